From an optimization exercise on the open Yosys and OpenROAD flow, aimed at small area; shortcuts taken in it are not production practice. RTL that was checked went through simulation tests only; none was proved equivalent to the original. The runs stand in the order in which they began. Some may have run side by side, so a run need not build on the results above it, and the first need not be the original design. The series may have gaps, and a smaller design here may also do less where the tests do not look. The RTL of runs 4 to 7 and 20 was laid out without a check of its function. The clock cells of runs 7 to 23 come from the design's own scripts or RTL, not from TritonCTS. The clock input has no modelled driver; a real chip could not lean on it and would need a root buffer or a full tree.

File: run.sh
#!/bin/bash
# synth_recipe.tcl (not shown) runs the flow's synth.tcl, then flattens the netlist and writes it again
# the make line also repeats each setting of config.mk as NAME=value (left out here)
make -C /OpenROAD-flow-scripts/flow DESIGN_CONFIG=/design/flow/config.mk WORK_HOME=/design/flow/orfs CLKGATE_MAP_FILE= SYNTH_SCRIPT=/design/flow/synth_recipe.tcl finish
File: config.mk
export PLATFORM = sky130hd
export DESIGN_NAME = adcSGM58600Ctrler
export DESIGN_NICKNAME = adcSGM58600Ctrler
export VERILOG_FILES = /design/flow/design.v
export SDC_FILE = /design/flow/constraint.sdc
export NUM_CORES = 4
export LEC_CHECK = 0
export CAP_MARGIN = 20
export CORE_MARGIN = 2
export CORE_UTILIZATION = 40
export SLEW_MARGIN = 20
File: constraint.sdc
create_clock -name core_clock -period 10.0 [get_ports {clk}]
set_input_delay 2.0000 -clock core_clock [delete_from_list [all_inputs] [get_ports {clk}]]
set_output_delay 2.0000 -clock core_clock [all_outputs]
set_load 0.01 [all_outputs]
File: design.v
`default_nettype none
module adcSGM58600Ctrler
#(
  parameter STATUS = 8'b0000_0100, 
  parameter MUX    = 8'b0001_0000,  
  parameter ADCON  = 8'b0000_0001,  
  parameter DRATE  = 8'b1111_0000   
)(
  output reg  [23 : 0]  adc_dout_24b,
  output reg            adc_dout_24b_valid,
  output wire         adc_cs_n,
  output wire         adc_sclk,
  output reg          adc_din,
  input  wire         adc_dout,
  input  wire         adc_drdy_n,
  output wire         adc_sync_n,
  output wire         adc_rst_n,
  input  wire         clk,     
  input  wire         rstn
);
wire adc_clk = clk;
reg adc_drdy_n_r1;
always @(posedge adc_clk) begin
  adc_drdy_n_r1 <= adc_drdy_n;
end
wire adc_drdy_n_nedge = ~adc_drdy_n && adc_drdy_n_r1;
wire adc_drdy_n_pedge = adc_drdy_n && ~adc_drdy_n_r1;
assign adc_cs_n   = 1'b0;  
assign adc_sync_n = 1'b1; 
assign adc_rst_n  = rstn;  
localparam IDLE                     = 4'b0001;
localparam WRITE_REG                = 4'b0010;
localparam SEND_CONTINUOUS_READ_CMD = 4'b0100;
localparam CONTINUOUS_READ_DATA     = 4'b1000;
reg [3 : 0] state, next;
always @(posedge adc_clk) begin
  if (~rstn)
    state <= IDLE;
  else
    state <= next;
end
wire write_reg_finish; 
wire rdatac_cmd_clk_space_finish;  
always @(*) begin
  next = state;
  case (1'b1)
    state[0]: if (adc_drdy_n_nedge)                     next = WRITE_REG;
    state[1]: if (adc_drdy_n_nedge && write_reg_finish) next = SEND_CONTINUOUS_READ_CMD;
    state[2]: if (rdatac_cmd_clk_space_finish)          next = CONTINUOUS_READ_DATA;
    state[3]: ;
    default: next = IDLE;
  endcase
end
reg adc_sclk_en;
reg [1:0] adc_sclk_cnt;
always @(posedge adc_clk) begin
  if (adc_sclk_en)
    adc_sclk_cnt <= adc_sclk_cnt + 1'b1;
  else if (adc_sclk_cnt == 2'b10)  
    adc_sclk_cnt <= adc_sclk_cnt + 1'b1;
  else
    adc_sclk_cnt <= 'd0;
end
assign adc_sclk = adc_sclk_cnt[1];  
wire adc_sclk_pedge = (adc_sclk_cnt == 2'b10);
localparam [5 : 0] STATE_1_SCLK_CNT_MAX = 16 + 32;
reg [5 : 0] state_1_sclk_pedge_cnt;
always @(posedge adc_clk) begin
  if (~rstn)
    state_1_sclk_pedge_cnt <= 'd0;
  else
    case (1'b1)
      state[1]: if (adc_sclk_pedge && state_1_sclk_pedge_cnt < STATE_1_SCLK_CNT_MAX)
                  state_1_sclk_pedge_cnt <= state_1_sclk_pedge_cnt + 1'b1;
      default: ;
    endcase
end
assign write_reg_finish = (state_1_sclk_pedge_cnt == STATE_1_SCLK_CNT_MAX) ? 1'b1 : 1'b0;
localparam [3 : 0] RDATAC_CMD_SCLK_CNT_MAX = 8;
reg [3 : 0] rdatac_cmd_sclk_pedge_cnt;
always @(posedge adc_clk) begin
  if (~rstn)
    rdatac_cmd_sclk_pedge_cnt <= 'd0;
  else
    case (1'b1)
      state[2]: if (adc_sclk_pedge && rdatac_cmd_sclk_pedge_cnt < RDATAC_CMD_SCLK_CNT_MAX)
                  rdatac_cmd_sclk_pedge_cnt <= rdatac_cmd_sclk_pedge_cnt + 1'b1;
      default: ;
    endcase
end
wire rdatac_cmd_finish = (rdatac_cmd_sclk_pedge_cnt == RDATAC_CMD_SCLK_CNT_MAX);
localparam RDATAC_CMD_CLK_SPACE_CNT_MAX = 50;  
reg [5 : 0] rdatac_cmd_clk_space_cnt;
always @(posedge adc_clk) begin
  if (~rstn)
    rdatac_cmd_clk_space_cnt <= 'd0;
  else
    case (1'b1)
      state[2]: if (rdatac_cmd_finish && rdatac_cmd_clk_space_cnt < RDATAC_CMD_CLK_SPACE_CNT_MAX)
                  rdatac_cmd_clk_space_cnt <= rdatac_cmd_clk_space_cnt + 1'b1;
      default: ;
    endcase
end
assign rdatac_cmd_clk_space_finish = (rdatac_cmd_clk_space_cnt == RDATAC_CMD_CLK_SPACE_CNT_MAX);
always @(*) begin
  adc_sclk_en = 1'b0;
  case (1'b1)
    state[1]: if (~write_reg_finish)                 adc_sclk_en = 1'b1;
    state[2]: if (~adc_drdy_n && ~rdatac_cmd_finish) adc_sclk_en = 1'b1;
    state[3]: if (~adc_drdy_n)                       adc_sclk_en = 1'b1;
    default: ;
  endcase
end
localparam WREG = 4'b0101;
localparam STATUS_ADDR = 4'h0;
localparam [15 : 0] WRITE_REG_CMD = {WREG, STATUS_ADDR, 4'h0, 4'h3};
localparam [31 : 0] ADC_DIN_VALUE = {STATUS, MUX, ADCON, DRATE};
reg [16+32 : 0] adc_din_wreg;
always @(posedge adc_clk) begin
  if (~rstn)
    adc_din_wreg <= {1'b0, WRITE_REG_CMD, ADC_DIN_VALUE};  
  else
    case (1'b1)
      state[1]: if (adc_sclk_pedge)
                  adc_din_wreg <= adc_din_wreg << 1;
      default: ;
    endcase
end
localparam RDATAC = 8'b0000_0011;
reg [8 : 0] adc_din_send_continuous_read_cmd;
always @(posedge adc_clk) begin
  if (~rstn)
    adc_din_send_continuous_read_cmd <= {1'b0, RDATAC};  
  else
    case (1'b1)
      state[2]: if (adc_sclk_pedge)
                  adc_din_send_continuous_read_cmd <= adc_din_send_continuous_read_cmd << 1;
      default: ;
    endcase
end
always @(*) begin
  adc_din = 1'b0;
  case (1'b1)
    state[1]: adc_din = adc_din_wreg[16 + 32];
    state[2]: adc_din = adc_din_send_continuous_read_cmd[8];
    default: ;
  endcase
end
reg adc_sclk_pedge_r1;  
always @(posedge adc_clk) begin
  adc_sclk_pedge_r1 <= adc_sclk_pedge;
end
reg [23 : 0] adc_dout_24b_temp;
always @(posedge adc_clk) begin
  case (1'b1)
    state[3]: if (adc_sclk_pedge_r1)
                adc_dout_24b_temp <= {adc_dout_24b_temp[22 : 0], adc_dout};
    default: adc_dout_24b_temp <= 'd0;
  endcase
end
always @(posedge adc_clk) begin
  if (~rstn)
    adc_dout_24b <= 'd0;
  else
    case (1'b1)
      state[3]: if (adc_drdy_n_pedge) adc_dout_24b <= adc_dout_24b_temp;
      default: ;
    endcase
end
always @(posedge adc_clk) begin
  case (1'b1)
    state[3]: if (adc_drdy_n_pedge) adc_dout_24b_valid <= 1'b1;
              else                  adc_dout_24b_valid <= 1'b0;
    default: adc_dout_24b_valid <= 1'b0;
  endcase
end
endmodule
`resetall
==> reports/metrics.yaml, run 1 <==
yosysTopAreaCell: "dfxtp_1"
numCtsBuffers: 17
cts.path.max_buffers: 2
cts-hold-fix-buffers: 0
grt_overflow_total: 0
timing.rr.end: "state_1_sclk_pedge_cnt[3]$_SDFFE_PN0P_"
num_rows: 40
synth_top_area_frac: 0.523
critical_path_depth: 3
route.detailed.drc: 0
slowest_stage: "clkdlybuf4s50_1"
cp_slowest_stage_delay_ns: 0.67
relSlewSlack: 0.410
syn_to_final_growth_pct: 19.9
start_kind: "primary input"
r2r_setup_slack_ns: 7.77
die_area_um2: 13100
via_count: 3502
reg2regPathDepth: 5
portBuffers: 31
path_delay_family: "buffers and inverters"
status: "finished clean"
end_kind: "output port"
finalClockSkew_ns: 0.00675
max_freq_mhz: 187
dp.final_hpwl_um: 4780
die_x_um: 114
hold_end: "adc_sclk_cnt[0]$_DFF_P_"
ys.flop_type: "dfxtp_1"
ys_ff_latch: 127
cts_resized: 0
multi_input_area_um2: 2110
critPathBufInv: 3
postCtsSetupBuffers: 0
arrival_ns: 3.36
drt_pass1_iterations: 4
grt_pass1_wl_um: 13500
timing_worst_slew_pin_value_ns: 0.885
seqCellArea_um2: 2540
synthTopCellsByArea: "dfxtp_1 52%, nand2_1 13%, a21boi_0 7.7%"
synth_edf_count: 0
cts_tree: "built"
grt_max_degree: 100
ant_nets: 0
clkTransAtPathRegs_ns: 0.05
rsz0062_at_grt: "no"
drt_iter0_markers: 132
wl_per_cell_um: 11.1
syn_nets: 563
cts.sinks: 127
path_cells: "buf_2 -> buf_4 -> clkdlybuf4s50_1"
setup_tns_ns: 0
grt_pass1_vias: 3115
cts_root_buf: "clkbuf_16"
synthCells: 552
setup-violations-final: 0
holdPathStages: 1
ioPinCount: 34
syn_area_um2: 4860
start_util: 0.407
antenna_found_initial: 0
period_share: 0.536
viasPerCell: 4.81
ys_seq_area_frac: 0.523
layout.nets: 579
hold_viol_final: 0
cap_violations: 0
grtUsageTotal: 0.129
fin_crit_ns: 5.36
clk_latency_ns: 0.41
routed_wirelength_um: 8050
synth_area_per_cell_um2: 8.81
die_h_um: 114
cp_data_required_time_ns: 8.00
ys_types: 41
critPathKind: "in2out"
final_max_slew_viol_count: 0
crit_path_max_fanout: 99
coreArea_um2: 12000
htree_levels: 4
num_antenna_cells: 0
nFillCells: 1134
hold_class: "reg2reg"
place_congestion: 0.713
synth_warnings: 1
r2r_start: "adc_sclk_cnt[1]$_DFF_P_"
async_flop_share: 0
layout-drive-gt1-share: 0.0637
min_from: "adc_sclk_cnt[0]$_DFF_P_"
## per-stage QoR
stage	utilization	setup WS [ns]	area, um2	cells	hold WS [ns]
after floorplan	-	5.88	4860	552	0.411
after global placement	0.435	4.60	5210	696	0.422
after detailed placement	0.435	4.59	5210	696	0.430
after CTS	0.487	4.60	5830	728	0.443
after global routing	0.487	4.52	5830	728	0.464
final	0.487	4.64	5830	728	0.443
## cells in the mapped netlist, types with 2 or more instances
library cell  count
xnor2_1           6
conb_1            2
a21boi_1         21
nand2_1         171
o211ai_1          2
mux2i_1          26
ha_1              7
o21ai_0           6
buf_2             6
o211a_1           2
nor3_1            3
nor2b_1           2
buf_4             6
nand3_1          14
a21oi_1           2
and2_1           11
a21boi_0         50
nor2_1           29
o21a_1            4
inv_1             9
or2_1             2
clkbuf_1         24
and3_1            2
or3_1             2
dfxtp_1         127
## placed cells by master (no fill, tap or decap), types with 7 or more instances in the layout
master and n:
nand3_1 14, and2_1 10, ha_1 7, nand2_1 171, dfxtp_1 127, inv_1 9
nor2_1 29, clkdlybuf4s50_1 30, a21boi_0 50, a21boi_1 21, clkbuf_16 17, mux2i_1 26
## state kept, by name, summed over array words and instances, names as in the netlist
register,flops
state,4
adc_dout_24b_temp,24
adc_sclk_pedge_r1,1
adc_dout_24b_valid,1
state_1_sclk_pedge_cnt,6
rdatac_cmd_sclk_pedge_cnt,4
adc_din_send_continuous_read_cmd,9
rdatac_cmd_clk_space_cnt,6
adc_drdy_n_r1,1
adc_dout_24b,24
adc_din_wreg,45
adc_sclk_cnt,2
## kinds of logic (layout without fill, tap and decap cells)
kind of cell	Yosys count	after routing	synth area share
buffers and inverters	48	77	0.0435
and+or+nand+nor	244	244	0.210
muxes	26	26	0.0535
AOI/OAI and AO/OA	91	91	0.138
DFF	127	127	0.523
adders and majority gates	7	7	0.0180
xor gates and xnor gates	7	7	0.0126
other	2	2	0.00154
## worst register-to-register path, cell delays in order (launching register included)
cell	delay, ns
dfxtp_1	0.35
ha_1	0.27
and2_2	0.73
nand2_1	0.25
or3_1	0.41
a21boi_1	0.15
## layout make-up
class / instances / area share
clock inverter: 11 / 0.0279
multi-input combinational: 377 / 0.362
inverter: 11 / 0.00708
tap: 147 / 0.0316
sequential: 127 / 0.436
clock buffer: 21 / 0.0790
timing repair buffer: 34 / 0.0562
## routing by layer
metal  global-route usage  share of wire
met3               0.0487          0.033
met4               0.0642          0.019
met5                    0              0
met2                0.202           0.44
met1                0.156           0.51
## worst max path at each step
| stage | from | slack (ns) | endpoint |
|---|---|---|---|
| final | rstn | 4.64 | adc_rst_n |
| after floorplan | rstn | 5.88 | adc_rst_n |
| after global routing | rstn | 4.52 | adc_rst_n |
| after CTS | rstn | 4.60 | adc_rst_n |
| after global placement | rstn | 4.60 | adc_rst_n |
| after detailed placement | rstn | 4.59 | adc_rst_n |
Power of run 1 is not shown: the default activity estimate is doubtful for this run.
==> inputs of run 2 (changes only) <==
==> design.v (replaced) <==
`default_nettype none
module adcSGM58600Ctrler
#(
  parameter STATUS = 8'b0000_0100,
  parameter MUX    = 8'b0001_0000,
  parameter ADCON  = 8'b0000_0001,
  parameter DRATE  = 8'b1111_0000
)(
  output reg  [23 : 0]  adc_dout_24b,
  output reg            adc_dout_24b_valid,
  output wire         adc_cs_n,
  output wire         adc_sclk,
  output reg          adc_din,
  input  wire         adc_dout,
  input  wire         adc_drdy_n,
  output wire         adc_sync_n,
  output wire         adc_rst_n,
  input  wire         clk,
  input  wire         rstn
);
reg adc_drdy_n_r1;
always @(posedge clk)
  adc_drdy_n_r1 <= adc_drdy_n;
wire adc_drdy_n_nedge = ~adc_drdy_n &  adc_drdy_n_r1;
wire adc_drdy_n_pedge =  adc_drdy_n & ~adc_drdy_n_r1;
assign adc_cs_n   = 1'b0;
assign adc_sync_n = 1'b1;
assign adc_rst_n  = rstn;
localparam [1:0] IDLE = 2'd0, WRITE_REG = 2'd1, SEND_CMD = 2'd2, READ = 2'd3;
reg [1:0] state;
reg [5:0] cnt;        
reg [1:0] adc_sclk_cnt;
wire s_idle = (state == IDLE);
wire s_wreg = (state == WRITE_REG);
wire s_cmd  = (state == SEND_CMD);
wire s_read = (state == READ);
assign adc_sclk = adc_sclk_cnt[1];
wire adc_sclk_pedge    = (adc_sclk_cnt == 2'b10);
wire adc_sclk_pedge_r1 = (adc_sclk_cnt == 2'b11);  
wire write_reg_finish  = cnt[5] & cnt[4];            
wire rdatac_cmd_finish = |cnt[5:3];                  
wire rdatac_wait_finish = cnt[5] & cnt[4] & cnt[3] & cnt[1];  
reg adc_sclk_en;
always @(*) begin
  case (state)
    WRITE_REG: adc_sclk_en = ~write_reg_finish;
    SEND_CMD:  adc_sclk_en = ~adc_drdy_n & ~rdatac_cmd_finish;
    READ:      adc_sclk_en = ~adc_drdy_n;
    default:   adc_sclk_en = 1'b0;
  endcase
end
always @(posedge clk) begin
  if (adc_sclk_en)
    adc_sclk_cnt <= adc_sclk_cnt + 1'b1;
  else if (adc_sclk_cnt == 2'b10)
    adc_sclk_cnt <= 2'b11;
  else
    adc_sclk_cnt <= 2'b00;
end
always @(posedge clk) begin
  if (~rstn) begin
    state <= IDLE;
    cnt   <= 6'd0;
  end else
    case (state)
      IDLE: if (adc_drdy_n_nedge) state <= WRITE_REG;
      WRITE_REG:
        if (adc_drdy_n_nedge && write_reg_finish) begin
          state <= SEND_CMD;
          cnt   <= 6'd0;
        end else if (adc_sclk_pedge)
          cnt <= cnt + 1'b1;
      SEND_CMD:
        if (rdatac_wait_finish)
          state <= READ;
        else if (adc_sclk_pedge || rdatac_cmd_finish)
          cnt <= cnt + 1'b1;
      default: ;
    endcase
end
localparam [48:0] WREG_FRAME = {1'b0, 4'b0101, 4'h0, 4'h0, 4'h3, STATUS, MUX, ADCON, DRATE};
wire wreg_bit = WREG_FRAME[6'd48 - cnt];
always @(*) begin
  case (state)
    WRITE_REG: adc_din = wreg_bit;
    SEND_CMD:  adc_din = (cnt >= 6'd7);  
    default:   adc_din = 1'b0;
  endcase
end
reg [23:0] adc_dout_24b_temp;
always @(posedge clk) begin
  if (s_read) begin
    if (adc_sclk_pedge_r1)
      adc_dout_24b_temp <= {adc_dout_24b_temp[22:0], adc_dout};
  end else
    adc_dout_24b_temp <= 24'd0;
end
always @(posedge clk) begin
  if (~rstn)
    adc_dout_24b <= 24'd0;
  else if (s_read && adc_drdy_n_pedge)
    adc_dout_24b <= adc_dout_24b_temp;
end
always @(posedge clk)
  adc_dout_24b_valid <= s_read & adc_drdy_n_pedge;
endmodule
`resetall
==> run 2 against run 1 <==
  * Still clean
  * Hold slack improved by 0.0076 ns
  * Die area is 40% lower
  * Global-route usage increased by 1.2 points
  * Cell count shrank 41%
  * Largest cell class is now multi-input combinational cells
==> reports/metrics.yaml, run 2 <==
place_congestion: 0.804  # +13%
htree_levels: 3  # -1
r2r_start: "state[0]$_SDFFE_PN0P_"
crit_path_max_fanout: 28  # -72%
dp.final_hpwl_um: 3310  # -31%
reg_top3: "adc_dout_24b: 24 flops, adc_dout_24b_temp: 24 flops, cnt: 6 flops"
setup-violations-final: 0  # unchanged
via_count: 2015  # -42%
portBuffers: 31  # unchanged
grt_pass1_wl_um: 8620  # -36%
viasPerCell: 4.73  # -1.7%
holdPathStages: 2  # +1
start_kind: "primary input"
final_common_cell: "dfxtp_1"
numCtsBuffers: 9  # -8
syn_area_um2: 2850  # -41%
synth_warnings: 1  # unchanged
cap_violations: 0  # unchanged
syn_to_final_growth_pct: 19.8  # about the same
cts-hold-fix-buffers: 0  # unchanged
mostFrequentLayoutCells: "60 x dfxtp_1, 54 x nand2_1, 31 x clkdlybuf4s50_1"
routed_wirelength_um: 5140  # -36%
grt_max_degree: 29  # -71%
end_kind: "output port"
grtUsageTotal: 0.141  # +0.0119
die_x_um: 88.5  # -23%
ant_nets: 0  # unchanged
hold_class: "reg2reg"
num_antenna_cells: 0  # unchanged
die_area_um2: 7830  # -40%
route.detailed.drc: 0  # unchanged
finalClockSkew_ns: 0.00677  # +0.0000212 ns
critPathKind: "in2out"
rsz0062_at_grt: "no"
grt_pass1_vias: 1864  # -40%
period_share: 0.529  # -0.00684
relSlewSlack: 0.474  # +0.0643
layout-drive-gt1-share: 0.0970  # +0.0333
ys_ff_latch: 60  # -53%
clkTransAtPathRegs_ns: 0.07  # +0.02 ns
synth_top_area_frac: 0.421  # -0.102
ioPinCount: 34  # unchanged
hold_end: "adc_dout_24b[1]$_SDFFE_PN0P_"
wl_per_cell_um: 12.1  # +9.2%
cp_data_required_time_ns: 8.00  # about the same
setup_tns_ns: 0  # unchanged
synthTopCellsByArea: "dfxtp_1 42%, mux2i_1 9.8%, nand2_1 7.1%"
max_freq_mhz: 189  # +1.3%
timing_worst_slew_pin_value_ns: 0.789  # -0.0964 ns
cts.sinks: 60  # -53%
grt_overflow_total: 0  # unchanged
min_from: "adc_dout_24b[1]$_SDFFE_PN0P_"
yosysMostFrequentCell: "dfxtp_1"
drt_pass1_iterations: 3  # -1
synth_edf_count: 0  # unchanged
cts.path.max_buffers: 2  # unchanged
syn_nets: 316  # -44%
start_util: 0.418  # +0.0112
clk_latency_ns: 0.33  # -0.08 ns
yosysTopAreaCell: "dfxtp_1"
timing.rr.end: "adc_dout_24b[18]$_SDFFE_PN0P_"
drt_iter0_markers: 72  # -45%
synthCells: 301  # -45%
antenna_found_initial: 0  # unchanged
postCtsSetupBuffers: 0  # unchanged
final_max_slew_viol_count: 0  # unchanged
cts_resized: 0  # unchanged
reg2regPathDepth: 5  # unchanged
die_h_um: 88.5  # -23%
num_rows: 30  # -25%
synth_area_per_cell_um2: 9.48  # +7.6%
synth_common_cells: "60 x dfxtp_1, 54 x nand2_1, 28 x mux2i_1, 28 x nor2b_1, 19 x a21boi_1"
arrival_ns: 3.29  # -0.07 ns
cts_root_buf: "clkbuf_8"
coreArea_um2: 6830  # -43%
ys_seq_area_frac: 0.421  # -0.102
fin_crit_ns: 5.29  # -0.0684 ns
ys_types: 49  # +20%
hold_viol_final: 0  # unchanged
async_flop_share: 0  # unchanged
r2r_setup_slack_ns: 7.53  # -0.24 ns
ys.flop_type: "dfxtp_1"
cts_tree: "built"
status: "finished clean"
layout.nets: 340  # -41%
[run 2: changes by cell type in the layout (fill, tap and decap cells not counted), moves of 7 or more]
cell / delta
nand2_1: -117
dfxtp_1: -67
a21boi_0: -45
nor2b_1: +26
nor2_1: -20
clkbuf_16: -17
nand3_1: -13
and2_1: -9
clkbuf_8: +7
[run 2: metal layers]
layer / up-vias / routed length [um] / GRT usage
met5: - / 0 / 0
met4: 0 / 77 / 0.0579
met3: 7 / 163 / 0.0448
met2: 29 / 2270 / 0.211
met1: 923 / 2630 / 0.188
li1: 1056 / - / -
[run 2: how the worst max path moves through the flow]
stage,start,endpoint,slack [ns],cells past startpoint
after CTS,rstn,adc_rst_n,4.69,3
after global routing,rstn,adc_rst_n,4.64,3
after global placement,rstn,adc_rst_n,4.69,3
final,rstn,adc_rst_n,4.71,3
after detailed placement,rstn,adc_rst_n,4.69,3
after floorplan,rstn,adc_rst_n,5.88,1
[run 2: through the flow]
step                      instance area (um2)   util  setup WS, ns  cells  hold WS [ns]
after floorplan                          2850      -          5.88    301         0.430
after global placement                   3170  0.464          4.69    409         0.440
after detailed placement                 3170  0.464          4.69    409         0.444
after CTS                                3410  0.499          4.69    425         0.455
after global routing                     3420  0.501          4.64    426         0.473
final                                    3420  0.501          4.71    426         0.450
[run 2: worst max-delay path: stages]
cell and delay [ns]:
clkdlybuf4s50_1 0.45, buf_4 0.25, clkdlybuf4s50_1 0.58
[run 2: kinds of logic after synthesis]
group / share of synthesized area
other: 0.00263
xor gates and xnor gates: 0.0272
and+or+nand+nor: 0.199
DFF: 0.421
AOI/OAI and AO/OA: 0.148
muxes: 0.0982
buffers and inverters: 0.0561
adders and majority gates: 0.0482
[run 2: area by class of cell]
type	instances	area [um2]
well taps	96	120
fillers	673	3410
multi-input cells	212	1490
inverters	8	30.0
clock buffers	10	128
clock inverters	6	111
repair buffers	34	337
flip-flops and latches	60	1200
Power of run 2 is not shown: the default activity estimate is doubtful for this run.
==> inputs of run 3 (changes only) <==
--- a/config.mk
+++ b/config.mk
@@ -5,7 +5,10 @@
 export SDC_FILE = /design/flow/constraint.sdc
 export NUM_CORES = 4
 export LEC_CHECK = 0
+export ABC_AREA = 1
 export CAP_MARGIN = 20
 export CORE_MARGIN = 2
 export CORE_UTILIZATION = 40
+export CTS_BUF_LIST = sky130_fd_sc_hd__clkbuf_4
+export CTS_CLUSTER_SIZE = 30
 export SLEW_MARGIN = 20
==> run 3 against run 2 <==
  * Still clean on timing, DRC and antenna
  * Wire length increased by 2.5%
  * Clock-buffer cell count stayed put
  * Synthesized cell count increased by 16%
  * Final area shrank 10%
  * Via count is 9.7% higher
  * Register-to-register slack got worse by 0.16 ns
  * Clock skew is 0.0015 ns higher
  * Synthesized area decreased by 8.3%
  * Die area shrank 7.9%
  * Cell count grew 7.0%
  * Sequential cell count did not move
  * Global-route usage is 1.1 points higher
==> reports/metrics.yaml, run 3 <==
yosysTopAreaCell: "dfxtp_1"
setup_tns_ns: 0  # unchanged
synth_area_per_cell_um2: 7.50  # -21%
syn_area_um2: 2620  # -8.3%
clk_latency_ns: 0.40  # +0.07 ns
critPathKind: "in2out"
max_freq_mhz: 171  # -9.5%
cap_violations: 0  # unchanged
ant_nets: 0  # unchanged
postCtsSetupBuffers: 0  # unchanged
cp_slowest_stage_delay_ns: 1.14  # +0.56 ns
synth_common_cells: "105 x nor2_1, 60 x dfxtp_1, 54 x o21ai_0"
dp.final_hpwl_um: 3440  # +4.0%
yosysMostFrequentCell: "nor2_1"
numCtsBuffers: 9  # unchanged
setup-violations-final: 0  # unchanged
cts_resized: 0  # unchanged
route.detailed.drc: 0  # unchanged
grt_pass1_vias: 2069  # +11%
layout.nets: 389  # +14%
r2r_setup_slack_ns: 7.37  # -0.16 ns
finalClockSkew_ns: 0.00830  # +0.00153 ns
htree_levels: 3  # unchanged
clkTransAtPathRegs_ns: 0.10  # +0.03 ns
antenna_found_initial: 0  # unchanged
relSlewSlack: 0.320  # -0.154
synth_top_area_frac: 0.459  # +0.0380
crit_path_max_fanout: 29  # +3.6%
timing_worst_slew_pin_value_ns: 1.02  # +0.228 ns
path_delay_family: "buffers and inverters"
place_congestion: 0.780  # -3.0%
drt_pass1_iterations: 4  # +1
seqCellArea_um2: 1200  # unchanged
cts.sinks: 60  # unchanged
wl_met1_um: 2610  # -0.57%
routed_wirelength_um: 5270  # +2.5%
rsz0062_at_grt: "no"
synthCells: 349  # +16%
final_common_cell: "nor2_1"
ys_types: 32  # -35%
ys.flop_type: "dfxtp_1"
cts_root_buf: "clkbuf_4"
met2_length_um: 2430  # +7.0%
hold_viol_final: 0  # unchanged
hold_class: "reg2reg"
die_h_um: 84.9  # -4.0%
route.met3.wl_um: 157  # -3.7%
grtUsageTotal: 0.152  # +0.0113
viasPerCell: 4.85  # +2.5%
cp_common_cell: "clkdlybuf4s50_1"
status: "finished clean"
via_count: 2210  # +9.7%
end_kind: "output port"
start_util: 0.412  # -0.00555
cts_tree: "built"
cts-hold-fix-buffers: 0  # unchanged
mostFrequentLayoutCells: "105 x nor2_1, 60 x dfxtp_1, 54 x o21ai_0"
slowest_stage: "clkdlybuf4s50_1"
synthTopCellsByArea: "dfxtp_1 46%, nor2_1 15%, o21ai_0 10%"
critPathBufInv: 2  # -1
period_share: 0.584  # +0.0553
multi_input_area_um2: 1220  # -18%
synth_warnings: 1  # unchanged
num_rows: 29  # -3.3%
die_x_um: 84.9  # -4.0%
reg_top3: "adc_dout_24b: 24 flops, adc_dout_24b_temp: 24 flops, cnt: 6 flops"
wl_per_cell_um: 11.6  # -4.2%
portBuffers: 31  # unchanged
nFillCells: 652  # -3.1%
ys_seq_area_frac: 0.459  # +0.0380
ioPinCount: 34  # unchanged
cp_data_required_time_ns: 8.00  # about the same
grt_pass1_wl_um: 8920  # +3.5%
async_flop_share: 0  # unchanged
ys_ff_latch: 60  # unchanged
drt_iter0_markers: 96  # +33%
fin_crit_ns: 5.84  # +0.553 ns
cts.path.max_buffers: 2  # unchanged
grt_overflow_total: 0  # unchanged
path_cells: "clkdlybuf4s50_1 -> clkdlybuf4s50_1"
start_kind: "primary input"
coreArea_um2: 6350  # -7.1%
synth_edf_count: 0  # unchanged
arrival_ns: 3.84  # +0.55 ns
num_antenna_cells: 0  # unchanged
die_area_um2: 7210  # -7.9%
top_layer_used: "met4"
final_max_slew_viol_count: 0  # unchanged
layout-drive-gt1-share: 0.0844  # -0.0125
syn_nets: 364  # +15%
syn_to_final_growth_pct: 17.1
grt_max_degree: 30  # +3.4%
[run 3: cell count changes after synthesis, moves of 8 or more]
cell	change
a21boi_1	-19
inv_1	+12
mux2i_1	-28
nand2_1	-24
nand3_1	+8
nor2_1	+96
nor2b_1	-28
o21ai_0	+50
[run 3: stage by stage]
step                      utilization  cells  worst slack (ns)  area [um2]  hold slack [ns]
after floorplan                     -    349              5.88        2620            0.438
after global placement          0.462    440              4.15        2940            0.455
after detailed placement        0.462    440              4.14        2940            0.466
after CTS                       0.483    456              4.14        3070            0.483
after global routing            0.483    456              4.08        3070            0.494
final                           0.483    456              4.16        3070            0.471
[run 3: area by class of cell]
class	instances	share of cell area
multi-input combinational	245	0.399
sequential	60	0.392
timing repair buffer	31	0.101
inverter	27	0.0339
tap	77	0.0314
clock buffer	10	0.0245
clock inverter	6	0.0180
[run 3: worst paths after layout]
kind                                               from                            end  depth (start not counted)
worst max-delay path                               rstn                      adc_rst_n                          2
worst min-delay path            adc_sclk_cnt[0]$_DFF_P_        adc_sclk_cnt[0]$_DFF_P_                          1
worst min register to register  adc_sclk_cnt[0]$_DFF_P_        adc_sclk_cnt[0]$_DFF_P_                          1
worst max register to register    state[0]$_SDFFE_PN0P_  adc_dout_24b[12]$_SDFFE_PN0P_                          6
[run 3: metal layers]
metal	up-vias	track usage
met5	-	0
met4	0	0.0606
met3	8	0.0457
met2	27	0.251
met1	1009	0.187
li1	1166	-
[run 3: worst reg2reg max path: stages (launching register included)]
cell and delay (ns):
dfxtp_1 0.36, ha_1 0.68, inv_2 0.12, nor3_4 0.68
inv_2 0.39, nor2_1 0.23, nor2_1 0.06
[run 3: cell families after synthesis]
logic type | count (synthesis) | synth area share
xor gates and xnor gates | 2 | 0.00669
and+or+nand+nor | 157 | 0.255
DFF | 60 | 0.459
AOI/OAI and AO/OA | 73 | 0.151
adders and majority gates | 11 | 0.0526
buffers and inverters | 44 | 0.0736
other | 2 | 0.00287
Power of run 3 is not shown: the default activity estimate is doubtful for this run.
==> inputs of run 4 (changes only) <==
--- a/design.v
+++ b/design.v
@@ -87,21 +87,19 @@
     default:   adc_din = 1'b0;
   endcase
 end
+wire tmp_shift = s_read &  adc_sclk_pedge_r1;
+wire tmp_hold  = s_read & ~adc_sclk_pedge_r1;    
+wire word_done = s_read & adc_drdy_n_pedge;
+wire out_load  = rstn &  word_done;
+wire out_hold  = rstn & ~word_done;               
 reg [23:0] adc_dout_24b_temp;
-always @(posedge clk) begin
-  if (s_read) begin
-    if (adc_sclk_pedge_r1)
-      adc_dout_24b_temp <= {adc_dout_24b_temp[22:0], adc_dout};
-  end else
-    adc_dout_24b_temp <= 24'd0;
-end
-always @(posedge clk) begin
-  if (~rstn)
-    adc_dout_24b <= 24'd0;
-  else if (s_read && adc_drdy_n_pedge)
-    adc_dout_24b <= adc_dout_24b_temp;
-end
 always @(posedge clk)
-  adc_dout_24b_valid <= s_read & adc_drdy_n_pedge;
+  adc_dout_24b_temp <= ({24{tmp_shift}} & {adc_dout_24b_temp[22:0], adc_dout})
+                     | ({24{tmp_hold}}  & adc_dout_24b_temp);
+always @(posedge clk)
+  adc_dout_24b <= ({24{out_load}} & adc_dout_24b_temp)
+                | ({24{out_hold}} & adc_dout_24b);
+always @(posedge clk)
+  adc_dout_24b_valid <= word_done;
 endmodule
 `resetall
==> flow/run.sh (new file) <==
#!/bin/bash
# Standard layout, unchanged; keeps the tool output in a log of its own.
bash standard.sh > standard.log 2>&1
==> standard.sh (new file) <==
#!/bin/bash
# synth_recipe.tcl (not shown) runs the flow's synth.tcl, then flattens the netlist and writes it again
# the make line also repeats each setting of config.mk as NAME=value (left out here)
make -C /OpenROAD-flow-scripts/flow DESIGN_CONFIG=/design/flow/config.mk WORK_HOME=/design/flow/orfs CLKGATE_MAP_FILE= SYNTH_SCRIPT=/design/flow/synth_recipe.tcl "${@:-finish}"
--- a/config.mk
+++ b/config.mk
@@ -9,6 +9,4 @@
 export CAP_MARGIN = 20
 export CORE_MARGIN = 2
 export CORE_UTILIZATION = 40
-export CTS_BUF_LIST = sky130_fd_sc_hd__clkbuf_4
-export CTS_CLUSTER_SIZE = 30
 export SLEW_MARGIN = 20
removed: run.sh
==> run 4 against run 3 <==
  * Non-clock buffer count stayed put
  * Clock-buffer cell count did not move
  * Cell count decreased by 11%
  * Synthesized cell count fell by 14%
  * Clock skew shrank 0.0017 ns
  * Largest cell class is now sequential cells
  * Core utilization is 3.1 points higher
  * Still clean
  * Global-route usage increased by 0.57 points
  * Fmax increased by 14%
  * Wire length shrank 7.6%
  * Synthesized area fell by 5.1%
  * Sequential share of layout area increased by 0.064 points
  * Register-to-register slack improved by 0.64 ns
==> reports/metrics.yaml, run 4 <==
status: "finished clean"
ant_nets: 0  # unchanged
crit_path_max_fanout: 6  # -79%
path_cells: "clkdlybuf4s50_1 -> clkdlybuf4s50_1"
multi_input_area_um2: 931  # -24%
grtUsageTotal: 0.158  # +0.00572
portBuffers: 31  # unchanged
arrival_ns: 3.14  # -0.70 ns
relSlewSlack: 0.382  # +0.0619
crit_start: "rstn"
timing.rr.end: "adc_dout_24b[12]$_DFF_P_"
drt_iter0_markers: 73  # -24%
die_h_um: 82.8  # -2.5%
synth_top_area_frac: 0.484  # +0.0247
yosysTopAreaCell: "dfxtp_1"
wl_per_cell_um: 12.0  # +3.5%
synth_area_per_cell_um2: 8.31  # +11%
ys_types: 33  # +3.1%
ys_ff_latch: 60  # unchanged
die_x_um: 82.8  # -2.5%
critPathKind: "in2out"
fin_crit_ns: 5.14  # -0.697 ns
final_max_slew_viol_count: 0  # unchanged
numCtsBuffers: 9  # unchanged
clkTransAtPathRegs_ns: 0.07  # -0.03 ns
clk_latency_ns: 0.34  # -0.06 ns
num_antenna_cells: 0  # unchanged
die_area_um2: 6860  # -4.9%
slowest_stage: "clkdlybuf4s50_1"
viasPerCell: 4.85  # about the same
syn_nets: 314  # -14%
syn_to_final_growth_pct: 23.2
synthCells: 299  # -14%
critical_path_depth: 2  # unchanged
cts_tree: "built"
cts-hold-fix-buffers: 0  # unchanged
r2r_start: "state[0]$_SDFFE_PN0P_"
synthTopCellsByArea: "dfxtp_1 48%, o22ai_1 12%, inv_1 11%"
syn_area_um2: 2480  # -5.1%
cp_slowest_stage_delay_ns: 0.57  # -0.57 ns
async_flop_share: 0  # unchanged
drt_pass1_iterations: 4  # unchanged
ys_seq_area_frac: 0.484  # +0.0247
yosysMostFrequentCell: "inv_1"
synth_common_cells: "71 x inv_1, 60 x dfxtp_1, 47 x o22ai_1"
via_count: 1972  # -11%
setup_tns_ns: 0  # unchanged
cts_resized: 0  # unchanged
coreArea_um2: 5960  # -6.2%
synth_top_family_by_area: "compound AO/OA/AOI/OAI gates"
max_freq_mhz: 194  # +14%
grt_pass1_wl_um: 8110  # -9.1%
period_share: 0.514  # -0.0697
end_kind: "output port"
layout.nets: 342  # -12%
grt_max_degree: 25  # -17%
dp.final_hpwl_um: 3180  # -7.6%
synth_warnings: 1  # unchanged
timing_worst_slew_pin_value_ns: 0.925  # -0.0920 ns
postCtsSetupBuffers: 0  # unchanged
num_rows: 28  # -3.4%
route.detailed.drc: 0  # unchanged
worstSetupEndpoint: "adc_rst_n"
critPathBufInv: 2  # unchanged
cts_root_buf: "clkbuf_8"
cp_common_cell: "clkdlybuf4s50_1"
grt_pass1_vias: 1794  # -13%
cap_violations: 0  # unchanged
synth_edf_count: 0  # unchanged
antenna_found_initial: 0  # unchanged
rsz0062_at_grt: "no"
start_kind: "primary input"
mostFrequentLayoutCells: "71 x inv_1, 60 x dfxtp_1, 47 x o22ai_1"
reg_top3: "adc_dout_24b: 24 flops, adc_dout_24b_temp: 24 flops, cnt: 6 flops"
start_util: 0.417  # +0.00480
setup-violations-final: 0  # unchanged
synthMuxAreaShare: 0  # unchanged
reg2regPathDepth: 5  # -1
synth-xor-area-share: 0.0106  # +0.00389
ioPinCount: 34  # unchanged
holdPathStages: 2  # +1
layout-drive-gt1-share: 0.0813  # -0.00311
seqCellArea_um2: 1200  # unchanged
post_synth_and_or_nand_nor_area_fraction: 0.119  # -0.136
cts.path.max_buffers: 2  # unchanged
hold_viol_final: 0  # unchanged
finalClockSkew_ns: 0.00663  # -0.00167 ns
path_delay_family: "buffers and inverters"
synth_compound_area_frac: 0.187  # +0.0363
nFillCells: 596  # -8.6%
hold_class: "reg2reg"
place_congestion: 0.804  # +3.1%
r2r_setup_slack_ns: 8.01  # +0.64 ns
grt_overflow_total: 0  # unchanged
htree_levels: 3  # unchanged
cts.sinks: 60  # unchanged
ys.flop_type: "dfxtp_1"
synth_fa_ha_area_frac: 0.0554  # +0.00283
final_common_cell: "inv_1"
cp_data_required_time_ns: 8.00  # about the same
routed_wirelength_um: 4870  # -7.6%
## run 4: changes by cell type after synthesis, moves of 3 or more
cell and delta:
nor2_1 -97, o22ai_1 +47, inv_1 +52, inv_2 -6
nand3_1 +4, o21ai_0 -42, o21ai_1 -3
## run 4: kinds of logic (layout without fill, tap and decap cells)
kind of cell	count (synthesis)	in the layout
adders and majority gates	11	11
and+or+nand+nor	62	62
AOI/OAI and AO/OA	75	75
DFF	60	60
xor gates and xnor gates	3	3
other	2	2
buffers and inverters	86	119
## run 4: how the worst min path moves through the flow
stage / slack [ns] / start / to
2_1_floorplan: 0.42 / adc_drdy_n_r1$_DFF_P_ / adc_dout_24b_valid$_DFF_P_
3_3_place_gp: 0.45 / adc_drdy_n_r1$_DFF_P_ / adc_dout_24b_valid$_DFF_P_
3_5_place_dp: 0.45 / adc_drdy_n_r1$_DFF_P_ / adc_dout_24b_valid$_DFF_P_
4_1_cts: 0.46 / adc_drdy_n_r1$_DFF_P_ / adc_dout_24b_valid$_DFF_P_
5_1_grt: 0.48 / adc_drdy_n_r1$_DFF_P_ / adc_dout_24b_valid$_DFF_P_
6_report: 0.46 / adc_dout_24b[19]$_DFF_P_ / adc_dout_24b[19]$_DFF_P_
## run 4: through the flow
stage	hold slack (ns)	cell area, um2	instances	worst slack (ns)	utilization
floorplan	0.421	2480	299	5.88	-
CTS	0.456	3060	407	4.85	0.514
global route	0.478	3060	407	4.80	0.514
finish	0.464	3060	407	4.86	0.514
detailed placement	0.446	2810	391	4.86	0.472
global placement	0.448	2810	391	4.88	0.472
## run 4: per-layer routing
metal / part of all wire / track usage
met5: 0 / 0
met3: 0.037 / 0.0357
met4: 0.018 / 0.105
met1: 0.50 / 0.206
met2: 0.44 / 0.232
## run 4: cell type report
cell class | instances | share of cell area
tap | 75 | 0.0307
timing repair buffer | 31 | 0.101
sequential | 60 | 0.392
clock inverter | 6 | 0.0364
multi-input combinational | 153 | 0.304
inverter | 72 | 0.0899
clock buffer | 10 | 0.0450
Power of run 4 is not shown: the default activity estimate is doubtful for this run.
==> inputs of run 5 (changes only) <==
--- a/design.v
+++ b/design.v
@@ -28,17 +28,16 @@
 assign adc_rst_n  = rstn;
 localparam [1:0] IDLE = 2'd0, WRITE_REG = 2'd1, SEND_CMD = 2'd2, READ = 2'd3;
 reg [1:0] state;
-reg [5:0] cnt;        
-reg [1:0] adc_sclk_cnt;
-wire s_idle = (state == IDLE);
+reg [5:0] cnt;
 wire s_wreg = (state == WRITE_REG);
 wire s_cmd  = (state == SEND_CMD);
 wire s_read = (state == READ);
-assign adc_sclk = adc_sclk_cnt[1];
-wire adc_sclk_pedge    = (adc_sclk_cnt == 2'b10);
-wire adc_sclk_pedge_r1 = (adc_sclk_cnt == 2'b11);  
-wire write_reg_finish  = cnt[5] & cnt[4];            
-wire rdatac_cmd_finish = |cnt[5:3];                  
+reg [1:0] ph;
+assign adc_sclk = ph[1];
+wire adc_sclk_pedge    =  ph[1] &  ph[0];
+wire adc_sclk_pedge_r1 =  ph[1] & ~ph[0];
+wire write_reg_finish   = cnt[5] & cnt[4];                    
+wire rdatac_cmd_finish  = |cnt[5:3];                          
 wire rdatac_wait_finish = cnt[5] & cnt[4] & cnt[3] & cnt[1];  
 reg adc_sclk_en;
 always @(*) begin
@@ -50,36 +49,33 @@
   endcase
 end
 always @(posedge clk) begin
-  if (adc_sclk_en)
-    adc_sclk_cnt <= adc_sclk_cnt + 1'b1;
-  else if (adc_sclk_cnt == 2'b10)
-    adc_sclk_cnt <= 2'b11;
+  ph[0] <= adc_sclk_en & ~ph[1];
+  ph[1] <= ph[0] & (adc_sclk_en | ph[1]);
+end
+wire wreg_done = s_wreg & adc_drdy_n_nedge & write_reg_finish;
+wire cnt_keep  = rstn & ((s_wreg & ~wreg_done) | s_cmd);    
+wire cnt_inc   = adc_sclk_pedge | (s_cmd & rdatac_cmd_finish);
+always @(posedge clk)
+  cnt <= {6{cnt_keep}} & (cnt + cnt_inc);
+always @(posedge clk) begin
+  if (~rstn)
+    state <= IDLE;
   else
-    adc_sclk_cnt <= 2'b00;
-end
-always @(posedge clk) begin
-  if (~rstn) begin
-    state <= IDLE;
-    cnt   <= 6'd0;
-  end else
     case (state)
-      IDLE: if (adc_drdy_n_nedge) state <= WRITE_REG;
-      WRITE_REG:
-        if (adc_drdy_n_nedge && write_reg_finish) begin
-          state <= SEND_CMD;
-          cnt   <= 6'd0;
-        end else if (adc_sclk_pedge)
-          cnt <= cnt + 1'b1;
-      SEND_CMD:
-        if (rdatac_wait_finish)
-          state <= READ;
-        else if (adc_sclk_pedge || rdatac_cmd_finish)
-          cnt <= cnt + 1'b1;
+      IDLE:      if (adc_drdy_n_nedge)   state <= WRITE_REG;
+      WRITE_REG: if (wreg_done)          state <= SEND_CMD;
+      SEND_CMD:  if (rdatac_wait_finish) state <= READ;
       default: ;
     endcase
 end
 localparam [48:0] WREG_FRAME = {1'b0, 4'b0101, 4'h0, 4'h0, 4'h3, STATUS, MUX, ADCON, DRATE};
-wire wreg_bit = WREG_FRAME[6'd48 - cnt];
+reg wreg_bit;
+integer k;
+always @(*) begin
+  wreg_bit = 1'b0;
+  for (k = 0; k <= 48; k = k + 1)
+    if (cnt == k) wreg_bit = WREG_FRAME[48 - k];
+end
 always @(*) begin
   case (state)
     WRITE_REG: adc_din = wreg_bit;
==> run.sh (new file) <==
#!/bin/bash
# synth_recipe.tcl (not shown) runs the flow's synth.tcl, then flattens the netlist and writes it again
# the make line also repeats each setting of config.mk as NAME=value (left out here)
make -C /OpenROAD-flow-scripts/flow DESIGN_CONFIG=/design/flow/config.mk WORK_HOME=/design/flow/orfs CLKGATE_MAP_FILE= SYNTH_SCRIPT=/design/flow/synth_recipe.tcl finish
--- a/config.mk
+++ b/config.mk
@@ -9,4 +9,7 @@
 export CAP_MARGIN = 20
 export CORE_MARGIN = 2
 export CORE_UTILIZATION = 40
+export CTS_BUF_LIST = sky130_fd_sc_hd__clkbuf_8
+export CTS_CLUSTER_DIAMETER = 500
+export CTS_CLUSTER_SIZE = 64
 export SLEW_MARGIN = 20
removed: flow/run.sh
removed: standard.sh
==> run 5 against run 4 <==
  * Still clean on timing, DRC and antenna
  * Critical path depth up 1
  * Clock skew increased by 0.00081 ns
  * Highest routed layer unchanged
  * Non-clock buffer count is 1 higher
==> reports/metrics.yaml, run 5 <==
numCtsBuffers: 9  # unchanged
die_h_um: 80.3  # -3.0%
start_util: 0.418  # +0.000716
synth_edf_count: 0  # unchanged
fin_cells: 375  # -7.9%
arrival_ns: 3.35  # +0.21 ns
crit_path_max_fanout: 29  # +23
grt_overflow_total: 0  # unchanged
synth_top_area_frac: 0.516  # +0.0322
routed_wirelength_um: 4570  # -6.1%
portBuffers: 31  # unchanged
hold_class: "reg2reg"
ant_nets: 0  # unchanged
mostFrequentLayoutCells: "60 x dfxtp_1, 43 x inv_1, 33 x nand3_1"
cts_root_buf: "clkbuf_8"
syn_nets: 280  # -11%
dp.final_hpwl_um: 2950  # -7.0%
critPathBufInv: 3  # +1
grt_pass1_wl_um: 7890  # -2.6%
relSlewSlack: 0.355  # -0.0268
ys.flop_type: "dfxtp_1"
clkTransAtPathRegs_ns: 0.07  # about the same
async_flop_share: 0  # unchanged
final_max_slew_viol_count: 0  # unchanged
critPathKind: "in2out"
drt_pass1_iterations: 4  # unchanged
die_area_um2: 6450  # -5.9%
fin_crit_ns: 5.35  # +0.212 ns
synth_common_cells: "60 x dfxtp_1, 42 x inv_1, 33 x nand3_1"
reg_top3: "adc_dout_24b: 24 flops, adc_dout_24b_temp: 24 flops, cnt: 6 flops"
yosysTopAreaCell: "dfxtp_1"
postCtsSetupBuffers: 0  # unchanged
viasPerCell: 4.87  # +0.61%
ys_types: 25  # -24%
route.detailed.drc: 0  # unchanged
cts.sinks: 60  # unchanged
via_count: 1828  # -7.3%
cap_violations: 0  # unchanged
ioPinCount: 34  # unchanged
cts_tree: "built"
finalClockSkew_ns: 0.00744  # +0.000807 ns
synth_warnings: 1  # unchanged
num_rows: 27  # -3.6%
cp_slowest_stage_delay_ns: 0.60  # +0.03 ns
grt_max_degree: 30  # +20%
syn_area_um2: 2330  # -6.2%
clk_latency_ns: 0.33  # about the same
path_delay_family: "buffers and inverters"
die_x_um: 80.3  # -3.0%
ys_seq_area_frac: 0.516  # +0.0322
ys_ff_latch: 60  # unchanged
htree_levels: 3  # unchanged
nFillCells: 538  # -9.7%
synthTopCellsByArea: "dfxtp_1 52%, o21ai_2 7.9%, nand3_1 7.1%"
grt_pass1_vias: 1755  # -2.2%
setup_tns_ns: 0  # unchanged
final_common_cell: "dfxtp_1"
max_freq_mhz: 187  # -4.0%
period_share: 0.535  # +0.0212
layout-drive-gt1-share: 0.132  # +0.0507
cts.path.max_buffers: 2  # unchanged
hold_viol_final: 0  # unchanged
slowest_stage: "clkdlybuf4s50_1"
cts_resized: 0  # unchanged
timing_worst_slew_pin_value_ns: 0.965  # +0.0397 ns
num_antenna_cells: 0  # unchanged
coreArea_um2: 5570  # -6.4%
synth_area_per_cell_um2: 8.66  # +4.2%
status: "finished clean"
layout.nets: 309  # -9.6%
grtUsageTotal: 0.161  # +0.00300
cts-hold-fix-buffers: 0  # unchanged
cp_common_cell: "clkdlybuf4s50_1"
rsz0062_at_grt: "no"
start_kind: "primary input"
synthCells: 269  # -10%
place_congestion: 0.785  # -2.4%
setup-violations-final: 0  # unchanged
path_cells: "clkdlybuf4s50_1 -> buf_4 -> clkdlybuf4s50_1"
antenna_found_initial: 0  # unchanged
drt_iter0_markers: 66  # -9.6%
end_kind: "output port"
wl_per_cell_um: 12.2  # +1.9%
syn_to_final_growth_pct: 24.1
cp_data_required_time_ns: 8.00  # about the same
yosysMostFrequentCell: "dfxtp_1"
dpl.cell_count: 359  # -8.2%
run 5: kinds of logic after synthesis:
logic type,share of synthesized area
other,0.00323
xor gates and xnor gates,0.00376
AOI/OAI and AO/OA,0.172
buffers and inverters,0.106
DFF,0.516
and+or+nand+nor,0.161
adders and majority gates,0.0376
run 5: worst paths after layout:
check,slack [ns],endpoint,cells past startpoint,start
worst min register to register,0.48,adc_dout_24b_temp[23]$_DFF_P_,2,adc_dout_24b_temp[23]$_DFF_P_
worst max-delay path,4.65,adc_rst_n,3,rstn
worst max register to register,7.97,adc_dout_24b[13]$_DFF_P_,5,state[0]$_SDFFE_PN0P_
worst min-delay path,0.48,adc_dout_24b_temp[23]$_DFF_P_,2,adc_dout_24b_temp[23]$_DFF_P_
run 5: layout make-up:
| class | count | area (um2) | share of cell area |
|---|---|---|---|
| inverters | 43 | 161 | 0.0558 |
| repair buffers | 32 | 318 | 0.110 |
| well taps | 72 | 90.1 | 0.0312 |
| clock buffers | 9 | 124 | 0.0429 |
| flip-flops and latches | 60 | 1200 | 0.416 |
| clock inverters | 7 | 116 | 0.0403 |
| multi-input cells | 152 | 880 | 0.304 |
run 5: tightest hold or removal path, stage by stage (launching register included):
cell     delay [ns]
dfxtp_1        0.30
inv_1          0.06
o22ai_1        0.07
run 5: through the flow:
stage / cell area (um2) / utilization / hold WS [ns] / setup WS (ns)
2_1_floorplan: 2330 / - / 0.444 / 5.88
3_3_place_gp: 2650 / 0.475 / 0.455 / 4.63
3_5_place_dp: 2650 / 0.475 / 0.464 / 4.63
4_1_cts: 2890 / 0.519 / 0.474 / 4.63
5_1_grt: 2890 / 0.519 / 0.508 / 4.58
6_report: 2890 / 0.519 / 0.476 / 4.65
run 5: layer usage:
layer  GRT usage  vias up  share of wire
met4      0.0559        0         0.0070
met2       0.249       32           0.45
li1            -      943              -
met5           0        -              0
met1       0.200      849           0.50
met3      0.0685        4          0.044
Power of run 5 is not shown: the default activity estimate is doubtful for this run.
==> inputs of run 6 (changes only) <==
==> flow/run.sh (new file) <==
#!/bin/bash
# Standard ORFS layout with three changes:
#  - synthesis maps logic with an area-oriented ABC script (synth.tcl, area.abc);
#  - port buffers use the smallest buffer, sky130_fd_sc_hd__buf_1;
#  - CTS builds one cluster of sinks under a single buffer level.
set -euo pipefail
here=$(pwd)
export MY_ABC_SCRIPT=$here/flow/area.abc
bash standard.sh \
  SYNTH_SCRIPT=$here/flow/synth.tcl \
  "BUFFER_PORTS_ARGS=-buffer_cell sky130_fd_sc_hd__buf_1" \
  "CTS_ARGS=-sink_clustering_enable -sink_clustering_size 64 -sink_clustering_max_diameter 500 -buf_list sky130_fd_sc_hd__clkbuf_8 -root_buf sky130_fd_sc_hd__clkbuf_8 -repair_clock_nets" \
  finish > standard.log 2>&1
==> flow/area.abc (new file) <==
strash
&get -n
&st
&dch -f
&nf -R 1000
&put
topo
==> flow/synth.tcl (new file) <==
# The standard flow's synthesis script (synth_recipe.tcl) with one change: ABC maps the
# logic with an area-oriented script (MY_ABC_SCRIPT) in place of ORFS's.
# Registers, their names and the flatten/rename steps are unchanged.
proc synth {args} { yosys synth -nofsm -noshare {*}$args }
proc abc {args} {
  set i [lsearch -exact $args -script]
  if { $i >= 0 && [info exists ::env(MY_ABC_SCRIPT)] } {
    set args [lreplace $args [expr {$i + 1}] [expr {$i + 1}] $::env(MY_ABC_SCRIPT)]
  }
  yosys abc {*}$args
}
source $::env(SCRIPTS_DIR)/synth.tcl
# left out here: clear keep_hierarchy, flatten, clean up, hide names made inside functions, write 1_2_yosys.v
==> standard.sh (new file) <==
#!/bin/bash
# synth_recipe.tcl (not shown) runs the flow's synth.tcl, then flattens the netlist and writes it again
# the make line also repeats each setting of config.mk as NAME=value (left out here)
make -C /OpenROAD-flow-scripts/flow DESIGN_CONFIG=/design/flow/config.mk WORK_HOME=/design/flow/orfs CLKGATE_MAP_FILE= SYNTH_SCRIPT=/design/flow/synth_recipe.tcl "${@:-finish}"
--- a/config.mk
+++ b/config.mk
@@ -9,7 +9,4 @@
 export CAP_MARGIN = 20
 export CORE_MARGIN = 2
 export CORE_UTILIZATION = 40
-export CTS_BUF_LIST = sky130_fd_sc_hd__clkbuf_8
-export CTS_CLUSTER_DIAMETER = 500
-export CTS_CLUSTER_SIZE = 64
 export SLEW_MARGIN = 20
removed: run.sh
==> run 6 against run 5 <==
  * Sequential share of layout area up 7.0 points
  * Largest cell class unchanged
  * Wire length down 13%
  * Synthesized cell count down 32%
  * Critical path depth down 1
  * Die area down 10%
==> reports/metrics.yaml, run 6 <==
place_congestion: 0.828  # +5.4%
syn_nets: 195  # -30%
ys_ff_latch: 60  # unchanged
syn_to_final_growth_pct: 19.0
timing_worst_slew_pin_value_ns: 0.845  # -0.120 ns
synth_top_area_frac: 0.578  # +0.0618
numCtsBuffers: 9  # unchanged
layout-drive-gt1-share: 0.0823  # -0.0498
synthTopCellsByArea: "dfxtp_1 58%, a22o_1 20%, ha_1 4.2%"
r2r_setup_slack_ns: 8.12  # +0.15 ns
synth_area_per_cell_um2: 11.3  # +31%
synth_edf_count: 0  # unchanged
portBuffers: 31  # unchanged
reg2regPathDepth: 9  # +4
coreArea_um2: 5070  # -9.0%
critPathKind: "in2out"
rsz0062_at_grt: "no"
async_flop_share: 0  # unchanged
cp_slowest_stage_delay_ns: 0.17  # -0.43 ns
ys.flop_type: "dfxtp_1"
max_freq_mhz: 231  # +24%
relSlewSlack: 0.437  # +0.0815
worstSetupEndpoint: "adc_rst_n"
synth_warnings: 1  # unchanged
start_util: 0.410  # -0.00797
routed_wirelength_um: 3960  # -13%
layout.nets: 237  # -23%
use_met1: 0.183  # -0.0176
ant_nets: 0  # unchanged
slowest_stage: "buf_1"
setup-violations-final: 0  # unchanged
critPathBufInv: 2  # -1
grtUsageMet3: 0.0699  # +0.00137
ys_types: 28  # +12%
path_delay_family: "buffers and inverters"
period_share: 0.433  # -0.103
cts_tree: "built"
die_area_um2: 5790  # -10%
yosysMostFrequentCell: "dfxtp_1"
htree_levels: 3  # unchanged
status: "finished clean"
via_count: 1557  # -15%
synthCells: 184  # -32%
final_max_slew_viol_count: 0  # unchanged
hold_viol_final: 0  # unchanged
route.detailed.drc: 0  # unchanged
die_h_um: 76.1  # -5.2%
grt_max_degree: 25  # -17%
antenna_found_initial: 0  # unchanged
hold_class: "reg2reg"
setup_tns_ns: 0  # unchanged
critical_path_depth: 2  # -1
clkTransAtPathRegs_ns: 0.06  # about the same
cts-hold-fix-buffers: 0  # unchanged
cts_resized: 0  # unchanged
path_cells: "buf_1 -> buf_1"
mostFrequentLayoutCells: "60 x dfxtp_1, 48 x a22o_1, 31 x buf_1"
use_met2: 0.222  # -0.0268
grt-busiest-layer: "met2"
syn_area_um2: 2080  # -11%
start_kind: "primary input"
viasPerCell: 5.17  # +6.1%
crit_start: "rstn"
min_from: "adc_drdy_n_r1$_DFF_P_"
ioPinCount: 34  # unchanged
arrival_ns: 2.33  # -1.02 ns
postCtsSetupBuffers: 0  # unchanged
finalClockSkew_ns: 0.00825  # +0.000810 ns
wl_per_cell_um: 13.1  # +7.8%
cp_data_required_time_ns: 8.00  # about the same
die_x_um: 76.1  # -5.2%
cap_violations: 0  # unchanged
grt_pass1_wl_um: 6790  # -14%
ys_seq_area_frac: 0.578  # +0.0618
drt_pass1_iterations: 4  # unchanged
r2r_start: "state[0]$_SDFFE_PN0P_"
num_rows: 26  # -3.7%
grt_overflow_total: 0  # unchanged
crit_path_max_fanout: 6  # -79%
clk_latency_ns: 0.33  # about the same
cts_root_buf: "clkbuf_8"
yosysTopAreaCell: "dfxtp_1"
num_antenna_cells: 0  # unchanged
grtUsageTotal: 0.150  # -0.0115
cts.path.max_buffers: 2  # unchanged
final_common_cell: "dfxtp_1"
end_kind: "output port"
grt_pass1_vias: 1421  # -19%
synth_common_cells: "60 x dfxtp_1, 48 x a22o_1, 9 x nand2_1"
cp_common_cell: "buf_1"
drt_iter0_markers: 76  # +15%
cts.sinks: 60  # unchanged
dp.final_hpwl_um: 2510  # -15%
timing.rr.end: "cnt[4]$_DFF_P_"
fin_crit_ns: 4.33  # -1.03 ns
reg_top3: "adc_dout_24b: 24 flops, adc_dout_24b_temp: 24 flops, cnt: 6 flops"
==> run 6: cell types whose count changed in the layout (fill, tap and decap cells not counted), moves of 3 or more <==
cell             delta
o22ai_1            -24
nor2b_1             +3
nand2_1            -20
bufinv_16           -3
buf_1              +31
clkdlybuf4s50_1    -31
nor3_1              +4
inv_1              -42
a22o_1             +48
nor2_1              -8
clkinv_1            +7
o21ai_2            -21
nand3_1            -32
==> run 6: cell families after synthesis <==
family	Yosys count	synth area share
mux	1	0.00481
compound gates	68	0.258
other cells	2	0.00361
buf+inv	10	0.0235
fa+ha+maj	7	0.0421
xor+xnor	2	0.00843
flops	60	0.578
simple gates	34	0.0818
==> run 6: worst min-delay path by stage <==
stage                                 endpoint  cells past startpoint
floorplan           adc_dout_24b_valid$_DFF_P_                      1
global placement    adc_dout_24b_valid$_DFF_P_                      1
detailed placement  adc_dout_24b_valid$_DFF_P_                      1
CTS                 adc_dout_24b_valid$_DFF_P_                      1
global route          adc_dout_24b[20]$_DFF_P_                      1
finish              adc_dout_24b_valid$_DFF_P_                      1
==> run 6: metal layers <==
layer / routed length [um] / part of all wire
met1: 1920 / 0.49
met2: 1720 / 0.43
met3: 257 / 0.065
met4: 61 / 0.015
met5: 0 / 0
==> run 6: final cells by class <==
type	instances	area (um2)
fill	491	2600
clock inverter	5	27.5
clock buffer	11	151
multi-input combinational	114	833
tap	70	87.6
timing repair buffer	34	146
inverter	7	26.3
sequential	60	1200
==> run 6: per-stage QoR <==
| stage | instance area [um2] | setup WS [ns] | hold WS [ns] | util | cells |
|---|---|---|---|---|---|
| global placement | 2280 | 5.69 | 0.444 | 0.449 | 284 |
| detailed placement | 2280 | 5.67 | 0.448 | 0.449 | 284 |
| CTS | 2460 | 5.67 | 0.466 | 0.484 | 300 |
| global route | 2470 | 5.63 | 0.484 | 0.487 | 301 |
| finish | 2470 | 5.67 | 0.463 | 0.487 | 301 |
| floorplan | 2080 | 5.88 | 0.411 | - | 184 |
Power of run 6 is not shown: the default activity estimate is doubtful for this run.
==> inputs of run 7 (changes only) <==
==> flow/run.sh (replaced) <==
#!/bin/bash
# Standard ORFS layout with these changes:
#  - synthesis maps logic with an area-oriented ABC script (synth.tcl, area.abc);
#  - port buffers use the smallest buffer, sky130_fd_sc_hd__buf_1;
#  - CTS is a one-level tree: the clock port drives a few buffers, each
#    driving a group of nearby registers (cts_pre.tcl, clock_buffers.tcl).
set -euo pipefail
here=$(pwd)
export MY_ABC_SCRIPT=$here/flow/area.abc
export MY_CLK_BUF=${MY_CLK_BUF:-sky130_fd_sc_hd__clkbuf_8}
export MY_CLK_GROUPS=${MY_CLK_GROUPS:-4}
bash standard.sh \
  SYNTH_SCRIPT=$here/flow/synth.tcl \
  "BUFFER_PORTS_ARGS=-buffer_cell sky130_fd_sc_hd__buf_1" \
  PRE_CTS_TCL=$here/flow/cts_pre.tcl \
  finish > standard.log 2>&1
==> flow/clock_buffers.tcl (new file) <==
# Manual clock buffering: split the clock sinks into K groups (k-means on
# their positions) and drive each group from its own buffer placed at the
# group's centroid; the clock port drives the K buffers directly.
proc manual_clock_buffers { clk_net_name buf_cell k } {
  set block [ord::get_db_block]
  set net [$block findNet $clk_net_name]
  set pts {}
  foreach it [$net getITerms] {
    set b [[$it getInst] getBBox]
    lappend pts [list [expr {([$b xMin] + [$b xMax]) / 2.0}] [expr {([$b yMin] + [$b yMax]) / 2.0}] [$it getInst] [[$it getMTerm] getName]]
  }
  set n [llength $pts]
  # initial centres: sinks spread along x order
  set sorted [lsort -real -index 0 $pts]
  set cent {}
  for {set c 0} {$c < $k} {incr c} {
    set p [lindex $sorted [expr {int(($c + 0.5) * $n / $k)}]]
    lappend cent [list [lindex $p 0] [lindex $p 1]]
  }
  for {set iter 0} {$iter < 50} {incr iter} {
    set asg {}
    foreach p $pts {
      set best 0; set bd 1e30
      for {set c 0} {$c < $k} {incr c} {
        set d [expr {abs([lindex $p 0] - [lindex $cent $c 0]) + abs([lindex $p 1] - [lindex $cent $c 1])}]
        if {$d < $bd} { set bd $d; set best $c }
      }
      lappend asg $best
    }
    set newc {}
    for {set c 0} {$c < $k} {incr c} {
      set sx 0; set sy 0; set m 0
      foreach p $pts a $asg { if {$a == $c} { set sx [expr {$sx + [lindex $p 0]}]; set sy [expr {$sy + [lindex $p 1]}]; incr m } }
      if {$m > 0} { lappend newc [list [expr {$sx / $m}] [expr {$sy / $m}]] } else { lappend newc [lindex $cent $c] }
    }
    set cent $newc
  }
  set dbu [$block getDbUnitsPerMicron]
  for {set c 0} {$c < $k} {incr c} {
    set pins {}
    foreach p $pts a $asg {
      if {$a == $c} { lappend pins [get_pins -of_objects [get_cells [[lindex $p 2] getName]] -filter "name == [lindex $p 3]"] }
    }
    if {[llength $pins] == 0} { continue }
    set x [expr {[lindex $cent $c 0] / $dbu}]
    set y [expr {[lindex $cent $c 1] / $dbu}]
    puts "clock group $c: [llength $pins] sinks, buffer at $x $y"
    insert_buffer -buffer_cell $buf_cell -net $clk_net_name -load_pins $pins -location [list $x $y] \
      -buffer_name clkbuf_leaf_$c -net_name clknet_leaf_$c
  }
}
==> flow/cts_pre.tcl (new file) <==
# PRE_CTS hook: replace TritonCTS by a one-level clock tree. The clock port
# drives MY_CLK_GROUPS buffers (MY_CLK_BUF), each driving the registers
# nearest to it (see clock_buffers.tcl).
source [file join [file dirname [info script]] clock_buffers.tcl]
proc clock_tree_synthesis { args } {
  manual_clock_buffers clk $::env(MY_CLK_BUF) $::env(MY_CLK_GROUPS)
  set_propagated_clock [all_clocks]
}
--- a/config.mk
+++ b/config.mk
@@ -6,7 +6,7 @@
 export NUM_CORES = 4
 export LEC_CHECK = 0
 export ABC_AREA = 1
-export CAP_MARGIN = 20
+export CAP_MARGIN = 0
 export CORE_MARGIN = 2
 export CORE_UTILIZATION = 40
-export SLEW_MARGIN = 20
+export SLEW_MARGIN = 0
==> run 7 against run 6 <==
  * Wire length decreased by 5.8%
  * Register-to-register slack about the same
  * Core utilization decreased by 2.7 points
  * Die area unchanged
  * Critical path depth unchanged
  * Highest routed layer unchanged
  * Global-route usage decreased by 1.9 points
  * Synthesized area unchanged
==> reports/metrics.yaml, run 7 <==
synthTopCellsByArea: "dfxtp_1 58%, a22o_1 20%, ha_1 4.2%"
relSlewSlack: 0.326  # -0.110
synth_common_cells: "60 x dfxtp_1, 48 x a22o_1, 9 x nand2_1"
ys.flop_type: "dfxtp_1"
synth_area_per_cell_um2: 11.3  # unchanged
crit_path_max_fanout: 6  # unchanged
period_share: 0.433  # +0.000599
grt_pass1_wl_um: 6630  # -2.3%
viasPerCell: 5.24  # +1.2%
synth_top_area_frac: 0.578  # unchanged
async_flop_share: 0  # unchanged
routed_wirelength_um: 3730  # -5.8%
grt_overflow_total: 0  # unchanged
die_x_um: 76.1  # unchanged
start_util: 0.410  # unchanged
hold_class: "reg2reg"
finalClockSkew_ns: 0.0114  # +0.00311 ns
grt_pass1_vias: 1392  # -2.0%
cts-hold-fix-buffers: 0  # unchanged
clkTransAtPathRegs_ns: 0.08  # +0.02 ns
cap_violations: 0  # unchanged
reg2regPathDepth: 9  # unchanged
mostFrequentLayoutCells: "60 x dfxtp_1, 48 x a22o_1, 31 x buf_1"
synth_edf_count: 0  # unchanged
layout.nets: 231  # -2.5%
ys_ff_latch: 60  # unchanged
yosysTopAreaCell: "dfxtp_1"
fin_crit_ns: 4.33  # +0.00599 ns
route.detailed.drc: 0  # unchanged
synth_warnings: 1  # unchanged
yosysMostFrequentCell: "dfxtp_1"
slowest_stage: "buf_1"
critPathBufInv: 2  # unchanged
portBuffers: 31  # unchanged
ioPinCount: 34  # unchanged
coreArea_um2: 5070  # unchanged
num_rows: 26  # unchanged
path_cells: "buf_1 -> buf_1"
grt_max_degree: 25  # unchanged
ys_types: 28  # unchanged
path_delay_family: "buffers and inverters"
ant_nets: 0  # unchanged
end_kind: "output port"
num_antenna_cells: 0  # unchanged
layout-drive-gt1-share: 0.0321  # -0.0501
final_max_slew_viol_count: 0  # unchanged
die_area_um2: 5790  # unchanged
wl_per_cell_um: 12.9  # -1.5%
cts_resized: 0  # unchanged
syn_to_final_growth_pct: 12.3
arrival_ns: 2.33  # about the same
rsz0062_at_grt: "no"
reg_top3: "adc_dout_24b: 24 flops, adc_dout_24b_temp: 24 flops, cnt: 6 flops"
setup_tns_ns: 0  # unchanged
cp_slowest_stage_delay_ns: 0.17  # about the same
critical_path_depth: 2  # unchanged
dp.final_hpwl_um: 2510  # unchanged
cp_data_required_time_ns: 8.00  # about the same
postCtsSetupBuffers: 0  # unchanged
antenna_found_initial: 0  # unchanged
critPathKind: "in2out"
syn_nets: 195  # unchanged
syn_area_um2: 2080  # unchanged
clk_latency_ns: 0.15  # -0.18 ns
die_h_um: 76.1  # unchanged
max_freq_mhz: 231  # -0.14%
drt_pass1_iterations: 4  # unchanged
drt_iter0_markers: 70  # -7.9%
timing_worst_slew_pin_value_ns: 1.00  # +0.159 ns
setup-violations-final: 0  # unchanged
via_count: 1508  # -3.1%
ys_seq_area_frac: 0.578  # unchanged
fin_hold_ws_ns: 0.475  # +0.0123 ns
synthCells: 184  # unchanged
cp_common_cell: "buf_1"
final_common_cell: "dfxtp_1"
status: "finished clean"
hold_viol_final: 0  # unchanged
start_kind: "primary input"
place_congestion: 0.828  # unchanged
holdPathStages: 1  # unchanged
grtUsageTotal: 0.130  # -0.0192
-- run 7: kinds of logic after synthesis --
logic type                 after synthesis  synth area share
DFF                                     60             0.578
other                                    2           0.00361
muxes                                    1           0.00481
buffers and inverters                   10            0.0235
AOI/OAI and AO/OA                       68             0.258
adders and majority gates                7            0.0421
and+or+nand+nor                         34            0.0818
xor gates and xnor gates                 2           0.00843
-- run 7: area by class of cell, without the clock buffers --
type | instances | area (um2)
Multi-Input combinational cell | 114 | 833
Timing Repair Buffer | 33 | 131
Tap cell | 70 | 87.6
Inverter | 7 | 26.3
Sequential cell | 60 | 1200
Fill cell | 500 | 2740
-- run 7: through the flow --
step / utilization / cells / instance area (um2) / setup slack (ns)
after floorplan: - / 184 / 2080 / 5.88
after global placement: 0.449 / 284 / 2280 / 5.69
after detailed placement: 0.449 / 284 / 2280 / 5.67
after CTS: 0.460 / 288 / 2330 / 5.67
after global routing: 0.460 / 288 / 2330 / 5.63
final: 0.460 / 288 / 2330 / 5.67
-- run 7: final timing paths --
path | startpoint | end | slack [ns]
setup / recovery | rstn | adc_rst_n | 5.67
setup reg to reg | state[0]$_SDFFE_PN0P_ | cnt[4]$_DFF_P_ | 8.11
hold / removal | adc_drdy_n_r1$_DFF_P_ | adc_dout_24b_valid$_DFF_P_ | 0.48
hold reg to reg | adc_drdy_n_r1$_DFF_P_ | adc_dout_24b_valid$_DFF_P_ | 0.48
-- run 7: layer usage --
metal | wire length (um) | global-route usage
met5 | 0 | 0
met4 | 56 | 0.0218
met3 | 177 | 0.0154
met2 | 1670 | 0.229
met1 | 1820 | 0.176
Power of run 7 is not shown: the default activity estimate is doubtful for this run.
==> inputs of run 8 (changes only) <==
--- a/design.v
+++ b/design.v
@@ -26,7 +26,7 @@
 assign adc_cs_n   = 1'b0;
 assign adc_sync_n = 1'b1;
 assign adc_rst_n  = rstn;
-localparam [1:0] IDLE = 2'd0, WRITE_REG = 2'd1, SEND_CMD = 2'd2, READ = 2'd3;
+localparam [1:0] IDLE = 2'd1, WRITE_REG = 2'd3, SEND_CMD = 2'd2, READ = 2'd0;
 reg [1:0] state;
 reg [5:0] cnt;
 wire s_wreg = (state == WRITE_REG);
@@ -36,9 +36,22 @@
 assign adc_sclk = ph[1];
 wire adc_sclk_pedge    =  ph[1] &  ph[0];
 wire adc_sclk_pedge_r1 =  ph[1] & ~ph[0];
-wire write_reg_finish   = cnt[5] & cnt[4];                    
-wire rdatac_cmd_finish  = |cnt[5:3];                          
-wire rdatac_wait_finish = cnt[5] & cnt[4] & cnt[3] & cnt[1];  
+wire wreg_bit = (cnt[5] & cnt[4] & ~cnt[3] & ~cnt[2])
+  | (cnt[5] & ~cnt[3] & cnt[2] & ~cnt[1] & ~cnt[0])
+  | (~cnt[5] & ~cnt[3] & cnt[2] & cnt[1] & cnt[0])
+  | (cnt[4] & cnt[3] & cnt[2] & cnt[1] & ~cnt[0])
+  | (~cnt[5] & ~cnt[4] & cnt[2] & ~cnt[1] & ~cnt[0])
+  | (~cnt[5] & ~cnt[4] & ~cnt[2] & cnt[1] & ~cnt[0])
+  | (~cnt[5] & cnt[4] & cnt[3] & ~cnt[2] & ~cnt[1] & ~cnt[0]);
+wire write_reg_finish = (cnt[5] & cnt[4] & cnt[3]);
+wire rdatac_cmd_finish = (~cnt[4])
+  | (~cnt[5])
+  | (~cnt[3]);
+wire rdatac_din = (~cnt[4])
+  | (~cnt[5])
+  | (~cnt[3])
+  | (cnt[2] & cnt[1] & cnt[0]);
+wire rdatac_wait_finish = (cnt[5] & cnt[4] & ~cnt[3] & cnt[1]);
 reg adc_sclk_en;
 always @(*) begin
   case (state)
@@ -53,10 +66,11 @@
   ph[1] <= ph[0] & (adc_sclk_en | ph[1]);
 end
 wire wreg_done = s_wreg & adc_drdy_n_nedge & write_reg_finish;
-wire cnt_keep  = rstn & ((s_wreg & ~wreg_done) | s_cmd);    
 wire cnt_inc   = adc_sclk_pedge | (s_cmd & rdatac_cmd_finish);
+wire cnt_keep = rstn & (s_wreg | s_cmd);    
+wire [5:0] cnt_next = cnt + cnt_inc;
 always @(posedge clk)
-  cnt <= {6{cnt_keep}} & (cnt + cnt_inc);
+  cnt <= ({6{cnt_keep}} & cnt_next) | (~{6{cnt_keep}} & 6'd8);
 always @(posedge clk) begin
   if (~rstn)
     state <= IDLE;
@@ -68,18 +82,10 @@
       default: ;
     endcase
 end
-localparam [48:0] WREG_FRAME = {1'b0, 4'b0101, 4'h0, 4'h0, 4'h3, STATUS, MUX, ADCON, DRATE};
-reg wreg_bit;
-integer k;
-always @(*) begin
-  wreg_bit = 1'b0;
-  for (k = 0; k <= 48; k = k + 1)
-    if (cnt == k) wreg_bit = WREG_FRAME[48 - k];
-end
 always @(*) begin
   case (state)
     WRITE_REG: adc_din = wreg_bit;
-    SEND_CMD:  adc_din = (cnt >= 6'd7);  
+    SEND_CMD:  adc_din = rdatac_din;    
     default:   adc_din = 1'b0;
   endcase
 end
==> run 8 against run 7 <==
  * Still clean
  * Final area shrank 4.2%
  * Cell count shrank 6.6%
  * Fmax shrank 1.7%
  * Clock skew grew 0.019 ns
  * Wire length grew 0.78%
==> reports/metrics.yaml, run 8 <==
status: "finished clean"
arrival_ns: 2.41  # +0.08 ns
grt_max_degree: 25  # unchanged
async_flop_share: 0  # unchanged
cts-hold-fix-buffers: 0  # unchanged
num_rows: 25  # -3.8%
end_kind: "output port"
critPathKind: "in2out"
layout.nets: 210  # -9.1%
mostFrequentLayoutCells: "60 x dfxtp_1, 48 x a22o_1, 31 x buf_1"
num_antenna_cells: 0  # unchanged
postCtsSetupBuffers: 0  # unchanged
rsz0062_at_grt: "no"
syn_area_um2: 1970  # -5.4%
ys.flop_type: "dfxtp_1"
syn_to_final_growth_pct: 13.6
die_x_um: 74.1  # -2.6%
clkTransAtPathRegs_ns: 0.08  # about the same
grt_pass1_vias: 1244  # -11%
fin_hold_ws_ns: 0.466  # -0.00893 ns
layout-drive-gt1-share: 0.0495  # +0.0174
relSlewSlack: 0.317  # -0.00969
start_util: 0.417  # +0.00693
cts_resized: 0  # unchanged
yosysMostFrequentCell: "dfxtp_1"
max_freq_mhz: 227  # -1.7%
antenna_found_initial: 0  # unchanged
portBuffers: 31  # unchanged
syn_nets: 173  # -11%
die_h_um: 74.1  # -2.6%
cp_common_cell: "buf_1"
place_congestion: 0.772  # -6.8%
grt_overflow_total: 0  # unchanged
grt_pass1_wl_um: 6070  # -8.4%
start_kind: "primary input"
yosysTopAreaCell: "dfxtp_1"
clk_latency_ns: 0.17  # +0.02 ns
fin_cells: 269  # -6.6%
path_delay_family: "buffers and inverters"
ys_types: 24  # -14%
dpl.cell_count: 265  # -6.7%
fin_area_um2: 2240  # -4.2%
reg_top3: "adc_dout_24b: 24 flops, adc_dout_24b_temp: 24 flops, cnt: 6 flops"
ys_seq_area_frac: 0.610  # +0.0327
crit_path_max_fanout: 8  # +2
final_common_cell: "dfxtp_1"
ioPinCount: 34  # unchanged
setup-violations-final: 0  # unchanged
synth_area_per_cell_um2: 11.8  # +4.3%
synth_edf_count: 0  # unchanged
route.detailed.drc: 0  # unchanged
ant_nets: 0  # unchanged
synth_warnings: 1  # unchanged
grtUsageTotal: 0.133  # +0.00273
routed_wirelength_um: 3760  # +0.78%
synth_common_cells: "60 x dfxtp_1, 48 x a22o_1, 7 x nand2_1, 7 x nor2_1, 6 x o21ai_0"
drt_iter0_markers: 74  # +5.7%
cp_slowest_stage_delay_ns: 0.21  # +0.04 ns
hold_viol_final: 0  # unchanged
die_area_um2: 5500  # -5.1%
drt_pass1_iterations: 4  # unchanged
viasPerCell: 5.36  # +2.4%
critPathBufInv: 2  # unchanged
period_share: 0.441  # +0.00744
synth_top_area_frac: 0.610  # +0.0327
coreArea_um2: 4720  # -6.9%
synthCells: 167  # -9.2%
wl_per_cell_um: 14.0  # +7.9%
final_max_slew_viol_count: 0  # unchanged
r2r_setup_slack_ns: 8.02  # -0.09 ns
path_cells: "buf_1 -> buf_1"
fin_crit_ns: 4.41  # +0.0744 ns
cp_data_required_time_ns: 8.00  # about the same
timing_worst_slew_pin_value_ns: 1.02  # +0.0158 ns
dp.final_hpwl_um: 2510  # about the same
synthTopCellsByArea: "dfxtp_1 61%, a22o_1 21%, o21ai_0 1.5%"
hold_class: "reg2reg"
setup_tns_ns: 0  # unchanged
cap_violations: 0  # unchanged
via_count: 1442  # -4.4%
slowest_stage: "buf_1"
ys_ff_latch: 60  # unchanged
post_dp_cell_area_um2: 2180  # -4.3%
finalClockSkew_ns: 0.0299  # +0.0185 ns
-- run 8: cells by family after synthesis --
kind of cell             after synthesis  synth area share
AO/OA/AOI/OAI                         65             0.267
XOR/XNOR                               1           0.00445
adder cells (fa/ha/maj)                2            0.0127
buffers and inverters                  5            0.0153
flip-flops                            60             0.610
multiplexers                           1           0.00509
other                                  2           0.00382
AND/OR/NAND/NOR                       31            0.0814
-- run 8: final timing paths --
check / startpoint / cells after the start / to
hold reg to reg: ph[1]$_DFF_P_ / 1 / ph[0]$_DFF_P_
hold / removal: ph[1]$_DFF_P_ / 1 / ph[0]$_DFF_P_
setup reg to reg: cnt[3]$_DFF_P_ / 8 / cnt[4]$_DFF_P_
setup / recovery: rstn / 2 / adc_rst_n
-- run 8: stage by stage --
stage               setup slack (ns)   util
finish                          5.59  0.473
global route                    5.57  0.473
CTS                             5.60  0.473
detailed placement              5.60  0.462
global placement                5.60  0.462
floorplan                       5.88      -
-- run 8: area by class of cell, without the clock buffers --
| class | instances | area (um2) |
|---|---|---|
| multi-input cells | 102 | 749 |
| fillers | 440 | 2490 |
| well taps | 67 | 83.8 |
| flip-flops and latches | 60 | 1200 |
| inverters | 2 | 7.51 |
| repair buffers | 34 | 139 |
-- run 8: layer usage --
metal,up-vias,track usage,wire (um)
li1,713,-,-
met1,691,0.191,1830
met2,30,0.217,1720
met3,8,0.0122,134
met4,0,0.0323,72
met5,-,0,0
Power of run 8 is not shown: the default activity estimate is doubtful for this run.
==> inputs of run 9 (changes only) <==
==> flow/area.abc (replaced) <==
strash
&get -n
&st
&deepsyn -T 20
&dch -f
&nf -R 1000
&put
topo
==> run 9 against run 8 <==
  * Sequential cell count unchanged
  * First-iteration DRC count decreased by 8.1%
  * Via count decreased by 1.0%
  * Sequential share of layout area increased by 0.45 points
  * Core utilization decreased by 0.40 points
  * Clock skew increased by 0.0025 ns
  * Register-to-register slack improved by 0.14 ns
  * Synthesized area decreased by 0.95%
  * Final area decreased by 0.84%
  * Die area decreased by 0.90%
  * Fmax about the same
  * Setup slack about the same
==> reports/metrics.yaml, run 9 <==
arrival_ns: 2.41  # about the same
place_congestion: 0.770  # -0.31%
portBuffers: 31  # unchanged
syn_nets: 170  # -1.7%
dp.final_hpwl_um: 2430  # -3.0%
synth_top_area_frac: 0.616  # +0.00588
yosysTopAreaCell: "dfxtp_1"
cp_common_cell: "buf_1"
fin_area_um2: 2220  # -0.84%
hold_viol_final: 0  # unchanged
synth_common_cells: "60 x dfxtp_1, 48 x a22o_1, 7 x nand2_1, 7 x nor2_1, 5 x nor3_1"
synth_edf_count: 0  # unchanged
dpl.cell_count: 262  # -1.1%
cap_violations: 0  # unchanged
fin_cells: 266  # -1.1%
relSlewSlack: 0.314  # -0.00268
ys.flop_type: "dfxtp_1"
setup_tns_ns: 0  # unchanged
final_common_cell: "dfxtp_1"
setup-violations-final: 0  # unchanged
synth_warnings: 1  # unchanged
max_freq_mhz: 227  # about the same
cts_resized: 0  # unchanged
grt_pass1_wl_um: 6110  # +0.56%
clk_latency_ns: 0.17  # about the same
rsz0062_at_grt: "no"
layout.nets: 207  # -1.4%
critPathKind: "in2out"
hold_class: "reg2reg"
ant_nets: 0  # unchanged
coreArea_um2: 4720  # unchanged
viasPerCell: 5.36  # about the same
num_rows: 25  # unchanged
cp_slowest_stage_delay_ns: 0.22  # about the same
period_share: 0.441  # about the same
yosysMostFrequentCell: "dfxtp_1"
postCtsSetupBuffers: 0  # unchanged
die_area_um2: 5450  # -0.90%
drt_iter0_markers: 68  # -8.1%
ys_ff_latch: 60  # unchanged
route.detailed.drc: 0  # unchanged
wl_per_cell_um: 14.1  # +1.1%
post_synth_and_or_nand_nor_area_fraction: 0.0873  # +0.00592
ys_types: 22  # -8.3%
routed_wirelength_um: 3760  # unchanged
cts-hold-fix-buffers: 0  # unchanged
timing_worst_slew_pin_value_ns: 1.02  # +0.00400 ns
path_cells: "buf_1 -> buf_1"
end_kind: "output port"
via_count: 1427  # -1.0%
reg_top3: "adc_dout_24b: 24 flops, adc_dout_24b_temp: 24 flops, cnt: 6 flops"
path_delay_family: "buffers and inverters"
mostFrequentLayoutCells: "60 x dfxtp_1, 48 x a22o_1, 31 x buf_1"
ioPinCount: 34  # unchanged
num_antenna_cells: 0  # unchanged
grt_max_degree: 25  # unchanged
syn_to_final_growth_pct: 13.7
synth_fa_ha_area_frac: 0.0128  # +0.000122
die_h_um: 73.8  # -0.45%
fin_crit_ns: 4.41  # -0.000460 ns
synthTopCellsByArea: "dfxtp_1 62%, a22o_1 22%, nand2_1 1.3%"
cp_data_required_time_ns: 8.00  # about the same
die_x_um: 73.8  # -0.45%
grt_overflow_total: 0  # unchanged
layout-drive-gt1-share: 0.0503  # +0.000746
synth_compound_area_frac: 0.268  # +0.00129
status: "finished clean"
grtUsageTotal: 0.136  # +0.00312
synthMuxAreaShare: 0  # -0.00509
drt_pass1_iterations: 4  # unchanged
synth-xor-area-share: 0  # -0.00445
final_max_slew_viol_count: 0  # unchanged
slowest_stage: "buf_1"
grt_pass1_vias: 1284  # +3.2%
clkTransAtPathRegs_ns: 0.07  # about the same
syn_area_um2: 1950  # -0.95%
post_dp_cell_area_um2: 2160  # -0.86%
async_flop_share: 0  # unchanged
start_kind: "primary input"
synthCells: 164  # -1.8%
antenna_found_initial: 0  # unchanged
ys_seq_area_frac: 0.616  # +0.00588
critPathBufInv: 2  # unchanged
crit_path_max_fanout: 8  # unchanged
synth_top_family_by_area: "compound AO/OA/AOI/OAI gates"
finalClockSkew_ns: 0.0324  # +0.00248 ns
synth_area_per_cell_um2: 11.9  # +0.86%
start_util: 0.413  # -0.00397
## run 9: cell types whose count changed in the layout (fill, tap and decap cells not counted), sizes merged, moves of 2 or more
cell,delta
o211ai,+3
clkinv,-2
nor3,+2
o21a,+2
o21ai,-2
o311ai,-2
## run 9: per-stage QoR
stage          utilization  setup slack (ns)  hold WS [ns]
2_1_floorplan            -              5.88         0.409
3_3_place_gp         0.458              5.60         0.434
3_5_place_dp         0.458              5.58         0.452
4_1_cts              0.469              5.58         0.467
5_1_grt              0.469              5.54         0.488
6_report             0.469              5.59         0.460
## run 9: path summary, 6_finish.rpt
check | from | to | slack, ns | depth (start not counted)
worst max-delay path | rstn | adc_rst_n | 5.59 | 2
worst min register to register | adc_drdy_n_r1$_DFF_P_ | adc_dout_24b_valid$_DFF_P_ | 0.46 | 1
worst min-delay path | adc_drdy_n_r1$_DFF_P_ | adc_dout_24b_valid$_DFF_P_ | 0.46 | 1
worst max register to register | cnt[3]$_DFF_P_ | cnt[4]$_DFF_P_ | 8.16 | 8
## run 9: final cells by class, without the clock buffers
class                           count  area, um2
Sequential cell                    60       1200
Tap cell                           67       83.8
Multi-Input combinational cell    101        738
Fill cell                         458       2510
Timing Repair Buffer               34        139
## run 9: kinds of logic (layout without fill, tap and decap cells)
logic type | count (synthesis) | in the layout
flip-flops | 60 | 60
adder cells (fa/ha/maj) | 2 | 2
AO/OA/AOI/OAI | 64 | 64
other | 2 | 2
AND/OR/NAND/NOR | 33 | 33
buffers and inverters | 3 | 38
## run 9: per-layer routing
layer / share of wire / vias up / GRT usage
met5: 0 / - / 0
met4: 0.011 / 0 / 0.0222
met3: 0.049 / 3 / 0.00960
met2: 0.45 / 44 / 0.227
met1: 0.49 / 680 / 0.196
li1: - / 700 / -
Power of run 9 is not shown: the default activity estimate is doubtful for this run.
==> inputs of run 10 (changes only) <==
--- a/flow/run.sh
+++ b/flow/run.sh
@@ -7,8 +7,8 @@
 set -euo pipefail
 here=$(pwd)
 export MY_ABC_SCRIPT=$here/flow/area.abc
-export MY_CLK_BUF=${MY_CLK_BUF:-sky130_fd_sc_hd__clkbuf_8}
-export MY_CLK_GROUPS=${MY_CLK_GROUPS:-4}
+export MY_CLK_BUF=${MY_CLK_BUF:-sky130_fd_sc_hd__clkbuf_16}
+export MY_CLK_GROUPS=${MY_CLK_GROUPS:-2}
 bash standard.sh \
   SYNTH_SCRIPT=$here/flow/synth.tcl \
   "BUFFER_PORTS_ARGS=-buffer_cell sky130_fd_sc_hd__buf_1" \
==> flow/area.abc (replaced) <==
strash
&get -n
&st
&dch -f
&nf -R 1000
&put
topo
==> run 10 against run 9 <==
  * Via count increased by 0.70%
  * Critical path type unchanged
  * Cell count increased by 0.38%
  * First-iteration DRC count decreased by 16%
  * Final area increased by 0.62%
  * Die area increased by 0.91%
  * Sequential share of layout area decreased by 0.33 points
  * Wire length decreased by 0.59%
  * Global-route usage decreased by 0.43 points
  * Setup slack improved by 0.0017 ns
==> reports/metrics.yaml, run 10 <==
die_h_um: 74.1  # +0.45%
synth_top_area_frac: 0.610  # -0.00588
synthTopCellsByArea: "dfxtp_1 61%, a22o_1 21%, o21ai_0 1.5%"
mostFrequentLayoutCells: "60 x dfxtp_1, 48 x a22o_1, 31 x buf_1"
fin_crit_ns: 4.40  # -0.00175 ns
synth_area_per_cell_um2: 11.8  # -0.85%
relSlewSlack: 0.307  # -0.00740
grt-busiest-layer: "met2"
cp_slowest_stage_delay_ns: 0.21  # about the same
crit_path_max_fanout: 8  # unchanged
finalClockSkew_ns: 0.0239  # -0.00842 ns
ys.flop_type: "dfxtp_1"
multi_input_area_um2: 749  # +1.5%
portBuffers: 31  # unchanged
syn_to_final_growth_pct: 13.4
ys_types: 24  # +9.1%
critPathBufInv: 2  # unchanged
synth_edf_count: 0  # unchanged
cap_violations: 0  # unchanged
hold_viol_final: 0  # unchanged
yosysTopAreaCell: "dfxtp_1"
synth_common_cells: "60 x dfxtp_1, 48 x a22o_1, 7 x nand2_1, 7 x nor2_1, 6 x o21ai_0"
syn_nets: 173  # +1.8%
setup_tns_ns: 0  # unchanged
routed_wirelength_um: 3730  # -0.59%
clk_latency_ns: 0.17  # about the same
nFillCells: 438  # -4.4%
cts-hold-fix-buffers: 0  # unchanged
cts_resized: 0  # unchanged
drt_pass1_iterations: 4  # unchanged
viasPerCell: 5.38  # +0.32%
final_max_slew_viol_count: 0  # unchanged
place_congestion: 0.772  # +0.31%
drt_iter0_markers: 57  # -16%
critPathKind: "in2out"
seqCellArea_um2: 1200  # unchanged
async_flop_share: 0  # unchanged
num_antenna_cells: 0  # unchanged
grtUsageMet3: 0.0122  # +0.00259
arrival_ns: 2.40  # about the same
fin_cells: 267  # +0.38%
layout-drive-gt1-share: 0.0400  # -0.0103
use_met2: 0.219  # -0.00794
num_rows: 25  # unchanged
start_kind: "primary input"
hold_class: "reg2reg"
reg_top3: "adc_dout_24b: 24 flops, adc_dout_24b_temp: 24 flops, cnt: 6 flops"
grtUsageTotal: 0.132  # -0.00425
slowest_stage: "buf_1"
use_met1: 0.190  # -0.00576
antenna_found_initial: 0  # unchanged
period_share: 0.440  # about the same
end_kind: "output port"
die_x_um: 74.1  # +0.45%
dp.final_hpwl_um: 2510  # +3.1%
syn_area_um2: 1970  # +0.96%
die_area_um2: 5500  # +0.91%
crit_start: "rstn"
ys_seq_area_frac: 0.610  # -0.00588
final_common_cell: "dfxtp_1"
path_cells: "buf_1 -> buf_1"
via_count: 1437  # +0.70%
wl_per_cell_um: 14.0  # -0.96%
clkTransAtPathRegs_ns: 0.09  # +0.02 ns
ys_ff_latch: 60  # unchanged
route.detailed.drc: 0  # unchanged
grt_pass1_wl_um: 6040  # -1.1%
grt_max_degree: 36  # +44%
ant_nets: 0  # unchanged
dpl.cell_count: 265  # +1.1%
postCtsSetupBuffers: 0  # unchanged
r2r_setup_slack_ns: 8.02  # -0.14 ns
timing_worst_slew_pin_value_ns: 1.04  # +0.0111 ns
coreArea_um2: 4720  # unchanged
max_freq_mhz: 227  # about the same
grt_overflow_total: 0  # unchanged
r2r_start: "cnt[3]$_DFF_P_"
layout.nets: 208  # +0.48%
cp_data_required_time_ns: 8.00  # about the same
setup-violations-final: 0  # unchanged
cp_common_cell: "buf_1"
rsz0062_at_grt: "no"
synthCells: 167  # +1.8%
synth_warnings: 1  # unchanged
path_delay_family: "buffers and inverters"
grt_pass1_vias: 1231  # -4.1%
min_from: "ph[1]$_DFF_P_"
ioPinCount: 34  # unchanged
yosysMostFrequentCell: "dfxtp_1"
status: "finished clean"
start_util: 0.417  # +0.00397
run 10: cell count changes after synthesis, moves of 2 or more:
cell      change
o211ai_1      -3
o21ai_0       +2
o311ai_0      +2
o21a_1        -2
clkinv_1      +2
nor3_1        -2
run 10: stage by stage:
stage                     setup slack [ns]  cell area [um2]  utilization  hold slack, ns
after global routing                  5.57             2230        0.472           0.504
final                                 5.60             2230        0.472           0.469
after CTS                             5.60             2230        0.472           0.475
after floorplan                       5.88             1970            -           0.424
after global placement                5.60             2180        0.462           0.440
after detailed placement              5.60             2180        0.462           0.453
run 10: layout make-up, without the clock buffers:
class | instances | share of cell area
Multi-Input combinational cell | 102 | 0.336
Tap cell | 67 | 0.0376
Timing Repair Buffer | 34 | 0.0623
Sequential cell | 60 | 0.538
Inverter | 2 | 0.00337
run 10: final timing paths:
path / end / depth (start not counted)
worst max-delay path: adc_rst_n / 2
worst min-delay path: ph[0]$_DFF_P_ / 1
worst max register to register: cnt[4]$_DFF_P_ / 8
worst min register to register: ph[0]$_DFF_P_ / 1
run 10: logic make-up after synthesis:
| family | Yosys count | share of synthesized area |
|---|---|---|
| AO/OA/AOI/OAI | 65 | 0.267 |
| flip-flops | 60 | 0.610 |
| AND/OR/NAND/NOR | 31 | 0.0814 |
| buffers and inverters | 5 | 0.0153 |
| adder cells (fa/ha/maj) | 2 | 0.0127 |
| other | 2 | 0.00382 |
| XOR/XNOR | 1 | 0.00445 |
| multiplexers | 1 | 0.00509 |
run 10: metal layers:
metal / vias up / wire, um / part of all wire
met4: 0 / 55 / 0.015
met2: 33 / 1750 / 0.47
met1: 687 / 1800 / 0.48
met3: 6 / 131 / 0.035
li1: 711 / - / -
met5: - / 0 / 0
Power of run 10 is not shown: the default activity estimate is doubtful for this run.
==> inputs of run 11 (changes only) <==
--- a/design.v
+++ b/design.v
@@ -26,9 +26,9 @@
 assign adc_cs_n   = 1'b0;
 assign adc_sync_n = 1'b1;
 assign adc_rst_n  = rstn;
-localparam [1:0] IDLE = 2'd1, WRITE_REG = 2'd3, SEND_CMD = 2'd2, READ = 2'd0;
+localparam [1:0] IDLE = 2'd0, WRITE_REG = 2'd2, SEND_CMD = 2'd3, READ = 2'd1;
 reg [1:0] state;
-reg [5:0] cnt;
+wire s_idle = (state == IDLE);
 wire s_wreg = (state == WRITE_REG);
 wire s_cmd  = (state == SEND_CMD);
 wire s_read = (state == READ);
@@ -36,22 +36,21 @@
 assign adc_sclk = ph[1];
 wire adc_sclk_pedge    =  ph[1] &  ph[0];
 wire adc_sclk_pedge_r1 =  ph[1] & ~ph[0];
-wire wreg_bit = (cnt[5] & cnt[4] & ~cnt[3] & ~cnt[2])
-  | (cnt[5] & ~cnt[3] & cnt[2] & ~cnt[1] & ~cnt[0])
-  | (~cnt[5] & ~cnt[3] & cnt[2] & cnt[1] & cnt[0])
-  | (cnt[4] & cnt[3] & cnt[2] & cnt[1] & ~cnt[0])
-  | (~cnt[5] & ~cnt[4] & cnt[2] & ~cnt[1] & ~cnt[0])
-  | (~cnt[5] & ~cnt[4] & ~cnt[2] & cnt[1] & ~cnt[0])
-  | (~cnt[5] & cnt[4] & cnt[3] & ~cnt[2] & ~cnt[1] & ~cnt[0]);
-wire write_reg_finish = (cnt[5] & cnt[4] & cnt[3]);
-wire rdatac_cmd_finish = (~cnt[4])
-  | (~cnt[5])
-  | (~cnt[3]);
-wire rdatac_din = (~cnt[4])
-  | (~cnt[5])
-  | (~cnt[3])
-  | (cnt[2] & cnt[1] & cnt[0]);
-wire rdatac_wait_finish = (cnt[5] & cnt[4] & ~cnt[3] & cnt[1]);
+reg  [23:0] adc_dout_24b_temp;
+wire [23:0] cnt = adc_dout_24b_temp;
+wire wreg_bit = (cnt[14] & ~cnt[9] & ~cnt[4])
+  | (~cnt[4] & ~cnt[2] & cnt[1])
+  | (~cnt[16] & cnt[14] & cnt[1])
+  | (~cnt[9] & ~cnt[4] & cnt[3])
+  | (cnt[13] & ~cnt[8] & cnt[7]);
+wire write_reg_finish = (~cnt[10] & cnt[7] & ~cnt[0]);
+wire rdatac_cmd_finish = (cnt[7])
+  | (cnt[12])
+  | (cnt[17]);
+wire rdatac_din = (cnt[6])
+  | (cnt[11])
+  | (cnt[16]);
+wire rdatac_wait_finish = (cnt[13] & ~cnt[8] & cnt[7] & ~cnt[0]);
 reg adc_sclk_en;
 always @(*) begin
   case (state)
@@ -66,11 +65,6 @@
   ph[1] <= ph[0] & (adc_sclk_en | ph[1]);
 end
 wire wreg_done = s_wreg & adc_drdy_n_nedge & write_reg_finish;
-wire cnt_inc   = adc_sclk_pedge | (s_cmd & rdatac_cmd_finish);
-wire cnt_keep = rstn & (s_wreg | s_cmd);    
-wire [5:0] cnt_next = cnt + cnt_inc;
-always @(posedge clk)
-  cnt <= ({6{cnt_keep}} & cnt_next) | (~{6{cnt_keep}} & 6'd8);
 always @(posedge clk) begin
   if (~rstn)
     state <= IDLE;
@@ -89,14 +83,18 @@
     default:   adc_din = 1'b0;
   endcase
 end
-wire tmp_shift = s_read &  adc_sclk_pedge_r1;
-wire tmp_hold  = s_read & ~adc_sclk_pedge_r1;    
+wire cnt_step  = s_wreg ? adc_sclk_pedge
+               : (adc_sclk_pedge | rdatac_cmd_finish);           
+wire tmp_shift = s_read ?  adc_sclk_pedge_r1
+               : ((s_wreg & ~wreg_done) | (s_cmd & ~rdatac_wait_finish)) & cnt_step;
+wire tmp_hold  = s_read ? ~adc_sclk_pedge_r1
+               : ((s_wreg & ~wreg_done) | (s_cmd & ~rdatac_wait_finish)) & ~cnt_step;
+wire tmp_in    = s_read ? adc_dout : ~(cnt[19] ^ cnt[14]);
 wire word_done = s_read & adc_drdy_n_pedge;
 wire out_load  = rstn &  word_done;
 wire out_hold  = rstn & ~word_done;               
-reg [23:0] adc_dout_24b_temp;
 always @(posedge clk)
-  adc_dout_24b_temp <= ({24{tmp_shift}} & {adc_dout_24b_temp[22:0], adc_dout})
+  adc_dout_24b_temp <= ({24{tmp_shift}} & {adc_dout_24b_temp[22:0], tmp_in})
                      | ({24{tmp_hold}}  & adc_dout_24b_temp);
 always @(posedge clk)
   adc_dout_24b <= ({24{out_load}} & adc_dout_24b_temp)
--- a/flow/run.sh
+++ b/flow/run.sh
@@ -7,8 +7,8 @@
 set -euo pipefail
 here=$(pwd)
 export MY_ABC_SCRIPT=$here/flow/area.abc
-export MY_CLK_BUF=${MY_CLK_BUF:-sky130_fd_sc_hd__clkbuf_16}
-export MY_CLK_GROUPS=${MY_CLK_GROUPS:-2}
+export MY_CLK_BUF=${MY_CLK_BUF:-sky130_fd_sc_hd__clkbuf_8}
+export MY_CLK_GROUPS=${MY_CLK_GROUPS:-4}
 bash standard.sh \
   SYNTH_SCRIPT=$here/flow/synth.tcl \
   "BUFFER_PORTS_ARGS=-buffer_cell sky130_fd_sc_hd__buf_1" \
==> run 11 against run 10 <==
  * Setup slack better by 0.081 ns
  * Synthesized area fell by 11%
  * Final area shrank 10%
  * Cell count shrank 12%
  * Register-to-register slack better by 0.04 ns
  * Synthesized cell count shrank 11%
  * Highest routed layer unchanged
==> reports/metrics.yaml, run 11 <==
status: "finished clean"
ys.flop_type: "dfxtp_1"
grt_overflow_total: 0  # unchanged
r2r_start: "adc_dout_24b_temp[7]$_DFF_P_"
cp_common_cell: "buf_1"
reg2regPathDepth: 6  # -2
die_h_um: 70.2  # -5.3%
crit_start: "rstn"
grt_max_degree: 25  # -31%
syn_area_um2: 1750  # -11%
period_share: 0.432  # -0.00811
slowest_stage: "buf_1"
mostFrequentLayoutCells: "54 x dfxtp_1, 49 x a22o_1, 31 x buf_1"
portBuffers: 31  # unchanged
place_congestion: 0.846  # +9.5%
ys_seq_area_frac: 0.616  # +0.00596
setup-violations-final: 0  # unchanged
finalClockSkew_ns: 0.0204  # -0.00357 ns
die_x_um: 70.2  # -5.3%
async_flop_share: 0  # unchanged
timing.rr.end: "adc_dout_24b_temp[8]$_DFF_P_"
ant_nets: 0  # unchanged
yosysTopAreaCell: "dfxtp_1"
dp.final_hpwl_um: 2300  # -8.2%
wl_per_cell_um: 14.7  # +5.0%
max_freq_mhz: 231  # +1.9%
syn_nets: 152  # -12%
holdPathStages: 1  # unchanged
ys_ff_latch: 54  # -10%
via_count: 1287  # -10%
fin_crit_ns: 4.32  # -0.0811 ns
postCtsSetupBuffers: 0  # unchanged
synthTopCellsByArea: "dfxtp_1 62%, a22o_1 24%, o21ai_0 1.7%"
crit_path_max_fanout: 5  # -3
num_rows: 24  # -4.0%
layout-drive-gt1-share: 0.0435  # +0.00348
critPathKind: "in2out"
cap_violations: 0  # unchanged
routed_wirelength_um: 3470  # -7.2%
grtUsageTotal: 0.138  # +0.00592
synth_warnings: 1  # unchanged
antenna_found_initial: 0  # unchanged
grt_pass1_wl_um: 5770  # -4.5%
path_delay_family: "buffers and inverters"
reg_top3: "adc_dout_24b: 24 flops, adc_dout_24b_temp: 24 flops"
hold_end: "adc_dout_24b_valid$_DFF_P_"
critPathBufInv: 2  # unchanged
layout.nets: 190  # -8.7%
synth_common_cells: "54 x dfxtp_1, 49 x a22o_1, 6 x o21ai_0"
start_util: 0.409  # -0.00818
synth_top_area_frac: 0.616  # +0.00596
clk_latency_ns: 0.15  # -0.02 ns
path_cells: "buf_1 -> buf_1"
r2r_setup_slack_ns: 8.06  # +0.04 ns
route.detailed.drc: 0  # unchanged
cp_data_required_time_ns: 8.00  # about the same
hold_class: "reg2reg"
viasPerCell: 5.45  # +1.3%
seqCellArea_um2: 1080  # -10%
min_from: "adc_drdy_n_r1$_DFF_P_"
multi_input_area_um2: 636  # -15%
grt_pass1_vias: 1212  # -1.5%
coreArea_um2: 4290  # -9.1%
cts-hold-fix-buffers: 0  # unchanged
setup_tns_ns: 0  # unchanged
cp_slowest_stage_delay_ns: 0.17  # -0.04 ns
start_kind: "primary input"
num_antenna_cells: 0  # unchanged
arrival_ns: 2.32  # -0.08 ns
fin_area_um2: 2000  # -10%
drt_pass1_iterations: 4  # unchanged
clkTransAtPathRegs_ns: 0.08  # about the same
drt_iter0_markers: 61  # +7.0%
hold_viol_final: 0  # unchanged
syn_to_final_growth_pct: 13.9
synth_edf_count: 0  # unchanged
final_common_cell: "dfxtp_1"
end_kind: "output port"
post_dp_cell_area_um2: 1940  # -11%
synth_area_per_cell_um2: 11.9  # +0.57%
yosysMostFrequentCell: "dfxtp_1"
final_max_slew_viol_count: 0  # unchanged
die_area_um2: 4930  # -10%
synthCells: 148  # -11%
ys_types: 23  # -4.2%
cts_resized: 0  # unchanged
rsz0062_at_grt: "no"
ioPinCount: 34  # unchanged
nFillCells: 421  # -3.9%
run 11: how the worst max path moves through the flow:
stage                     end  slack (ns)  depth (start not counted)
floorplan           adc_rst_n        5.88                          1
global placement    adc_rst_n        5.69                          2
global route        adc_rst_n        5.63                          2
CTS                 adc_rst_n        5.67                          2
finish              adc_rst_n        5.68                          2
detailed placement  adc_rst_n        5.67                          2
run 11: cell type report, without the clock buffers:
type / instances / area share
Inverter: 4 / 0.00751
Sequential cell: 54 / 0.541
Tap cell: 52 / 0.0326
Timing Repair Buffer: 35 / 0.0733
Multi-Input combinational cell: 87 / 0.318
run 11: cell families (layout without fill, tap and decap cells):
kind of cell,Yosys count,after routing,share of synthesized area
compound gates,65,65,0.297
flops,54,54,0.616
simple gates,19,19,0.0556
buf+inv,7,43,0.0214
other cells,2,2,0.00428
xor+xnor,1,1,0.00499
run 11: per-stage QoR:
stage	std cells	utilization	hold WS, ns	setup slack, ns
after floorplan	148	-	0.410	5.88
after global placement	232	0.453	0.432	5.69
after detailed placement	232	0.453	0.434	5.67
after CTS	236	0.465	0.455	5.67
after global routing	236	0.465	0.473	5.63
final	236	0.465	0.452	5.68
run 11: routing by layer:
metal	share of wire	GRT usage	vias to the layer above
met5	0	0	-
met4	0.013	0.0128	0
met3	0.040	0.0130	3
met2	0.45	0.227	29
met1	0.50	0.203	623
li1	-	-	632
Power of run 11 is not shown: the default activity estimate is doubtful for this run.
==> inputs of run 12 (changes only) <==
--- a/flow/run.sh
+++ b/flow/run.sh
@@ -7,8 +7,8 @@
 set -euo pipefail
 here=$(pwd)
 export MY_ABC_SCRIPT=$here/flow/area.abc
-export MY_CLK_BUF=${MY_CLK_BUF:-sky130_fd_sc_hd__clkbuf_8}
-export MY_CLK_GROUPS=${MY_CLK_GROUPS:-4}
+export MY_CLK_BUF=${MY_CLK_BUF:-sky130_fd_sc_hd__clkbuf_16}
+export MY_CLK_GROUPS=${MY_CLK_GROUPS:-2}
 bash standard.sh \
   SYNTH_SCRIPT=$here/flow/synth.tcl \
   "BUFFER_PORTS_ARGS=-buffer_cell sky130_fd_sc_hd__buf_1" \
==> flow/area.abc (replaced) <==
strash
&get -n
&st
&deepsyn -T 20
&dch -f
&nf -R 1000
&put
topo
==> run 12 against run 11 <==
  * Still clean on timing, DRC and antenna
  * Final area decreased by 0.19%
  * Fmax increased by 0.20%
  * Synthesized area about the same
  * Sequential cell count unchanged
==> reports/metrics.yaml, run 12 <==
status: "finished clean"
mostFrequentLayoutCells: "54 x dfxtp_1, 48 x a22o_1, 31 x buf_1"
async_flop_share: 0  # unchanged
cts_resized: 0  # unchanged
layout.nets: 187  # -1.6%
hold_class: "reg2reg"
routed_wirelength_um: 3340  # -3.5%
reg2regPathDepth: 10  # +4
grt_max_degree: 29  # +16%
hold_viol_final: 0  # unchanged
seqCellArea_um2: 1080  # unchanged
critPathKind: "in2out"
viasPerCell: 5.38  # -1.3%
ys_ff_latch: 54  # unchanged
die_x_um: 70.2  # about the same
setup-violations-final: 0  # unchanged
r2r_setup_slack_ns: 7.72  # -0.34 ns
syn_area_um2: 1760  # about the same
synth_warnings: 1  # unchanged
max_freq_mhz: 232  # +0.20%
crit_path_max_fanout: 5  # unchanged
syn_to_final_growth_pct: 13.6
hold_end: "adc_dout_24b_valid$_DFF_P_"
start_kind: "primary input"
min_from: "adc_drdy_n_r1$_DFF_P_"
grt_overflow_total: 0  # unchanged
dp.final_hpwl_um: 2270  # -1.4%
path_cells: "buf_1 -> buf_1"
synthTopCellsByArea: "dfxtp_1 62%, a22o_1 24%, a21oi_1 1.7%"
start_util: 0.409  # about the same
synth_top_area_frac: 0.616  # about the same
layout-drive-gt1-share: 0.0331  # -0.0103
path_delay_family: "buffers and inverters"
cp_slowest_stage_delay_ns: 0.17  # about the same
synth_area_per_cell_um2: 11.9  # +0.75%
fin_crit_ns: 4.31  # -0.00877 ns
ys_types: 22  # -4.3%
route.detailed.drc: 0  # unchanged
holdPathStages: 1  # unchanged
end_kind: "output port"
arrival_ns: 2.31  # about the same
timing.rr.end: "adc_dout_24b_temp[13]$_DFF_P_"
synth_common_cells: "54 x dfxtp_1, 48 x a22o_1, 7 x nor2_1"
critical_path_depth: 2  # unchanged
yosysTopAreaCell: "dfxtp_1"
synthCells: 147  # -0.68%
drt_pass1_iterations: 4  # unchanged
die_h_um: 70.2  # about the same
rsz0062_at_grt: "no"
die_area_um2: 4930  # about the same
drt_iter0_markers: 64  # +4.9%
r2r_start: "adc_dout_24b_temp[7]$_DFF_P_"
reg_top3: "adc_dout_24b: 24 flops, adc_dout_24b_temp: 24 flops"
grt_pass1_wl_um: 5550  # -3.7%
ant_nets: 0  # unchanged
multi_input_area_um2: 641  # +0.79%
final_max_slew_viol_count: 0  # unchanged
slowest_stage: "buf_1"
wl_per_cell_um: 14.3  # -2.3%
coreArea_um2: 4290  # unchanged
critPathBufInv: 2  # unchanged
ys.flop_type: "dfxtp_1"
cts-hold-fix-buffers: 0  # unchanged
clkTransAtPathRegs_ns: 0.09  # about the same
clk_latency_ns: 0.16  # about the same
num_antenna_cells: 0  # unchanged
synth_edf_count: 0  # unchanged
grt_pass1_vias: 1130  # -6.8%
syn_nets: 151  # -0.66%
period_share: 0.431  # -0.000877
nFillCells: 410  # -2.6%
final_common_cell: "dfxtp_1"
cp_common_cell: "buf_1"
finalClockSkew_ns: 0.00799  # -0.0124 ns
antenna_found_initial: 0  # unchanged
postCtsSetupBuffers: 0  # unchanged
grtUsageTotal: 0.132  # -0.00624
cp_data_required_time_ns: 8.00  # about the same
cap_violations: 0  # unchanged
ioPinCount: 34  # unchanged
yosysMostFrequentCell: "dfxtp_1"
portBuffers: 31  # unchanged
ys_seq_area_frac: 0.616  # about the same
place_congestion: 0.723  # -15%
via_count: 1254  # -2.6%
setup_tns_ns: 0  # unchanged
num_rows: 24  # unchanged
-- run 12: metrics by stage --
stage	std cells	instance area, um2	worst slack, ns	hold WS (ns)	util
3_5_place_dp	231	1940	5.69	0.442	0.453
3_3_place_gp	231	1940	5.71	0.421	0.453
6_report	233	1990	5.69	0.456	0.464
4_1_cts	233	1990	5.68	0.456	0.464
2_1_floorplan	147	1760	5.39	0.409	-
5_1_grt	233	1990	5.65	0.476	0.464
-- run 12: cell type report, without the clock buffers --
class | instances | area share
Inverter | 3 | 0.00565
Multi-Input combinational cell | 87 | 0.321
Sequential cell | 54 | 0.542
Tap cell | 52 | 0.0326
Timing Repair Buffer | 35 | 0.0734
-- run 12: worst max path at each step --
| stage | from | end |
|---|---|---|
| 2_1_floorplan | adc_drdy_n | adc_dout_24b_temp[0]$_DFF_P_ |
| 3_3_place_gp | rstn | adc_rst_n |
| 3_5_place_dp | rstn | adc_rst_n |
| 4_1_cts | rstn | adc_rst_n |
| 5_1_grt | rstn | adc_rst_n |
| 6_report | rstn | adc_rst_n |
-- run 12: metal layers --
layer	wire (um)	track usage	vias to the layer above
li1	-	-	633
met1	1650	0.198	595
met2	1540	0.216	23
met3	116	0.00866	3
met4	35	0.0107	0
met5	0	0	-
-- run 12: cells by family (layout without fill, tap and decap cells) --
logic type                after synthesis  count (layout)  synth area share
buffers and inverters                   6              40            0.0192
other                                   2               2           0.00428
AOI/OAI and AO/OA                      63              63             0.291
DFF                                    54              54             0.616
and+or+nand+nor                        21              21            0.0649
xor gates and xnor gates                1               1           0.00499
Power of run 12 is not shown: the default activity estimate is doubtful for this run.
==> inputs of run 13 (changes only) <==
--- a/config.mk
+++ b/config.mk
@@ -8,5 +8,6 @@
 export ABC_AREA = 1
 export CAP_MARGIN = 0
 export CORE_MARGIN = 2
-export CORE_UTILIZATION = 40
+export CORE_UTILIZATION = 65
+export PLACE_DENSITY = 0.75
 export SLEW_MARGIN = 0
==> run 13 against run 12 <==
  * Register-to-register slack lost 0.05 ns
  * Critical path type unchanged
  * Synthesized cell count did not move
  * Sequential share of layout area grew 0.97 points
  * Core utilization rose by 31 points
  * Clock skew fell by 0.0042 ns
  * Final area fell by 1.8%
  * Setup slack better by 0.011 ns
  * Hold slack got worse by 0.016 ns
  * Sequential cell count unchanged
==> reports/metrics.yaml, run 13 <==
place_congestion: 0.739  # +2.2%
portBuffers: 31  # unchanged
syn_nets: 151  # unchanged
route.detailed.drc: 0  # unchanged
setup_tns_ns: 0  # unchanged
relSlewSlack: 0.147
max_freq_mhz: 232  # +0.26%
start_kind: "primary input"
grt_max_degree: 28  # -3.4%
hold_viol_final: 0  # unchanged
cts-hold-fix-buffers: 0  # unchanged
period_share: 0.430  # -0.00112
status: "finished clean"
crit_path_max_fanout: 5  # unchanged
cap_violations: 0  # unchanged
grt_pass1_wl_um: 5550  # -0.13%
grtUsageTotal: 0.210  # +0.0786
num_antenna_cells: 0  # unchanged
r2r_setup_slack_ns: 7.67  # -0.05 ns
drt_iter0_markers: 52  # -19%
fin_crit_ns: 4.30  # -0.0112 ns
cp_slowest_stage_delay_ns: 0.17  # about the same
hold_class: "reg2reg"
cp_data_required_time_ns: 8.00  # about the same
r2r_start: "adc_dout_24b_temp[7]$_DFF_P_"
wl_per_cell_um: 16.1  # +12%
use_met1: 0.317  # +0.119
reg_top3: "adc_dout_24b: 24 flops, adc_dout_24b_temp: 24 flops"
use_met2: 0.353  # +0.137
grt-busiest-layer: "met2"
critPathBufInv: 2  # unchanged
layout.nets: 186  # -0.53%
path_cells: "buf_1 -> buf_1"
final_max_slew_viol_count: 0  # unchanged
mostFrequentLayoutCells: "54 x dfxtp_1, 48 x a22o_1, 31 x buf_1"
cts_resized: 0  # unchanged
worstSetupEndpoint: "adc_rst_n"
via_count: 1321  # +5.3%
start_util: 0.696  # +0.287
path_delay_family: "buffers and inverters"
slowest_stage: "buf_1"
viasPerCell: 6.29  # +17%
ys_seq_area_frac: 0.616  # unchanged
dp.final_hpwl_um: 2270  # about the same
synth_fa_ha_area_frac: 0  # unchanged
finalClockSkew_ns: 0.00382  # -0.00417 ns
clkTransAtPathRegs_ns: 0.10  # about the same
synth_warnings: 1  # unchanged
die_x_um: 56.0  # -20%
synth_area_per_cell_um2: 11.9  # unchanged
arrival_ns: 2.30  # about the same
grt_overflow_total: 0  # unchanged
synth_common_cells: "54 x dfxtp_1, 48 x a22o_1, 7 x nor2_1"
crit_start: "rstn"
nFillCells: 184  # -55%
setup-violations-final: 0  # unchanged
synth_top_area_frac: 0.616  # unchanged
postCtsSetupBuffers: 0  # unchanged
reg2regPathDepth: 10  # unchanged
final_common_cell: "dfxtp_1"
timing.rr.end: "adc_dout_24b_temp[7]$_DFF_P_"
num_rows: 18  # -25%
die_area_um2: 3130  # -37%
synth-xor-area-share: 0.00499  # unchanged
synthCells: 147  # unchanged
synth_compound_area_frac: 0.291  # unchanged
yosysTopAreaCell: "dfxtp_1"
drt_pass1_iterations: 7  # +3
async_flop_share: 0  # unchanged
ys_types: 22  # unchanged
synthTopCellsByArea: "dfxtp_1 62%, a22o_1 24%, a21oi_1 1.7%"
yosysMostFrequentCell: "dfxtp_1"
ant_nets: 0  # unchanged
synth_top_family_by_area: "compound AO/OA/AOI/OAI gates"
coreArea_um2: 2520  # -41%
ys.flop_type: "dfxtp_1"
syn_area_um2: 1760  # unchanged
rsz0062_at_grt: "no"
cp_common_cell: "buf_1"
routed_wirelength_um: 3380  # +1.2%
post_synth_and_or_nand_nor_area_fraction: 0.0649  # unchanged
critPathKind: "in2out"
synthMuxAreaShare: 0  # unchanged
grt_pass1_vias: 1174  # +3.9%
clk_latency_ns: 0.16  # about the same
ys_ff_latch: 54  # unchanged
syn_to_final_growth_pct: 11.6
ioPinCount: 34  # unchanged
critical_path_depth: 2  # unchanged
grtUsageMet3: 0.00930  # +0.000644
timing_worst_slew_pin_value_ns: 1.28
die_h_um: 56.0  # -20%
end_kind: "output port"
synth_edf_count: 0  # unchanged
antenna_found_initial: 0  # unchanged
layout-drive-gt1-share: 0.0278  # -0.00537
fin_hold_ws_ns: 0.440  # -0.0158 ns
[run 13: cell count changes in the layout (fill, tap and decap cells not counted), sizes merged]
cell | before | now
buf | 35 | 34
[run 13: cells by family (layout without fill, tap and decap cells)]
kind of cell	after synthesis	in the layout
XOR/XNOR	1	1
buffers and inverters	6	39
AO/OA/AOI/OAI	63	63
flip-flops	54	54
other	2	2
AND/OR/NAND/NOR	21	21
[run 13: routing by layer]
| layer | up-vias | part of all wire |
|---|---|---|
| li1 | 629 | - |
| met1 | 649 | 0.44 |
| met2 | 41 | 0.50 |
| met3 | 2 | 0.047 |
| met4 | 0 | 0.0062 |
| met5 | - | 0 |
[run 13: worst min path at each step]
| stage | from | end | slack (ns) | cells past startpoint |
|---|---|---|---|---|
| 5_1_grt | adc_drdy_n_r1$_DFF_P_ | adc_dout_24b_valid$_DFF_P_ | 0.47 | 1 |
| 3_5_place_dp | adc_drdy_n_r1$_DFF_P_ | adc_dout_24b_valid$_DFF_P_ | 0.43 | 1 |
| 2_1_floorplan | adc_drdy_n_r1$_DFF_P_ | adc_dout_24b_valid$_DFF_P_ | 0.41 | 1 |
| 4_1_cts | adc_drdy_n_r1$_DFF_P_ | adc_dout_24b_valid$_DFF_P_ | 0.44 | 1 |
| 6_report | adc_drdy_n_r1$_DFF_P_ | adc_dout_24b_valid$_DFF_P_ | 0.44 | 1 |
| 3_3_place_gp | adc_drdy_n_r1$_DFF_P_ | adc_dout_24b_valid$_DFF_P_ | 0.42 | 1 |
[run 13: cell type report, without the clock buffers]
cell class,instances,area (um2),area share
tap,30,37.5,0.0192
sequential,54,1080,0.552
multi-input combinational,87,641,0.327
inverter,3,11.3,0.00575
timing repair buffer,34,139,0.0709
[run 13: per-stage QoR]
stage,util,setup WS (ns),instance area [um2],cells
2_1_floorplan,-,5.39,1760,147
3_5_place_dp,0.757,5.70,1910,208
4_1_cts,0.777,5.69,1960,210
3_3_place_gp,0.757,5.71,1910,208
6_report,0.777,5.70,1960,210
5_1_grt,0.777,5.67,1960,210
Power of run 13 is not shown: the default activity estimate is doubtful for this run.
==> inputs of run 14 (changes only) <==
==> flow/run.sh (replaced) <==
#!/bin/bash
# Standard ORFS layout with these changes:
#  - synthesis maps logic with an area-oriented ABC script (synth.tcl, area.abc);
#  - port buffers use the smallest buffer, sky130_fd_sc_hd__buf_1;
#  - CTS is a one-level tree: the clock port drives a few buffers, each
#    driving a group of nearby registers (cts_pre.tcl, clock_buffers.tcl);
#  - before the post-placement repair, high-fanout nets get a stronger driver
#    in place of buffers (upsize.tcl).
set -euo pipefail
here=$(pwd)
export MY_ABC_SCRIPT=$here/flow/area.abc
export MY_CLK_BUF=${MY_CLK_BUF:-sky130_fd_sc_hd__clkbuf_8}
export MY_CLK_GROUPS=${MY_CLK_GROUPS:-3}
export MY_SLEW_TARGET=${MY_SLEW_TARGET:-1.1}
bash standard.sh \
  SYNTH_SCRIPT=$here/flow/synth.tcl \
  "BUFFER_PORTS_ARGS=-buffer_cell sky130_fd_sc_hd__buf_1" \
  PRE_CTS_TCL=$here/flow/cts_pre.tcl \
  PRE_RESIZE_TCL=$here/flow/upsize.tcl \
  finish > standard.log 2>&1
==> flow/upsize.tcl (new file) <==
# PRE_RESIZE hook: drive high-fanout nets by upsizing their driver instead of
# splitting them with buffers. Buffers that timing-driven global placement
# added inside the logic are removed first; then each driver whose output
# slew exceeds MY_SLEW_TARGET (ns) is replaced by the next stronger cell of
# the same function (_1 -> _2 -> _4) while that cell exists.
proc upsize_weak_drivers { target } {
  set bufs [get_cells -quiet {place* load_slew* split* rebuffer* wire*}]
  if { [llength $bufs] > 0 } {
    puts "upsize_weak_drivers: removing [llength $bufs] buffers"
    remove_buffers $bufs
  }
  estimate_parasitics -placement
  foreach net [get_nets *] {
    set drv [get_pins -quiet -of_objects $net -filter "direction == output"]
    if { [llength $drv] != 1 } { continue }
    set inst [get_cells -quiet -of_objects $drv]
    if { [llength $inst] != 1 } { continue }
    set ref [get_property $inst ref_name]
    if { [string match "*df*" $ref] || [string match "*conb*" $ref] } { continue }
    while { [get_property $drv slew_max] > $target } {
      if { ![regexp {^(.*)_(\d+)$} $ref -> base size] } { break }
      set next ""
      foreach s {2 4 8} {
        if { $s > $size && [llength [get_lib_cells -quiet */${base}_$s]] > 0 } { set next ${base}_$s; break }
      }
      if { $next eq "" } { break }
      puts "upsize_weak_drivers: [get_full_name $inst] $ref -> $next (slew [get_property $drv slew_max])"
      replace_cell $inst [lindex [get_lib_cells */$next] 0]
      set ref $next
      estimate_parasitics -placement
    }
  }
}
upsize_weak_drivers $::env(MY_SLEW_TARGET)
==> run 14 against run 13 <==
  * Critical endpoint is now adc_dout_24b_temp[5]$_DFF_P_
  * Clock skew is 0.014 ns higher
  * Global-route usage is 1.6 points lower
  * Register-to-register slack worse by 0.65 ns
  * First-iteration DRC count is 23% lower
  * Critical path depth is 6 higher
  * Largest cell class unchanged
  * Setup slack better by 0.017 ns
==> reports/metrics.yaml, run 14 <==
status: "finished clean"
synthTopCellsByArea: "dfxtp_1 62%, a22o_1 24%, a21oi_1 1.7%"
end_kind: "flip-flop"
cp_slowest_stage_delay_ns: 0.84  # +0.67 ns
cap_violations: 0  # unchanged
critPathKind: "in2reg"
crit_path_max_fanout: 25  # +20
hold_class: "reg2reg"
path_cells: "or3b_1 -> nor2_1 -> nor2_1 -> nand3_1 -> o21ai_0 -> a21oi_2 -> nor2_2 -> a22o_1"
ioPinCount: 34  # unchanged
cp_common_cell: "nor2_1"
viasPerCell: 6.60  # +5.0%
max_freq_mhz: 233  # +0.39%
grt_pass1_vias: 1087  # -7.4%
async_flop_share: 0  # unchanged
critPathBufInv: 0  # -2
postCtsSetupBuffers: 0  # unchanged
arrival_ns: 4.33  # +2.03 ns
num_rows: 18  # unchanged
use_met2: 0.314  # -0.0387
clkTransAtPathRegs_ns: 0.11  # about the same
clk_latency_ns: 0.17  # about the same
use_met1: 0.286  # -0.0313
via_count: 1169  # -12%
relSlewSlack: 0.235  # +0.0876
grtUsageMet3: 0.0349  # +0.0256
final_common_cell: "dfxtp_1"
grt_max_degree: 26  # -7.1%
final_util: 0.722  # -0.0546
start_kind: "primary input"
wl_per_cell_um: 17.7  # +10%
ys_types: 22  # unchanged
layout.nets: 153  # -18%
ys.flop_type: "dfxtp_1"
rsz0062_at_grt: "no"
grtUsageTotal: 0.194  # -0.0158
ys_seq_area_frac: 0.616  # unchanged
fin_crit_ns: 4.29  # -0.0168 ns
synth_area_per_cell_um2: 11.9  # unchanged
grt_overflow_total: 0  # unchanged
num_antenna_cells: 0  # unchanged
synth_common_cells: "54 x dfxtp_1, 48 x a22o_1, 7 x nor2_1"
route.detailed.drc: 0  # unchanged
syn_to_final_growth_pct: 3.78
portBuffers: 31  # unchanged
cts-hold-fix-buffers: 0  # unchanged
coreArea_um2: 2520  # unchanged
slowest_stage: "a21oi_2"
dp_slack_ns: 5.58  # -0.114 ns
finalClockSkew_ns: 0.0173  # +0.0135 ns
ant_nets: 0  # unchanged
drt_iter0_markers: 40  # -23%
synth_warnings: 1  # unchanged
synthCells: 147  # unchanged
synth_top_area_frac: 0.616  # unchanged
yosysTopAreaCell: "dfxtp_1"
die_x_um: 56.0  # unchanged
grt_pass1_wl_um: 5180  # -6.6%
routed_wirelength_um: 3140  # -7.2%
syn_nets: 151  # unchanged
timing_worst_slew_pin_value_ns: 1.15  # -0.131 ns
synth_edf_count: 0  # unchanged
path_delay_family: "compound AO/OA/AOI/OAI gates"
r2r_start: "adc_dout_24b_temp[7]$_DFF_P_"
crit_start: "adc_drdy_n"
dp.final_hpwl_um: 2030  # -11%
die_h_um: 56.0  # unchanged
antenna_found_initial: 0  # unchanged
period_share: 0.429  # -0.00168
ys_ff_latch: 54  # unchanged
syn_area_um2: 1760  # unchanged
drt_pass1_iterations: 4  # -3
place_congestion: 0.739  # unchanged
cts_resized: 0  # unchanged
yosysMostFrequentCell: "dfxtp_1"
nFillCells: 190  # +3.3%
die_area_um2: 3130  # unchanged
reg_top3: "adc_dout_24b: 24 flops, adc_dout_24b_temp: 24 flops"
setup_tns_ns: 0  # unchanged
start_util: 0.696  # unchanged
grt-busiest-layer: "met2"
hold_viol_final: 0  # unchanged
setup_ws_ns: 5.71  # +0.0168 ns
final_max_slew_viol_count: 0  # unchanged
min_from: "adc_drdy_n_r1$_DFF_P_"
setup-violations-final: 0  # unchanged
cp_data_required_time_ns: 10.05  # +2.05 ns
fin_hold_ws_ns: 0.462  # +0.0212 ns
layout-drive-gt1-share: 0.0476  # +0.0198
mostFrequentLayoutCells: "54 x dfxtp_1, 48 x a22o_1, 6 x nor2_1"
-- run 14: cell count changes in the layout (fill, tap and decap cells not counted), moves of 2 or more --
cell       delta
clkbuf_8      +3
buf_4         -3
buf_1        -31
clkbuf_16     -2
-- run 14: cell families (layout without fill, tap and decap cells) --
group	after synthesis	after routing	share of synthesized area
compound gates	63	63	0.291
simple gates	21	21	0.0649
buf+inv	6	6	0.0192
xor+xnor	1	1	0.00499
flops	54	54	0.616
other cells	2	2	0.00428
-- run 14: final timing paths --
check / end / slack, ns / cells past startpoint
max: adc_dout_24b_temp[5]$_DFF_P_ / 5.71 / 8
min: adc_dout_24b_valid$_DFF_P_ / 0.46 / 1
max reg2reg: adc_dout_24b_temp[5]$_DFF_P_ / 7.02 / 8
min reg2reg: adc_dout_24b_valid$_DFF_P_ / 0.46 / 1
-- run 14: area by class of cell, without the clock buffers --
cell class                      count  area, um2  share of cell area
Sequential cell                    54       1080               0.593
Inverter                            3       11.3             0.00618
Multi-Input combinational cell     87        651               0.357
Tap cell                           30       37.5              0.0206
-- run 14: routing by layer --
metal	routed length, um	part of all wire	vias to the layer above
li1	-	-	560
met1	1430	0.46	575
met2	1520	0.48	32
met3	167	0.053	2
met4	21	0.0067	0
met5	0	0	-
-- run 14: through the flow --
step	std cells	instance area [um2]
3_5_place_dp	174	1780
2_1_floorplan	147	1760
3_3_place_gp	208	1910
4_1_cts	177	1820
6_report	177	1820
5_1_grt	177	1820
Power of run 14 is not shown: the default activity estimate is doubtful for this run.
==> inputs of run 15 (changes only) <==
--- a/flow/run.sh
+++ b/flow/run.sh
@@ -9,8 +9,8 @@
 set -euo pipefail
 here=$(pwd)
 export MY_ABC_SCRIPT=$here/flow/area.abc
-export MY_CLK_BUF=${MY_CLK_BUF:-sky130_fd_sc_hd__clkbuf_8}
-export MY_CLK_GROUPS=${MY_CLK_GROUPS:-3}
+export MY_CLK_BUF=${MY_CLK_BUF:-sky130_fd_sc_hd__clkbuf_16}
+export MY_CLK_GROUPS=${MY_CLK_GROUPS:-2}
 export MY_SLEW_TARGET=${MY_SLEW_TARGET:-1.1}
 bash standard.sh \
   SYNTH_SCRIPT=$here/flow/synth.tcl \
--- a/flow/upsize.tcl
+++ b/flow/upsize.tcl
@@ -5,9 +5,21 @@
 # the same function (_1 -> _2 -> _4) while that cell exists.
 proc upsize_weak_drivers { target } {
   set bufs [get_cells -quiet {place* load_slew* split* rebuffer* wire*}]
-  if { [llength $bufs] > 0 } {
-    puts "upsize_weak_drivers: removing [llength $bufs] buffers"
-    remove_buffers $bufs
+  foreach b $bufs {
+    # reconnect the buffer's loads to its input net, then delete it
+    set inst [[ord::get_db_block] findInst [get_full_name $b]]
+    set in_net ""; set out_net ""
+    foreach it [$inst getITerms] {
+      if { [$it isInputSignal] } { set in_net [$it getNet] }
+      if { [$it isOutputSignal] } { set out_net [$it getNet] }
+    }
+    if { $in_net eq "" || $out_net eq "" || [llength [$out_net getBTerms]] > 0 } { continue }
+    puts "upsize_weak_drivers: removing buffer [$inst getName]"
+    foreach it [$out_net getITerms] {
+      if { [$it getInst] ne $inst } { $it disconnect; $it connect $in_net }
+    }
+    odb::dbInst_destroy $inst
+    odb::dbNet_destroy $out_net
   }
   estimate_parasitics -placement
   foreach net [get_nets *] {
--- a/config.mk
+++ b/config.mk
@@ -8,6 +8,5 @@
 export ABC_AREA = 1
 export CAP_MARGIN = 0
 export CORE_MARGIN = 2
-export CORE_UTILIZATION = 65
-export PLACE_DENSITY = 0.75
+export CORE_UTILIZATION = 40
 export SLEW_MARGIN = 0
==> run 15 against run 14 <==
  * Critical endpoint is now adc_dout_24b_temp[23]$_DFF_P_
  * Synthesized cell count is the same
  * Largest cell class unchanged
  * Wire length grew 6.1%
  * First-iteration DRC count grew 83%
  * Hold slack lost 0.0062 ns
==> reports/metrics.yaml, run 15 <==
route.detailed.drc: 0  # unchanged
path_cells: "buf_1 -> or3b_1 -> nor2_1 -> nor2_1 -> nand3_1 -> o21ai_0 -> a21oi_2 -> nor2_2 -> a22o_1"
die_area_um2: 4930  # +58%
synthCells: 147  # unchanged
fin_crit_ns: 4.34  # +0.0525 ns
clk_latency_ns: 0.17  # about the same
top_layer_used: "met4"
hold_viol_final: 0  # unchanged
num_rows: 24  # +6
ioPinCount: 34  # unchanged
ant_nets: 0  # unchanged
timing_worst_slew_pin_value_ns: 1.10  # -0.0519 ns
path_delay_family: "compound AO/OA/AOI/OAI gates"
via_count: 1250  # +6.9%
start_kind: "primary input"
clkTransAtPathRegs_ns: 0.10  # about the same
cap_violations: 0  # unchanged
num_antenna_cells: 0  # unchanged
viasPerCell: 5.46  # -17%
dp_slack_ns: 5.45  # -0.132 ns
hold_class: "reg2reg"
grt_max_degree: 29  # +12%
synth_warnings: 1  # unchanged
drt_iter0_markers: 73  # +83%
die_x_um: 70.2  # +26%
dp.final_hpwl_um: 2260  # +11%
seqCellArea_um2: 1080  # unchanged
period_share: 0.434  # +0.00525
layout-drive-gt1-share: 0.0339  # -0.0137
finalClockSkew_ns: 0.0114  # -0.00589 ns
synth_top_area_frac: 0.616  # unchanged
synth_common_cells: "54 x dfxtp_1, 48 x a22o_1, 7 x nor2_1"
routed_wirelength_um: 3330  # +6.1%
arrival_ns: 4.39  # +0.06 ns
cts-hold-fix-buffers: 0  # unchanged
setup-violations-final: 0  # unchanged
relSlewSlack: 0.270  # +0.0346
synth_edf_count: 0  # unchanged
cts_resized: 0  # unchanged
coreArea_um2: 4290  # +70%
syn_nets: 151  # unchanged
critPathKind: "in2reg"
grt_pass1_wl_um: 5590  # +7.9%
wl_met1_um: 1650  # +15%
cp_data_required_time_ns: 10.06  # about the same
reg_top3: "adc_dout_24b: 24 flops, adc_dout_24b_temp: 24 flops"
final_common_cell: "dfxtp_1"
end_kind: "flip-flop"
async_flop_share: 0  # unchanged
ys_ff_latch: 54  # unchanged
drt_pass1_iterations: 4  # unchanged
ys_seq_area_frac: 0.616  # unchanged
met2_length_um: 1530  # +1.1%
mostFrequentLayoutCells: "54 x dfxtp_1, 48 x a22o_1, 31 x buf_1"
synth_area_per_cell_um2: 11.9  # unchanged
grtUsageTotal: 0.131  # -0.0634
crit_path_max_fanout: 25  # unchanged
syn_area_um2: 1760  # unchanged
antenna_found_initial: 0  # unchanged
wl_per_cell_um: 14.5  # -18%
yosysMostFrequentCell: "dfxtp_1"
cp_common_cell: "nor2_1"
place_congestion: 0.723  # -2.1%
final_max_slew_viol_count: 0  # unchanged
setup_ws_ns: 5.66  # -0.0525 ns
yosysTopAreaCell: "dfxtp_1"
rsz0062_at_grt: "no"
portBuffers: 31  # unchanged
critPathBufInv: 1  # +1
slowest_stage: "a21oi_2"
route.met3.wl_um: 120  # -28%
setup_tns_ns: 0  # unchanged
grt_overflow_total: 0  # unchanged
ys.flop_type: "dfxtp_1"
max_freq_mhz: 231  # -1.2%
synthTopCellsByArea: "dfxtp_1 62%, a22o_1 24%, a21oi_1 1.7%"
die_h_um: 70.2  # +26%
syn_to_final_growth_pct: 12.5
status: "finished clean"
cp_slowest_stage_delay_ns: 0.81  # -0.03 ns
ys_types: 22  # unchanged
layout.nets: 183  # +20%
grt_pass1_vias: 1163  # +7.0%
start_util: 0.409  # -0.287
postCtsSetupBuffers: 0  # unchanged
multi_input_area_um2: 651  # unchanged
nFillCells: 412  # +120%
-- run 15: final cells by class, without the clock buffers --
cell class                      instances  share of cell area
Inverter                                3             0.00570
Multi-Input combinational cell         87               0.330
Sequential cell                        54               0.548
Tap cell                               52              0.0330
Timing Repair Buffer                   31              0.0589
-- run 15: final timing paths --
path | from | endpoint | slack [ns] | cells after the start
worst max-delay path | adc_drdy_n | adc_dout_24b_temp[23]$_DFF_P_ | 5.66 | 9
worst max register to register | adc_dout_24b_temp[7]$_DFF_P_ | adc_dout_24b_temp[23]$_DFF_P_ | 7.08 | 8
worst min register to register | adc_drdy_n_r1$_DFF_P_ | adc_dout_24b_valid$_DFF_P_ | 0.46 | 1
worst min-delay path | adc_drdy_n_r1$_DFF_P_ | adc_dout_24b_valid$_DFF_P_ | 0.46 | 1
-- run 15: cell families (layout without fill, tap and decap cells) --
logic type,after synthesis,after routing,share of synthesized area
AOI/OAI and AO/OA,63,63,0.291
buffers and inverters,6,36,0.0192
and+or+nand+nor,21,21,0.0649
other,2,2,0.00428
DFF,54,54,0.616
xor gates and xnor gates,1,1,0.00499
-- run 15: layer usage --
| layer | global-route usage | up-vias |
|---|---|---|
| met1 | 0.194 | 606 |
| met4 | 0.00641 | 0 |
| met5 | 0 | - |
| met2 | 0.219 | 21 |
| met3 | 0.0115 | 2 |
| li1 | - | 621 |
-- run 15: per-stage QoR --
step	util	cell area, um2	hold WS, ns	cells
floorplan	-	1760	0.409	147
global placement	0.453	1940	0.421	231
detailed placement	0.448	1920	0.441	227
CTS	0.460	1970	0.459	229
global route	0.460	1970	0.475	229
finish	0.460	1970	0.455	229
Power of run 15 is not shown: the default activity estimate is doubtful for this run.
==> inputs of run 16 (changes only) <==
--- a/flow/run.sh
+++ b/flow/run.sh
@@ -9,8 +9,8 @@
 set -euo pipefail
 here=$(pwd)
 export MY_ABC_SCRIPT=$here/flow/area.abc
-export MY_CLK_BUF=${MY_CLK_BUF:-sky130_fd_sc_hd__clkbuf_16}
-export MY_CLK_GROUPS=${MY_CLK_GROUPS:-2}
+export MY_CLK_BUF=${MY_CLK_BUF:-sky130_fd_sc_hd__clkbuf_8}
+export MY_CLK_GROUPS=${MY_CLK_GROUPS:-3}
 export MY_SLEW_TARGET=${MY_SLEW_TARGET:-1.1}
 bash standard.sh \
   SYNTH_SCRIPT=$here/flow/synth.tcl \
--- a/flow/upsize.tcl
+++ b/flow/upsize.tcl
@@ -1,4 +1,6 @@
-# PRE_RESIZE hook: drive high-fanout nets by upsizing their driver instead of
+# PRE_RESIZE hook, run after global placement.
+# 1. merge_tie_cells: see below.
+# 2. upsize_weak_drivers: drive high-fanout nets by upsizing their driver instead of
 # splitting them with buffers. Buffers that timing-driven global placement
 # added inside the logic are removed first; then each driver whose output
 # slew exceeds MY_SLEW_TARGET (ns) is replaced by the next stronger cell of
@@ -43,4 +45,28 @@
     }
   }
 }
+
+# One sky130 conb_1 tie cell has both a HI and a LO output: when one tie
+# cell drives only HI and another only LO, move the LO net to the first cell
+# and delete the second.
+proc merge_tie_cells { } {
+  set block [ord::get_db_block]
+  set hi_only {}; set lo_only {}
+  foreach inst [$block getInsts] {
+    if { [[$inst getMaster] getName] ne "sky130_fd_sc_hd__conb_1" } { continue }
+    set hi [$inst findITerm HI]; set lo [$inst findITerm LO]
+    set hn [$hi getNet]; set ln [$lo getNet]
+    if { $hn ne "NULL" && $hn ne "" && ($ln eq "NULL" || $ln eq "") } { lappend hi_only $inst }
+    if { $ln ne "NULL" && $ln ne "" && ($hn eq "NULL" || $hn eq "") } { lappend lo_only $inst }
+  }
+  foreach keep $hi_only drop $lo_only {
+    if { $keep eq "" || $drop eq "" } { break }
+    set net [[$drop findITerm LO] getNet]
+    [$drop findITerm LO] disconnect
+    [$keep findITerm LO] connect $net
+    puts "merge_tie_cells: [$drop getName] LO moved to [$keep getName]"
+    odb::dbInst_destroy $drop
+  }
+}
+merge_tie_cells
 upsize_weak_drivers $::env(MY_SLEW_TARGET)
--- a/config.mk
+++ b/config.mk
@@ -9,4 +9,5 @@
 export CAP_MARGIN = 0
 export CORE_MARGIN = 2
 export CORE_UTILIZATION = 40
+export PLACE_DENSITY = 0.9
 export SLEW_MARGIN = 0
==> run 16 against run 15 <==
  * Sequential cell count stayed put
  * Largest cell class unchanged
  * Register-to-register slack better by 0.02 ns
  * Highest routed layer unchanged
  * Sequential share of layout area is 0.35 points higher
==> reports/metrics.yaml, run 16 <==
path_cells: "buf_1 -> or3b_1 -> nor2_1 -> nor2_1 -> nand3_1 -> o21ai_0 -> a21oi_2 -> nor2_2 -> a22o_1"
rsz0062_at_grt: "no"
slowest_stage: "a21oi_2"
max_freq_mhz: 231  # +0.24%
end_kind: "flip-flop"
period_share: 0.433  # -0.00106
cts_resized: 0  # unchanged
ys_types: 22  # unchanged
yosysMostFrequentCell: "dfxtp_1"
drt_pass1_iterations: 4  # unchanged
cap_violations: 0  # unchanged
postCtsSetupBuffers: 0  # unchanged
syn_to_final_growth_pct: 11.8
cp_slowest_stage_delay_ns: 0.79  # -0.02 ns
die_x_um: 70.2  # unchanged
grt_overflow_total: 0  # unchanged
ant_nets: 0  # unchanged
final_max_slew_viol_count: 0  # unchanged
grtUsageTotal: 0.136  # +0.00554
mostFrequentLayoutCells: "54 x dfxtp_1, 48 x a22o_1, 31 x buf_1"
critPathKind: "in2reg"
cts-hold-fix-buffers: 0  # unchanged
via_count: 1255  # +0.40%
post_synth_and_or_nand_nor_area_fraction: 0.0649  # unchanged
synth_compound_area_frac: 0.291  # unchanged
synth_area_per_cell_um2: 11.9  # unchanged
grt_pass1_wl_um: 5730  # +2.5%
layout-drive-gt1-share: 0.0395  # +0.00565
nFillCells: 413  # +0.24%
wl_per_cell_um: 14.7  # +1.1%
setup_tns_ns: 0  # unchanged
coreArea_um2: 4290  # unchanged
arrival_ns: 4.38  # about the same
dp.final_hpwl_um: 2280  # +0.92%
start_kind: "primary input"
synth_edf_count: 0  # unchanged
clkTransAtPathRegs_ns: 0.10  # about the same
cp_common_cell: "nor2_1"
place_congestion: 0.797  # +10%
ys_ff_latch: 54  # unchanged
viasPerCell: 5.48  # +0.40%
finalClockSkew_ns: 0.0100  # -0.00140 ns
synth_common_cells: "54 x dfxtp_1, 48 x a22o_1, 7 x nor2_1"
synthCells: 147  # unchanged
route.detailed.drc: 0  # unchanged
syn_area_um2: 1760  # unchanged
grt-busiest-layer: "met1"
final_common_cell: "dfxtp_1"
fin_hold_ws_ns: 0.449  # -0.00619 ns
synth_top_family_by_area: "compound AO/OA/AOI/OAI gates"
grtUsageMet3: 0.0159  # +0.00433
layout.nets: 184  # +0.55%
synth-xor-area-share: 0.00499  # unchanged
die_area_um2: 4930  # unchanged
num_antenna_cells: 0  # unchanged
use_met2: 0.209  # -0.0105
drt_iter0_markers: 103  # +41%
start_util: 0.409  # unchanged
routed_wirelength_um: 3370  # +1.1%
synthMuxAreaShare: 0  # unchanged
async_flop_share: 0  # unchanged
ioPinCount: 34  # unchanged
synthTopCellsByArea: "dfxtp_1 62%, a22o_1 24%, a21oi_1 1.7%"
portBuffers: 31  # unchanged
synth_top_area_frac: 0.616  # unchanged
grt_pass1_vias: 1127  # -3.1%
timing_worst_slew_pin_value_ns: 1.08  # -0.0179 ns
synth_fa_ha_area_frac: 0  # unchanged
antenna_found_initial: 0  # unchanged
cp_data_required_time_ns: 10.05  # about the same
grt_max_degree: 26  # -10%
yosysTopAreaCell: "dfxtp_1"
clk_latency_ns: 0.16  # about the same
crit_path_max_fanout: 25  # unchanged
ys_seq_area_frac: 0.616  # unchanged
ys.flop_type: "dfxtp_1"
setup-violations-final: 0  # unchanged
status: "finished clean"
hold_class: "reg2reg"
num_rows: 24  # unchanged
relSlewSlack: 0.281  # +0.0120
die_h_um: 70.2  # unchanged
synth_warnings: 1  # unchanged
syn_nets: 151  # unchanged
setup_ws_ns: 5.67  # +0.0106 ns
hold_viol_final: 0  # unchanged
use_met1: 0.213  # +0.0196
fin_crit_ns: 4.33  # -0.0106 ns
dp_slack_ns: 5.53  # +0.0756 ns
reg_top3: "adc_dout_24b: 24 flops, adc_dout_24b_temp: 24 flops"
-- run 16: changes by cell type in the layout (fill, tap and decap cells not counted) --
cell,change
clkbuf_8,+3
conb_1,-1
clkbuf_16,-2
-- run 16: layout make-up, without the clock buffers --
type | instances | area, um2 | share of cell area
timing repair buffer | 31 | 116 | 0.0593
sequential | 54 | 1080 | 0.551
inverter | 3 | 11.3 | 0.00574
multi-input combinational | 86 | 647 | 0.330
tap | 52 | 65.1 | 0.0332
-- run 16: logic make-up after synthesis --
kind of cell           count (synthesis)
buffers and inverters                  6
AO/OA/AOI/OAI                         63
flip-flops                            54
AND/OR/NAND/NOR                       21
other                                  2
XOR/XNOR                               1
-- run 16: stage by stage --
step	cells	instance area, um2	utilization
6_report	229	1960	0.457
5_1_grt	229	1960	0.457
4_1_cts	229	1960	0.457
3_5_place_dp	226	1920	0.447
3_3_place_gp	231	1940	0.453
2_1_floorplan	147	1760	-
-- run 16: metal layers --
metal	wire length, um	up-vias
li1	-	624
met1	1590	593
met2	1550	34
met3	185	4
met4	41	0
met5	0	-
-- run 16: path summary, 6_finish.rpt --
| path | start | to | slack [ns] | cells after the start |
|---|---|---|---|---|
| worst max-delay path | adc_drdy_n | adc_dout_24b_temp[10]$_DFF_P_ | 5.67 | 9 |
| worst min-delay path | adc_drdy_n_r1$_DFF_P_ | adc_dout_24b_valid$_DFF_P_ | 0.45 | 1 |
| worst max register to register | adc_dout_24b_temp[7]$_DFF_P_ | adc_dout_24b_temp[10]$_DFF_P_ | 7.10 | 8 |
| worst min register to register | adc_drdy_n_r1$_DFF_P_ | adc_dout_24b_valid$_DFF_P_ | 0.45 | 1 |
-- run 16: critical path: cells and delay by family --
kind / cells / cell delay [ns]
buffers and inverters: 1 / 0.10
AND/OR/NAND/NOR: 5 / 1.10
AO/OA/AOI/OAI: 3 / 1.18
Power of run 16 is not shown: the default activity estimate is doubtful for this run.
==> inputs of run 17 (changes only) <==
--- a/design.v
+++ b/design.v
@@ -26,7 +26,7 @@
 assign adc_cs_n   = 1'b0;
 assign adc_sync_n = 1'b1;
 assign adc_rst_n  = rstn;
-localparam [1:0] IDLE = 2'd0, WRITE_REG = 2'd2, SEND_CMD = 2'd3, READ = 2'd1;
+localparam [1:0] IDLE = 2'd2, WRITE_REG = 2'd0, SEND_CMD = 2'd1, READ = 2'd3;
 reg [1:0] state;
 wire s_idle = (state == IDLE);
 wire s_wreg = (state == WRITE_REG);
@@ -38,19 +38,17 @@
 wire adc_sclk_pedge_r1 =  ph[1] & ~ph[0];
 reg  [23:0] adc_dout_24b_temp;
 wire [23:0] cnt = adc_dout_24b_temp;
-wire wreg_bit = (cnt[14] & ~cnt[9] & ~cnt[4])
-  | (~cnt[4] & ~cnt[2] & cnt[1])
-  | (~cnt[16] & cnt[14] & cnt[1])
-  | (~cnt[9] & ~cnt[4] & cnt[3])
-  | (cnt[13] & ~cnt[8] & cnt[7]);
-wire write_reg_finish = (~cnt[10] & cnt[7] & ~cnt[0]);
+wire wreg_bit = (~cnt[20] & cnt[9] & ~cnt[1] & ~cnt[0])
+  | (~cnt[4] & cnt[3])
+  | (~cnt[22] & ~cnt[16] & cnt[14])
+  | (cnt[3] & ~cnt[2])
+  | (~cnt[7] & ~cnt[2] & cnt[1]);
+wire write_reg_finish = (cnt[10] & ~cnt[9] & ~cnt[0]);
 wire rdatac_cmd_finish = (cnt[7])
-  | (cnt[12])
   | (cnt[17]);
 wire rdatac_din = (cnt[6])
-  | (cnt[11])
   | (cnt[16]);
-wire rdatac_wait_finish = (cnt[13] & ~cnt[8] & cnt[7] & ~cnt[0]);
+wire rdatac_wait_finish = (~cnt[10] & cnt[1] & ~cnt[0]);
 reg adc_sclk_en;
 always @(*) begin
   case (state)
@@ -85,11 +83,10 @@
 end
 wire cnt_step  = s_wreg ? adc_sclk_pedge
                : (adc_sclk_pedge | rdatac_cmd_finish);           
-wire tmp_shift = s_read ?  adc_sclk_pedge_r1
-               : ((s_wreg & ~wreg_done) | (s_cmd & ~rdatac_wait_finish)) & cnt_step;
-wire tmp_hold  = s_read ? ~adc_sclk_pedge_r1
-               : ((s_wreg & ~wreg_done) | (s_cmd & ~rdatac_wait_finish)) & ~cnt_step;
-wire tmp_in    = s_read ? adc_dout : ~(cnt[19] ^ cnt[14]);
+wire cnt_run   = (s_wreg & ~wreg_done) | (s_cmd & ~rdatac_wait_finish);
+wire tmp_shift = s_read ?  adc_sclk_pedge_r1 : cnt_run &  cnt_step;
+wire tmp_hold  = s_read ? ~adc_sclk_pedge_r1 : cnt_run & ~cnt_step;
+wire tmp_in    = s_read ? adc_dout : ~(cnt[23] ^ cnt[18]);
 wire word_done = s_read & adc_drdy_n_pedge;
 wire out_load  = rstn &  word_done;
 wire out_hold  = rstn & ~word_done;               
==> run 17 against run 16 <==
  * Still clean
  * Core utilization rose by 1.7 points
  * Sequential cell count did not move
  * Fmax rose by 0.44%
  * Die area fell by 1.1%
  * Hold slack got worse by 0.0032 ns
  * Register-to-register slack improved by 0.08 ns
  * Synthesized cell count fell by 2.0%
  * First-iteration DRC count fell by 26%
  * Sequential share of layout area rose by 0.75 points
  * Critical path depth fell by 7
  * Wire length fell by 2.7%
  * Cell count fell by 2.2%
==> reports/metrics.yaml, run 17 <==
status: "finished clean"
cap_violations: 0  # unchanged
ant_nets: 0  # unchanged
post_dp_cell_area_um2: 1890  # -1.4%
timing.rr.end: "adc_dout_24b_temp[13]$_DFF_P_"
wl_per_cell_um: 14.6  # -0.50%
seqCellArea_um2: 1080  # unchanged
min_from: "adc_drdy_n_r1$_DFF_P_"
viasPerCell: 5.45  # -0.54%
relSlewSlack: 0.308  # +0.0269
die_area_um2: 4880  # -1.1%
grt_pass1_wl_um: 5390  # -5.9%
fin_crit_ns: 4.31  # -0.0189 ns
ioPinCount: 34  # unchanged
timing_worst_slew_pin_value_ns: 1.04  # -0.0404 ns
layout-drive-gt1-share: 0.0345  # -0.00507
portBuffers: 31  # unchanged
period_share: 0.431  # -0.00189
path_cells: "buf_1 -> buf_1"
antenna_found_initial: 0  # unchanged
dp_slack_ns: 5.66  # +0.137 ns
start_util: 0.424  # +0.0156
cp_common_cell: "buf_1"
reg2regPathDepth: 7  # -1
synth_edf_count: 0  # unchanged
fin_hold_ws_ns: 0.446  # -0.00320 ns
worstSetupEndpoint: "adc_rst_n"
grtUsageTotal: 0.128  # -0.00875
drt_iter0_markers: 76  # -26%
syn_to_final_growth_pct: 11.6
path_delay_family: "buffers and inverters"
critPathKind: "in2out"
async_flop_share: 0  # unchanged
synth_area_per_cell_um2: 12.0  # +0.85%
synthCells: 144  # -2.0%
critPathBufInv: 2  # +1
grt_pass1_vias: 1054  # -6.5%
synth_top_area_frac: 0.623  # +0.00755
cts-hold-fix-buffers: 0  # unchanged
ys_seq_area_frac: 0.623  # +0.00755
dp.final_hpwl_um: 2230  # -2.0%
synthTopCellsByArea: "dfxtp_1 62%, a22o_1 24%, o21ai_0 1.4%"
crit_start: "rstn"
final_max_slew_viol_count: 0  # unchanged
end_kind: "output port"
synth_warnings: 1  # unchanged
route.detailed.drc: 0  # unchanged
max_freq_mhz: 232  # +0.44%
die_x_um: 69.8  # -0.57%
grt_overflow_total: 0  # unchanged
num_antenna_cells: 0  # unchanged
setup_ws_ns: 5.69  # +0.0189 ns
ys.flop_type: "dfxtp_1"
synth_common_cells: "54 x dfxtp_1, 48 x a22o_1, 5 x nand2_1, 5 x nor2_1, 5 x o21ai_0"
finalClockSkew_ns: 0.0358  # +0.0258 ns
ys_ff_latch: 54  # unchanged
hold_class: "reg2reg"
syn_nets: 148  # -2.0%
arrival_ns: 2.31  # -2.07 ns
hold_viol_final: 0  # unchanged
critical_path_depth: 2  # -7
setup_tns_ns: 0  # unchanged
ys_types: 20  # -9.1%
reg_top3: "adc_dout_24b: 24 flops, adc_dout_24b_temp: 24 flops"
num_rows: 23  # -4.2%
mostFrequentLayoutCells: "54 x dfxtp_1, 48 x a22o_1, 31 x buf_1"
via_count: 1221  # -2.7%
multi_input_area_um2: 623  # -3.7%
r2r_start: "adc_dout_24b_temp[10]$_DFF_P_"
cts_resized: 0  # unchanged
yosysTopAreaCell: "dfxtp_1"
r2r_setup_slack_ns: 7.18  # +0.08 ns
coreArea_um2: 4090  # -4.8%
crit_path_max_fanout: 5  # -80%
clkTransAtPathRegs_ns: 0.12  # +0.02 ns
cp_data_required_time_ns: 8.00  # -2.05 ns
nFillCells: 383  # -7.3%
final_common_cell: "dfxtp_1"
grt_max_degree: 26  # unchanged
drt_pass1_iterations: 4  # unchanged
cp_slowest_stage_delay_ns: 0.17  # -0.62 ns
yosysMostFrequentCell: "dfxtp_1"
layout.nets: 181  # -1.6%
clk_latency_ns: 0.17  # about the same
start_kind: "primary input"
die_h_um: 69.8  # -0.57%
fin_area_um2: 1940  # -1.3%
setup-violations-final: 0  # unchanged
place_congestion: 0.813  # +2.1%
routed_wirelength_um: 3280  # -2.7%
syn_area_um2: 1730  # -1.2%
postCtsSetupBuffers: 0  # unchanged
rsz0062_at_grt: "no"
slowest_stage: "buf_1"
==> run 17: cell count changes after synthesis, sizes merged, moves of 2 or more <==
cell and delta:
nor2 -2, or3b -2, a21oi -3, a31oi +2, o21ai +2, a21boi -2
nand2 +2, nor3b +2
==> run 17: logic make-up (layout without fill, tap and decap cells) <==
group	count (synthesis)	in the layout	share of synthesized area
AOI/OAI and AO/OA	62	62	0.292
buffers and inverters	6	37	0.0195
xor gates and xnor gates	1	1	0.00505
other	2	1	0.00433
DFF	54	54	0.623
and+or+nand+nor	19	19	0.0556
==> run 17: area by class of cell, without the clock buffers <==
cell class,instances,area share
well taps,50,0.0323
flip-flops and latches,54,0.559
multi-input cells,83,0.322
repair buffers,31,0.0601
inverters,3,0.00582
==> run 17: per-stage QoR <==
| stage | utilization | cells |
|---|---|---|
| 2_1_floorplan | - | 144 |
| 3_3_place_gp | 0.466 | 224 |
| 3_5_place_dp | 0.464 | 221 |
| 4_1_cts | 0.474 | 224 |
| 5_1_grt | 0.474 | 224 |
| 6_report | 0.474 | 224 |
==> run 17: routing by layer <==
layer,GRT usage,vias up,part of all wire,wire [um]
met5,0,-,0,0
met4,0.0128,0,0.0076,25
met1,0.189,580,0.49,1610
met2,0.206,27,0.45,1480
met3,0.0160,2,0.051,167
li1,-,612,-,-
==> run 17: worst min-delay path by stage <==
stage,end,slack [ns],depth (start not counted)
after global routing,adc_dout_24b_valid$_DFF_P_,0.46,1
final,adc_dout_24b_valid$_DFF_P_,0.45,1
after global placement,adc_dout_24b_valid$_DFF_P_,0.43,1
after detailed placement,adc_dout_24b_valid$_DFF_P_,0.45,1
after CTS,adc_dout_24b_valid$_DFF_P_,0.45,1
after floorplan,adc_dout_24b_valid$_DFF_P_,0.41,1
Power of run 17 is not shown: the default activity estimate is doubtful for this run.
==> inputs of run 18 (changes only) <==
--- a/flow/clock_buffers.tcl
+++ b/flow/clock_buffers.tcl
@@ -17,15 +17,25 @@
     set p [lindex $sorted [expr {int(($c + 0.5) * $n / $k)}]]
     lappend cent [list [lindex $p 0] [lindex $p 1]]
   }
+  # k-means, with each group holding at most ceil(n / k) sinks: sinks are
+  # assigned greedily in order of distance to the group centres.
+  set cap [expr {($n + $k - 1) / $k}]
   for {set iter 0} {$iter < 50} {incr iter} {
-    set asg {}
-    foreach p $pts {
-      set best 0; set bd 1e30
+    set pairs {}
+    for {set i 0} {$i < $n} {incr i} {
+      set p [lindex $pts $i]
       for {set c 0} {$c < $k} {incr c} {
-        set d [expr {abs([lindex $p 0] - [lindex $cent $c 0]) + abs([lindex $p 1] - [lindex $cent $c 1])}]
-        if {$d < $bd} { set bd $d; set best $c }
+        lappend pairs [list [expr {abs([lindex $p 0] - [lindex $cent $c 0]) + abs([lindex $p 1] - [lindex $cent $c 1])}] $i $c]
       }
-      lappend asg $best
+    }
+    set pairs [lsort -real -index 0 $pairs]
+    set asg [lrepeat $n -1]
+    set fill [lrepeat $k 0]
+    foreach pr $pairs {
+      lassign $pr d i c
+      if { [lindex $asg $i] >= 0 || [lindex $fill $c] >= $cap } { continue }
+      lset asg $i $c
+      lset fill $c [expr {[lindex $fill $c] + 1}]
     }
     set newc {}
     for {set c 0} {$c < $k} {incr c} {
==> run 18 against run 17 <==
  * Sequential cell count unchanged
  * Wire length increased by 2.0%
  * Die area unchanged
  * Clock skew decreased by 0.019 ns
  * Setup slack about the same
  * Via count decreased by 0.16%
  * Hold slack improved by 0.0014 ns
  * Cell count unchanged
  * Critical path depth unchanged
==> reports/metrics.yaml, run 18 <==
status: "finished clean"
start_util: 0.424  # unchanged
syn_nets: 148  # unchanged
synth_top_family_by_area: "compound AO/OA/AOI/OAI gates"
ioPinCount: 34  # unchanged
die_x_um: 69.8  # unchanged
cp_common_cell: "buf_1"
die_area_um2: 4880  # unchanged
post_synth_and_or_nand_nor_area_fraction: 0.0556  # unchanged
drt_pass1_iterations: 4  # unchanged
syn_to_final_growth_pct: 11.6  # unchanged
grt_overflow_total: 0  # unchanged
synth_top_area_frac: 0.623  # unchanged
critPathKind: "in2out"
relSlewSlack: 0.301  # -0.00790
max_freq_mhz: 232  # about the same
finalClockSkew_ns: 0.0170  # -0.0188 ns
cap_violations: 0  # unchanged
crit_path_max_fanout: 5  # unchanged
drt_iter0_markers: 64  # -16%
synth_edf_count: 0  # unchanged
num_rows: 23  # unchanged
synth_fa_ha_area_frac: 0  # unchanged
clkTransAtPathRegs_ns: 0.11  # about the same
hold_class: "reg2reg"
yosysMostFrequentCell: "dfxtp_1"
period_share: 0.431  # about the same
ant_nets: 0  # unchanged
dp.final_hpwl_um: 2230  # unchanged
fin_crit_ns: 4.31  # -0.000350 ns
ys_types: 20  # unchanged
cp_slowest_stage_delay_ns: 0.17  # about the same
ys_seq_area_frac: 0.623  # unchanged
setup_tns_ns: 0  # unchanged
critPathBufInv: 2  # unchanged
synth-xor-area-share: 0.00505  # unchanged
synthCells: 144  # unchanged
cts_resized: 0  # unchanged
grt_max_degree: 26  # unchanged
cts-hold-fix-buffers: 0  # unchanged
rsz0062_at_grt: "no"
grtUsageTotal: 0.130  # +0.00243
wl_per_cell_um: 14.9  # +2.0%
syn_area_um2: 1730  # unchanged
start_kind: "primary input"
reg_top3: "adc_dout_24b: 24 flops, adc_dout_24b_temp: 24 flops"
synthTopCellsByArea: "dfxtp_1 62%, a22o_1 24%, o21ai_0 1.4%"
grt_pass1_wl_um: 5490  # +1.8%
setup-violations-final: 0  # unchanged
antenna_found_initial: 0  # unchanged
routed_wirelength_um: 3340  # +2.0%
via_count: 1219  # -0.16%
timing_worst_slew_pin_value_ns: 1.05  # +0.0119 ns
yosysTopAreaCell: "dfxtp_1"
final_common_cell: "dfxtp_1"
async_flop_share: 0  # unchanged
end_kind: "output port"
final_max_slew_viol_count: 0  # unchanged
synth_compound_area_frac: 0.292  # unchanged
ys.flop_type: "dfxtp_1"
path_cells: "buf_1 -> buf_1"
route.detailed.drc: 0  # unchanged
arrival_ns: 2.31  # about the same
postCtsSetupBuffers: 0  # unchanged
hold_viol_final: 0  # unchanged
cp_data_required_time_ns: 8.00  # about the same
synthMuxAreaShare: 0  # unchanged
slowest_stage: "buf_1"
die_h_um: 69.8  # unchanged
coreArea_um2: 4090  # unchanged
portBuffers: 31  # unchanged
num_antenna_cells: 0  # unchanged
synth_area_per_cell_um2: 12.0  # unchanged
grt_pass1_vias: 1071  # +1.6%
synth_common_cells: "54 x dfxtp_1, 48 x a22o_1, 5 x nand2_1, 5 x nor2_1, 5 x o21ai_0"
place_congestion: 0.813  # unchanged
synth_warnings: 1  # unchanged
layout.nets: 181  # unchanged
path_delay_family: "buffers and inverters"
mostFrequentLayoutCells: "54 x dfxtp_1, 48 x a22o_1, 31 x buf_1"
viasPerCell: 5.44  # -0.16%
clk_latency_ns: 0.17  # about the same
layout-drive-gt1-share: 0.0345  # unchanged
ys_ff_latch: 54  # unchanged
[run 18: final cells by class, without the clock buffers]
cell class | count | area, um2
Tap cell | 50 | 62.6
Timing Repair Buffer | 31 | 116
Fill cell | 385 | 2150
Multi-Input combinational cell | 83 | 623
Inverter | 3 | 11.3
Sequential cell | 54 | 1080
[run 18: kinds of logic (layout without fill, tap and decap cells)]
group           Yosys count  after routing
compound gates           62             62
xor+xnor                  1              1
buf+inv                   6             37
simple gates             19             19
flops                    54             54
other cells               2              1
[run 18: path summary, 6_finish.rpt]
path | start | depth (start not counted) | endpoint | slack, ns
worst max-delay path | rstn | 2 | adc_rst_n | 5.69
worst min-delay path | adc_drdy_n_r1$_DFF_P_ | 1 | adc_dout_24b_valid$_DFF_P_ | 0.45
worst max register to register | adc_dout_24b_temp[10]$_DFF_P_ | 7 | adc_dout_24b_temp[10]$_DFF_P_ | 7.22
worst min register to register | adc_drdy_n_r1$_DFF_P_ | 1 | adc_dout_24b_valid$_DFF_P_ | 0.45
[run 18: stage by stage]
stage                     area [um2]  setup WS [ns]  utilization  std cells  hold slack [ns]
after floorplan                 1730           5.87            -        144            0.408
after global placement          1910           5.70        0.466        224            0.427
after detailed placement        1890           5.66        0.464        221            0.445
after CTS                       1940           5.68        0.474        224            0.448
after global routing            1940           5.57        0.474        224            0.467
final                           1940           5.69        0.474        224            0.447
[run 18: metal layers]
metal	global-route usage	share of wire	routed length (um)
met1	0.189	0.49	1620
met2	0.215	0.46	1540
met3	0.0160	0.045	152
met4	0.0128	0.0075	25
met5	0	0	0
Power of run 18 is not shown: the default activity estimate is doubtful for this run.
==> inputs of run 19 (changes only) <==
--- a/config.mk
+++ b/config.mk
@@ -9,5 +9,5 @@
 export CAP_MARGIN = 0
 export CORE_MARGIN = 2
 export CORE_UTILIZATION = 40
-export PLACE_DENSITY = 0.9
+export PLACE_DENSITY = 0.95
 export SLEW_MARGIN = 0
==> run 19 against run 18 <==
  * Still clean
  * Die area did not move
  * Critical path depth did not move
  * Synthesized area did not move
  * Clock skew fell by 0.0018 ns
  * Via count rose by 0.74%
  * Sequential cell count did not move
  * Register-to-register slack improved by 0.03 ns
  * Final area did not move
  * Wire length rose by 0.99%
  * Critical path type unchanged
  * Critical endpoint unchanged
==> reports/metrics.yaml, run 19 <==
status: "finished clean"
postCtsSetupBuffers: 0  # unchanged
worstSetupEndpoint: "adc_rst_n"
fin_hold_ws_ns: 0.452  # +0.00420 ns
synthTopCellsByArea: "dfxtp_1 62%, a22o_1 24%, o21ai_0 1.4%"
critPathKind: "in2out"
syn_nets: 148  # unchanged
grt_pass1_wl_um: 5530  # +0.88%
final_max_slew_viol_count: 0  # unchanged
end_kind: "output port"
synth_top_area_frac: 0.623  # unchanged
num_rows: 23  # unchanged
holdPathStages: 1  # unchanged
reg2regPathDepth: 7  # unchanged
syn_area_um2: 1730  # unchanged
dp.final_hpwl_um: 2300  # +3.1%
setup-violations-final: 0  # unchanged
yosysMostFrequentCell: "dfxtp_1"
path_cells: "buf_1 -> buf_1"
ant_nets: 0  # unchanged
final_util: 0.474  # unchanged
r2r_setup_slack_ns: 7.25  # +0.03 ns
antenna_found_initial: 0  # unchanged
grt_max_degree: 26  # unchanged
die_h_um: 69.8  # unchanged
cts_resized: 0  # unchanged
fin_crit_ns: 4.31  # +0.00141 ns
clkTransAtPathRegs_ns: 0.10  # about the same
layout.nets: 181  # unchanged
reg_top3: "adc_dout_24b: 24 flops, adc_dout_24b_temp: 24 flops"
wl_per_cell_um: 15.1  # +0.99%
r2r_start: "adc_dout_24b_temp[10]$_DFF_P_"
synth_area_per_cell_um2: 12.0  # unchanged
nFillCells: 388  # +0.78%
via_count: 1228  # +0.74%
grt_pass1_vias: 1084  # +1.2%
ys_types: 20  # unchanged
cts-hold-fix-buffers: 0  # unchanged
hold_class: "reg2reg"
portBuffers: 31  # unchanged
ioPinCount: 34  # unchanged
grt_overflow_total: 0  # unchanged
cap_violations: 0  # unchanged
crit_path_max_fanout: 5  # unchanged
period_share: 0.431  # about the same
viasPerCell: 5.48  # +0.74%
ys_seq_area_frac: 0.623  # unchanged
timing_worst_slew_pin_value_ns: 1.01  # -0.0395 ns
grtUsageTotal: 0.134  # +0.00422
die_x_um: 69.8  # unchanged
synthCells: 144  # unchanged
clk_latency_ns: 0.17  # about the same
synth_common_cells: "54 x dfxtp_1, 48 x a22o_1, 5 x nand2_1, 5 x nor2_1, 5 x o21ai_0"
place_congestion: 0.778  # -4.4%
rsz0062_at_grt: "no"
max_freq_mhz: 232  # about the same
mostFrequentLayoutCells: "54 x dfxtp_1, 48 x a22o_1, 31 x buf_1"
drt_pass1_iterations: 4  # unchanged
route.detailed.drc: 0  # unchanged
path_delay_family: "buffers and inverters"
layout-drive-gt1-share: 0.0345  # unchanged
ys.flop_type: "dfxtp_1"
start_util: 0.424  # unchanged
crit_start: "rstn"
routed_wirelength_um: 3370  # +0.99%
slowest_stage: "buf_1"
ys_ff_latch: 54  # unchanged
final_common_cell: "dfxtp_1"
arrival_ns: 2.31  # about the same
synth_warnings: 1  # unchanged
cp_data_required_time_ns: 8.00  # about the same
num_antenna_cells: 0  # unchanged
cp_slowest_stage_delay_ns: 0.17  # about the same
critPathBufInv: 2  # unchanged
relSlewSlack: 0.327  # +0.0263
finalClockSkew_ns: 0.0152  # -0.00180 ns
drt_iter0_markers: 61  # -4.7%
die_area_um2: 4880  # unchanged
start_kind: "primary input"
hold_viol_final: 0  # unchanged
syn_to_final_growth_pct: 11.6  # unchanged
cp_common_cell: "buf_1"
setup_tns_ns: 0  # unchanged
timing.rr.end: "adc_dout_24b_temp[0]$_DFF_P_"
critical_path_depth: 2  # unchanged
synth_edf_count: 0  # unchanged
coreArea_um2: 4090  # unchanged
yosysTopAreaCell: "dfxtp_1"
async_flop_share: 0  # unchanged
[run 19: kinds of logic after synthesis]
logic type,synth area share
and+or+nand+nor,0.0556
xor gates and xnor gates,0.00505
AOI/OAI and AO/OA,0.292
other,0.00433
buffers and inverters,0.0195
DFF,0.623
[run 19: layout make-up, without the clock buffers]
| class | count | area [um2] | share of cell area |
|---|---|---|---|
| well taps | 50 | 62.6 | 0.0323 |
| inverters | 3 | 11.3 | 0.00582 |
| flip-flops and latches | 54 | 1080 | 0.559 |
| multi-input cells | 83 | 623 | 0.322 |
| repair buffers | 31 | 116 | 0.0601 |
[run 19: layer usage]
metal / part of all wire / vias to the layer above / global-route usage
li1: - / 618 / -
met1: 0.50 / 582 / 0.188
met4: 0.0024 / 0 / 0.0150
met5: 0 / - / 0
met3: 0.042 / 2 / 0.0174
met2: 0.46 / 26 / 0.229
[run 19: how the worst min path moves through the flow]
stage / from / endpoint / slack, ns
2_1_floorplan: adc_drdy_n_r1$_DFF_P_ / adc_dout_24b_valid$_DFF_P_ / 0.41
3_3_place_gp: adc_drdy_n_r1$_DFF_P_ / adc_dout_24b_valid$_DFF_P_ / 0.42
3_5_place_dp: adc_drdy_n_r1$_DFF_P_ / adc_dout_24b_valid$_DFF_P_ / 0.44
4_1_cts: adc_drdy_n_r1$_DFF_P_ / adc_dout_24b_valid$_DFF_P_ / 0.46
5_1_grt: adc_drdy_n_r1$_DFF_P_ / adc_dout_24b_valid$_DFF_P_ / 0.50
6_report: adc_drdy_n_r1$_DFF_P_ / adc_dout_24b_valid$_DFF_P_ / 0.45
[run 19: stage by stage]
stage,setup WS (ns),std cells,instance area [um2]
2_1_floorplan,5.87,144,1730
3_3_place_gp,5.70,224,1910
3_5_place_dp,5.69,221,1890
4_1_cts,5.68,224,1940
5_1_grt,5.61,224,1940
6_report,5.69,224,1940
Power of run 19 is not shown: the default activity estimate is doubtful for this run.
==> inputs of run 20 (changes only) <==
--- a/design.v
+++ b/design.v
@@ -38,17 +38,19 @@
 wire adc_sclk_pedge_r1 =  ph[1] & ~ph[0];
 reg  [23:0] adc_dout_24b_temp;
 wire [23:0] cnt = adc_dout_24b_temp;
-wire wreg_bit = (~cnt[20] & cnt[9] & ~cnt[1] & ~cnt[0])
-  | (~cnt[4] & cnt[3])
-  | (~cnt[22] & ~cnt[16] & cnt[14])
-  | (cnt[3] & ~cnt[2])
-  | (~cnt[7] & ~cnt[2] & cnt[1]);
-wire write_reg_finish = (cnt[10] & ~cnt[9] & ~cnt[0]);
+wire wreg_bit = (cnt[14] & ~cnt[9] & ~cnt[4])
+  | (~cnt[4] & ~cnt[2] & cnt[1])
+  | (~cnt[16] & cnt[14] & cnt[1])
+  | (~cnt[9] & ~cnt[4] & cnt[3])
+  | (cnt[13] & ~cnt[8] & cnt[7]);
+wire write_reg_finish = (~cnt[10] & cnt[7] & ~cnt[0]);
 wire rdatac_cmd_finish = (cnt[7])
+  | (cnt[12])
   | (cnt[17]);
 wire rdatac_din = (cnt[6])
+  | (cnt[11])
   | (cnt[16]);
-wire rdatac_wait_finish = (~cnt[10] & cnt[1] & ~cnt[0]);
+wire rdatac_wait_finish = (cnt[13] & ~cnt[8] & cnt[7] & ~cnt[0]);
 reg adc_sclk_en;
 always @(*) begin
   case (state)
@@ -86,7 +88,7 @@
 wire cnt_run   = (s_wreg & ~wreg_done) | (s_cmd & ~rdatac_wait_finish);
 wire tmp_shift = s_read ?  adc_sclk_pedge_r1 : cnt_run &  cnt_step;
 wire tmp_hold  = s_read ? ~adc_sclk_pedge_r1 : cnt_run & ~cnt_step;
-wire tmp_in    = s_read ? adc_dout : ~(cnt[23] ^ cnt[18]);
+wire tmp_in    = s_read ? adc_dout : ~(cnt[19] ^ cnt[14]);
 wire word_done = s_read & adc_drdy_n_pedge;
 wire out_load  = rstn &  word_done;
 wire out_hold  = rstn & ~word_done;               
==> flow/run.sh (replaced) <==
#!/bin/bash
# Standard ORFS layout with these changes:
#  - synthesis maps logic with an area-oriented ABC script (synth.tcl, area.abc);
#  - port buffers use the smallest buffer, sky130_fd_sc_hd__buf_1;
#  - CTS is a one-level tree: the clock port drives a few buffers (MY_CLK_BUF), each
#    driving a group of nearby registers (cts_pre.tcl, clock_buffers.tcl);
#  - before the post-placement repair, high-fanout nets get a stronger driver
#    in place of buffers (upsize.tcl).
set -euo pipefail
here=$(pwd)
export MY_ABC_SCRIPT=$here/flow/area.abc
export MY_CLK_BUF=${MY_CLK_BUF:-sky130_fd_sc_hd__buf_12}
export MY_CLK_GROUPS=${MY_CLK_GROUPS:-2}
export MY_SLEW_TARGET=${MY_SLEW_TARGET:-1.1}
bash standard.sh \
  SYNTH_SCRIPT=$here/flow/synth.tcl \
  "BUFFER_PORTS_ARGS=-buffer_cell sky130_fd_sc_hd__buf_1" \
  PRE_CTS_TCL=$here/flow/cts_pre.tcl \
  PRE_RESIZE_TCL=$here/flow/upsize.tcl \
  finish > standard.log 2>&1
==> run 20 against run 19 <==
  * Still clean on timing, DRC and antenna
  * Critical path depth unchanged
  * Hold slack better by 0.016 ns
  * Sequential share of layout area about the same
==> reports/metrics.yaml, run 20 <==
status: "finished clean"
critical_path_depth: 2  # unchanged
num_antenna_cells: 0  # unchanged
wl_per_cell_um: 15.8  # +4.6%
drt_iter0_markers: 71  # +16%
synth_area_per_cell_um2: 12.1  # +0.14%
synth_top_area_frac: 0.622  # -0.000898
start_util: 0.425  # +0.000613
clk_latency_ns: 0.13  # -0.04 ns
via_count: 1246  # +1.5%
mostFrequentLayoutCells: "54 x dfxtp_1, 48 x a22o_1, 31 x buf_1"
fin_crit_ns: 4.32  # +0.0125 ns
reg2regPathDepth: 7  # unchanged
worstSetupEndpoint: "adc_rst_n"
grt_pass1_wl_um: 5830  # +5.4%
portBuffers: 31  # unchanged
die_x_um: 69.9  # about the same
syn_to_final_growth_pct: 11.5  # about the same
ys_types: 22  # +10%
synth_fa_ha_area_frac: 0  # unchanged
period_share: 0.432  # +0.00125
post_synth_and_or_nand_nor_area_fraction: 0.0519  # -0.00368
layout.nets: 180  # -0.55%
top_layer_used: "met4"
final_common_cell: "dfxtp_1"
path_delay_family: "buffers and inverters"
r2r_start: "adc_dout_24b_temp[7]$_DFF_P_"
crit_path_max_fanout: 5  # unchanged
synth_common_cells: "54 x dfxtp_1, 48 x a22o_1, 6 x nand2_1"
synth_compound_area_frac: 0.295  # +0.00246
hold_class: "reg2reg"
route.met3.wl_um: 148  # +5.0%
dp.final_hpwl_um: 2420  # +5.1%
critPathKind: "in2out"
place_congestion: 0.812  # +4.5%
synth_top_family_by_area: "compound AO/OA/AOI/OAI gates"
end_kind: "output port"
timing.rr.end: "adc_dout_24b_temp[0]$_DFF_P_"
syn_area_um2: 1740  # +0.14%
route.detailed.drc: 0  # unchanged
relSlewSlack: 0.314  # -0.0126
ant_nets: 0  # unchanged
cp_data_required_time_ns: 8.00  # about the same
coreArea_um2: 4090  # unchanged
cp_common_cell: "buf_1"
ys.flop_type: "dfxtp_1"
synth-xor-area-share: 0.00504  # -0.00000728
timing_worst_slew_pin_value_ns: 1.03  # +0.0189 ns
synth_warnings: 1  # unchanged
cts_resized: 0  # unchanged
slowest_stage: "buf_1"
fin_area_um2: 1940  # about the same
routed_wirelength_um: 3510  # +4.1%
cap_violations: 0  # unchanged
setup_tns_ns: 0  # unchanged
max_freq_mhz: 231  # -0.29%
grt_max_degree: 28  # +7.7%
hold_viol_final: 0  # unchanged
yosysTopAreaCell: "dfxtp_1"
clkTransAtPathRegs_ns: 0.10  # about the same
antenna_found_initial: 0  # unchanged
final_max_slew_viol_count: 0  # unchanged
rsz0062_at_grt: "no"
crit_start: "rstn"
synthTopCellsByArea: "dfxtp_1 62%, a22o_1 24%, buf_4 1.3%"
setup-violations-final: 0  # unchanged
synth_edf_count: 0  # unchanged
ys_seq_area_frac: 0.622  # -0.000898
cp_slowest_stage_delay_ns: 0.18  # about the same
die_area_um2: 4880  # +0.13%
critPathBufInv: 2  # unchanged
reg_top3: "adc_dout_24b: 24 flops, adc_dout_24b_temp: 24 flops"
postCtsSetupBuffers: 0  # unchanged
grt_pass1_vias: 1126  # +3.9%
post_dp_cell_area_um2: 1900  # +0.13%
die_h_um: 69.9  # about the same
cts-hold-fix-buffers: 0  # unchanged
finalClockSkew_ns: 0.00485  # -0.0103 ns
ys_ff_latch: 54  # unchanged
synthMuxAreaShare: 0  # unchanged
met2_length_um: 1630  # +5.5%
grt_overflow_total: 0  # unchanged
viasPerCell: 5.59  # +1.9%
grtUsageTotal: 0.140  # +0.00600
syn_nets: 148  # unchanged
yosysMostFrequentCell: "dfxtp_1"
wl_met1_um: 1720  # +2.2%
drt_pass1_iterations: 4  # unchanged
ioPinCount: 34  # unchanged
async_flop_share: 0  # unchanged
arrival_ns: 2.32  # about the same
num_rows: 23  # unchanged
r2r_setup_slack_ns: 7.23  # -0.02 ns
path_cells: "buf_1 -> buf_1"
start_kind: "primary input"
layout-drive-gt1-share: 0.0289  # -0.00558
synthCells: 144  # unchanged
==> run 20: cell type report, without the clock buffers <==
cell class / instances / area (um2)
well taps: 50 / 62.6
multi-input cells: 82 / 622
inverters: 4 / 15.0
fillers: 391 / 2150
repair buffers: 31 / 116
flip-flops and latches: 54 / 1080
==> run 20: metrics by stage <==
step / util / cells / hold WS [ns] / setup WS [ns]
floorplan: - / 144 / 0.408 / 5.86
global placement: 0.469 / 225 / 0.426 / 5.71
detailed placement: 0.464 / 221 / 0.438 / 5.68
CTS: 0.474 / 223 / 0.459 / 5.68
global route: 0.474 / 223 / 0.483 / 5.56
finish: 0.474 / 223 / 0.468 / 5.68
==> run 20: how the worst min path moves through the flow <==
stage | start | cells past startpoint | endpoint
4_1_cts | adc_drdy_n_r1$_DFF_P_ | 1 | adc_dout_24b_valid$_DFF_P_
6_report | adc_drdy_n_r1$_DFF_P_ | 1 | adc_dout_24b_valid$_DFF_P_
3_5_place_dp | adc_drdy_n_r1$_DFF_P_ | 1 | adc_dout_24b_valid$_DFF_P_
5_1_grt | adc_drdy_n_r1$_DFF_P_ | 1 | adc_dout_24b_valid$_DFF_P_
2_1_floorplan | adc_drdy_n_r1$_DFF_P_ | 1 | adc_dout_24b_valid$_DFF_P_
3_3_place_gp | adc_drdy_n_r1$_DFF_P_ | 1 | adc_dout_24b_valid$_DFF_P_
==> run 20: metal layers <==
metal  up-vias  global-route usage
met5         -                   0
met4         0             0.00641
met3         3              0.0115
met2        26               0.236
met1       603               0.208
li1        614                   -
==> run 20: logic make-up after synthesis <==
kind of cell	Yosys count
simple gates	18
other cells	2
compound gates	62
xor+xnor	1
buf+inv	7
flops	54
Power of run 20 is not shown: the default activity estimate is doubtful for this run.
==> inputs of run 21 (changes only) <==
--- a/design.v
+++ b/design.v
@@ -38,19 +38,17 @@
 wire adc_sclk_pedge_r1 =  ph[1] & ~ph[0];
 reg  [23:0] adc_dout_24b_temp;
 wire [23:0] cnt = adc_dout_24b_temp;
-wire wreg_bit = (cnt[14] & ~cnt[9] & ~cnt[4])
-  | (~cnt[4] & ~cnt[2] & cnt[1])
-  | (~cnt[16] & cnt[14] & cnt[1])
-  | (~cnt[9] & ~cnt[4] & cnt[3])
-  | (cnt[13] & ~cnt[8] & cnt[7]);
-wire write_reg_finish = (~cnt[10] & cnt[7] & ~cnt[0]);
+wire wreg_bit = (~cnt[20] & cnt[9] & ~cnt[1] & ~cnt[0])
+  | (~cnt[4] & cnt[3])
+  | (~cnt[22] & ~cnt[16] & cnt[14])
+  | (cnt[3] & ~cnt[2])
+  | (~cnt[7] & ~cnt[2] & cnt[1]);
+wire write_reg_finish = (cnt[10] & ~cnt[9] & ~cnt[0]);
 wire rdatac_cmd_finish = (cnt[7])
-  | (cnt[12])
   | (cnt[17]);
 wire rdatac_din = (cnt[6])
-  | (cnt[11])
   | (cnt[16]);
-wire rdatac_wait_finish = (cnt[13] & ~cnt[8] & cnt[7] & ~cnt[0]);
+wire rdatac_wait_finish = (~cnt[10] & cnt[1] & ~cnt[0]);
 reg adc_sclk_en;
 always @(*) begin
   case (state)
@@ -88,7 +86,7 @@
 wire cnt_run   = (s_wreg & ~wreg_done) | (s_cmd & ~rdatac_wait_finish);
 wire tmp_shift = s_read ?  adc_sclk_pedge_r1 : cnt_run &  cnt_step;
 wire tmp_hold  = s_read ? ~adc_sclk_pedge_r1 : cnt_run & ~cnt_step;
-wire tmp_in    = s_read ? adc_dout : ~(cnt[19] ^ cnt[14]);
+wire tmp_in    = s_read ? adc_dout : ~(cnt[23] ^ cnt[18]);
 wire word_done = s_read & adc_drdy_n_pedge;
 wire out_load  = rstn &  word_done;
 wire out_hold  = rstn & ~word_done;               
--- a/flow/run.sh
+++ b/flow/run.sh
@@ -11,7 +11,7 @@
 export MY_ABC_SCRIPT=$here/flow/area.abc
 export MY_CLK_BUF=${MY_CLK_BUF:-sky130_fd_sc_hd__buf_12}
 export MY_CLK_GROUPS=${MY_CLK_GROUPS:-2}
-export MY_SLEW_TARGET=${MY_SLEW_TARGET:-1.1}
+export MY_SLEW_TARGET=${MY_SLEW_TARGET:-1.3}
 bash standard.sh \
   SYNTH_SCRIPT=$here/flow/synth.tcl \
   "BUFFER_PORTS_ARGS=-buffer_cell sky130_fd_sc_hd__buf_1" \
==> run 21 against run 20 <==
  * Register-to-register slack improved by 0.03 ns
  * Die area down 0.13%
  * Wire length shrank 5.8%
  * Critical path depth unchanged
  * Core utilization decreased by 0.092 points
  * Global-route usage is 0.95 points lower
  * Cell count unchanged
  * Critical endpoint unchanged
==> reports/metrics.yaml, run 21 <==
status: "finished clean"
num_rows: 23  # unchanged
min_from: "adc_drdy_n_r1$_DFF_P_"
layout.nets: 180  # unchanged
postCtsSetupBuffers: 0  # unchanged
layout-drive-gt1-share: 0.0231  # -0.00578
grt_max_degree: 28  # unchanged
cts_resized: 0  # unchanged
period_share: 0.431  # -0.00119
hold_viol_final: 0  # unchanged
synthTopCellsByArea: "dfxtp_1 62%, a22o_1 24%, o21ai_0 1.4%"
fin_crit_ns: 4.31  # -0.0119 ns
mostFrequentLayoutCells: "54 x dfxtp_1, 48 x a22o_1, 31 x buf_1"
post_dp_cell_area_um2: 1890  # -0.20%
synth_area_per_cell_um2: 12.0  # -0.14%
ys_ff_latch: 54  # unchanged
ioPinCount: 34  # unchanged
crit_path_max_fanout: 5  # unchanged
ys.flop_type: "dfxtp_1"
clkTransAtPathRegs_ns: 0.10  # about the same
timing_worst_slew_pin_value_ns: 1.22  # +0.186 ns
via_count: 1244  # -0.16%
synth_edf_count: 0  # unchanged
cp_data_required_time_ns: 8.00  # about the same
critPathKind: "in2out"
multi_input_area_um2: 622  # unchanged
reg2regPathDepth: 7  # unchanged
finalClockSkew_ns: 0.00414  # -0.000713 ns
cts-hold-fix-buffers: 0  # unchanged
holdPathStages: 1  # unchanged
synth_common_cells: "54 x dfxtp_1, 48 x a22o_1, 5 x nand2_1, 5 x nor2_1, 5 x o21ai_0"
nFillCells: 392  # +0.26%
use_met1: 0.185  # -0.0225
timing.rr.end: "adc_dout_24b_temp[0]$_DFF_P_"
final_max_slew_viol_count: 0  # unchanged
critPathBufInv: 2  # unchanged
path_delay_family: "buffers and inverters"
ys_types: 20  # -9.1%
grt_pass1_vias: 1103  # -2.0%
setup_tns_ns: 0  # unchanged
grt_pass1_wl_um: 5440  # -6.6%
synth_top_area_frac: 0.623  # +0.000898
max_freq_mhz: 232  # +0.28%
seqCellArea_um2: 1080  # unchanged
yosysTopAreaCell: "dfxtp_1"
reg_top3: "adc_dout_24b: 24 flops, adc_dout_24b_temp: 24 flops"
die_area_um2: 4880  # -0.13%
synthCells: 144  # unchanged
use_met2: 0.225  # -0.0106
place_congestion: 0.778  # -4.3%
num_antenna_cells: 0  # unchanged
path_cells: "buf_1 -> buf_1"
syn_to_final_growth_pct: 11.5  # about the same
dp.final_hpwl_um: 2300  # -4.8%
die_h_um: 69.8  # about the same
wl_per_cell_um: 14.8  # -5.8%
grtUsageTotal: 0.131  # -0.00946
final_common_cell: "dfxtp_1"
async_flop_share: 0  # unchanged
drt_pass1_iterations: 4  # unchanged
fin_area_um2: 1930  # -0.19%
relSlewSlack: 0.190  # -0.125
r2r_start: "adc_dout_24b_temp[10]$_DFF_P_"
syn_area_um2: 1730  # -0.14%
coreArea_um2: 4090  # unchanged
end_kind: "output port"
clk_latency_ns: 0.13  # about the same
yosysMostFrequentCell: "dfxtp_1"
rsz0062_at_grt: "no"
arrival_ns: 2.31  # about the same
portBuffers: 31  # unchanged
cp_slowest_stage_delay_ns: 0.17  # about the same
ant_nets: 0  # unchanged
viasPerCell: 5.58  # -0.16%
setup-violations-final: 0  # unchanged
cap_violations: 0  # unchanged
die_x_um: 69.8  # about the same
r2r_setup_slack_ns: 7.26  # +0.03 ns
grt-busiest-layer: "met2"
hold_class: "reg2reg"
start_kind: "primary input"
grt_overflow_total: 0  # unchanged
synth_warnings: 1  # unchanged
syn_nets: 148  # unchanged
antenna_found_initial: 0  # unchanged
hold_end: "adc_dout_24b_valid$_DFF_P_"
slowest_stage: "buf_1"
start_util: 0.424  # -0.000613
route.detailed.drc: 0  # unchanged
ys_seq_area_frac: 0.623  # +0.000898
drt_iter0_markers: 77  # +8.5%
cp_common_cell: "buf_1"
routed_wirelength_um: 3310  # -5.8%
grtUsageMet3: 0.0145  # +0.00299
[run 21: cell type report, without the clock buffers]
type | count | area share
flip-flops and latches | 54 | 0.559
multi-input cells | 83 | 0.322
repair buffers | 31 | 0.0602
well taps | 50 | 0.0324
inverters | 3 | 0.00583
[run 21: cell families after synthesis]
family | count (synthesis) | synth area share
AO/OA/AOI/OAI | 62 | 0.292
flip-flops | 54 | 0.623
AND/OR/NAND/NOR | 19 | 0.0556
buffers and inverters | 6 | 0.0195
other | 2 | 0.00433
XOR/XNOR | 1 | 0.00505
[run 21: how the worst max path moves through the flow]
| stage | cells after the start | slack [ns] | from | endpoint |
|---|---|---|---|---|
| floorplan | 7 | 5.87 | adc_drdy_n | adc_dout_24b_temp[0]$_DFF_P_ |
| global placement | 2 | 5.70 | rstn | adc_rst_n |
| detailed placement | 2 | 5.69 | rstn | adc_rst_n |
| CTS | 2 | 5.68 | rstn | adc_rst_n |
| global route | 8 | 5.61 | adc_drdy_n | adc_dout_24b_temp[0]$_DFF_P_ |
| finish | 2 | 5.69 | rstn | adc_rst_n |
[run 21: layer usage]
metal  vias to the layer above  wire [um]
met3                         2        226
met5                         -          0
met1                       587       1550
li1                        614          -
met2                        41       1510
met4                         0         29
[run 21: per-stage QoR]
step,utilization,hold slack (ns),std cells,setup slack [ns]
after global routing,0.473,0.496,223,5.61
after CTS,0.473,0.458,223,5.68
after floorplan,-,0.408,144,5.87
after global placement,0.466,0.425,224,5.70
final,0.473,0.453,223,5.69
after detailed placement,0.463,0.442,221,5.69
Power of run 21 is not shown: the default activity estimate is doubtful for this run.
==> inputs of run 22 (changes only) <==
==> flow/area.abc (replaced) <==
strash
&get -n
&st
&dch -f
&nf -R 1000
&put
topo
==> run 22 against run 21 <==
  * Wire length is 1.0% higher
  * Final area is 1.4% higher
  * Still clean on timing, DRC and antenna
  * Die area is 1.4% higher
  * Cell count is 2.7% higher
  * Critical endpoint unchanged
  * Core utilization is 1.6 points lower
  * First-iteration DRC count is 62% higher
==> reports/metrics.yaml, run 22 <==
grt_max_degree: 28  # unchanged
setup-violations-final: 0  # unchanged
multi_input_area_um2: 654  # +5.2%
synth_common_cells: "54 x dfxtp_1, 48 x a22o_1, 8 x nor2_1"
ant_nets: 0  # unchanged
synthCells: 148  # +2.8%
grt_pass1_vias: 1071  # -2.9%
coreArea_um2: 4290  # +5.1%
route.detailed.drc: 0  # unchanged
viasPerCell: 5.43  # -2.7%
reg_top3: "adc_dout_24b: 24 flops, adc_dout_24b_temp: 24 flops"
nFillCells: 408  # +4.1%
die_x_um: 70.3  # +0.67%
start_util: 0.410  # -0.0147
grt_pass1_wl_um: 5470  # +0.50%
die_area_um2: 4940  # +1.4%
critPathKind: "in2out"
path_delay_family: "buffers and inverters"
cp_common_cell: "buf_1"
seqCellArea_um2: 1080  # unchanged
postCtsSetupBuffers: 0  # unchanged
synthTopCellsByArea: "dfxtp_1 61%, a22o_1 24%, o21ai_0 1.7%"
portBuffers: 31  # unchanged
synth_edf_count: 0  # unchanged
cts-hold-fix-buffers: 0  # unchanged
syn_area_um2: 1760  # +1.4%
final_common_cell: "dfxtp_1"
clk_latency_ns: 0.13  # about the same
timing_worst_slew_pin_value_ns: 1.30  # +0.0804 ns
crit_path_max_fanout: 5  # unchanged
final_max_slew_viol_count: 0  # unchanged
drt_iter0_markers: 125  # +62%
max_freq_mhz: 232  # about the same
syn_to_final_growth_pct: 11.5  # about the same
hold_viol_final: 0  # unchanged
synth_top_area_frac: 0.615  # -0.00887
relSlewSlack: 0.136  # -0.0536
period_share: 0.431  # about the same
num_rows: 24  # +4.3%
clkTransAtPathRegs_ns: 0.10  # about the same
hold_class: "reg2reg"
path_cells: "buf_1 -> buf_1"
status: "finished clean"
ys.flop_type: "dfxtp_1"
layout-drive-gt1-share: 0.0226  # -0.000523
critPathBufInv: 2  # unchanged
cp_data_required_time_ns: 8.00  # about the same
ys_ff_latch: 54  # unchanged
setup_tns_ns: 0  # unchanged
routed_wirelength_um: 3340  # +1.0%
syn_nets: 152  # +2.7%
yosysMostFrequentCell: "dfxtp_1"
ys_seq_area_frac: 0.615  # -0.00887
cap_violations: 0  # unchanged
async_flop_share: 0  # unchanged
rsz0062_at_grt: "no"
slowest_stage: "buf_1"
die_h_um: 70.3  # +0.67%
fin_crit_ns: 4.31  # +0.0000600 ns
via_count: 1243  # -0.080%
finalClockSkew_ns: 0.00602  # +0.00188 ns
cts_resized: 0  # unchanged
antenna_found_initial: 0  # unchanged
dp.final_hpwl_um: 2340  # +1.6%
arrival_ns: 2.31  # about the same
mostFrequentLayoutCells: "54 x dfxtp_1, 48 x a22o_1, 31 x buf_1"
synth_area_per_cell_um2: 11.9  # -1.3%
end_kind: "output port"
layout.nets: 184  # +2.2%
drt_pass1_iterations: 4  # unchanged
start_kind: "primary input"
place_congestion: 0.834  # +7.3%
ys_types: 22  # +10%
grt_overflow_total: 0  # unchanged
num_antenna_cells: 0  # unchanged
grtUsageTotal: 0.130  # -0.00124
ioPinCount: 34  # unchanged
wl_per_cell_um: 14.6  # -1.6%
yosysTopAreaCell: "dfxtp_1"
synth_warnings: 1  # unchanged
cp_slowest_stage_delay_ns: 0.17  # about the same
## run 22: cell type report, without the clock buffers
class                           count  area share
Inverter                            1     0.00191
Multi-Input combinational cell     89       0.334
Sequential cell                    54       0.551
Tap cell                           52      0.0332
Timing Repair Buffer               31      0.0593
## run 22: final timing paths
| path | startpoint | end | slack, ns | cells past startpoint |
|---|---|---|---|---|
| worst max-delay path | rstn | adc_rst_n | 5.69 | 2 |
| worst min-delay path | adc_drdy_n_r1$_DFF_P_ | adc_dout_24b_valid$_DFF_P_ | 0.46 | 1 |
| worst max register to register | state[1]$_SDFFE_PN1P_ | adc_dout_24b_temp[3]$_DFF_P_ | 7.65 | 7 |
| worst min register to register | adc_drdy_n_r1$_DFF_P_ | adc_dout_24b_valid$_DFF_P_ | 0.46 | 1 |
## run 22: kinds of logic (layout without fill, tap and decap cells)
kind of cell | count (synthesis) | after routing | synth area share
xor gates and xnor gates | 1 | 1 | 0.00498
DFF | 54 | 54 | 0.615
AOI/OAI and AO/OA | 61 | 61 | 0.284
and+or+nand+nor | 26 | 26 | 0.0768
buffers and inverters | 4 | 34 | 0.0149
other | 2 | 1 | 0.00427
## run 22: metal layers
layer	up-vias	share of wire	GRT usage
li1	625	-	-
met1	574	0.49	0.208
met2	42	0.44	0.199
met3	2	0.066	0.0115
met4	0	0.0033	0.00214
met5	-	0	0
## run 22: through the flow
step | hold WS [ns] | setup slack (ns) | cells | cell area [um2] | util
floorplan | 0.419 | 5.88 | 148 | 1760 | -
global placement | 0.431 | 5.70 | 230 | 1930 | 0.450
detailed placement | 0.446 | 5.69 | 227 | 1920 | 0.447
CTS | 0.463 | 5.69 | 229 | 1960 | 0.457
global route | 0.477 | 5.64 | 229 | 1960 | 0.457
finish | 0.460 | 5.69 | 229 | 1960 | 0.457
Power of run 22 is not shown: the default activity estimate is doubtful for this run.
==> inputs of run 23 (changes only) <==
==> flow/area.abc (replaced) <==
strash
&get -n
&st
&deepsyn -T 60
&dch -f
&nf -R 1000
&put
topo
==> run 23 against run 22 <==
  * Still clean on timing, DRC and antenna
  * Register-to-register slack got worse by 0.39 ns
  * Sequential share of layout area increased by 0.79 points
  * First-iteration DRC count decreased by 38%
  * Clock skew decreased by 0.0019 ns
==> reports/metrics.yaml, run 23 <==
num_antenna_cells: 0  # unchanged
hold_class: "reg2reg"
grt_pass1_vias: 1103  # +3.0%
synth_top_area_frac: 0.623  # +0.00887
final_common_cell: "dfxtp_1"
slowest_stage: "buf_1"
ys_seq_area_frac: 0.623  # +0.00887
drt_pass1_iterations: 4  # unchanged
layout.nets: 180  # -2.2%
timing_worst_slew_pin_value_ns: 1.22  # -0.0804 ns
holdPathStages: 1  # unchanged
end_kind: "output port"
setup_tns_ns: 0  # unchanged
postCtsSetupBuffers: 0  # unchanged
ioPinCount: 34  # unchanged
clkTransAtPathRegs_ns: 0.10  # about the same
critPathKind: "in2out"
grt_overflow_total: 0  # unchanged
dp.final_hpwl_um: 2300  # -1.6%
setup-violations-final: 0  # unchanged
syn_to_final_growth_pct: 11.5  # about the same
antenna_found_initial: 0  # unchanged
die_x_um: 69.8  # -0.67%
hold_viol_final: 0  # unchanged
min_from: "adc_drdy_n_r1$_DFF_P_"
route.detailed.drc: 0  # unchanged
hold_end: "adc_dout_24b_valid$_DFF_P_"
routed_wirelength_um: 3310  # -0.99%
viasPerCell: 5.58  # +2.8%
ys_ff_latch: 54  # unchanged
mostFrequentLayoutCells: "54 x dfxtp_1, 48 x a22o_1, 31 x buf_1"
start_util: 0.424  # +0.0147
cap_violations: 0  # unchanged
synthTopCellsByArea: "dfxtp_1 62%, a22o_1 24%, o21ai_0 1.4%"
timing.rr.end: "adc_dout_24b_temp[0]$_DFF_P_"
clk_latency_ns: 0.13  # about the same
reg2regPathDepth: 7  # unchanged
syn_area_um2: 1730  # -1.4%
max_freq_mhz: 232  # about the same
synth_area_per_cell_um2: 12.0  # +1.3%
portBuffers: 31  # unchanged
relSlewSlack: 0.190  # +0.0536
ys.flop_type: "dfxtp_1"
path_cells: "buf_1 -> buf_1"
yosysTopAreaCell: "dfxtp_1"
r2r_start: "adc_dout_24b_temp[10]$_DFF_P_"
async_flop_share: 0  # unchanged
arrival_ns: 2.31  # about the same
via_count: 1244  # +0.080%
status: "finished clean"
grt_pass1_wl_um: 5440  # -0.49%
die_h_um: 69.8  # -0.67%
layout-drive-gt1-share: 0.0231  # +0.000523
num_rows: 23  # -4.2%
r2r_setup_slack_ns: 7.26  # -0.39 ns
syn_nets: 148  # -2.6%
cts_resized: 0  # unchanged
ys_types: 20  # -9.1%
fin_crit_ns: 4.31  # -0.0000600 ns
ant_nets: 0  # unchanged
rsz0062_at_grt: "no"
grtUsageTotal: 0.131  # +0.00124
crit_path_max_fanout: 5  # unchanged
drt_iter0_markers: 77  # -38%
place_congestion: 0.778  # -6.8%
yosysMostFrequentCell: "dfxtp_1"
cp_slowest_stage_delay_ns: 0.17  # about the same
period_share: 0.431  # about the same
critPathBufInv: 2  # unchanged
start_kind: "primary input"
synth_warnings: 1  # unchanged
cp_data_required_time_ns: 8.00  # about the same
die_area_um2: 4880  # -1.3%
cts-hold-fix-buffers: 0  # unchanged
final_max_slew_viol_count: 0  # unchanged
synth_common_cells: "54 x dfxtp_1, 48 x a22o_1, 5 x nand2_1, 5 x nor2_1, 5 x o21ai_0"
grt_max_degree: 28  # unchanged
reg_top3: "adc_dout_24b: 24 flops, adc_dout_24b_temp: 24 flops"
coreArea_um2: 4090  # -4.8%
cp_common_cell: "buf_1"
synth_edf_count: 0  # unchanged
wl_per_cell_um: 14.8  # +1.7%
synthCells: 144  # -2.7%
path_delay_family: "buffers and inverters"
finalClockSkew_ns: 0.00414  # -0.00188 ns
run 23: layout make-up, without the clock buffers:
type                            instances  area, um2
Sequential cell                        54       1080
Multi-Input combinational cell         83        622
Tap cell                               50       62.6
Timing Repair Buffer                   31        116
Inverter                                3       11.3
Fill cell                             392       2150
run 23: worst max path at each step:
| stage | from | to | cells past startpoint |
|---|---|---|---|
| floorplan | adc_drdy_n | adc_dout_24b_temp[0]$_DFF_P_ | 7 |
| global placement | rstn | adc_rst_n | 2 |
| detailed placement | rstn | adc_rst_n | 2 |
| CTS | rstn | adc_rst_n | 2 |
| global route | adc_drdy_n | adc_dout_24b_temp[0]$_DFF_P_ | 8 |
| finish | rstn | adc_rst_n | 2 |
run 23: metrics by stage:
| stage | std cells | hold WS, ns | setup WS [ns] | cell area [um2] | utilization |
|---|---|---|---|---|---|
| finish | 223 | 0.453 | 5.69 | 1930 | 0.473 |
| global route | 223 | 0.496 | 5.61 | 1930 | 0.473 |
| CTS | 223 | 0.458 | 5.68 | 1930 | 0.473 |
| detailed placement | 221 | 0.442 | 5.69 | 1890 | 0.463 |
| global placement | 224 | 0.425 | 5.70 | 1910 | 0.466 |
| floorplan | 144 | 0.408 | 5.87 | 1730 | - |
run 23: metal layers:
layer / GRT usage / part of all wire / up-vias / wire [um]
li1: - / - / 614 / -
met1: 0.185 / 0.47 / 587 / 1550
met2: 0.225 / 0.46 / 41 / 1510
met3: 0.0145 / 0.068 / 2 / 226
met4: 0.00855 / 0.0088 / 0 / 29
met5: 0 / 0 / - / 0
run 23: kinds of logic after synthesis:
logic type                count (synthesis)  share of synthesized area
xor gates and xnor gates                  1                    0.00505
buffers and inverters                     6                     0.0195
other                                     2                    0.00433
and+or+nand+nor                          19                     0.0556
DFF                                      54                      0.623
AOI/OAI and AO/OA                        62                      0.292
Power of run 23 is not shown: the default activity estimate is doubtful for this run.

==> afterwards: timing with drivers on the ports <==
The flow's constraints put no driver on any port. The routed layouts listed below were extracted and timed again, unchanged, in two steps.
Step 1, drivers: a clkbuf_16 drives clk and a buf_2 each remaining input, both assumed.
Step 2 also shifts input and output timing later by t, the mid clock arrival at the registers, as if the neighbouring blocks saw the same clock.
Three values: ideal ports, drivers, drivers and shift; two values: the first two.
run	t, ns	setup slack, ns	latest minus earliest clock arrival (ns)	slew at the worst register clock pin (ns)	cell pins on the clock port's net
run 1	0.442	4.644 / 4.622 / 4.622	0.007 / 0.007	0.06 / 0.06	1
run 2	0.358	4.713 / 4.687 / 4.687	0.007 / 0.007	0.07 / 0.07	1
run 3	0.417	4.160 / 4.134 / 4.134	0.009 / 0.009	0.10 / 0.10	1
run 4	0.361	4.857 / 4.835 / 4.835	0.007 / 0.007	0.07 / 0.07	1
run 5	0.353	4.645 / 4.623 / 4.623	0.007 / 0.007	0.07 / 0.07	1
run 6	0.356	5.675 / 5.653 / 5.653	0.009 / 0.009	0.07 / 0.07	1
run 7	0.202	5.669 / 5.647 / 5.647	0.012 / 0.013	0.09 / 0.09	4
run 8	0.203	5.594 / 5.570 / 5.570	0.030 / 0.030	0.11 / 0.11	4
run 9	0.210	5.595 / 5.570 / 5.570	0.032 / 0.032	0.11 / 0.11	4
run 10	0.206	5.596 / 5.573 / 5.573	0.024 / 0.024	0.12 / 0.12	2
run 11	0.194	5.677 / 5.657 / 5.657	0.020 / 0.020	0.09 / 0.09	4
run 12	0.205	5.686 / 5.665 / 5.665	0.008 / 0.009	0.10 / 0.10	2
run 13	0.201	5.697 / 5.672 / 5.672	0.004 / 0.003	0.10 / 0.10	2
run 14	0.200	5.714 / 5.719 / 5.519	0.017 / 0.017	0.11 / 0.11	3
run 15	0.206	5.662 / 5.675 / 5.483	0.012 / 0.012	0.10 / 0.10	2
run 16	0.214	5.672 / 5.671 / 5.495	0.010 / 0.010	0.11 / 0.11	3
run 17	0.203	5.691 / 5.670 / 5.634	0.036 / 0.036	0.12 / 0.12	3
run 18	0.208	5.691 / 5.671 / 5.637	0.017 / 0.017	0.11 / 0.11	3
run 19	0.208	5.690 / 5.669 / 5.666	0.017 / 0.016	0.11 / 0.11	3
run 20	0.180	5.678 / 5.657 / 5.653	0.005 / 0.005	0.10 / 0.10	2
run 21	0.181	5.689 / 5.669 / 5.657	0.004 / 0.004	0.10 / 0.10	2
run 22	0.175	5.689 / 5.668 / 5.668	0.006 / 0.006	0.10 / 0.10	2
run 23	0.181	5.689 / 5.669 / 5.657	0.004 / 0.004	0.10 / 0.10	2
After both steps every run listed still meets setup and hold. For run 14, which loses most, drivers alone change the setup slack by +0.005 ns; drivers and shift together by -0.195 ns.
